Source: an optimization exercise on an open RTL-to-GDS flow (aim: small area). Production flows keep margins and buffers that such runs may drop. At most, simulation tests tie the RTL to the original design; equivalence was not proved. Order is by start time. A run may have started before the one above it ended, and the first run may already hold edits. Some runs may be left out. An edit can pass the tests and still lose a function that they never use. The RTL of runs 2 and 8 was laid out without a check of its function.

<file path="flow/run.sh">
#!/bin/bash
# synth_recipe.tcl (not shown) runs the flow's synth.tcl, then flattens the netlist and writes it again
# the make line also repeats each setting of config.mk as NAME=value (left out here)
make -C /OpenROAD-flow-scripts/flow DESIGN_CONFIG=/design/flow/config.mk WORK_HOME=/design/flow/orfs CLKGATE_MAP_FILE= SYNTH_SCRIPT=/design/flow/synth_recipe.tcl finish
</file>
<file path="flow/config.mk">
export PLATFORM = sky130hd
export DESIGN_NAME = fme_satd_8x8
export DESIGN_NICKNAME = fme_satd_8x8
export VERILOG_FILES = /design/flow/design.v
export SDC_FILE = /design/flow/constraint.sdc
export NUM_CORES = 4
export LEC_CHECK = 0
export CAP_MARGIN = 20
export CORE_MARGIN = 2
export CORE_UTILIZATION = 40
export SLEW_MARGIN = 20
</file>
<file path="flow/design.v">
`timescale 1ns/100ps
module fme_abs (
    a_i,
    b_o
);
parameter INPUT_BITS = 8;
input     [INPUT_BITS-1 : 0] a_i;
output    [INPUT_BITS-2 : 0] b_o;
wire      [INPUT_BITS-1 : 0] b_o_w ; 
assign b_o_w = ({(INPUT_BITS-1){a_i[INPUT_BITS-1]}} ^ {a_i[INPUT_BITS-2:0]}) + {{(INPUT_BITS-1){1'b0}},a_i[INPUT_BITS-1]};
assign b_o   = b_o_w[INPUT_BITS-2:0];
endmodule
module hadamard_trans_1d (
    idata_0, 
    idata_1, 
    idata_2, 
    idata_3, 
    idata_4, 
    idata_5, 
    idata_6, 
    idata_7,
    odata_0,
    odata_1,
    odata_2,
    odata_3,
    odata_4,
    odata_5,
    odata_6,
    odata_7
);
parameter DATA_WIDTH = 8 + 1;
input  signed  [DATA_WIDTH-1         :0] idata_0;
input  signed  [DATA_WIDTH-1         :0] idata_1;
input  signed  [DATA_WIDTH-1         :0] idata_2;
input  signed  [DATA_WIDTH-1         :0] idata_3;
input  signed  [DATA_WIDTH-1         :0] idata_4;
input  signed  [DATA_WIDTH-1         :0] idata_5;
input  signed  [DATA_WIDTH-1         :0] idata_6;
input  signed  [DATA_WIDTH-1         :0] idata_7;
output signed  [DATA_WIDTH+2         :0] odata_0;
output signed  [DATA_WIDTH+2         :0] odata_1;
output signed  [DATA_WIDTH+2         :0] odata_2;
output signed  [DATA_WIDTH+2         :0] odata_3;
output signed  [DATA_WIDTH+2         :0] odata_4;
output signed  [DATA_WIDTH+2         :0] odata_5;
output signed  [DATA_WIDTH+2         :0] odata_6;
output signed  [DATA_WIDTH+2         :0] odata_7;
wire   signed  [DATA_WIDTH           :0] m1_0;
wire   signed  [DATA_WIDTH           :0] m1_1;
wire   signed  [DATA_WIDTH           :0] m1_2;
wire   signed  [DATA_WIDTH           :0] m1_3;
wire   signed  [DATA_WIDTH           :0] m1_4;
wire   signed  [DATA_WIDTH           :0] m1_5;
wire   signed  [DATA_WIDTH           :0] m1_6;
wire   signed  [DATA_WIDTH           :0] m1_7;
wire   signed  [DATA_WIDTH+1         :0] m2_0;
wire   signed  [DATA_WIDTH+1         :0] m2_1;
wire   signed  [DATA_WIDTH+1         :0] m2_2;
wire   signed  [DATA_WIDTH+1         :0] m2_3;
wire   signed  [DATA_WIDTH+1         :0] m2_4;
wire   signed  [DATA_WIDTH+1         :0] m2_5;
wire   signed  [DATA_WIDTH+1         :0] m2_6;
wire   signed  [DATA_WIDTH+1         :0] m2_7;
assign m1_0    = {idata_0[DATA_WIDTH-1],idata_0} + {idata_4[DATA_WIDTH-1],idata_4};
assign m1_1    = {idata_1[DATA_WIDTH-1],idata_1} + {idata_5[DATA_WIDTH-1],idata_5};
assign m1_2    = {idata_2[DATA_WIDTH-1],idata_2} + {idata_6[DATA_WIDTH-1],idata_6};
assign m1_3    = {idata_3[DATA_WIDTH-1],idata_3} + {idata_7[DATA_WIDTH-1],idata_7};
assign m1_4    = {idata_0[DATA_WIDTH-1],idata_0} - {idata_4[DATA_WIDTH-1],idata_4};
assign m1_5    = {idata_1[DATA_WIDTH-1],idata_1} - {idata_5[DATA_WIDTH-1],idata_5};
assign m1_6    = {idata_2[DATA_WIDTH-1],idata_2} - {idata_6[DATA_WIDTH-1],idata_6};
assign m1_7    = {idata_3[DATA_WIDTH-1],idata_3} - {idata_7[DATA_WIDTH-1],idata_7};
assign m2_0    = {m1_0[DATA_WIDTH],m1_0}         + {m1_2[DATA_WIDTH],m1_2};
assign m2_1    = {m1_1[DATA_WIDTH],m1_1}         + {m1_3[DATA_WIDTH],m1_3};
assign m2_2    = {m1_0[DATA_WIDTH],m1_0}         - {m1_2[DATA_WIDTH],m1_2};
assign m2_3    = {m1_1[DATA_WIDTH],m1_1}         - {m1_3[DATA_WIDTH],m1_3};
assign m2_4    = {m1_4[DATA_WIDTH],m1_4}         + {m1_6[DATA_WIDTH],m1_6};
assign m2_5    = {m1_5[DATA_WIDTH],m1_5}         + {m1_7[DATA_WIDTH],m1_7};
assign m2_6    = {m1_4[DATA_WIDTH],m1_4}         - {m1_6[DATA_WIDTH],m1_6};
assign m2_7    = {m1_5[DATA_WIDTH],m1_5}         - {m1_7[DATA_WIDTH],m1_7};
assign odata_0 = {m2_0[DATA_WIDTH+1],m2_0}       + {m2_1[DATA_WIDTH+1],m2_1};
assign odata_1 = {m2_0[DATA_WIDTH+1],m2_0}       - {m2_1[DATA_WIDTH+1],m2_1};
assign odata_2 = {m2_2[DATA_WIDTH+1],m2_2}       + {m2_3[DATA_WIDTH+1],m2_3};
assign odata_3 = {m2_2[DATA_WIDTH+1],m2_2}       - {m2_3[DATA_WIDTH+1],m2_3};
assign odata_4 = {m2_4[DATA_WIDTH+1],m2_4}       + {m2_5[DATA_WIDTH+1],m2_5};
assign odata_5 = {m2_4[DATA_WIDTH+1],m2_4}       - {m2_5[DATA_WIDTH+1],m2_5};
assign odata_6 = {m2_6[DATA_WIDTH+1],m2_6}       + {m2_7[DATA_WIDTH+1],m2_7};
assign odata_7 = {m2_6[DATA_WIDTH+1],m2_6}       - {m2_7[DATA_WIDTH+1],m2_7};
endmodule
module hadamard_trans_2d (
    clk,
    rstn,
    valid_i,
    diff0_i, diff1_i, diff2_i, diff3_i,
    diff4_i, diff5_i, diff6_i, diff7_i,
    htvalid_o,
    ht0_o,   ht1_o,   ht2_o,   ht3_o,
    ht4_o,   ht5_o,   ht6_o,   ht7_o
);
parameter DATAIN_WIDTH      = 8 + 1;
localparam HAD_1D_IN_WIDTH  = DATAIN_WIDTH;
localparam HAD_1D_OUT_WIDTH = DATAIN_WIDTH + 3;
localparam HAD_2D_IN_WIDTH  = DATAIN_WIDTH + 3;
localparam HAD_2D_OUT_WIDTH = DATAIN_WIDTH + 6;
localparam DATAOUT_WIDTH    = DATAIN_WIDTH + 6;
input                               clk; 
input				    rstn;
input                               valid_i;
input  signed [DATAIN_WIDTH-1  : 0] diff0_i, diff1_i, diff2_i, diff3_i;
input  signed [DATAIN_WIDTH-1  : 0] diff4_i, diff5_i, diff6_i, diff7_i;
output                              htvalid_o;
output signed [DATAOUT_WIDTH-1 : 0] ht0_o,   ht1_o,   ht2_o,   ht3_o;
output signed [DATAOUT_WIDTH-1 : 0] ht4_o,   ht5_o,   ht6_o,   ht7_o;
wire   signed [DATAIN_WIDTH+2  : 0] ht_0, ht_1, ht_2, ht_3, ht_4, ht_5, ht_6, ht_7; 
reg           [2               : 0] write_cnt, read_cnt;
reg                                 flag               ;  
reg                                 read_available     ;  
wire   signed [DATAIN_WIDTH+2  : 0] ht_2d_0, ht_2d_1, ht_2d_2, ht_2d_3, ht_2d_4, ht_2d_5, ht_2d_6, ht_2d_7; 
always @ (posedge clk or negedge rstn) begin
    if (~rstn) begin
	read_available <= 1'b0;
    end
    else if (write_cnt == 3'd7 && valid_i) begin 
	read_available <= 1'b1;
    end
    else if (read_cnt == 3'd7) begin
	read_available <= 1'b0;
    end
end
always @ (posedge clk or negedge rstn) begin
    if (~rstn) begin
	write_cnt <= 'd0;
    end
    else if(valid_i) begin
	write_cnt <= write_cnt + 'd1;
    end
end
always @ (posedge clk or negedge rstn) begin
    if (~rstn) begin
	read_cnt <= 'd0;
    end
    else if(read_available) begin
	read_cnt <= read_cnt + 'd1;
    end
end
always @ (posedge clk or negedge rstn) begin
    if (~rstn) begin
	flag <= 1'b0;
    end
    else if (write_cnt == 3'd7 && valid_i) begin
	flag <= ~flag;
    end
end
reg	      [DATAIN_WIDTH+2  : 0] tb00,tb01,tb02,tb03,tb04,tb05,tb06,tb07; 
reg	      [DATAIN_WIDTH+2  : 0] tb10,tb11,tb12,tb13,tb14,tb15,tb16,tb17; 
reg	      [DATAIN_WIDTH+2  : 0] tb20,tb21,tb22,tb23,tb24,tb25,tb26,tb27; 
reg	      [DATAIN_WIDTH+2  : 0] tb30,tb31,tb32,tb33,tb34,tb35,tb36,tb37; 
reg	      [DATAIN_WIDTH+2  : 0] tb40,tb41,tb42,tb43,tb44,tb45,tb46,tb47; 
reg	      [DATAIN_WIDTH+2  : 0] tb50,tb51,tb52,tb53,tb54,tb55,tb56,tb57; 
reg	      [DATAIN_WIDTH+2  : 0] tb60,tb61,tb62,tb63,tb64,tb65,tb66,tb67; 
reg	      [DATAIN_WIDTH+2  : 0] tb70,tb71,tb72,tb73,tb74,tb75,tb76,tb77; 
always @ (posedge clk or negedge rstn) begin
    if(~rstn) begin
	tb00 <= 'd0; tb01 <= 'd0; tb02 <= 'd0; tb03 <= 'd0; tb04 <= 'd0; tb05 <= 'd0; tb06 <= 'd0; tb07 <= 'd0;
	tb10 <= 'd0; tb11 <= 'd0; tb12 <= 'd0; tb13 <= 'd0; tb14 <= 'd0; tb15 <= 'd0; tb16 <= 'd0; tb17 <= 'd0;
	tb20 <= 'd0; tb21 <= 'd0; tb22 <= 'd0; tb23 <= 'd0; tb24 <= 'd0; tb25 <= 'd0; tb26 <= 'd0; tb27 <= 'd0;
	tb30 <= 'd0; tb31 <= 'd0; tb32 <= 'd0; tb33 <= 'd0; tb34 <= 'd0; tb35 <= 'd0; tb36 <= 'd0; tb37 <= 'd0;
	tb40 <= 'd0; tb41 <= 'd0; tb42 <= 'd0; tb43 <= 'd0; tb44 <= 'd0; tb45 <= 'd0; tb46 <= 'd0; tb47 <= 'd0;
	tb50 <= 'd0; tb51 <= 'd0; tb52 <= 'd0; tb53 <= 'd0; tb54 <= 'd0; tb55 <= 'd0; tb56 <= 'd0; tb57 <= 'd0;
	tb60 <= 'd0; tb61 <= 'd0; tb62 <= 'd0; tb63 <= 'd0; tb64 <= 'd0; tb65 <= 'd0; tb66 <= 'd0; tb67 <= 'd0;
	tb70 <= 'd0; tb71 <= 'd0; tb72 <= 'd0; tb73 <= 'd0; tb74 <= 'd0; tb75 <= 'd0; tb76 <= 'd0; tb77 <= 'd0;
    end
    else if (flag & (valid_i | read_available)) begin
	tb00 <= ht_0; tb01 <= ht_1; tb02 <= ht_2; tb03 <= ht_3; tb04 <= ht_4; tb05 <= ht_5; tb06 <= ht_6; tb07 <= ht_7; 
	tb10 <= tb00; tb11 <= tb01; tb12 <= tb02; tb13 <= tb03; tb14 <= tb04; tb15 <= tb05; tb16 <= tb06; tb17 <= tb07; 
	tb20 <= tb10; tb21 <= tb11; tb22 <= tb12; tb23 <= tb13; tb24 <= tb14; tb25 <= tb15; tb26 <= tb16; tb27 <= tb17; 
	tb30 <= tb20; tb31 <= tb21; tb32 <= tb22; tb33 <= tb23; tb34 <= tb24; tb35 <= tb25; tb36 <= tb26; tb37 <= tb27; 
	tb40 <= tb30; tb41 <= tb31; tb42 <= tb32; tb43 <= tb33; tb44 <= tb34; tb45 <= tb35; tb46 <= tb36; tb47 <= tb37; 
	tb50 <= tb40; tb51 <= tb41; tb52 <= tb42; tb53 <= tb43; tb54 <= tb44; tb55 <= tb45; tb56 <= tb46; tb57 <= tb47; 
	tb60 <= tb50; tb61 <= tb51; tb62 <= tb52; tb63 <= tb53; tb64 <= tb54; tb65 <= tb55; tb66 <= tb56; tb67 <= tb57; 
	tb70 <= tb60; tb71 <= tb61; tb72 <= tb62; tb73 <= tb63; tb74 <= tb64; tb75 <= tb65; tb76 <= tb66; tb77 <= tb67; 
    end
    else if (~flag & (valid_i | read_available)) begin
	tb00 <= ht_0; tb10 <= ht_1; tb20 <= ht_2; tb30 <= ht_3; tb40 <= ht_4; tb50 <= ht_5; tb60 <= ht_6; tb70 <= ht_7;
	tb01 <= tb00; tb11 <= tb10; tb21 <= tb20; tb31 <= tb30; tb41 <= tb40; tb51 <= tb50; tb61 <= tb60; tb71 <= tb70;
	tb02 <= tb01; tb12 <= tb11; tb22 <= tb21; tb32 <= tb31; tb42 <= tb41; tb52 <= tb51; tb62 <= tb61; tb72 <= tb71;
	tb03 <= tb02; tb13 <= tb12; tb23 <= tb22; tb33 <= tb32; tb43 <= tb42; tb53 <= tb52; tb63 <= tb62; tb73 <= tb72;
	tb04 <= tb03; tb14 <= tb13; tb24 <= tb23; tb34 <= tb33; tb44 <= tb43; tb54 <= tb53; tb64 <= tb63; tb74 <= tb73;
	tb05 <= tb04; tb15 <= tb14; tb25 <= tb24; tb35 <= tb34; tb45 <= tb44; tb55 <= tb54; tb65 <= tb64; tb75 <= tb74;
	tb06 <= tb05; tb16 <= tb15; tb26 <= tb25; tb36 <= tb35; tb46 <= tb45; tb56 <= tb55; tb66 <= tb65; tb76 <= tb75;
	tb07 <= tb06; tb17 <= tb16; tb27 <= tb26; tb37 <= tb36; tb47 <= tb46; tb57 <= tb56; tb67 <= tb66; tb77 <= tb76;
    end
end
hadamard_trans_1d #( .DATA_WIDTH(HAD_1D_IN_WIDTH)
) ht_1d(
    .idata_0(diff0_i), 
    .idata_1(diff1_i), 
    .idata_2(diff2_i), 
    .idata_3(diff3_i), 
    .idata_4(diff4_i), 
    .idata_5(diff5_i), 
    .idata_6(diff6_i), 
    .idata_7(diff7_i),
    .odata_0(ht_0),
    .odata_1(ht_1),
    .odata_2(ht_2),
    .odata_3(ht_3),
    .odata_4(ht_4),
    .odata_5(ht_5),
    .odata_6(ht_6),
    .odata_7(ht_7)
);
assign ht_2d_0 = (flag) ?  tb70 : tb07 ;
assign ht_2d_1 = (flag) ?  tb71 : tb17 ;
assign ht_2d_2 = (flag) ?  tb72 : tb27 ;
assign ht_2d_3 = (flag) ?  tb73 : tb37 ;
assign ht_2d_4 = (flag) ?  tb74 : tb47 ;
assign ht_2d_5 = (flag) ?  tb75 : tb57 ;
assign ht_2d_6 = (flag) ?  tb76 : tb67 ;
assign ht_2d_7 = (flag) ?  tb77 : tb77 ;
hadamard_trans_1d #( .DATA_WIDTH(HAD_2D_IN_WIDTH) 
) ht_2d(
    .idata_0(ht_2d_0), 
    .idata_1(ht_2d_1), 
    .idata_2(ht_2d_2), 
    .idata_3(ht_2d_3), 
    .idata_4(ht_2d_4), 
    .idata_5(ht_2d_5), 
    .idata_6(ht_2d_6), 
    .idata_7(ht_2d_7),
    .odata_0(ht0_o),
    .odata_1(ht1_o),
    .odata_2(ht2_o),
    .odata_3(ht3_o),
    .odata_4(ht4_o),
    .odata_5(ht5_o),
    .odata_6(ht6_o),
    .odata_7(ht7_o)
);
assign htvalid_o = read_available;
endmodule
module fme_satd_8x8 (
    clk,
    rstn,
    cur_p0_i, cur_p1_i, cur_p2_i, cur_p3_i,
    cur_p4_i, cur_p5_i, cur_p6_i, cur_p7_i,
    sp0_i,    sp1_i,    sp2_i,    sp3_i,
    sp4_i,    sp5_i,    sp6_i,    sp7_i,
    sp_valid_i,
    satd_8x8_o,
    satd_8x8_valid_o
);
parameter       DIFF_WIDTH          = 8 + 1               ;  
parameter       HAD_1D_WIDTH        = 8 + 1 + 3           ;  
parameter       HAD_2D_WIDTH        = 8 + 1 + 3 + 3       ;  
parameter       ABS_WIDTH           = 8 + 1 + 3 + 3 -1    ;  
parameter       SATD_SUM_WIDTH      = 8 + 1 + 3 + 3 -1 + 6;  
parameter       SATD_WIDTH          = 8 + 1 + 3 + 3 -1 + 6 - 2;  
input                                 clk;
input                                 rstn;
input		[8-1  : 0] cur_p0_i, cur_p1_i, cur_p2_i, cur_p3_i;
input		[8-1  : 0] cur_p4_i, cur_p5_i, cur_p6_i, cur_p7_i;
input           [8-1  : 0] sp0_i,    sp1_i,    sp2_i,    sp3_i;
input           [8-1  : 0] sp4_i,    sp5_i,    sp6_i,    sp7_i;
input                                 sp_valid_i;
output          [SATD_WIDTH-1    : 0] satd_8x8_o;
output                                satd_8x8_valid_o;
wire            [DIFF_WIDTH-1    : 0] diff0,diff1,diff2,diff3,diff4,diff5,diff6,diff7;
wire            [HAD_2D_WIDTH-1  : 0] ht0,ht1,ht2,ht3,ht4,ht5,ht6,ht7;
wire            [ABS_WIDTH-1     : 0] abs_ht0,abs_ht1,abs_ht2,abs_ht3,abs_ht4,abs_ht5,abs_ht6,abs_ht7;
wire                                  htvalid;
reg             [HAD_2D_WIDTH-1  : 0] ht0_r,ht1_r,ht2_r,ht3_r,ht4_r,ht5_r,ht6_r,ht7_r;
reg				      sum_satd_valid;
wire            [ABS_WIDTH       : 0] sum_satd00, sum_satd01, sum_satd02, sum_satd03;
wire            [ABS_WIDTH+1     : 0] sum_satd10, sum_satd11;
wire            [ABS_WIDTH+2     : 0] sum_satd_row;
reg             [SATD_SUM_WIDTH-1: 0] satd_8x8;
wire            [SATD_SUM_WIDTH-1: 0] satd_8x8_tmp;
reg		[2               : 0] cnt;
reg                                   satd_8x8_valid_o;
assign          diff0 = {1'b0,cur_p0_i} - {1'b0,sp0_i};
assign          diff1 = {1'b0,cur_p1_i} - {1'b0,sp1_i};
assign          diff2 = {1'b0,cur_p2_i} - {1'b0,sp2_i};
assign          diff3 = {1'b0,cur_p3_i} - {1'b0,sp3_i};
assign          diff4 = {1'b0,cur_p4_i} - {1'b0,sp4_i};
assign          diff5 = {1'b0,cur_p5_i} - {1'b0,sp5_i};
assign          diff6 = {1'b0,cur_p6_i} - {1'b0,sp6_i};
assign          diff7 = {1'b0,cur_p7_i} - {1'b0,sp7_i};
assign          sum_satd00 = abs_ht0 + abs_ht1;
assign          sum_satd01 = abs_ht2 + abs_ht3;
assign          sum_satd02 = abs_ht4 + abs_ht5;
assign          sum_satd03 = abs_ht6 + abs_ht7;
assign          sum_satd10 = sum_satd00 + sum_satd01;
assign          sum_satd11 = sum_satd02 + sum_satd03;
assign          sum_satd_row = sum_satd10 + sum_satd11;  
assign          satd_8x8_tmp = satd_8x8 + 2;
assign          satd_8x8_o   = satd_8x8_tmp[SATD_SUM_WIDTH-1:2];
always @ (posedge clk or negedge rstn) begin
    if (~rstn) begin
        ht0_r <= 'd0;
	ht1_r <= 'd0;
	ht2_r <= 'd0;
	ht3_r <= 'd0;
	ht4_r <= 'd0;
	ht5_r <= 'd0;
	ht6_r <= 'd0;
	ht7_r <= 'd0;
	sum_satd_valid <= 1'b0;
    end
    else begin
	ht0_r <= ht0;
	ht1_r <= ht1;
	ht2_r <= ht2;
	ht3_r <= ht3;
	ht4_r <= ht4;
	ht5_r <= ht5;
	ht6_r <= ht6;
	ht7_r <= ht7;
	sum_satd_valid <= htvalid;
    end
end
always @ (posedge clk or negedge rstn) begin
    if (~rstn) begin
	cnt <= 'd0;
    end
    else if (sum_satd_valid) begin
	cnt <= cnt + 'd1;
    end
end
always @ (posedge clk or negedge rstn) begin
    if (~rstn) begin
	satd_8x8 <= 'd0;
	satd_8x8_valid_o <= 1'b0;
    end
    else if (sum_satd_valid) begin
	satd_8x8 <= ((cnt == 'd0) ? ({SATD_SUM_WIDTH{1'b0}}) : (satd_8x8)) + {3'b0,sum_satd_row};
	satd_8x8_valid_o <= (cnt == 'd7);
    end
    else begin
	satd_8x8 <= satd_8x8;
	satd_8x8_valid_o <= 1'b0;
    end
end
hadamard_trans_2d #(
    .DATAIN_WIDTH(DIFF_WIDTH)
) hadamard (
    .clk      (clk ),
    .rstn     (rstn),
    .valid_i  (sp_valid_i),
    .diff0_i  (diff0  ),   .diff1_i(diff1),  .diff2_i(diff2),   .diff3_i(diff3),
    .diff4_i  (diff4  ),   .diff5_i(diff5),  .diff6_i(diff6),   .diff7_i(diff7),
    .htvalid_o(htvalid),
    .ht0_o    (ht0    ),   .ht1_o  (ht1  ),  .ht2_o  (ht2  ),   .ht3_o  (ht3  ),
    .ht4_o    (ht4    ),   .ht5_o  (ht5  ),  .ht6_o  (ht6  ),   .ht7_o  (ht7  )
);
fme_abs #(.INPUT_BITS(HAD_2D_WIDTH)) ht_abs0 (.a_i(ht0_r), .b_o(abs_ht0));
fme_abs #(.INPUT_BITS(HAD_2D_WIDTH)) ht_abs1 (.a_i(ht1_r), .b_o(abs_ht1));
fme_abs #(.INPUT_BITS(HAD_2D_WIDTH)) ht_abs2 (.a_i(ht2_r), .b_o(abs_ht2));
fme_abs #(.INPUT_BITS(HAD_2D_WIDTH)) ht_abs3 (.a_i(ht3_r), .b_o(abs_ht3));
fme_abs #(.INPUT_BITS(HAD_2D_WIDTH)) ht_abs4 (.a_i(ht4_r), .b_o(abs_ht4));
fme_abs #(.INPUT_BITS(HAD_2D_WIDTH)) ht_abs5 (.a_i(ht5_r), .b_o(abs_ht5));
fme_abs #(.INPUT_BITS(HAD_2D_WIDTH)) ht_abs6 (.a_i(ht6_r), .b_o(abs_ht6));
fme_abs #(.INPUT_BITS(HAD_2D_WIDTH)) ht_abs7 (.a_i(ht7_r), .b_o(abs_ht7));
endmodule
</file>
<file path="flow/constraint.sdc">
create_clock -name core_clock -period 7.0 [get_ports {clk}]
set_input_delay 1.4000 -clock core_clock [delete_from_list [all_inputs] [get_ports {clk}]]
set_output_delay 1.4000 -clock core_clock [all_outputs]
set_load 0.01 [all_outputs]
</file>
==> qor.csv, run 1 <==
stage;metric;value;unit
critical_path;crit_arrival;7.29;ns
critical_path;timing.rr.end;ht7_r[13];
placed_design;port_buffers;149;
sta;relSlewSlack;0.257;
cts;clk_path_buf_depth;3;
yosys;synth_edf_count;0;
global_routing;grt_pass1_vias;55600;
cts;root_buffer;clkbuf_16;
global_routing;grt_max_degree;307;
yosys;yosysSeqAreaShare;0.310;
yosys;synth.distinct_cells;94;
final_layout;n_fill_cell;17900;
yosys;ys_top_cells_by_count;dfrtp_1 (917), o21ai_0 (907), nand2_1 (870);
yosys;syn-cell-area;0.0740;sq mm
placed_design;dpl.hpwl;152000;um
yosys;synth.top_cells.by_area;dfrtp_1 (31%), ha_1 (11%), mux2i_1 (9.6%), o21ai_0 (6.1%), xnor2_1 (5.1%);
cts;cts-htree-levels;3;
yosys;ys.warnings.count;2;
sta;grt_setup_unrepaired;false;
yosys;synth_cells;8374;
hold_path;hold_end;hadamard.write_cnt[0];
route;drtIter0Drc;3681;
cts;post-cts-setup-buffers;0;
final_layout;syn2layout_area_growth;11.6;%
yosys;synth_top_area_share;0.310;
critical_path;critPathCaptureType;flop;
placed_design;place_area;0.0793;sq mm
critical_path;crit_buf_inv;6;
die;start_util;0.403;
critical_path;cp_cell_sequence;buf_12 > buf_12 > buf_12 > buf_12 > mux2_2 > ha_1 > inv_1 > o41ai_1 > nor2_1 > xnor2_1 > ha_1 > nor2_1 > a21oi_1 > nand3_1 > xnor2_1 > ha_1 > inv_1 > a21oi_1 > o21bai_1 > nor3_1 > a221oi_1 > xnor2_1;
critical_path;r2r-start;hadamard.flag;
critical_path;critical_path.max_stage_delay;0.66;ns
sta;tns;0;ns
final_layout;design_area;0.0826;sq mm
critical_path;crit_family;compound AO/OA/AOI/OAI gates;
cts;cts_buffers;100;
route;first_pass_iters;5;
placed_design;globalplace.congestion;0.914;
critical_path;critPathRequiredTime;7.65;ns
final_layout;nNetsFinal;9422;
yosys;synth_flop_cell;dfrtp_1;
critical_path;regToRegSetupSlack;0.36;ns
placed_design;pre_cts_ws;-0.278;ns
hold_path;whs_path_depth;1;
yosys;synth_top_area_cell;dfrtp_1;
sta;tightest_slew;1.12;ns
critical_path;path_max_fanout;32;
global_routing;grt_remaining_overflow;0;
die;core;0.183;sq mm
route;avgViaCountPerCell;5.21;
critical_path;critPathKind;reg2reg;
cts;cts.sinks;917;
hold_path;worstHoldStart;hadamard.write_cnt[0];
die;io_pins;150;
sta;setup_viol;0;
sta;finalCritPeriodShare;0.948;
final_layout;drive_above_1_share;0.0728;
critical_path;critPathLaunchType;flop;
die;fp.dieW;434;um
global_routing;antenna_found_initial;2;
route;vias;57400;
yosys;ys_async_sr_fraction;1.00;
cts;cts_resized;0;
global_routing;grt_pass1_wl;307000;um
cts;cts_tree;built;
sta;timing.hold.ws;0.474;ns
yosys;avgSynthCellArea;8.84;sq um
run_status;status;timing/DRC/antenna clean;
critical_path;crit_top_cell;buf_12;
sta;fmax;151;MHz
route;post-route-drc-count;0;
cts;ctsHoldBuffers;0;
yosys;ys_ff_latch;917;
sta;setup_ws;0.361;ns
route;routed_wl;193000;um
route;wire_per_inst;17.5;um
critical_path;reg2reg_depth;22;
global_routing;grt_usage;0.202;
die;num_rows;157;
cts;clk_latency;0.75;ns
sta;period_minus_slack;6.64;ns
hold_path;hp-class;reg2reg;
yosys;synth_most_common_cell;dfrtp_1;
cts;clk_pin_slew;0.06;ns
die;die-area;0.189;sq mm
sta;finalHoldViolations;0;
critical_path;slowest_stage;dfrtp_4;
sta;fin_skew;0.0599;ns
sta;drv_slew;0;
run;maxCapViolCount;0;
route;ant_nets;0;
die;dieHeight;434;um
==> cells in the final DEF (no fill, tap or decap), drive strengths merged, types with 59 or more instances in the layout <==
master,n
nor2b,73
fa,153
nand2b,105
ha,663
xor2,227
buf,298
o21ai,911
inv,654
mux2i,709
a21o,87
clkbuf,149
o21bai,59
and3,59
mux2,76
xnor2,435
a21oi,437
nand2,870
nor2,458
nand3,73
clkdlybuf4s50,148
o21a,62
nor3,169
dfrtp,917
==> logic make-up after synthesis <==
group           Yosys count  share of synthesized area
simple gates           2069                      0.129
compound gates         2030                      0.165
buf+inv                1095                     0.0569
flops                   917                      0.310
fa+ha+maj               816                      0.153
mux                     785                      0.107
xor+xnor                662                     0.0783
==> per-stage QoR <==
step,util,instances
floorplan,-,8374
global placement,0.432,10800
detailed placement,0.432,10800
CTS,0.450,11000
global route,0.450,11000
finish,0.450,11000
==> how the worst max path moves through the flow <==
stage / depth (start not counted) / slack (ns) / from / endpoint
after floorplan: 23 / 0.57 / cur_p2_i[0] / hadamard.tb20[9]
after global placement: 23 / -0.22 / cur_p2_i[0] / hadamard.tb20[9]
after detailed placement: 22 / -0.28 / sp2_i[0] / hadamard.tb20[9]
after CTS: 24 / 0.31 / hadamard.flag / ht2_r[12]
after global routing: 23 / 0.003 / hadamard.flag / ht7_r[13]
final: 22 / 0.36 / hadamard.flag / ht7_r[13]
==> registers in the layout, summed over array words and instances (netlist names), 14 cells and up <==
name and flops:
ht5_r 15, ht4_r 14, ht3_r 15, ht6_r 15, ht7_r 14, ht1_r 15
satd_8x8 20, ht2_r 14, ht0_r 14
==> layer usage <==
metal / GRT usage / up-vias / wire, um
met5: 0 / - / 13
met4: 0.0612 / 2 / 5660
met3: 0.0197 / 240 / 5680
met2: 0.347 / 886 / 93700
met1: 0.268 / 27300 / 87800
li1: - / 29000 / -
==> area by class of cell <==
| cell class | instances | area, sq um | share of cell area |
|---|---|---|---|
| inverter | 648 | 2430 | 0.0295 |
| antenna | 1 | 2.50 | 0.0000303 |
| sequential | 917 | 23000 | 0.278 |
| clock buffer | 149 | 2910 | 0.0352 |
| timing repair buffer | 446 | 3950 | 0.0478 |
| tap | 2464 | 3080 | 0.0373 |
| multi-input combinational | 6362 | 46900 | 0.567 |
| clock inverter | 31 | 410 | 0.00497 |
Power of run 1 is left out: the tool's default activity adds up to more than one toggle a clock period on the data nets, which glitch-free logic cannot reach.
==> run 2, diff against run 1 <==
==> flow/design.v (replaced) <==
`timescale 1ns/100ps
module satd_rca #(parameter W = 8) (
    input  [W-1:0] a,
    input  [W-1:0] b,
    input          ci,
    output [W-1:0] s
);
wire [W:0] c;
assign c[0] = ci;
genvar i;
generate
for (i = 0; i < W; i = i + 1) begin : bit_
    assign s[i]   = a[i] ^ b[i] ^ c[i];
    assign c[i+1] = (a[i] & b[i]) | (c[i] & (a[i] ^ b[i]));
end
endgenerate
endmodule
module fme_satd_8x8 (
    clk,
    rstn,
    cur_p0_i, cur_p1_i, cur_p2_i, cur_p3_i,
    cur_p4_i, cur_p5_i, cur_p6_i, cur_p7_i,
    sp0_i,    sp1_i,    sp2_i,    sp3_i,
    sp4_i,    sp5_i,    sp6_i,    sp7_i,
    sp_valid_i,
    satd_8x8_o,
    satd_8x8_valid_o
);
input                                 clk;
input                                 rstn;
input		[8-1  : 0] cur_p0_i, cur_p1_i, cur_p2_i, cur_p3_i;
input		[8-1  : 0] cur_p4_i, cur_p5_i, cur_p6_i, cur_p7_i;
input           [8-1  : 0] sp0_i,    sp1_i,    sp2_i,    sp3_i;
input           [8-1  : 0] sp4_i,    sp5_i,    sp6_i,    sp7_i;
input                                 sp_valid_i;
output          [17              : 0] satd_8x8_o;
output                                satd_8x8_valid_o;
reg  [2:0] cnt;           
reg        win;           
wire       adv = sp_valid_i | win;
always @(posedge clk or negedge rstn) begin
    if (~rstn) begin
        cnt <= 3'd0;
        win <= 1'b0;
    end else if (adv) begin
        cnt <= cnt + 3'd1;
        if (cnt == 3'd7) win <= sp_valid_i;
    end
end
reg        adv1;
reg  [1:0] cnt1;
reg  [3:0] load_d;        
reg  [4:0] done_d;        
always @(posedge clk) begin
    adv1   <= adv;
    cnt1   <= cnt[1:0];
    load_d <= {load_d[2:0], adv & (cnt == 3'd7)};
end
always @(posedge clk or negedge rstn) begin
    if (~rstn) done_d <= 5'd0;
    else       done_d <= {done_d[3:0], win & (cnt == 3'd6)};
end
assign satd_8x8_valid_o = done_d[4];
wire [8-1:0] cur [0:7];
wire [8-1:0] sp  [0:7];
assign cur[0] = cur_p0_i; assign cur[1] = cur_p1_i; assign cur[2] = cur_p2_i; assign cur[3] = cur_p3_i;
assign cur[4] = cur_p4_i; assign cur[5] = cur_p5_i; assign cur[6] = cur_p6_i; assign cur[7] = cur_p7_i;
assign sp[0]  = sp0_i;    assign sp[1]  = sp1_i;    assign sp[2]  = sp2_i;    assign sp[3]  = sp3_i;
assign sp[4]  = sp4_i;    assign sp[5]  = sp5_i;    assign sp[6]  = sp6_i;    assign sp[7]  = sp7_i;
reg  [9:0]  f1 [0:3][0:7];
reg  [10:0] f2 [0:1][0:7];
reg  [11:0] f3 [0:7];
reg  [9:0]  r1 [0:7];       
reg  [11:0] r2 [0:7];       
wire h1 = cnt[2];
wire h2 = cnt1[1];
wire h3 = cnt1[0];
genvar g;
generate
for (g = 0; g < 8; g = g + 1) begin : lane
    wire [8:0] x1;
    satd_rca #(9) u_d (.a({1'b0, cur[g]}), .b({1'b1, ~sp[g]}), .ci(1'b1), .s(x1));
    wire [9:0] x1e = {x1[8], x1};
    wire [9:0] o1, i1;
    satd_rca #(10) u_o1 (.a(f1[3][g]), .b(x1e & {10{h1}}),    .ci(1'b0), .s(o1));
    satd_rca #(10) u_i1 (.a(x1e),      .b(~(f1[3][g] & {10{h1}})), .ci(1'b1), .s(i1));
    always @(posedge clk) begin
        if (adv) begin
            f1[0][g] <= i1;
            f1[1][g] <= f1[0][g];
            f1[2][g] <= f1[1][g];
            f1[3][g] <= f1[2][g];
        end
        r1[g] <= o1;
    end
    wire [10:0] x2e = {r1[g][9], r1[g]};
    wire [10:0] o2, i2;
    satd_rca #(11) u_o2 (.a(f2[1][g]), .b(x2e & {11{h2}}),    .ci(1'b0), .s(o2));
    satd_rca #(11) u_i2 (.a(x2e),      .b(~(f2[1][g] & {11{h2}})), .ci(1'b1), .s(i2));
    always @(posedge clk) if (adv1) begin
        f2[0][g] <= i2;
        f2[1][g] <= f2[0][g];
    end
    wire [11:0] x3e = {o2[10], o2};
    wire [11:0] o3, i3;
    satd_rca #(12) u_o3 (.a(f3[g]), .b(x3e & {12{h3}}),    .ci(1'b0), .s(o3));
    satd_rca #(12) u_i3 (.a(x3e),   .b(~(f3[g] & {12{h3}})), .ci(1'b1), .s(i3));
    always @(posedge clk) begin
        if (adv1) f3[g] <= i3;
        r2[g] <= o3;
    end
end
endgenerate
wire [12:0] a [0:7];
wire [13:0] b [0:7];
reg  [13:0] r3 [0:7];
generate
for (g = 0; g < 4; g = g + 1) begin : rs1
    satd_rca #(13) u_s (.a({r2[g][11], r2[g]}), .b({r2[g+4][11], r2[g+4]}),  .ci(1'b0), .s(a[g]));
    satd_rca #(13) u_d (.a({r2[g][11], r2[g]}), .b(~{r2[g+4][11], r2[g+4]}), .ci(1'b1), .s(a[g+4]));
end
for (g = 0; g < 4; g = g + 1) begin : rs2
    localparam integer I = (g < 2) ? g : g + 2;    
    wire [13:0] ae  = {a[I][12],   a[I]};
    wire [13:0] ae2 = {a[I+2][12], a[I+2]};
    satd_rca #(14) u_s (.a(ae), .b(ae2),  .ci(1'b0), .s(b[I]));
    satd_rca #(14) u_d (.a(ae), .b(~ae2), .ci(1'b1), .s(b[I+2]));
end
for (g = 0; g < 8; g = g + 1) begin : rr3
    always @(posedge clk) r3[g] <= b[g];
end
endgenerate
reg  [12:0] r4 [0:3];      
reg  [3:0]  r4s;           
generate
for (g = 0; g < 4; g = g + 1) begin : mx
    wire signed [14:0] p = {r3[2*g][13],   r3[2*g]};
    wire signed [14:0] q = {r3[2*g+1][13], r3[2*g+1]};
    wire [14:0] sum = p + q;
    wire [14:0] dif = p - q;
    wire        selp = ~(sum[14] ^ dif[14]);
    wire [13:0] v = selp ? r3[2*g] : r3[2*g+1];
    always @(posedge clk) begin
        r4[g]  <= v[12:0] ^ {13{v[13]}};
        r4s[g] <= v[13];
    end
end
endgenerate
reg  [15:0] acc;
wire [15:0] acc_n = (load_d[3] ? 16'd1 : acc) + r4[0] + r4[1] + r4[2] + r4[3]
                    + r4s[0] + r4s[1] + r4s[2] + r4s[3];
always @(posedge clk) acc <= acc_n;
assign satd_8x8_o = {3'b000, acc[15:1]};
endmodule
==> run 2 against run 1 <==
Synthesized area decreased by 30%. Core utilization increased by 0.69 points. Synthesized cell count decreased by 55%. Global-route usage decreased by 5.7 points. Critical path type unchanged. Largest cell class is now sequential cells.
==> qor.csv, run 2 <==
stage;metric;value;unit;change
run_status;status;timing/DRC/antenna clean;;
yosys;yosysSeqAreaShare;0.487;;+0.177
route;vias;25200;;-56%
cts;ctsHoldBuffers;0;;unchanged
global_routing;grt_usage;0.145;;-0.0569
cts;cts-htree-levels;3;;unchanged
sta;tns;0;ns;unchanged
placed_design;dpl.hpwl;70200;um;-54%
critical_path;worstSetupStartpoint;r2[4][0];;
critical_path;critPathKind;reg2reg;;
critical_path;reg2reg_depth;16;;-27%
critical_path;crit_arrival;7.30;ns;about the same
yosys;ys.warnings.count;15;;+13
yosys;ys_top_cells_by_count;inv_1 (851), fa_1 (713), edfxtp_1 (592);;
run;maxCapViolCount;0;;unchanged
cts;root_buffer;clkbuf_16;;
sta;tightest_slew;1.06;ns;-0.0545 ns
sta;grt_setup_unrepaired;false;;
final_layout;syn2layout_area_growth;13.9;%;
sta;finalHoldViolations;0;;unchanged
die;fp.dieW;364;um;-16%
final_layout;drive_above_1_share;0.0574;;-0.0154
route;ant_nets;0;;unchanged
yosys;synth_cells;3797;;-55%
global_routing;grt_pass1_wl;149000;um;-51%
yosys;synth_edf_count;592;;+592
die;io_pins;150;;unchanged
final_layout;reg_top3;f1: 320 flops, f2: 176 flops, r3: 106 flops;;
die;core;0.129;sq mm;-30%
sta;finalCritPeriodShare;0.959;;+0.0107
die;num_rows;132;;-16%
cts;cts_tree;built;;
route;routed_wl;90700;um;-53%
final_layout;nNetsFinal;5035;;-47%
final_layout;final_common_cell;inv_1;;
yosys;synth_most_common_cell;inv_1;;
yosys;syn-cell-area;0.0519;sq mm;-30%
route;drtIter0Drc;1405;;-62%
sta;fmax;149;MHz;-1.1%
sta;setup_viol;0;;unchanged
sta;timing.hold.ws;0.326;ns;-0.148 ns
die;dieHeight;364;um;-16%
final_layout;n_fill_cell;11700;;-35%
sta;relSlewSlack;0.292;;+0.0354
placed_design;port_buffers;146;;-2.0%
global_routing;grt_max_degree;164;;-47%
critical_path;critPathCaptureType;flop;;
critical_path;timing.rr.end;r3[0][12];;
yosys;ys_ff_latch;962;;+4.9%
sta;drv_slew;0;;unchanged
route;avgViaCountPerCell;4.32;;-17%
global_routing;grt_pass1_vias;27700;;-50%
final_layout;largest_register_ffs;320;;+1500%
sta;period_minus_slack;6.71;ns;+0.0749 ns
cts;clk_pin_slew;0.06;ns;about the same
final_layout;multi_input_area;0.0230;sq mm;-51%
yosys;synth_top_area_share;0.343;;+0.0328
yosys;synth.top_cells.by_area;edfxtp_1 (34%), fa_1 (28%), dfxtp_1 (14%), inv_1 (6.2%), ha_1 (4.6%);;
cts;clk_path_buf_depth;3;;unchanged
critical_path;regToRegSetupSlack;0.29;ns;-0.07 ns
critical_path;critPathRequiredTime;7.59;ns;-0.06 ns
critical_path;critical_path.endpoint;r3[0][12];;
route;first_pass_iters;5;;unchanged
sta;fin_skew;0.0490;ns;-0.0109 ns
critical_path;r2r-start;r2[4][0];;
die;start_util;0.401;;-0.00195
yosys;synth_flop_cell;edfxtp_1;;
global_routing;antenna_found_initial;2;;unchanged
critical_path;critPathLaunchType;flop;;
final_layout;register_area;0.0252;sq mm;+10%
yosys;avgSynthCellArea;13.7;sq um;+54%
final_layout;layout.cells.most_common_list;inv_1 (850), fa_1 (712), edfxtp_1 (592), dfxtp_1 (358), nand2_1 (267);;
yosys;synth.distinct_cells;46;;-51%
cts;clk_latency;0.72;ns;-0.03 ns
route;wire_per_inst;15.5;um;-11%
critical_path;path_max_fanout;2;;-94%
cts;cts_buffers;107;;+7.0%
final_layout;regMostFlops;f1;;
cts;cts.sinks;962;;+4.9%
yosys;ys_async_sr_fraction;0.00936;;-0.991
hold_path;hp-class;reg2reg;;
global_routing;grt_remaining_overflow;0;;unchanged
placed_design;globalplace.congestion;0.870;;-4.9%
die;die-area;0.133;sq mm;-30%
yosys;synth_top_area_cell;edfxtp_1;;
route;post-route-drc-count;0;;unchanged
## run 2: cell types whose count changed in the layout (fill, tap and decap cells not counted), sizes merged, moves of 471 or more
cell | before | now
dfrtp | 917 | 9
edfxtp | 0 | 592
fa | 153 | 713
ha | 663 | 192
mux2i | 709 | 52
nand2 | 870 | 267
o21ai | 911 | 19
## run 2: layout make-up
cell class	instances	area share
clock inverter	59	0.0105
antenna	1	0.0000424
sequential	962	0.428
multi-input combinational	1890	0.389
clock buffer	143	0.0508
timing repair buffer	187	0.0307
inverter	851	0.0542
tap	1742	0.0369
## run 2: metal layers
layer,up-vias,GRT usage,share of wire
met2,381,0.222,0.45
met1,12700,0.214,0.49
met4,0,0.0430,0.023
li1,12000,-,-
met5,-,0,0
met3,126,0.0225,0.038
## run 2: repair_timing
| item | in CTS | in global routing |
|---|---|---|
| setup endpoints to repair | 0 | 4 |
| gates resized for setup | 0 | 1 |
| buffers inserted | 0 | 1 |
## run 2: cells by family (layout without fill, tap and decap cells)
family / count (synthesis) / in the layout / synth area share
buffers and inverters: 947 / 1240 / 0.0707
adders and majority gates: 905 / 905 / 0.322
xor gates and xnor gates: 219 / 219 / 0.0371
other: 1 / 4 / 0.0000723
DFF: 962 / 962 / 0.487
muxes: 58 / 58 / 0.0113
and+or+nand+nor: 586 / 586 / 0.0568
AOI/OAI and AO/OA: 119 / 119 / 0.0159
## run 2: critical path, cell delays in order, from the launching register on
cell	delay, ns
dfxtp_1	0.35
ha_1	0.15
inv_1	0.05
fa_1	0.46
fa_1	0.46
fa_1	0.47
fa_1	0.48
fa_2	0.41
fa_1	0.45
fa_1	0.47
fa_1	0.46
fa_1	0.45
fa_1	0.57
inv_1	0.08
fa_1	0.43
fa_1	0.40
fa_1	0.44
## run 2: worst min-delay path by stage
stage	from	endpoint	slack [ns]	cells after the start
after floorplan	load_d[0]	load_d[1]	0.31	0
after global placement	load_d[1]	load_d[2]	0.32	0
after global routing	load_d[2]	load_d[3]	0.35	0
after detailed placement	load_d[2]	load_d[3]	0.31	0
final	load_d[2]	load_d[3]	0.33	0
after CTS	load_d[2]	load_d[3]	0.33	0
## run 2: through the flow
step / setup WS [ns] / cells / cell area [sq um] / util
floorplan: 0.0427 / 3799 / 51900 / -
global placement: 0.226 / 5631 / 55400 / 0.429
detailed placement: 0.181 / 5631 / 55400 / 0.429
CTS: 0.159 / 5833 / 59000 / 0.457
global route: 0.0195 / 5834 / 59000 / 0.457
finish: 0.286 / 5835 / 59000 / 0.457
Power of run 2 is left out for the same reason.
==> run 3, diff against run 2 <==
--- a/flow/design.v
+++ b/flow/design.v
@@ -49,18 +49,18 @@
 end
 reg        adv1;
 reg  [1:0] cnt1;
-reg  [3:0] load_d;        
-reg  [4:0] done_d;        
+reg  [2:0] load_d;        
+reg  [3:0] done_d;        
 always @(posedge clk) begin
     adv1   <= adv;
     cnt1   <= cnt[1:0];
-    load_d <= {load_d[2:0], adv & (cnt == 3'd7)};
+    load_d <= {load_d[1:0], adv & (cnt == 3'd7)};
 end
 always @(posedge clk or negedge rstn) begin
-    if (~rstn) done_d <= 5'd0;
-    else       done_d <= {done_d[3:0], win & (cnt == 3'd6)};
+    if (~rstn) done_d <= 4'd0;
+    else       done_d <= {done_d[2:0], win & (cnt == 3'd6)};
 end
-assign satd_8x8_valid_o = done_d[4];
+assign satd_8x8_valid_o = done_d[3];
 wire [8-1:0] cur [0:7];
 wire [8-1:0] sp  [0:7];
 assign cur[0] = cur_p0_i; assign cur[1] = cur_p1_i; assign cur[2] = cur_p2_i; assign cur[3] = cur_p3_i;
@@ -130,8 +130,8 @@
     always @(posedge clk) r3[g] <= b[g];
 end
 endgenerate
-reg  [12:0] r4 [0:3];      
-reg  [3:0]  r4s;           
+wire [12:0] mv [0:3];      
+wire [3:0]  ms;            
 generate
 for (g = 0; g < 4; g = g + 1) begin : mx
     wire signed [14:0] p = {r3[2*g][13],   r3[2*g]};
@@ -140,15 +140,13 @@
     wire [14:0] dif = p - q;
     wire        selp = ~(sum[14] ^ dif[14]);
     wire [13:0] v = selp ? r3[2*g] : r3[2*g+1];
-    always @(posedge clk) begin
-        r4[g]  <= v[12:0] ^ {13{v[13]}};
-        r4s[g] <= v[13];
-    end
+    assign mv[g] = v[12:0] ^ {13{v[13]}};
+    assign ms[g] = v[13];
 end
 endgenerate
 reg  [15:0] acc;
-wire [15:0] acc_n = (load_d[3] ? 16'd1 : acc) + r4[0] + r4[1] + r4[2] + r4[3]
-                    + r4s[0] + r4s[1] + r4s[2] + r4s[3];
+wire [15:0] acc_n = (load_d[2] ? 16'd1 : acc) + mv[0] + mv[1] + mv[2] + mv[3]
+                    + ms[0] + ms[1] + ms[2] + ms[3];
 always @(posedge clk) acc <= acc_n;
 assign satd_8x8_o = {3'b000, acc[15:1]};
 endmodule
==> run 3 against run 2 <==
Count of clock-buffer cells in the layout is 8 lower. First-iteration DRC count is 2.0% lower. Maximum frequency is 1.3% higher. Core utilization is 0.13 points lower. Synthesized area is 1.5% lower. Sequential share of layout area is 1.1 points lower. Synthesized cell count is 0.50% higher. Clock skew is 0.027 ns lower. Via count hardly changed. Final cell count is 1.3% lower. Critical path depth is 2 higher. Wire length is 2.1% higher. Critical path type unchanged. Largest cell class unchanged.
==> qor.csv, run 3 <==
stage;metric;value;unit;change
run_status;status;timing/DRC/antenna clean;;
critical_path;critPathCaptureType;flop;;
route;routed_wl;92600;um;+2.1%
global_routing;antenna_found_initial;0;;-2
yosys;synth_most_common_cell;inv_1;;
sta;finalCritPeriodShare;0.947;;-0.0123
route;route.met2.wl;40400;um;-0.51%
cts;cts-htree-levels;3;;unchanged
yosys;synth_edf_count;592;;unchanged
critical_path;crit_family;adder cells;;
sta;relSlewSlack;0.342;;+0.0499
placed_design;place_area;0.0545;sq mm;-1.5%
critical_path;critPathKind;reg2reg;;
final_layout;nNetsFinal;5049;;+0.28%
final_layout;drive_above_1_share;0.0523;;-0.00517
yosys;ys_async_sr_fraction;0.00883;;-0.000525
route;wl_met3;4280;um;+25%
global_routing;grt_remaining_overflow;0;;unchanged
final_layout;regMostFlops;f1;;
yosys;ys.warnings.count;13;;-2
hold_path;hp-class;reg2reg;;
yosys;synth.top_cells.by_area;edfxtp_1 (35%), fa_1 (28%), dfxtp_1 (12%), inv_1 (6.4%), ha_1 (4.8%);;
route;avgViaCountPerCell;4.38;;+1.3%
route;wire_per_inst;16.1;um;+3.5%
yosys;synth_cells;3816;;+0.50%
critical_path;critPathLaunchType;flop;;
cts;clk_path_buf_depth;3;;unchanged
cts;cts_buffers;98;;-8.4%
placed_design;dpl.hpwl;72600;um;+3.5%
critical_path;cp_cell_sequence;buf_12 > and2_1 > ha_1 > inv_1 > fa_1 > inv_1 > fa_1 > fa_1 > fa_1 > fa_1 > fa_1 > fa_1 > fa_1 > fa_1 > fa_1 > fa_1 > xnor2_1 > xnor2_1;;
sta;tns;0;ns;unchanged
cts;clk_pin_slew;0.06;ns;about the same
yosys;avgSynthCellArea;13.4;sq um;-2.0%
sta;grt_setup_unrepaired;false;;
sta;fmax;151;MHz;+1.3%
yosys;yosysSeqAreaShare;0.472;;-0.0144
route;drtIter0Drc;1377;;-2.0%
sta;fin_skew;0.0220;ns;-0.0270 ns
die;num_rows;131;;-0.76%
critical_path;crit_arrival;7.06;ns;-0.24 ns
route;post-route-drc-count;0;;unchanged
yosys;synth.distinct_cells;67;;+46%
placed_design;place_inst;5571;;-1.1%
yosys;synth_top_area_cell;edfxtp_1;;
placed_design;port_buffers;146;;unchanged
route;ant_nets;0;;unchanged
die;die-area;0.131;sq mm;-1.5%
critical_path;slowest_stage;fa_1;;
die;core;0.127;sq mm;-1.6%
sta;timing.hold.ws;0.324;ns;-0.00152 ns
yosys;ys_top_cells_by_count;inv_1 (870), fa_1 (712), edfxtp_1 (592);;
cts;clk_latency;0.70;ns;-0.02 ns
final_layout;syn2layout_area_growth;13.4;%;
sta;tightest_slew;0.987;ns;-0.0734 ns
cts;ctsHoldBuffers;0;;unchanged
die;start_util;0.402;;+0.000415
final_layout;n_fill_cell;11400;;-2.9%
sta;period_minus_slack;6.63;ns;-0.0864 ns
yosys;ys_ff_latch;906;;-5.8%
final_layout;reg_top3;f1: 320 flops, f2: 176 flops, r3: 108 flops;;
route;wl_met1;44900;um;+0.45%
final_layout;layout.cells.most_common_list;inv_1 (869), fa_1 (712), edfxtp_1 (592), dfxtp_1 (303), nand2_1 (273);;
cts;root_buffer;clkbuf_16;;
die;dieHeight;361;um;-0.77%
global_routing;grt_pass1_wl;152000;um;+1.8%
final_layout;design_area;0.0579;sq mm;-1.9%
sta;drv_slew;0;;unchanged
critical_path;path_max_fanout;19;;+17
global_routing;grt_pass1_vias;27500;;-0.57%
route;top_layer;met4;;
critical_path;critical_path.max_stage_delay;0.50;ns;-0.07 ns
cts;cts.sinks;906;;-5.8%
critical_path;critPathRequiredTime;7.43;ns;-0.16 ns
sta;setup_viol;0;;unchanged
yosys;syn-cell-area;0.0511;sq mm;-1.5%
sta;finalHoldViolations;0;;unchanged
die;io_pins;150;;unchanged
placed_design;globalplace.congestion;0.875;;+0.56%
yosys;synth_top_area_share;0.348;;+0.00538
final_layout;largest_register_ffs;320;;unchanged
final_layout;layout.cells.non_filler;5758;;-1.3%
route;vias;25200;;-0.059%
run;maxCapViolCount;0;;unchanged
final_layout;final_common_cell;inv_1;;
die;fp.dieW;361;um;-0.77%
route;first_pass_iters;5;;unchanged
global_routing;grt_max_degree;172;;+4.9%
cts;cts_tree;built;;
yosys;synth_flop_cell;edfxtp_1;;
global_routing;grt_usage;0.149;;+0.00453
critical_path;crit_buf_inv;3;;+1
critical_path;crit_top_cell;fa_1;;
## run 3: changes by cell type in the layout (fill, tap and decap cells not counted), sizes merged, moves of 9 or more
cell    change
xor2       +41
inv        +15
nand2b     +20
a21oi      -10
o21ai      +10
xnor2      -43
dfxtp      -55
mux2i       -9
## run 3: area by class of cell
| cell class | instances | area [sq um] | area share |
|---|---|---|---|
| Clock inverter | 51 | 622 | 0.0107 |
| Tap cell | 1662 | 2080 | 0.0359 |
| Sequential cell | 906 | 24100 | 0.417 |
| Antenna cell | 1 | 2.50 | 0.0000432 |
| Clock buffer | 135 | 2720 | 0.0470 |
| Timing Repair Buffer | 186 | 1820 | 0.0315 |
| Inverter | 870 | 3270 | 0.0565 |
| Multi-Input combinational cell | 1947 | 23300 | 0.402 |
## run 3: through the flow
| stage | setup slack (ns) | util |
|---|---|---|
| global route | 0.00365 | 0.456 |
| global placement | 0.401 | 0.429 |
| floorplan | 0.0434 | - |
| detailed placement | 0.308 | 0.429 |
| CTS | 0.309 | 0.456 |
| finish | 0.372 | 0.456 |
## run 3: final timing paths
check,slack (ns),to,depth (start not counted),startpoint
max in group asynchronous,5.69,cnt[2],1,rstn
min in group asynchronous,1.00,cnt[2],1,rstn
hold reg to reg,0.32,load_d[1],0,load_d[0]
setup / recovery,0.37,f3[4][11],18,cnt1[1]
setup reg to reg,0.37,f3[4][11],18,cnt1[1]
hold / removal,0.32,load_d[1],0,load_d[0]
## run 3: per-layer routing
metal,GRT usage,vias to the layer above
met5,0,-
li1,-,12000
met4,0.0583,0
met2,0.224,441
met3,0.0249,138
met1,0.217,12600
## run 3: kinds of logic (layout without fill, tap and decap cells)
family	Yosys count	count (layout)	share of synthesized area
buf+inv	965	1242	0.0725
fa+ha+maj	909	909	0.327
flops	906	906	0.472
simple gates	639	639	0.0635
xor+xnor	217	217	0.0374
compound gates	131	131	0.0173
mux	48	48	0.00961
other cells	1	4	0.0000735
## run 3: what timing repair did
| item | 4_1_cts | 5_1_grt |
|---|---|---|
| gates resized for setup | 0 | 2 |
| setup buffers | 0 | 0 |
| setup endpoints to repair | 0 | 3 |
## run 3: worst register-to-register path, delay by kind of cell, from the launching register on
kind	cells	cell delay, ns
and+or+nand+nor	1	0.14
buffers and inverters	3	0.28
xor gates and xnor gates	2	0.28
DFF	1	0.42
adders and majority gates	12	5.24
Power of run 3 is left out for the same reason.
==> run 4, diff against run 3 <==
--- a/flow/config.mk
+++ b/flow/config.mk
@@ -7,5 +7,8 @@
 export LEC_CHECK = 0
 export CAP_MARGIN = 20
 export CORE_MARGIN = 2
-export CORE_UTILIZATION = 40
+export CORE_UTILIZATION = 60
+export CTS_BUF_LIST = sky130_fd_sc_hd__clkbuf_4 sky130_fd_sc_hd__clkbuf_8
+export CTS_CLUSTER_DIAMETER = 60
+export CTS_CLUSTER_SIZE = 20
 export SLEW_MARGIN = 20
==> run 4 against run 3 <==
Cell area decreased by 3.8%. Wire length grew 2.4%. Clock skew increased by 0.049 ns. Flip-flop and latch count is the same. Setup slack got worse by 0.035 ns. Maximum frequency decreased by 0.53%. Final cell count down 9.8%. Critical endpoint unchanged.
==> qor.csv, run 4 <==
stage;metric;value;unit;change
die;num_rows;106;;-19%
final_layout;syn2layout_area_growth;9.06;%;
final_layout;reg_top3;f1: 320 flops, f2: 176 flops, r3: 108 flops;;
yosys;synth.distinct_cells;67;;unchanged
critical_path;path_max_fanout;18;;-1
sta;fin_skew;0.0709;ns;+0.0489 ns
sta;drv_slew;0;;unchanged
sta;period_minus_slack;6.66;ns;+0.0353 ns
final_layout;multi_input_area;0.0233;sq mm;unchanged
placed_design;dpl.hpwl;75300;um;+3.7%
placed_design;place_area;0.0539;sq mm;-1.3%
route;post-route-drc-count;0;;unchanged
die;fp.dieW;296;um;-18%
yosys;synth_compound_area_frac;0.0173;;unchanged
final_layout;design_area;0.0557;sq mm;-3.8%
route;routed_wl;94800;um;+2.4%
final_layout;register_area;0.0241;sq mm;unchanged
yosys;synth_mux_area_frac;0.00961;;unchanged
yosys;synth_top_area_cell;edfxtp_1;;
run_status;status;timing/DRC/antenna clean;;
critical_path;critPathCaptureType;flop;;
cts;clk_pin_slew;0.12;ns;+0.06 ns
sta;tns;0;ns;unchanged
yosys;synth_fa_ha_area_frac;0.327;;unchanged
route;avgViaCountPerCell;4.95;;+13%
die;dieHeight;296;um;-18%
placed_design;globalplace.congestion;0.896;;+2.5%
global_routing;grt_usage;0.234;;+0.0844
die;core;0.0840;sq mm;-34%
yosys;synth_cells;3816;;unchanged
route;vias;25700;;+1.9%
route;wire_per_inst;18.3;um;+14%
yosys;synth_top_area_share;0.348;;unchanged
cts;cts_tree;built;;
critical_path;critPathRequiredTime;7.47;ns;+0.04 ns
sta;tightest_slew;1.02;ns;+0.0327 ns
global_routing;gr-max-usage-layer;met2;;
global_routing;grt_use_met2;0.374;;+0.150
yosys;avgSynthCellArea;13.4;sq um;unchanged
global_routing;grt_remaining_overflow;0;;unchanged
global_routing;grtUsageMet1;0.346;;+0.128
yosys;ys_ff_latch;906;;unchanged
sta;setup_viol;0;;unchanged
final_layout;final_common_cell;inv_1;;
yosys;synthSimpleGateAreaFrac;0.0635;;unchanged
yosys;synth_most_common_cell;inv_1;;
global_routing;grt_pass1_wl;156000;um;+3.0%
cts;cts.sinks;906;;unchanged
placed_design;port_buffers;146;;unchanged
final_layout;layout.cells.most_common_list;inv_1 (869), fa_1 (712), edfxtp_1 (592), dfxtp_1 (303), nand2_1 (273);;
yosys;synth_edf_count;592;;unchanged
route;ant_nets;0;;unchanged
placed_design;place_inst;5045;;-9.4%
final_layout;n_fill_cell;6201;;-45%
final_layout;largest_register_ffs;320;;unchanged
hold_path;hp-class;reg2reg;;
cts;ctsHoldBuffers;0;;unchanged
die;start_util;0.608;;+0.206
critical_path;crit_arrival;7.13;ns;+0.07 ns
die;die-area;0.0874;sq mm;-33%
yosys;synthXorXnorAreaFrac;0.0374;;unchanged
sta;relSlewSlack;0.320;;-0.0218
yosys;synth_top_family_by_area;adder cells;;
route;first_pass_iters;5;;unchanged
yosys;yosysSeqAreaShare;0.472;;unchanged
cts;root_buffer;clkbuf_8;;
yosys;ys_top_cells_by_count;inv_1 (870), fa_1 (712), edfxtp_1 (592);;
final_layout;regMostFlops;f1;;
route;drtIter0Drc;1509;;+9.6%
global_routing;antenna_found_initial;1;;+1
cts;cts_buffers;77;;-21%
sta;finalHoldViolations;0;;unchanged
sta;timing.hold.ws;0.351;ns;+0.0265 ns
run;maxCapViolCount;0;;unchanged
yosys;ys_async_sr_fraction;0.00883;;unchanged
yosys;synth.top_cells.by_area;edfxtp_1 (35%), fa_1 (28%), dfxtp_1 (12%), inv_1 (6.4%), ha_1 (4.8%);;
critical_path;critPathKind;reg2reg;;
critical_path;critPathLaunchType;flop;;
cts;clk_path_buf_depth;3;;unchanged
yosys;ys.warnings.count;13;;unchanged
final_layout;layout.cells.non_filler;5192;;-9.8%
global_routing;grt_max_degree;178;;+3.5%
global_routing;grt_pass1_vias;28600;;+3.8%
cts;clk_latency;0.73;ns;+0.03 ns
sta;finalCritPeriodShare;0.952;;+0.00505
yosys;syn-cell-area;0.0511;sq mm;unchanged
final_layout;drive_above_1_share;0.0508;;-0.00147
cts;cts-htree-levels;3;;unchanged
final_layout;nNetsFinal;5032;;-0.34%
yosys;synth_flop_cell;edfxtp_1;;
sta;fmax;150;MHz;-0.53%
global_routing;grtUsageMet3;0.0239;;-0.00104
die;io_pins;150;;unchanged
run 4: through the flow:
stage          utilization  setup WS (ns)
5_1_grt              0.663        -0.0196
4_1_cts              0.662          0.176
6_report             0.663          0.337
3_3_place_gp         0.642          0.276
3_5_place_dp         0.642          0.205
2_1_floorplan            -         0.0434
run 4: worst max-delay path, stage by stage (launching register included):
cell and delay [ns]:
dfxtp_4 0.56, and2_1 0.23, ha_1 0.15, inv_1 0.05
fa_1 0.42, fa_1 0.54, inv_1 0.05, fa_1 0.39
fa_1 0.48, fa_1 0.46, fa_1 0.46, fa_1 0.48
fa_1 0.46, fa_1 0.47, fa_1 0.46, fa_1 0.45
xnor2_1 0.21, xnor2_1 0.09
run 4: final timing paths:
kind	start	endpoint	depth (start not counted)	slack, ns
worst max-delay path	cnt1[1]	f3[4][11]	17	0.34
worst min-delay path	done_d[0]	done_d[1]	0	0.35
worst max register to register	cnt1[1]	f3[4][11]	17	0.34
worst min register to register	done_d[0]	done_d[1]	0	0.35
max in group asynchronous	rstn	cnt[2]	1	5.78
min in group asynchronous	rstn	cnt[2]	1	0.94
run 4: cell families (layout without fill, tap and decap cells):
| group | count (synthesis) | after routing |
|---|---|---|
| DFF | 906 | 906 |
| other | 1 | 5 |
| and+or+nand+nor | 639 | 639 |
| buffers and inverters | 965 | 1203 |
| adders and majority gates | 909 | 909 |
| muxes | 48 | 48 |
| xor gates and xnor gates | 217 | 217 |
| AOI/OAI and AO/OA | 131 | 131 |
run 4: repair_timing:
| item | in CTS | in global routing |
|---|---|---|
| setup buffers | 0 | 1 |
| endpoints found under the setup margin | 0 | 8 |
| gates resized for setup | 0 | 1 |
run 4: metal layers:
metal	vias up	wire, um
met5	-	0
met4	0	2710
met3	130	3110
met2	430	44700
met1	13200	44300
li1	12000	-
run 4: cell type report:
cell class	count	share of cell area
inverters	870	0.0587
well taps	1134	0.0255
multi-input cells	1947	0.418
clock inverters	46	0.00921
repair buffers	190	0.0331
diodes	2	0.0000899
flip-flops and latches	906	0.433
clock buffers	97	0.0223
Power of run 4 is left out for the same reason.
==> run 5, diff against run 4 <==
--- a/flow/config.mk
+++ b/flow/config.mk
@@ -7,7 +7,7 @@
 export LEC_CHECK = 0
 export CAP_MARGIN = 20
 export CORE_MARGIN = 2
-export CORE_UTILIZATION = 60
+export CORE_UTILIZATION = 40
 export CTS_BUF_LIST = sky130_fd_sc_hd__clkbuf_4 sky130_fd_sc_hd__clkbuf_8
 export CTS_CLUSTER_DIAMETER = 60
 export CTS_CLUSTER_SIZE = 20
==> run 5 against run 4 <==
Still clean on timing, DRC and antenna. Wire length fell by 3.3%. Register-to-register slack improved by 0.02 ns. Non-clock buffer count fell by 4. Cell area rose by 1.5%. Critical path type unchanged. Critical endpoint is now f3[0][11].
==> qor.csv, run 5 <==
stage;metric;value;unit;change
critical_path;crit_top_cell;fa_1;;
critical_path;critical_path.max_stage_delay;0.49;ns;-0.07 ns
die;start_util;0.402;;-0.206
global_routing;grt_usage;0.147;;-0.0865
placed_design;globalplace.congestion;0.875;;-2.4%
route;post-route-drc-count;0;;unchanged
final_layout;largest_register_ffs;320;;unchanged
route;vias;25100;;-2.3%
die;num_rows;131;;+24%
critical_path;critPathLaunchType;flop;;
sta;fmax;150;MHz;+0.24%
route;avgViaCountPerCell;4.38;;-11%
global_routing;grt_pass1_vias;27300;;-4.6%
cts;post-cts-setup-buffers;0;;unchanged
yosys;avgSynthCellArea;13.4;sq um;unchanged
route;drtIter0Drc;1420;;-5.9%
critical_path;path_max_fanout;19;;+1
cts;clk_path_buf_depth;3;;unchanged
die;core;0.127;sq mm;+51%
yosys;syn-cell-area;0.0511;sq mm;unchanged
cts;root_buffer;clkbuf_8;;
cts;clk_pin_slew;0.10;ns;-0.02 ns
sta;setup_viol;0;;unchanged
critical_path;critPathRequiredTime;7.46;ns;about the same
critical_path;crit_arrival;7.11;ns;-0.02 ns
critical_path;worstSetupStartpoint;cnt1[1];;
final_layout;layout.cells.most_common_list;inv_1 (869), fa_1 (712), edfxtp_1 (592), dfxtp_1 (303), nand2_1 (273);;
sta;finalCritPeriodShare;0.950;;-0.00230
sta;relSlewSlack;0.342;;+0.0217
cts;clk_latency;0.77;ns;+0.04 ns
critical_path;critPathCaptureType;flop;;
run;maxCapViolCount;0;;unchanged
critical_path;slowest_stage;fa_1;;
critical_path;r2r-start;cnt1[1];;
cts;cts_tree;built;;
final_layout;drive_above_1_share;0.0526;;+0.00186
final_layout;reg_top3;f1: 320 flops, f2: 176 flops, r3: 108 flops;;
final_layout;final_common_cell;inv_1;;
hold_path;worstHoldStart;load_d[0];;
global_routing;grt_max_degree;172;;-3.4%
yosys;synth.distinct_cells;67;;unchanged
yosys;synth.top_cells.by_area;edfxtp_1 (35%), fa_1 (28%), dfxtp_1 (12%), inv_1 (6.4%), ha_1 (4.8%);;
yosys;synth_top_area_cell;edfxtp_1;;
global_routing;antenna_found_initial;2;;+1
sta;period_minus_slack;6.65;ns;-0.0161 ns
sta;finalHoldViolations;0;;unchanged
yosys;ys_top_cells_by_count;inv_1 (870), fa_1 (712), edfxtp_1 (592);;
yosys;yosysSeqAreaShare;0.472;;unchanged
cts;ctsHoldBuffers;0;;unchanged
die;io_pins;150;;unchanged
route;routed_wl;91700;um;-3.3%
yosys;ys.warnings.count;13;;unchanged
route;ant_nets;0;;unchanged
yosys;synth_edf_count;592;;unchanged
die;dieHeight;361;um;+22%
yosys;synth_most_common_cell;inv_1;;
final_layout;nNetsFinal;5034;;+0.040%
global_routing;grt_remaining_overflow;0;;unchanged
yosys;synth_flop_cell;edfxtp_1;;
placed_design;port_buffers;146;;unchanged
route;first_pass_iters;5;;unchanged
route;wire_per_inst;16.0;um;-12%
cts;cts_buffers;83;;+7.8%
cts;cts-htree-levels;3;;unchanged
yosys;ys_async_sr_fraction;0.00883;;unchanged
sta;grt_setup_unrepaired;false;;
sta;fin_skew;0.0535;ns;-0.0174 ns
sta;tightest_slew;0.987;ns;-0.0325 ns
run_status;status;timing/DRC/antenna clean;;
final_layout;design_area;0.0565;sq mm;+1.5%
yosys;synth_cells;3816;;unchanged
yosys;ys_ff_latch;906;;unchanged
hold_path;hp-class;reg2reg;;
global_routing;grt_pass1_wl;150000;um;-3.7%
yosys;synth_top_area_share;0.348;;unchanged
critical_path;cp_cell_sequence;buf_12 > and2_1 > ha_1 > inv_1 > fa_1 > inv_1 > fa_1 > fa_1 > fa_1 > fa_1 > fa_1 > fa_1 > fa_1 > fa_1 > fa_1 > fa_1 > xnor2_1 > xnor2_1;;
placed_design;place_area;0.0545;sq mm;+1.3%
placed_design;dpl.hpwl;72600;um;-3.5%
die;die-area;0.131;sq mm;+49%
sta;drv_slew;0;;unchanged
final_layout;syn2layout_area_growth;10.7;%;
cts;cts.sinks;906;;unchanged
critical_path;critPathKind;reg2reg;;
sta;tns;0;ns;unchanged
final_layout;regMostFlops;f1;;
die;fp.dieW;361;um;+22%
-- run 5: cell counts after synthesis --
No cell type changed its count.
-- run 5: layer usage --
metal | vias up | track usage | share of wire
met5 | - | 0 | 0
met4 | 0 | 0.0447 | 0.025
met3 | 121 | 0.0202 | 0.038
met2 | 410 | 0.226 | 0.44
met1 | 12600 | 0.218 | 0.49
li1 | 12000 | - | -
-- run 5: cell type report --
| type | instances | area, sq um |
|---|---|---|
| diodes | 1 | 2.50 |
| repair buffers | 186 | 1820 |
| clock inverters | 68 | 769 |
| well taps | 1662 | 2080 |
| clock buffers | 88 | 1200 |
| inverters | 870 | 3270 |
| multi-input cells | 1947 | 23300 |
| flip-flops and latches | 906 | 24100 |
| fillers | 11500 | 70500 |
-- run 5: logic make-up (layout without fill, tap and decap cells) --
| kind of cell | after synthesis | after routing | share of synthesized area |
|---|---|---|---|
| xor gates and xnor gates | 217 | 217 | 0.0374 |
| AOI/OAI and AO/OA | 131 | 131 | 0.0173 |
| other | 1 | 4 | 0.0000735 |
| DFF | 906 | 906 | 0.472 |
| and+or+nand+nor | 639 | 639 | 0.0635 |
| buffers and inverters | 965 | 1212 | 0.0725 |
| muxes | 48 | 48 | 0.00961 |
| adders and majority gates | 909 | 909 | 0.327 |
-- run 5: path summary, 6_finish.rpt --
check                                  to  slack (ns)  depth (start not counted)
worst max-delay path            f3[0][11]        0.35                         18
worst min-delay path            load_d[1]        0.33                          0
worst max register to register  f3[0][11]        0.35                         18
worst min register to register  load_d[1]        0.33                          0
max in group asynchronous          cnt[2]        5.77                          1
min in group asynchronous       done_d[2]        0.92                          1
-- run 5: repair_timing --
item | 4_1_cts | 5_1_grt
hold endpoints to repair | 0 | 0
setup endpoints to repair | 0 | 3
gates resized for setup | 0 | 2
-- run 5: critical path: cells and delay by family (launching register included) --
family	cells	cell delay, ns
xor+xnor	2	0.30
buf+inv	3	0.27
flops	1	0.44
fa+ha+maj	12	5.19
simple gates	1	0.13
-- run 5: metrics by stage --
stage           util  hold slack [ns]  std cells  worst slack (ns)
2_1_floorplan      -            0.310       3818            0.0434
3_3_place_gp   0.429            0.318       5571             0.401
3_5_place_dp   0.429            0.312       5571             0.308
4_1_cts        0.445            0.332       5727             0.268
5_1_grt        0.445            0.345       5728            0.0154
6_report       0.445            0.331       5728             0.353
Power of run 5 is left out for the same reason.
==> run 6, diff against run 5 <==
--- a/flow/config.mk
+++ b/flow/config.mk
@@ -7,8 +7,8 @@
 export LEC_CHECK = 0
 export CAP_MARGIN = 20
 export CORE_MARGIN = 2
-export CORE_UTILIZATION = 40
+export CORE_UTILIZATION = 60
 export CTS_BUF_LIST = sky130_fd_sc_hd__clkbuf_4 sky130_fd_sc_hd__clkbuf_8
-export CTS_CLUSTER_DIAMETER = 60
-export CTS_CLUSTER_SIZE = 20
+export CTS_CLUSTER_DIAMETER = 40
+export CTS_CLUSTER_SIZE = 12
 export SLEW_MARGIN = 20
==> run 6 against run 5 <==
Maximum frequency decreased by 0.23%. Synthesized area unchanged. Cell area increased by 1.3%.
==> qor.csv, run 6 <==
stage;metric;value;unit;change
run_status;status;timing/DRC/antenna clean;;
sta;tns;0;ns;unchanged
route;vias;26100;;+4.0%
yosys;synth_top_family_by_area;adder cells;;
placed_design;pre_cts_ws;0.205;ns;-0.103 ns
route;routed_wl;96200;um;+4.9%
sta;fin_skew;0.0430;ns;-0.0105 ns
yosys;synth_mux_area_frac;0.00961;;unchanged
yosys;avgSynthCellArea;13.4;sq um;unchanged
die;dieHeight;296;um;-18%
yosys;synth_cells;3816;;unchanged
yosys;synth_top_area_share;0.348;;unchanged
critical_path;timing.rr.end;f3[4][11];;
final_layout;reg_top3;f1: 320 flops, f2: 176 flops, r3: 108 flops;;
yosys;synth_top_area_cell;edfxtp_1;;
global_routing;grt_pass1_vias;29400;;+8.0%
sta;fmax;150;MHz;-0.23%
global_routing;grt_usage;0.239;;+0.0920
critical_path;path_max_fanout;18;;-1
sta;tightest_slew;1.26;ns;+0.275 ns
cts;clk_latency;0.80;ns;+0.03 ns
run;maxCapViolCount;0;;unchanged
yosys;syn-cell-area;0.0511;sq mm;unchanged
global_routing;grt_remaining_overflow;0;;unchanged
global_routing;grtUsageMet3;0.0369;;+0.0167
yosys;yosysSeqAreaShare;0.472;;unchanged
die;fp.dieW;296;um;-18%
die;core;0.0840;sq mm;-34%
final_layout;layout.cells.most_common_list;inv_1 (869), fa_1 (712), edfxtp_1 (592), dfxtp_1 (303), nand2_1 (273);;
yosys;synth.top_cells.by_area;edfxtp_1 (35%), fa_1 (28%), dfxtp_1 (12%), inv_1 (6.4%), ha_1 (4.8%);;
global_routing;gr-max-usage-layer;met2;;
sta;finalHoldViolations;0;;unchanged
global_routing;grtUsageMet1;0.347;;+0.128
critical_path;critPathRequiredTime;7.54;ns;+0.08 ns
global_routing;antenna_found_initial;1;;-1
yosys;synth_edf_count;592;;unchanged
route;avgViaCountPerCell;4.92;;+12%
cts;root_buffer;clkbuf_8;;
final_layout;nNetsFinal;5098;;+1.3%
yosys;ys_async_sr_fraction;0.00883;;unchanged
route;drtIter0Drc;1513;;+6.5%
hold_path;hp-class;reg2reg;;
cts;clk_path_buf_depth;3;;unchanged
critical_path;reg2reg_depth;17;;-1
critical_path;critPathKind;reg2reg;;
critical_path;critPathCaptureType;flop;;
critical_path;crit_arrival;7.20;ns;+0.09 ns
die;num_rows;106;;-19%
hold_path;whs_path_depth;0;;unchanged
die;start_util;0.608;;+0.206
cts;cts_tree;built;;
cts;clk_pin_slew;0.08;ns;-0.02 ns
global_routing;grt_max_degree;178;;+3.5%
sta;grt_setup_unrepaired;false;;
final_layout;drive_above_1_share;0.0769;;+0.0242
placed_design;port_buffers;146;;unchanged
yosys;ys_ff_latch;906;;unchanged
critical_path;r2r-start;cnt1[1];;
cts;cts_buffers;144;;+73%
yosys;synth.distinct_cells;67;;unchanged
route;first_pass_iters;5;;unchanged
sta;drv_slew;0;;unchanged
route;wire_per_inst;18.1;um;+13%
global_routing;grt_pass1_wl;159000;um;+5.8%
final_layout;final_common_cell;inv_1;;
die;io_pins;150;;unchanged
sta;finalCritPeriodShare;0.952;;+0.00216
final_layout;largest_register_ffs;320;;unchanged
yosys;synth_most_common_cell;inv_1;;
cts;cts-htree-levels;4;;+1
cts;cts.sinks;906;;unchanged
die;die-area;0.0874;sq mm;-33%
global_routing;grt_use_met2;0.371;;+0.145
yosys;ys_top_cells_by_count;inv_1 (870), fa_1 (712), edfxtp_1 (592);;
sta;period_minus_slack;6.66;ns;+0.0151 ns
yosys;synthXorXnorAreaFrac;0.0374;;unchanged
hold_path;worstHoldStart;load_d[0];;
yosys;synthSimpleGateAreaFrac;0.0635;;unchanged
sta;setup_viol;0;;unchanged
hold_path;hold_end;load_d[1];;
placed_design;dpl.hpwl;75300;um;+3.7%
final_layout;syn2layout_area_growth;12.2;%;
cts;ctsHoldBuffers;0;;unchanged
critical_path;critPathLaunchType;flop;;
final_layout;regMostFlops;f1;;
yosys;synth_fa_ha_area_frac;0.327;;unchanged
route;post-route-drc-count;0;;unchanged
critical_path;regToRegSetupSlack;0.34;ns;-0.02 ns
yosys;synth_compound_area_frac;0.0173;;unchanged
sta;relSlewSlack;0.159;;-0.183
yosys;synth_flop_cell;edfxtp_1;;
placed_design;globalplace.congestion;0.896;;+2.5%
route;ant_nets;0;;unchanged
sta;setup_ws;0.338;ns;-0.0151 ns
yosys;ys.warnings.count;13;;unchanged
[run 6: cell counts after synthesis]
No cell type changed its count.
[run 6: critical path, stage by stage (launching register included)]
cell	delay (ns)
dfxtp_4	0.55
and2_1	0.22
ha_1	0.15
inv_1	0.05
fa_1	0.43
fa_1	0.54
inv_1	0.05
fa_1	0.39
fa_1	0.48
fa_1	0.46
fa_1	0.45
fa_1	0.48
fa_1	0.46
fa_1	0.47
fa_1	0.46
fa_1	0.45
xnor2_1	0.21
xnor2_1	0.09
[run 6: layout make-up]
| class | instances | area, sq um |
|---|---|---|
| clock inverter | 98 | 1200 |
| inverter | 870 | 3270 |
| fill | 6044 | 26700 |
| antenna | 3 | 7.51 |
| clock buffer | 165 | 2180 |
| timing repair buffer | 189 | 1820 |
| tap | 1134 | 1420 |
| sequential | 906 | 24100 |
| multi-input combinational | 1947 | 23300 |
[run 6: cell families (layout without fill, tap and decap cells)]
logic type / Yosys count / after routing
compound gates: 131 / 131
xor+xnor: 217 / 217
fa+ha+maj: 909 / 909
buf+inv: 965 / 1322
flops: 906 / 906
mux: 48 / 48
other cells: 1 / 6
simple gates: 639 / 639
[run 6: worst max-delay path by stage]
| stage | from | endpoint | slack [ns] | cells after the start |
|---|---|---|---|---|
| after global placement | cnt1[1] | f3[7][11] | 0.28 | 18 |
| after CTS | cnt1[1] | f3[7][11] | 0.18 | 18 |
| after detailed placement | cnt1[1] | f3[7][11] | 0.20 | 18 |
| after global routing | r3[3][7] | acc[15] | 0.01 | 24 |
| after floorplan | cnt1[1] | f3[6][11] | 0.04 | 20 |
| final | cnt1[1] | f3[4][11] | 0.34 | 17 |
[run 6: what timing repair did]
action	in CTS	in global routing
setup buffers	0	1
endpoints found under the setup margin	0	6
gates resized for setup	0	2
hold endpoints to repair	0	0
[run 6: per-stage QoR]
step	instance area, sq um	hold WS, ns	utilization	instances
CTS	57200	0.348	0.682	5308
global route	57300	0.354	0.682	5311
finish	57300	0.347	0.682	5312
detailed placement	53900	0.331	0.642	5045
global placement	53900	0.312	0.642	5045
floorplan	51100	0.310	-	3818
[run 6: metal layers]
metal  vias up  routed length (um)
li1      12200                   -
met3       169                3830
met5         -                   0
met4         0                3290
met1     13300               44100
met2       473               44900
Power of run 6 is left out for the same reason.
==> run 7, diff against run 6 <==
--- a/flow/config.mk
+++ b/flow/config.mk
@@ -8,7 +8,7 @@
 export CAP_MARGIN = 20
 export CORE_MARGIN = 2
 export CORE_UTILIZATION = 60
-export CTS_BUF_LIST = sky130_fd_sc_hd__clkbuf_4 sky130_fd_sc_hd__clkbuf_8
-export CTS_CLUSTER_DIAMETER = 40
-export CTS_CLUSTER_SIZE = 12
+export CTS_BUF_LIST = sky130_fd_sc_hd__clkbuf_8
+export CTS_CLUSTER_DIAMETER = 50
+export CTS_CLUSTER_SIZE = 16
 export SLEW_MARGIN = 20
==> run 7 against run 6 <==
Register-to-register slack about the same. Cell area down 1.7%. Wire length down 1.3%. Final cell count down 1.3%.
==> qor.csv, run 7 <==
stage;metric;value;unit;change
critical_path;crit_buf_inv;2;;unchanged
hold_path;worstHoldStart;load_d[0];;
die;fp.dieW;296;um;unchanged
critical_path;reg2reg_depth;17;;unchanged
placed_design;pre_cts_ws;0.205;ns;unchanged
sta;period_minus_slack;6.67;ns;+0.00705 ns
cts;ctsHoldBuffers;0;;unchanged
sta;setup_viol;0;;unchanged
placed_design;port_buffers;146;;unchanged
sta;drv_slew;0;;unchanged
route;routed_wl;95000;um;-1.3%
critical_path;timing.rr.end;f3[4][11];;
critical_path;critPathCaptureType;flop;;
cts;root_buffer;clkbuf_8;;
route;wire_per_inst;18.1;um;about the same
sta;timing.hold.ws;0.342;ns;-0.00494 ns
critical_path;r2r-start;cnt1[1];;
route;avgViaCountPerCell;4.93;;+0.26%
critical_path;critPathKind;reg2reg;;
die;dieHeight;296;um;unchanged
yosys;synth_cells;3816;;unchanged
critical_path;crit_arrival;7.17;ns;-0.03 ns
yosys;ys.warnings.count;13;;unchanged
die;io_pins;150;;unchanged
sta;finalCritPeriodShare;0.953;;+0.00101
global_routing;grt_pass1_wl;157000;um;-1.4%
run_status;status;timing/DRC/antenna clean;;
final_layout;n_fill_cell;6173;;+2.1%
yosys;synth_flop_cell;edfxtp_1;;
placed_design;globalplace.congestion;0.896;;unchanged
final_layout;drive_above_1_share;0.0594;;-0.0175
global_routing;grt_pass1_vias;28900;;-1.8%
final_layout;reg_top3;f1: 320 flops, f2: 176 flops, r3: 108 flops;;
cts;clk_latency;0.76;ns;-0.04 ns
sta;fmax;150;MHz;-0.11%
yosys;yosysSeqAreaShare;0.472;;unchanged
critical_path;regToRegSetupSlack;0.33;ns;about the same
critical_path;slowest_stage;dfxtp_4;;
yosys;ys_top_cells_by_count;inv_1 (870), fa_1 (712), edfxtp_1 (592);;
yosys;synth_edf_count;592;;unchanged
critical_path;path_max_fanout;18;;unchanged
yosys;synth_most_common_cell;inv_1;;
cts;cts-htree-levels;3;;-1
final_layout;layout.cells.most_common_list;inv_1 (882), fa_1 (712), edfxtp_1 (592), dfxtp_1 (303), nand2_1 (273);;
route;first_pass_iters;5;;unchanged
route;vias;25900;;-1.0%
critical_path;cp_cell_sequence;and2_1 > ha_1 > inv_1 > fa_1 > fa_1 > inv_1 > fa_1 > fa_1 > fa_1 > fa_1 > fa_1 > fa_1 > fa_1 > fa_1 > fa_1 > xnor2_1 > xnor2_1;;
yosys;avgSynthCellArea;13.4;sq um;unchanged
hold_path;whs_path_depth;0;;unchanged
final_layout;syn2layout_area_growth;10.2;%;
cts;cts.sinks;906;;unchanged
route;ant_nets;0;;unchanged
final_layout;register_area;0.0241;sq mm;unchanged
die;start_util;0.608;;unchanged
sta;setup_ws;0.331;ns;-0.00705 ns
placed_design;dpl.hpwl;75300;um;unchanged
final_layout;nNetsFinal;5057;;-0.80%
route;post-route-drc-count;0;;unchanged
cts;clk_path_buf_depth;3;;unchanged
hold_path;hold_end;load_d[1];;
global_routing;grt_max_degree;178;;unchanged
yosys;synth_top_area_share;0.348;;unchanged
die;num_rows;106;;unchanged
yosys;ys_async_sr_fraction;0.00883;;unchanged
yosys;synth_top_area_cell;edfxtp_1;;
final_layout;multi_input_area;0.0233;sq mm;about the same
critical_path;crit_top_cell;fa_1;;
yosys;synth.top_cells.by_area;edfxtp_1 (35%), fa_1 (28%), dfxtp_1 (12%), inv_1 (6.4%), ha_1 (4.8%);;
sta;fin_skew;0.0366;ns;-0.00642 ns
global_routing;grt_usage;0.235;;-0.00458
critical_path;crit_family;adder cells;;
final_layout;largest_register_ffs;320;;unchanged
sta;finalHoldViolations;0;;unchanged
cts;clk_pin_slew;0.09;ns;about the same
critical_path;critical_path.max_stage_delay;0.55;ns;about the same
final_layout;final_common_cell;inv_1;;
final_layout;regMostFlops;f1;;
yosys;syn-cell-area;0.0511;sq mm;unchanged
cts;cts_tree;built;;
route;drtIter0Drc;1577;;+4.2%
global_routing;antenna_found_initial;2;;+1
die;die-area;0.0874;sq mm;unchanged
global_routing;grt_remaining_overflow;0;;unchanged
yosys;ys_ff_latch;906;;unchanged
run;maxCapViolCount;0;;unchanged
critical_path;critPathLaunchType;flop;;
yosys;synth.distinct_cells;67;;unchanged
hold_path;hp-class;reg2reg;;
sta;relSlewSlack;0.325;;+0.166
die;core;0.0840;sq mm;unchanged
sta;tightest_slew;1.00;ns;-0.260 ns
critical_path;critPathRequiredTime;7.50;ns;-0.04 ns
cts;cts_buffers;102;;-29%
[run 7: cell type report]
class	instances	area share
antenna	4	0.000178
tap	1134	0.0252
clock buffer	106	0.0259
clock inverter	88	0.0159
multi-input combinational	1947	0.413
sequential	906	0.429
inverter	870	0.0581
timing repair buffer	190	0.0328
[run 7: per-layer routing]
metal	track usage	vias up	share of wire
met3	0.0304	146	0.040
met5	0	-	0
met1	0.346	13200	0.46
met4	0.0734	0	0.032
met2	0.370	479	0.47
li1	-	12100	-
[run 7: what timing repair did]
action,4_1_cts,5_1_grt
gates resized for setup,0,1
setup buffers,0,1
endpoints found under the setup margin,0,8
[run 7: metrics by stage]
| step | util | cell area, sq um | instances | setup TNS (ns) |
|---|---|---|---|---|
| final | 0.670 | 56300 | 5245 | 0 |
| after global routing | 0.670 | 56300 | 5245 | -0.00887 |
| after CTS | 0.670 | 56200 | 5239 | 0 |
| after detailed placement | 0.642 | 53900 | 5045 | 0 |
| after global placement | 0.642 | 53900 | 5045 | 0 |
| after floorplan | - | 51100 | 3818 | 0 |
[run 7: logic make-up after synthesis]
logic type | Yosys count | synth area share
xor gates and xnor gates | 217 | 0.0374
other | 1 | 0.0000735
buffers and inverters | 965 | 0.0725
muxes | 48 | 0.00961
adders and majority gates | 909 | 0.327
and+or+nand+nor | 639 | 0.0635
DFF | 906 | 0.472
AOI/OAI and AO/OA | 131 | 0.0173
[run 7: worst max path at each step]
stage,start,end,slack [ns],depth (start not counted)
6_report,cnt1[1],f3[4][11],0.33,17
4_1_cts,cnt1[1],f3[7][11],0.18,18
3_5_place_dp,cnt1[1],f3[7][11],0.20,18
2_1_floorplan,cnt1[1],f3[6][11],0.04,20
5_1_grt,r3[3][7],acc[14],-0.009,26
3_3_place_gp,cnt1[1],f3[7][11],0.28,18
Power of run 7 is left out for the same reason.
==> run 8, diff against run 7 <==
--- a/flow/design.v
+++ b/flow/design.v
@@ -14,6 +14,16 @@
     assign c[i+1] = (a[i] & b[i]) | (c[i] & (a[i] ^ b[i]));
 end
 endgenerate
+endmodule
+module satd_csa #(parameter W = 8) (
+    input  [W-1:0] a,
+    input  [W-1:0] b,
+    input  [W-1:0] c,
+    output [W-1:0] s,
+    output [W-1:0] co
+);
+assign s  = a ^ b ^ c;
+assign co = (a & b) | (c & (a ^ b));
 endmodule
 module fme_satd_8x8 (
     clk,
@@ -49,18 +59,18 @@
 end
 reg        adv1;
 reg  [1:0] cnt1;
-reg  [2:0] load_d;        
-reg  [3:0] done_d;        
+reg  [3:0] load_d;        
+reg  [4:0] done_d;        
 always @(posedge clk) begin
     adv1   <= adv;
     cnt1   <= cnt[1:0];
-    load_d <= {load_d[1:0], adv & (cnt == 3'd7)};
+    load_d <= {load_d[2:0], adv & (cnt == 3'd7)};
 end
 always @(posedge clk or negedge rstn) begin
-    if (~rstn) done_d <= 4'd0;
-    else       done_d <= {done_d[2:0], win & (cnt == 3'd6)};
+    if (~rstn) done_d <= 5'd0;
+    else       done_d <= {done_d[3:0], win & (cnt == 3'd6)};
 end
-assign satd_8x8_valid_o = done_d[3];
+assign satd_8x8_valid_o = done_d[4];
 wire [8-1:0] cur [0:7];
 wire [8-1:0] sp  [0:7];
 assign cur[0] = cur_p0_i; assign cur[1] = cur_p1_i; assign cur[2] = cur_p2_i; assign cur[3] = cur_p3_i;
@@ -83,7 +93,7 @@
     wire [9:0] x1e = {x1[8], x1};
     wire [9:0] o1, i1;
     satd_rca #(10) u_o1 (.a(f1[3][g]), .b(x1e & {10{h1}}),    .ci(1'b0), .s(o1));
-    satd_rca #(10) u_i1 (.a(x1e),      .b(~(f1[3][g] & {10{h1}})), .ci(1'b1), .s(i1));
+    satd_rca #(10) u_i1 (.a(x1e),      .b(~f1[3][g] & {10{h1}}), .ci(h1), .s(i1));
     always @(posedge clk) begin
         if (adv) begin
             f1[0][g] <= i1;
@@ -96,7 +106,7 @@
     wire [10:0] x2e = {r1[g][9], r1[g]};
     wire [10:0] o2, i2;
     satd_rca #(11) u_o2 (.a(f2[1][g]), .b(x2e & {11{h2}}),    .ci(1'b0), .s(o2));
-    satd_rca #(11) u_i2 (.a(x2e),      .b(~(f2[1][g] & {11{h2}})), .ci(1'b1), .s(i2));
+    satd_rca #(11) u_i2 (.a(x2e),      .b(~f2[1][g] & {11{h2}}), .ci(h2), .s(i2));
     always @(posedge clk) if (adv1) begin
         f2[0][g] <= i2;
         f2[1][g] <= f2[0][g];
@@ -104,7 +114,7 @@
     wire [11:0] x3e = {o2[10], o2};
     wire [11:0] o3, i3;
     satd_rca #(12) u_o3 (.a(f3[g]), .b(x3e & {12{h3}}),    .ci(1'b0), .s(o3));
-    satd_rca #(12) u_i3 (.a(x3e),   .b(~(f3[g] & {12{h3}})), .ci(1'b1), .s(i3));
+    satd_rca #(12) u_i3 (.a(x3e),   .b(~f3[g] & {12{h3}}), .ci(h3), .s(i3));
     always @(posedge clk) begin
         if (adv1) f3[g] <= i3;
         r2[g] <= o3;
@@ -130,23 +140,46 @@
     always @(posedge clk) r3[g] <= b[g];
 end
 endgenerate
-wire [12:0] mv [0:3];      
-wire [3:0]  ms;            
+reg  [12:0] r4 [0:3];      
+reg  [3:0]  r4s;           
 generate
 for (g = 0; g < 4; g = g + 1) begin : mx
-    wire signed [14:0] p = {r3[2*g][13],   r3[2*g]};
-    wire signed [14:0] q = {r3[2*g+1][13], r3[2*g+1]};
-    wire [14:0] sum = p + q;
-    wire [14:0] dif = p - q;
-    wire        selp = ~(sum[14] ^ dif[14]);
-    wire [13:0] v = selp ? r3[2*g] : r3[2*g+1];
-    assign mv[g] = v[12:0] ^ {13{v[13]}};
-    assign ms[g] = v[13];
+    wire [13:0] p = r3[2*g];
+    wire [13:0] q = r3[2*g+1];
+    wire [14:0] cs, cd;
+    assign cs[0] = 1'b0;
+    assign cd[0] = 1'b1;
+    genvar k;
+    for (k = 0; k < 14; k = k + 1) begin : ch
+        assign cs[k+1] = (p[k] & q[k])  | (p[k] & cs[k]) | (q[k] & cs[k]);
+        assign cd[k+1] = (p[k] & ~q[k]) | (p[k] & cd[k]) | (~q[k] & cd[k]);
+    end
+    wire        selp = cs[14] ^ cd[14];
+    wire [13:0] v = selp ? p : q;
+    always @(posedge clk) begin
+        r4[g]  <= v[12:0] ^ {13{v[13]}};
+        r4s[g] <= v[13];
+    end
 end
 endgenerate
+wire        load = load_d[3];
 reg  [15:0] acc;
-wire [15:0] acc_n = (load_d[2] ? 16'd1 : acc) + mv[0] + mv[1] + mv[2] + mv[3]
-                    + ms[0] + ms[1] + ms[2] + ms[3];
-always @(posedge clk) acc <= acc_n;
-assign satd_8x8_o = {3'b000, acc[15:1]};
+reg         c8;
+wire [15:0] accg = {acc[15:1] & {15{~load}}, acc[0] | load};
+wire [12:0] s1, k1;
+satd_csa #(13) u_l1 (.a(r4[0]), .b(r4[1]), .c(r4[2]), .s(s1), .co(k1));
+wire [13:0] s2, k2;
+satd_csa #(14) u_l2 (.a({1'b0, s1}), .b({k1, r4s[0]}), .c({1'b0, r4[3]}), .s(s2), .co(k2));
+wire [15:0] s3, k3;
+satd_csa #(16) u_l3 (.a({2'b00, s2}), .b({1'b0, k2, r4s[1]}), .c(accg), .s(s3), .co(k3));
+wire [8:0]  lo;
+satd_rca #(9) u_lo (.a({1'b0, s3[7:0]}), .b({1'b0, k3[6:0], r4s[2]}), .ci(r4s[3]), .s(lo));
+wire [7:0]  hi;
+satd_rca #(8) u_hi (.a(s3[15:8]), .b(k3[14:7]), .ci(c8 & ~load), .s(hi));
+always @(posedge clk) begin
+    acc <= {hi, lo[7:0]};
+    c8  <= lo[8];
+end
+wire [7:0] acc_hi = acc[15:8] + {7'd0, c8};
+assign satd_8x8_o = {3'b000, acc_hi, acc[7:1]};
 endmodule
==> flow/flow/run.sh (new file) <==
#!/bin/bash
set -euo pipefail
W="$(cd "$(dirname "${BASH_SOURCE[0]}")/.." && pwd)"
cd "$W"
F="$W/flow"
PLAT="${FLOW_PLATFORM:-sky130hd}"
R="$W/orfs/results/$PLAT/fme_satd_8x8/base"
LIB="$FLOW_HOME/platforms/$PLAT/lib/sky130_fd_sc_hd__tt_025C_1v80.lib"
PORTBUF="BUFFER_PORTS_ARGS=-buffer_cell sky130_fd_sc_hd__buf_1"

# 1. the standard synthesis
bash standard.sh "$PORTBUF" "$R/1_2_yosys.v" > "$W/log_1_synth.log" 2>&1
cp "$R/1_2_yosys.v" "$W/standard_1_2_yosys.v"

# 2. map the combinational logic again
P="$W/post"
mkdir -p "$P"
python3 "$F/gen_models.py" "$LIB" "$P/models.v" \
    sky130_fd_sc_hd__fa_1,sky130_fd_sc_hd__fa_2,sky130_fd_sc_hd__fa_4,sky130_fd_sc_hd__ha_1,sky130_fd_sc_hd__ha_2,sky130_fd_sc_hd__ha_4 \
    > "$W/log_2_models.log" 2>&1
POST_LIB="$LIB" POST_MODELS="$P/models.v" POST_NET="$W/standard_1_2_yosys.v" \
POST_TOP="${FLOW_TOP:-fme_satd_8x8}" POST_DIR="$P" POST_PY="$F/polarity.py" \
POST_ABC="$F/abc_area.script" POST_OUT="$P/1_2_yosys.v" \
    yosys -c "$F/post.tcl" > "$W/log_2_post.log" 2>&1
cp "$P/1_2_yosys.v" "$R/1_2_yosys.v"

# 3. the rest of the standard layout
bash standard.sh "$PORTBUF" finish > "$W/log_3_layout.log" 2>&1
==> flow/flow/abc_area.script (new file) <==
strash
dch
amap
topo
==> flow/flow/gen_models.py (new file) <==
#!/usr/bin/env python3
"""Write Verilog models of the library's single-output combinational cells (from their
liberty functions), and list the cells left as black boxes."""
import re, sys
lib, out = sys.argv[1], sys.argv[2]
keep_bb = set(sys.argv[3].split(',')) if len(sys.argv) > 3 else set()
t = open(lib).read()
# split into cell groups
starts = [m for m in re.finditer(r'\n\s*cell\s*\(\s*"?([\w]+)"?\s*\)\s*\{', t)]
mods = []
for i, m in enumerate(starts):
    name = m.group(1)
    body = t[m.end(): starts[i + 1].start() if i + 1 < len(starts) else len(t)]
    if name in keep_bb:
        continue
    if re.search(r'\b(ff|latch|statetable|ff_bank|latch_bank)\s*\(', body):
        continue
    pins = re.findall(r'\n\s*pin\s*\(\s*"?(\w+)"?\s*\)\s*\{(.*?)\n\s{8}\}', body, re.S)
    ins, outs = [], []
    for pn, pb in pins:
        d = re.search(r'direction\s*:\s*"?(\w+)"?', pb)
        if not d:
            continue
        f = re.search(r'function\s*:\s*"([^"]*)"', pb)
        if d.group(1) == 'input':
            ins.append(pn)
        elif d.group(1) == 'output':
            outs.append((pn, f.group(1) if f else None))
    if len(outs) != 1 or outs[0][1] is None or not ins:
        continue
    pn, fn = outs[0]
    if 'VPWR' in fn or 'VGND' in fn:
        continue
    expr = fn.replace('!', '~').replace('+', '|')
    mods.append(f"module {name} ({', '.join(ins + [pn])});\n" +
                ''.join(f"  input {x};\n" for x in ins) +
                f"  output {pn};\n  assign {pn} = {expr};\nendmodule\n")
open(out, 'w').write('\n'.join(mods))
print(len(mods), 'models')
==> flow/flow/polarity.py (new file) <==
#!/usr/bin/env python3
"""Choose, for each full-adder cell, whether to build it from inverted inputs (a full adder is
self-dual: FA(~a,~b,~c) = (~sum, ~cout)), so that fewer inverters sit between adder, flip-flop
and port pins. Works on a Yosys JSON netlist of generic gates plus library black boxes; a flipped
adder gets $_NOT_ cells on its inputs and outputs, which ABC then merges or cancels."""
import json, sys, collections, random
src, dst, top = sys.argv[1], sys.argv[2], sys.argv[3]
FA = {'sky130_fd_sc_hd__fa_1', 'sky130_fd_sc_hd__fa_2', 'sky130_fd_sc_hd__fa_4'}
d = json.load(open(src))
m = d['modules'][top]
cells = m['cells']
OUTP = {'SUM', 'COUT'}
# net -> driver (cell, pin) ; net -> loads
drv = {}
loads = collections.defaultdict(list)
for cn, c in cells.items():
    pd = c.get('port_directions', {})
    for p, bits in c['connections'].items():
        dirn = pd.get(p, 'input')
        for i, b in enumerate(bits):
            if isinstance(b, str):
                continue
            if dirn == 'output':
                drv[b] = (cn, p)
            else:
                loads[b].append((cn, p))
for pn, p in m['ports'].items():
    for b in p['bits']:
        if isinstance(b, str):
            continue
        if p['direction'] == 'input':
            drv[b] = ('$port', pn)
        else:
            loads[b].append(('$port', pn))

def kind(cn):
    if cn == '$port':
        return 'hard'
    t = cells[cn]['type']
    if t == '$_NOT_':
        return 'not'
    if t.startswith('$'):
        return 'soft'
    return 'hard'

fas = [cn for cn, c in cells.items() if c['type'] in FA]
# edges: trace each hard input pin back through NOT chains to its source net
# edge: (src_net, src_node or None, sink_node or None, parity)
edges = []
for cn, c in cells.items():
    if kind(cn) != 'hard':
        continue
    pd = c.get('port_directions', {})
    for p, bits in c['connections'].items():
        if pd.get(p, 'input') == 'output':
            continue
        for b in bits:
            if isinstance(b, str):
                continue
            par = 0
            n = b
            while n in drv and drv[n][0] != '$port' and kind(drv[n][0]) == 'not':
                n = cells[drv[n][0]]['connections']['A'][0]
                par ^= 1
                if isinstance(n, str):
                    break
            if isinstance(n, str) or n not in drv:
                continue
            sc, sp = drv[n]
            if sc != '$port' and kind(sc) != 'hard':
                continue
            edges.append((n, sc, cn, par))
# output ports
for pn, p in m['ports'].items():
    if p['direction'] != 'output':
        continue
    for b in p['bits']:
        if isinstance(b, str):
            continue
        par = 0
        n = b
        while n in drv and drv[n][0] != '$port' and kind(drv[n][0]) == 'not':
            n = cells[drv[n][0]]['connections']['A'][0]
            par ^= 1
            if isinstance(n, str):
                break
        if isinstance(n, str) or n not in drv:
            continue
        sc, sp = drv[n]
        if sc != '$port' and kind(sc) != 'hard':
            continue
        edges.append((n, sc, '$port', par))
faset = set(fas)
flip = {cn: 0 for cn in fas}
by_src = collections.defaultdict(list)
for e in edges:
    by_src[e[0]].append(e)
node_srcs = collections.defaultdict(set)
for e in edges:
    n, sc, sk, par = e
    if sc in faset:
        node_srcs[sc].add(n)
    if sk in faset:
        node_srcs[sk].add(n)

def fl(x):
    return flip.get(x, 0)

def src_cost(n):
    need = set()
    for (_, sc, sk, par) in by_src[n]:
        need.add(par ^ fl(sc) ^ fl(sk))
    return 1 if 1 in need else 0

def total():
    return sum(src_cost(n) for n in by_src)

before = total()
random.seed(1)
improved = True
it = 0
while improved and it < 50:
    improved = False
    it += 1
    order = fas[:]
    random.shuffle(order)
    for x in order:
        srcs = node_srcs[x]
        old = sum(src_cost(n) for n in srcs)
        flip[x] ^= 1
        new = sum(src_cost(n) for n in srcs)
        if new < old:
            improved = True
        else:
            flip[x] ^= 1
# try flipping connected groups (carry chains) together
def chains():
    adj = collections.defaultdict(set)
    for (n, sc, sk, par) in edges:
        if sc in faset and sk in faset and cells[sc]['connections'].get('COUT', [None])[0] == n:
            adj[sc].add(sk); adj[sk].add(sc)
    seen = set(); out = []
    for x in fas:
        if x in seen:
            continue
        st = [x]; grp = []
        seen.add(x)
        while st:
            y = st.pop(); grp.append(y)
            for z in adj[y]:
                if z not in seen:
                    seen.add(z); st.append(z)
        out.append(grp)
    return out
for rnd in range(20):
    changed = False
    for grp in chains():
        srcs = set().union(*(node_srcs[x] for x in grp))
        old = sum(src_cost(n) for n in srcs)
        for x in grp: flip[x] ^= 1
        new = sum(src_cost(n) for n in srcs)
        if new < old:
            changed = True
        else:
            for x in grp: flip[x] ^= 1
    for x in fas:
        srcs = node_srcs[x]
        old = sum(src_cost(n) for n in srcs)
        flip[x] ^= 1
        new = sum(src_cost(n) for n in srcs)
        if new < old:
            changed = True
        else:
            flip[x] ^= 1
    if not changed:
        break
after = total()
# rewrite flipped adders
nxt = [max([b for nn in m['netnames'].values() for b in nn['bits'] if not isinstance(b, str)] + [0]) + 1]
def newnet():
    nxt[0] += 1
    return nxt[0]
k = 0
def add_not(a, y):
    global k
    k += 1
    cells[f'$pol$not${k}'] = {'hide_name': 1, 'type': '$_NOT_', 'parameters': {}, 'attributes': {},
                              'port_directions': {'A': 'input', 'Y': 'output'},
                              'connections': {'A': [a], 'Y': [y]}}
nflip = 0
for x in fas:
    if not flip[x]:
        continue
    nflip += 1
    c = cells[x]
    for p in ('A', 'B', 'CIN'):
        a = c['connections'][p][0]
        y = newnet()
        if isinstance(a, str):
            y = '1' if a == '0' else '0' if a == '1' else a
        else:
            add_not(a, y)
        c['connections'][p] = [y]
    for p in ('SUM', 'COUT'):
        yo = c['connections'][p][0]
        if isinstance(yo, str):
            continue
        a = newnet()
        c['connections'][p] = [a]
        add_not(a, yo)
# collapse NOT(NOT(x)) -> x for loads that are cell pins
drv2 = {}
for cn, c in cells.items():
    pd = c.get('port_directions', {})
    for p, bits in c['connections'].items():
        if pd.get(p, 'input') == 'output':
            for b in bits:
                if not isinstance(b, str):
                    drv2[b] = cn
outbits = set(b for p in m['ports'].values() if p['direction'] == 'output' for b in p['bits'])
nfold = 0
for cn, c in list(cells.items()):
    if c['type'] != '$_NOT_':
        continue
    a = c['connections']['A'][0]
    n1 = drv2.get(a)
    if n1 is None or cells[n1]['type'] != '$_NOT_':
        continue
    s0 = cells[n1]['connections']['A'][0]
    y = c['connections']['Y'][0]
    if y in outbits:
        continue
    for cn2, c2 in cells.items():
        pd = c2.get('port_directions', {})
        for p, bits in c2['connections'].items():
            if pd.get(p, 'input') != 'output' and y in bits:
                c2['connections'][p] = [s0 if b == y else b for b in bits]
    nfold += 1
print('folded', nfold, 'double inverters')
json.dump({'creator': d.get('creator',''), 'modules': {top: m}}, open(dst, 'w'))
print(f'polarity: {len(fas)} adders, {len(edges)} edges, inverter estimate {before} -> {after}, flipped {nflip}')
==> flow/flow/post.tcl (new file) <==
# Re-map the combinational logic of the standard synthesis netlist. Flip-flops, full and half
# adders and tie cells stay exactly as synthesized (same instances, names and cell types); every
# other cell is turned back into gates (models.v, from the library's functions), polarity.py
# chooses each full adder's polarity to save inverters, and ABC maps the gates again with an
# area-oriented script.
set lib $::env(POST_LIB)
yosys read_liberty -lib $lib
yosys read_verilog -overwrite $::env(POST_MODELS)
yosys read_verilog $::env(POST_NET)
yosys hierarchy -top $::env(POST_TOP)
yosys flatten
yosys proc
yosys opt_clean
yosys techmap
yosys opt -fast
yosys opt_clean -purge
yosys write_json $::env(POST_DIR)/pre.json
exec python3 $::env(POST_PY) $::env(POST_DIR)/pre.json $::env(POST_DIR)/post.json $::env(POST_TOP) >@ stdout
yosys delete $::env(POST_TOP)
yosys read_json $::env(POST_DIR)/post.json
yosys hierarchy -top $::env(POST_TOP)
yosys opt_clean
yosys abc -script $::env(POST_ABC) -liberty $lib -dont_use sky130_fd_sc_hd__probe_p_8 -dont_use sky130_fd_sc_hd__probec_p_8 -dont_use sky130_fd_sc_hd__lpflow_*
yosys opt_clean -purge
yosys hilomap -singleton -hicell sky130_fd_sc_hd__conb_1 HI -locell sky130_fd_sc_hd__conb_1 LO
yosys splitnets
yosys opt_clean -purge
yosys tee -o $::env(POST_DIR)/post_stat.txt stat -liberty $lib
yosys write_verilog -noattr -nohex -nodec $::env(POST_OUT)
==> flow/standard.sh (new file) <==
#!/bin/bash
# synth_recipe.tcl (not shown) runs the flow's synth.tcl, then flattens the netlist and writes it again
# the make line also repeats each setting of config.mk as NAME=value (left out here)
make -C /OpenROAD-flow-scripts/flow DESIGN_CONFIG=/design/flow/config.mk WORK_HOME=/design/flow/orfs CLKGATE_MAP_FILE= SYNTH_SCRIPT=/design/flow/synth_recipe.tcl "${@:-finish}"
removed: flow/run.sh
==> run 8 against run 7 <==
Highest routed layer is now met5. Final cell count down 6.9%. Die area down 4.6%. Hold slack worse by 0.0079 ns. Setup slack better by 0.011 ns. Via count down 1.3%. Still clean on timing, DRC and antenna. Clock skew up 0.0028 ns. Register-to-register slack about the same. Cell area down 4.9%. Maximum frequency up 0.17%. Synthesized area down 4.7%. Critical path depth unchanged. Global-route usage down 0.11 points.
==> qor.csv, run 8 <==
stage;metric;value;unit;change
route;vias;25500;;-1.3%
cts;clk_path_buf_depth;3;;unchanged
yosys;synth_cells;3430;;-10%
critical_path;path_max_fanout;48;;+30
die;start_util;0.605;;-0.00295
final_layout;layout.cells.most_common_list;fa_1 (751), edfxtp_1 (592), clkinv_1 (523), nor2_1 (461), dfxtp_1 (362);;
cts;cts_tree;built;;
die;core;0.0804;sq mm;-4.2%
hold_path;hp-class;reg2reg;;
route;first_pass_iters;6;;+1
route;ant_nets;0;;unchanged
yosys;avgSynthCellArea;14.2;sq um;+6.1%
die;fp.dieW;289;um;-2.3%
sta;finalHoldViolations;0;;unchanged
global_routing;grt_remaining_overflow;0;;unchanged
critical_path;critPathLaunchType;flop;;
critical_path;critPathKind;reg2reg;;
cts;post-cts-setup-buffers;0;;unchanged
sta;tns;0;ns;unchanged
final_layout;largest_register_ffs;320;;unchanged
sta;grt_setup_unrepaired;false;;
die;num_rows;104;;-1.9%
final_layout;final_common_cell;fa_1;;
cts;clk_latency;0.75;ns;about the same
die;die-area;0.0834;sq mm;-4.6%
yosys;ys.warnings.count;15;;+2
cts;clk_pin_slew;0.10;ns;about the same
final_layout;nNetsFinal;4656;;-7.9%
global_routing;grt_usage;0.234;;-0.00107
cts;cts-htree-levels;3;;unchanged
cts;cts_resized;0;;unchanged
placed_design;globalplace.congestion;0.932;;+4.0%
global_routing;grt_max_degree;169;;-5.1%
route;post-route-drc-count;0;;unchanged
route;wire_per_inst;18.6;um;+2.8%
final_layout;drive_above_1_share;0.0628;;+0.00340
global_routing;grt_pass1_vias;28200;;-2.4%
global_routing;grt_pass1_wl;150000;um;-4.6%
critical_path;critPathCaptureType;flop;;
route;routed_wl;91000;um;-4.2%
sta;period_minus_slack;6.66;ns;-0.0112 ns
final_layout;regMostFlops;f1;;
cts;root_buffer;clkbuf_8;;
sta;fmax;150;MHz;+0.17%
cts;cts.sinks;965;;+6.5%
sta;relSlewSlack;0.310;;-0.0151
final_layout;reg_top3;f1: 320 flops, f2: 176 flops, r3: 108 flops;;
global_routing;antenna_found_initial;2;;unchanged
critical_path;critPathRequiredTime;7.48;ns;-0.02 ns
die;dieHeight;289;um;-2.3%
route;drtIter0Drc;1775;;+13%
sta;tightest_slew;1.03;ns;+0.0264 ns
placed_design;port_buffers;146;;unchanged
route;top_layer;met5;;
critical_path;crit_arrival;7.14;ns;-0.03 ns
sta;setup_viol;0;;unchanged
run;maxCapViolCount;0;;unchanged
route;wl_met1;41100;um;-5.8%
sta;drv_slew;0;;unchanged
route;route.met2.wl;42900;um;-3.4%
final_layout;syn2layout_area_growth;9.98;%;
cts;ctsHoldBuffers;0;;unchanged
die;io_pins;150;;unchanged
sta;finalCritPeriodShare;0.951;;-0.00160
sta;fin_skew;0.0394;ns;+0.00280 ns
route;wl_met3;4070;um;+6.9%
route;avgViaCountPerCell;5.23;;+6.0%
yosys;syn-cell-area;0.0487;sq mm;-4.7%
cts;cts_buffers;112;;+9.8%
run_status;status;timing/DRC/antenna clean;;
placed_design;dpl.hpwl;68900;um;-8.5%
-- run 8: layer usage --
layer	track usage	vias up
met1	0.347	13000
met2	0.366	620
li1	-	11800
met3	0.0311	160
met4	0.0741	2
met5	0	-
-- run 8: critical path, cell delays in order (launching register included) --
cell,delay [ns]
dfxtp_4,0.41
clkinv_8,0.21
buf_4,0.28
nor2b_1,0.17
fa_1,0.20
clkinv_1,0.08
fa_1,0.50
fa_1,0.42
fa_1,0.47
fa_1,0.46
fa_1,0.46
fa_1,0.46
fa_1,0.46
fa_1,0.46
fa_1,0.47
fa_1,0.46
o31ai_1,0.31
a21oi_1,0.11
-- run 8: worst paths after layout --
| path | from | slack (ns) | endpoint | cells past startpoint |
|---|---|---|---|---|
| max in group asynchronous | rstn | 6.06 | done_d[0] | 1 |
| min in group asynchronous | rstn | 0.59 | done_d[4] | 1 |
| worst max-delay path | cnt1[1] | 0.34 | f3[3][11] | 17 |
| worst max register to register | cnt1[1] | 0.34 | f3[3][11] | 17 |
| worst min-delay path | load_d[0] | 0.33 | load_d[1] | 0 |
| worst min register to register | load_d[0] | 0.33 | load_d[1] | 0 |
-- run 8: final cells by class --
cell class                      count  area, sq um
Tap cell                         1060         1330
Fill cell                        5921        26900
Multi-Input combinational cell   1939        21400
Clock inverter                     96         1030
Clock buffer                      118         1620
Timing Repair Buffer              177          818
Inverter                          526         2010
Antenna cell                        4         10.0
Sequential cell                   965        25300
-- run 8: stage by stage --
step	cell area (sq um)	util	setup WS, ns	hold slack (ns)	instances
finish	53500	0.666	0.342	0.334	4885
global route	53500	0.666	0.00147	0.342	4885
CTS	53500	0.665	0.286	0.337	4881
detailed placement	50800	0.632	0.256	0.315	4667
global placement	50800	0.632	0.391	0.322	4667
floorplan	48700	-	0.0439	0.310	3432
Power of run 8 is left out for the same reason.
==> run 9, diff against run 8 <==
--- a/flow/design.v
+++ b/flow/design.v
@@ -14,16 +14,6 @@
     assign c[i+1] = (a[i] & b[i]) | (c[i] & (a[i] ^ b[i]));
 end
 endgenerate
-endmodule
-module satd_csa #(parameter W = 8) (
-    input  [W-1:0] a,
-    input  [W-1:0] b,
-    input  [W-1:0] c,
-    output [W-1:0] s,
-    output [W-1:0] co
-);
-assign s  = a ^ b ^ c;
-assign co = (a & b) | (c & (a ^ b));
 endmodule
 module fme_satd_8x8 (
     clk,
@@ -59,18 +49,18 @@
 end
 reg        adv1;
 reg  [1:0] cnt1;
-reg  [3:0] load_d;        
-reg  [4:0] done_d;        
+reg  [2:0] load_d;        
+reg  [3:0] done_d;        
 always @(posedge clk) begin
     adv1   <= adv;
     cnt1   <= cnt[1:0];
-    load_d <= {load_d[2:0], adv & (cnt == 3'd7)};
+    load_d <= {load_d[1:0], adv & (cnt == 3'd7)};
 end
 always @(posedge clk or negedge rstn) begin
-    if (~rstn) done_d <= 5'd0;
-    else       done_d <= {done_d[3:0], win & (cnt == 3'd6)};
+    if (~rstn) done_d <= 4'd0;
+    else       done_d <= {done_d[2:0], win & (cnt == 3'd6)};
 end
-assign satd_8x8_valid_o = done_d[4];
+assign satd_8x8_valid_o = done_d[3];
 wire [8-1:0] cur [0:7];
 wire [8-1:0] sp  [0:7];
 assign cur[0] = cur_p0_i; assign cur[1] = cur_p1_i; assign cur[2] = cur_p2_i; assign cur[3] = cur_p3_i;
@@ -140,46 +130,23 @@
     always @(posedge clk) r3[g] <= b[g];
 end
 endgenerate
-reg  [12:0] r4 [0:3];      
-reg  [3:0]  r4s;           
+wire [12:0] mv [0:3];      
+wire [3:0]  ms;            
 generate
 for (g = 0; g < 4; g = g + 1) begin : mx
     wire [13:0] p = r3[2*g];
     wire [13:0] q = r3[2*g+1];
-    wire [14:0] cs, cd;
-    assign cs[0] = 1'b0;
-    assign cd[0] = 1'b1;
-    genvar k;
-    for (k = 0; k < 14; k = k + 1) begin : ch
-        assign cs[k+1] = (p[k] & q[k])  | (p[k] & cs[k]) | (q[k] & cs[k]);
-        assign cd[k+1] = (p[k] & ~q[k]) | (p[k] & cd[k]) | (~q[k] & cd[k]);
-    end
-    wire        selp = cs[14] ^ cd[14];
+    wire        same = ~(p[13] ^ q[13]);
+    wire [14:0] r = {p[13], p} + {q[13] ^ same, q ^ {14{same}}} + {14'd0, same};
+    wire        selp = ~(r[14] ^ p[13]);
     wire [13:0] v = selp ? p : q;
-    always @(posedge clk) begin
-        r4[g]  <= v[12:0] ^ {13{v[13]}};
-        r4s[g] <= v[13];
-    end
+    assign mv[g] = v[12:0] ^ {13{v[13]}};
+    assign ms[g] = v[13];
 end
 endgenerate
-wire        load = load_d[3];
 reg  [15:0] acc;
-reg         c8;
-wire [15:0] accg = {acc[15:1] & {15{~load}}, acc[0] | load};
-wire [12:0] s1, k1;
-satd_csa #(13) u_l1 (.a(r4[0]), .b(r4[1]), .c(r4[2]), .s(s1), .co(k1));
-wire [13:0] s2, k2;
-satd_csa #(14) u_l2 (.a({1'b0, s1}), .b({k1, r4s[0]}), .c({1'b0, r4[3]}), .s(s2), .co(k2));
-wire [15:0] s3, k3;
-satd_csa #(16) u_l3 (.a({2'b00, s2}), .b({1'b0, k2, r4s[1]}), .c(accg), .s(s3), .co(k3));
-wire [8:0]  lo;
-satd_rca #(9) u_lo (.a({1'b0, s3[7:0]}), .b({1'b0, k3[6:0], r4s[2]}), .ci(r4s[3]), .s(lo));
-wire [7:0]  hi;
-satd_rca #(8) u_hi (.a(s3[15:8]), .b(k3[14:7]), .ci(c8 & ~load), .s(hi));
-always @(posedge clk) begin
-    acc <= {hi, lo[7:0]};
-    c8  <= lo[8];
-end
-wire [7:0] acc_hi = acc[15:8] + {7'd0, c8};
-assign satd_8x8_o = {3'b000, acc_hi, acc[7:1]};
+wire [15:0] acc_n = (load_d[2] ? 16'd1 : acc) + mv[0] + mv[1] + mv[2] + mv[3]
+                    + ms[0] + ms[1] + ms[2] + ms[3];
+always @(posedge clk) acc <= acc_n;
+assign satd_8x8_o = {3'b000, acc[15:1]};
 endmodule
==> run 9 against run 8 <==
Still clean on timing, DRC and antenna. Sequential share of layout area is 2.1 points lower. Critical path depth is 3 lower. First-iteration DRC count is 9.9% lower. Wire length is 4.6% higher. Count of clock-buffer cells in the layout is 15 lower. Die area is 1.3% lower. Hold slack better by 0.0030 ns. Synthesized cell count is 0.87% lower. Critical path type unchanged. Largest cell class unchanged. Highest routed layer is now met4.
==> qor.csv, run 9 <==
stage;metric;value;unit;change
run_status;status;timing/DRC/antenna clean;;
yosys;synth_cells;3400;;-0.87%
global_routing;antenna_found_initial;1;;-1
die;dieHeight;287;um;-0.66%
sta;fmax;148;MHz;-1.5%
sta;tightest_slew;1.03;ns;-0.000116 ns
die;fp.dieW;287;um;-0.66%
route;post-route-drc-count;0;;unchanged
cts;cts_tree;built;;
critical_path;critPathKind;reg2reg;;
die;core;0.0791;sq mm;-1.6%
final_layout;largest_register_ffs;320;;unchanged
final_layout;regMostFlops;f1;;
cts;cts_buffers;99;;-12%
final_layout;layout.cells.most_common_list;fa_1 (739), edfxtp_1 (592), clkinv_1 (520), nor2_1 (371), dfxtp_1 (300);;
critical_path;critPathRequiredTime;7.60;ns;+0.12 ns
route;drtIter0Drc;1600;;-9.9%
placed_design;place_inst;4701;;+0.73%
global_routing;grt_max_degree;176;;+4.1%
final_layout;final_common_cell;fa_1;;
sta;setup_viol;0;;unchanged
route;avgViaCountPerCell;5.23;;+0.11%
final_layout;syn2layout_area_growth;11.3;%;
run;maxCapViolCount;0;;unchanged
global_routing;grt_pass1_wl;156000;um;+4.1%
final_layout;n_fill_cell;5660;;-4.4%
critical_path;path_max_fanout;2;;-96%
placed_design;dpl.hpwl;73900;um;+7.3%
cts;root_buffer;clkbuf_8;;
final_layout;drive_above_1_share;0.0905;;+0.0277
final_layout;reg_top3;f1: 320 flops, f2: 176 flops, r3: 108 flops;;
cts;clk_path_buf_depth;3;;unchanged
critical_path;crit_top_cell;fa_1;;
sta;finalHoldViolations;0;;unchanged
route;ant_nets;0;;unchanged
route;wire_per_inst;19.4;um;+4.4%
die;die-area;0.0823;sq mm;-1.3%
yosys;ys.warnings.count;13;;-2
final_layout;postLayoutCoreUtil;0.675;;+0.00962
route;routed_wl;95200;um;+4.6%
die;start_util;0.607;;+0.00165
route;first_pass_iters;6;;unchanged
critical_path;critPathLaunchType;flop;;
global_routing;grt_usage;0.248;;+0.0142
sta;drv_slew;0;;unchanged
route;vias;25600;;+0.36%
hold_path;hp-class;reg2reg;;
critical_path;cp_cell_sequence;ha_1 > fa_1 > fa_1 > fa_1 > fa_1 > fa_1 > fa_1 > fa_1 > fa_1 > fa_1 > fa_1 > fa_1 > fa_1 > fa_1;;
die;io_pins;150;;unchanged
cts;cts-htree-levels;3;;unchanged
sta;relSlewSlack;0.314;;+0.00468
sta;fin_skew;0.0561;ns;+0.0168 ns
sta;grt_setup_unrepaired;true;;
critical_path;crit_buf_inv;0;;-3
critical_path;critPathCaptureType;flop;;
cts;clk_pin_slew;0.10;ns;about the same
critical_path;slowest_stage;fa_1;;
sta;period_minus_slack;6.76;ns;+0.104 ns
yosys;syn-cell-area;0.0480;sq mm;-1.3%
die;num_rows;103;;-0.96%
yosys;avgSynthCellArea;14.1;sq um;-0.46%
placed_design;globalplace.congestion;0.950;;+2.0%
cts;cts.sinks;906;;-6.1%
critical_path;critical_path.max_stage_delay;0.56;ns;+0.06 ns
cts;ctsHoldBuffers;0;;unchanged
global_routing;grt_pass1_vias;28300;;+0.33%
critical_path;crit_arrival;7.36;ns;+0.22 ns
critical_path;crit_family;adder cells;;
cts;clk_latency;0.76;ns;about the same
final_layout;layout.cells.non_filler;4897;;+0.25%
final_layout;nNetsFinal;4753;;+2.1%
global_routing;grt_remaining_overflow;0;;unchanged
placed_design;port_buffers;146;;unchanged
sta;finalCritPeriodShare;0.966;;+0.0149
==> run 9: final cells by class <==
class,instances,area [sq um],share of cell area
repair buffers,263,1500,0.0280
multi-input cells,1956,22100,0.414
flip-flops and latches,906,24100,0.451
well taps,1050,1310,0.0246
clock inverters,85,926,0.0173
diodes,3,7.51,0.000141
inverters,531,2050,0.0384
clock buffers,103,1420,0.0265
==> run 9: worst register-to-register path, cell delays in order (launching register included) <==
cell and delay (ns):
dfxtp_1 0.35, ha_1 0.23, fa_1 0.45, fa_1 0.46
fa_1 0.47, fa_1 0.46, fa_1 0.47, fa_1 0.46
fa_1 0.46, fa_1 0.41, fa_1 0.42, fa_1 0.41
fa_1 0.56, fa_1 0.49, fa_1 0.50
==> run 9: worst paths after layout <==
kind / cells after the start / slack [ns] / from / to
max: 14 / 0.24 / r2[3][0] / r3[1][12]
min in group asynchronous: 1 / 0.59 / rstn / done_d[2]
min: 0 / 0.34 / load_d[1] / load_d[2]
max in group asynchronous: 1 / 6.10 / rstn / done_d[0]
max reg2reg: 14 / 0.24 / r2[3][0] / r3[1][12]
min reg2reg: 0 / 0.34 / load_d[1] / load_d[2]
==> run 9: repair_timing <==
action	CTS	global route
buffers inserted	0	5
endpoints found under the setup margin	0	15
gates resized for setup	0	59
==> run 9: metrics by stage <==
step                      hold WS, ns  TNS (ns)  setup WS, ns  area [sq um]
after detailed placement        0.317         0       0.00659         50800
final                           0.337         0         0.238         53400
after CTS                       0.340         0        0.0195         53200
after floorplan                 0.310         0       0.00318         48100
after global placement          0.318         0         0.205         50800
after global routing            0.348    -0.685        -0.185         53400
==> run 9: routing by layer <==
layer  vias to the layer above  part of all wire  GRT usage
met4                         0             0.025     0.0639
li1                      11900                 -          -
met2                       504              0.48      0.396
met1                     13100              0.45      0.363
met3                       120             0.043     0.0388
met5                         -                 0          0
Power of run 9 is left out for the same reason.
==> run 10, diff against run 9 <==
--- a/flow/design.v
+++ b/flow/design.v
@@ -137,8 +137,14 @@
     wire [13:0] p = r3[2*g];
     wire [13:0] q = r3[2*g+1];
     wire        same = ~(p[13] ^ q[13]);
-    wire [14:0] r = {p[13], p} + {q[13] ^ same, q ^ {14{same}}} + {14'd0, same};
-    wire        selp = ~(r[14] ^ p[13]);
+    wire [13:0] qq = q ^ {14{same}};
+    wire [14:0] c;                       
+    assign c[0] = same;
+    genvar k;
+    for (k = 0; k < 14; k = k + 1) begin : ch
+        assign c[k+1] = (p[k] & qq[k]) | (c[k] & (p[k] | qq[k]));
+    end
+    wire        selp = c[14] ^ p[13];
     wire [13:0] v = selp ? p : q;
     assign mv[g] = v[12:0] ^ {13{v[13]}};
     assign ms[g] = v[13];
--- a/flow/flow/polarity.py
+++ b/flow/flow/polarity.py
@@ -116,62 +116,81 @@
     return sum(src_cost(n) for n in by_src)
 
 before = total()
-random.seed(1)
-improved = True
-it = 0
-while improved and it < 50:
-    improved = False
-    it += 1
-    order = fas[:]
-    random.shuffle(order)
-    for x in order:
-        srcs = node_srcs[x]
-        old = sum(src_cost(n) for n in srcs)
-        flip[x] ^= 1
-        new = sum(src_cost(n) for n in srcs)
-        if new < old:
-            improved = True
-        else:
+# carry chains: adders joined COUT -> CIN flip together
+adj = collections.defaultdict(set)
+for (n, sc, sk, par) in edges:
+    if sc in faset and sk in faset and cells[sc]['connections'].get('COUT', [None])[0] == n \
+            and (par ^ fl(sc) ^ fl(sk)) == 0:
+        adj[sc].add(sk); adj[sk].add(sc)
+group = {}
+groups = []
+for x in fas:
+    if x in group:
+        continue
+    st = [x]; grp = []
+    group[x] = len(groups)
+    while st:
+        y = st.pop(); grp.append(y)
+        for z in adj[y]:
+            if z not in group:
+                group[z] = len(groups); st.append(z)
+    groups.append(grp)
+gsrcs = [set().union(*(node_srcs[x] for x in g)) for g in groups]
+# neighbouring groups: share a source net
+src_groups = collections.defaultdict(set)
+for gi, ss in enumerate(gsrcs):
+    for n in ss:
+        src_groups[n].add(gi)
+gnb = [set() for _ in groups]
+for n, gs in src_groups.items():
+    for gi in gs:
+        gnb[gi] |= gs
+for gi in range(len(groups)):
+    gnb[gi].discard(gi)
+
+def flip_groups(gl):
+    for gi in gl:
+        for x in groups[gi]:
             flip[x] ^= 1
-# try flipping connected groups (carry chains) together
-def chains():
-    adj = collections.defaultdict(set)
-    for (n, sc, sk, par) in edges:
-        if sc in faset and sk in faset and cells[sc]['connections'].get('COUT', [None])[0] == n:
-            adj[sc].add(sk); adj[sk].add(sc)
-    seen = set(); out = []
-    for x in fas:
-        if x in seen:
-            continue
-        st = [x]; grp = []
-        seen.add(x)
-        while st:
-            y = st.pop(); grp.append(y)
-            for z in adj[y]:
-                if z not in seen:
-                    seen.add(z); st.append(z)
-        out.append(grp)
-    return out
-for rnd in range(20):
-    changed = False
-    for grp in chains():
-        srcs = set().union(*(node_srcs[x] for x in grp))
-        old = sum(src_cost(n) for n in srcs)
-        for x in grp: flip[x] ^= 1
-        new = sum(src_cost(n) for n in srcs)
-        if new < old:
-            changed = True
-        else:
-            for x in grp: flip[x] ^= 1
+
+def try_move(gl):
+    srcs = set().union(*(gsrcs[gi] for gi in gl))
+    old = sum(src_cost(n) for n in srcs)
+    flip_groups(gl)
+    new = sum(src_cost(n) for n in srcs)
+    if new < old:
+        return True
+    flip_groups(gl)
+    return False
+
+def single_moves():
+    ch = False
     for x in fas:
         srcs = node_srcs[x]
         old = sum(src_cost(n) for n in srcs)
         flip[x] ^= 1
         new = sum(src_cost(n) for n in srcs)
         if new < old:
-            changed = True
+            ch = True
         else:
             flip[x] ^= 1
+    return ch
+
+for rnd in range(30):
+    changed = single_moves()
+    for gi in range(len(groups)):
+        if try_move([gi]):
+            changed = True
+    for gi in range(len(groups)):
+        for gj in gnb[gi]:
+            if gj > gi and try_move([gi, gj]):
+                changed = True
+    for gi in range(len(groups)):
+        nb = sorted(gnb[gi])
+        for a_ in range(len(nb)):
+            for b_ in range(a_ + 1, len(nb)):
+                if try_move([gi, nb[a_], nb[b_]]):
+                    changed = True
     if not changed:
         break
 after = total()
==> run 10 against run 9 <==
Now fails the layout checks on negative setup slack. First-iteration DRC count increased by 17%. Global-route usage fell by 0.46 points. Die area down 2.2%. Critical path depth is 22 higher. Setup slack worse by 0.60 ns. Largest cell class unchanged.
==> qor.csv, run 10 <==
stage;metric;value;unit;change
route;wire_per_inst;19.5;um;+0.59%
placed_design;globalplace.congestion;0.913;;-3.9%
final_layout;syn2layout_area_growth;12.9;%;
cts;clk_path_buf_depth;3;;unchanged
critical_path;critPathRequiredTime;7.64;ns;+0.04 ns
run_status;check.faults;negative setup slack;;
critical_path;critical_path.max_stage_delay;0.60;ns;+0.04 ns
route;avgViaCountPerCell;5.31;;+1.5%
critical_path;crit_arrival;8.00;ns;+0.64 ns
cts;cts_buffers;100;;+1.0%
die;start_util;0.606;;-0.000730
die;num_rows;102;;-0.97%
sta;setup_viol;5;;+5
global_routing;grt_usage;0.243;;-0.00458
sta;fin_skew;0.0475;ns;-0.00865 ns
run;maxCapViolCount;0;;unchanged
placed_design;pre_cts_ws;-0.710;ns;-0.716 ns
final_layout;regMostFlops;f1;;
yosys;ys.warnings.count;13;;unchanged
sta;finalHoldViolations;0;;unchanged
critical_path;critPathKind;reg2reg;;
global_routing;grt_max_degree;156;;-11%
sta;fmax;136;MHz;-8.2%
final_layout;reg_top3;f1: 320 flops, f2: 176 flops, r3: 108 flops;;
final_layout;register_area;0.0241;sq mm;about the same
cts;cts_tree;built;;
global_routing;antenna_found_initial;2;;+1
sta;period_minus_slack;7.36;ns;+0.600 ns
final_layout;layout.cells.most_common_list;fa_1 (733), edfxtp_1 (592), nor2_1 (442), clkinv_1 (347), dfxtp_1 (300);;
critical_path;critPathLaunchType;flop;;
final_layout;n_fill_cell;5415;;-4.3%
route;post-route-drc-count;0;;unchanged
final_layout;postLayoutCoreUtil;0.684;;+0.00896
hold_path;hp-class;reg2reg;;
final_layout;nNetsFinal;4559;;-4.1%
critical_path;critPathCaptureType;flop;;
route;ant_nets;0;;unchanged
sta;tns;-1.26;ns;-1.26 ns
route;first_pass_iters;7;;+1
cts;clk_latency;0.75;ns;about the same
cts;clk_pin_slew;0.10;ns;about the same
die;die-area;0.0805;sq mm;-2.2%
route;drtIter0Drc;1866;;+17%
run_status;status;failed layout checks;;
global_routing;grt_pass1_vias;27800;;-1.8%
critical_path;path_max_fanout;4;;+2
placed_design;port_buffers;146;;unchanged
critical_path;crit_top_cell;nor2_1;;
yosys;syn-cell-area;0.0470;sq mm;-2.2%
final_layout;multi_input_area;0.0218;sq mm;-1.2%
cts;cts.sinks;906;;unchanged
cts;ctsHoldBuffers;0;;unchanged
sta;drv_slew;0;;unchanged
final_layout;final_common_cell;fa_1;;
yosys;avgSynthCellArea;14.7;sq um;+4.2%
final_layout;drive_above_1_share;0.114;;+0.0235
sta;timing.hold.ws;0.337;ns;-0.000687 ns
die;core;0.0775;sq mm;-2.1%
critical_path;slowest_stage;a222oi_1;;
yosys;synth_cells;3190;;-6.2%
route;vias;25300;;-1.4%
die;io_pins;150;;unchanged
cts;cts-htree-levels;3;;unchanged
sta;tightest_slew;1.05;ns;+0.0254 ns
die;fp.dieW;284;um;-1.1%
cts;root_buffer;clkbuf_8;;
sta;setup_ws;-0.363;ns;-0.600 ns
route;routed_wl;93000;um;-2.3%
global_routing;grt_pass1_wl;151000;um;-3.1%
final_layout;largest_register_ffs;320;;unchanged
sta;relSlewSlack;0.297;;-0.0169
global_routing;grt_remaining_overflow;0;;unchanged
sta;finalCritPeriodShare;1.05;;+0.0858
sta;grt_setup_unrepaired;true;;
placed_design;dpl.hpwl;69700;um;-5.7%
die;dieHeight;284;um;-1.1%
-- run 10: layout make-up --
| type | count | share of cell area |
|---|---|---|
| Timing Repair Buffer | 329 | 0.0378 |
| Timing Repair inverter | 2 | 0.000331 |
| Sequential cell | 906 | 0.455 |
| Clock inverter | 80 | 0.0150 |
| Multi-Input combinational cell | 1925 | 0.412 |
| Tap cell | 1040 | 0.0246 |
| Clock buffer | 110 | 0.0286 |
| Antenna cell | 4 | 0.000189 |
| Inverter | 359 | 0.0266 |
-- run 10: stage by stage --
stage | area [sq um] | cells
2_1_floorplan | 47200 | 3192
3_3_place_gp | 50300 | 4536
3_5_place_dp | 50300 | 4536
4_1_cts | 52800 | 4741
5_1_grt | 53000 | 4755
6_report | 53000 | 4755
-- run 10: path summary, 6_finish.rpt --
path / startpoint / slack, ns / to / cells after the start
setup / recovery: r3[3][13] / -0.36 / acc[12] / 36
hold / removal: load_d[0] / 0.34 / load_d[1] / 0
setup reg to reg: r3[3][13] / -0.36 / acc[12] / 36
hold reg to reg: load_d[0] / 0.34 / load_d[1] / 0
max in group asynchronous: rstn / 6.09 / done_d[1] / 1
min in group asynchronous: rstn / 0.57 / cnt[1] / 1
-- run 10: critical path, delay by kind of cell (launching register included) --
family | cells | cell delay (ns)
simple gates | 8 | 0.83
buf+inv | 7 | 1.04
compound gates | 17 | 3.40
flops | 1 | 0.39
fa+ha+maj | 4 | 1.61
-- run 10: what timing repair did --
| item | CTS | global route |
|---|---|---|
| setup endpoints to repair | 5 | 16 |
| pin swaps | 14 | 29 |
| resized for setup | 20 | 31 |
| cloned | 0 | 2 |
| setup buffers | 15 | 14 |
-- run 10: routing by layer --
layer / track usage / part of all wire
met1: 0.374 / 0.46
met2: 0.377 / 0.47
met3: 0.0285 / 0.040
met4: 0.0643 / 0.024
met5: 0 / 0
Power of run 10 is left out for the same reason.
==> run 11, diff against run 10 <==
--- a/flow/design.v
+++ b/flow/design.v
@@ -137,14 +137,8 @@
     wire [13:0] p = r3[2*g];
     wire [13:0] q = r3[2*g+1];
     wire        same = ~(p[13] ^ q[13]);
-    wire [13:0] qq = q ^ {14{same}};
-    wire [14:0] c;                       
-    assign c[0] = same;
-    genvar k;
-    for (k = 0; k < 14; k = k + 1) begin : ch
-        assign c[k+1] = (p[k] & qq[k]) | (c[k] & (p[k] | qq[k]));
-    end
-    wire        selp = c[14] ^ p[13];
+    wire [14:0] r = {p[13], p} + {q[13] ^ same, q ^ {14{same}}} + {14'd0, same};
+    wire        selp = ~(r[14] ^ p[13]);
     wire [13:0] v = selp ? p : q;
     assign mv[g] = v[12:0] ^ {13{v[13]}};
     assign ms[g] = v[13];
==> run 11 against run 10 <==
Now clean on timing, DRC and antenna. Maximum frequency grew 7.8%. Sequential share of layout area is essentially flat. Die area grew 1.1%. Count of clock-buffer cells in the layout grew 1. Via count grew 0.25%. Wire length grew 4.4%. Core utilization shrank 0.96 points. Global-route usage grew 0.99 points. Critical path depth grew 3. Hold slack gained 0.00080 ns. Highest routed layer unchanged.
==> qor.csv, run 11 <==
stage;metric;value;unit;change
run_status;status;timing/DRC/antenna clean;;
die;die-area;0.0814;sq mm;+1.1%
placed_design;dpl.hpwl;74400;um;+6.8%
cts;clk_latency;0.75;ns;about the same
cts;ctsHoldBuffers;0;;unchanged
global_routing;grt_pass1_wl;157000;um;+3.8%
critical_path;crit_family;adder cells;;
die;core;0.0786;sq mm;+1.5%
cts;cts-htree-levels;3;;unchanged
sta;finalHoldViolations;0;;unchanged
final_layout;reg_top3;f1: 320 flops, f2: 176 flops, r3: 108 flops;;
critical_path;path_max_fanout;5;;+1
route;avgViaCountPerCell;5.34;;+0.61%
route;vias;25300;;+0.25%
critical_path;slowest_stage;fa_1;;
critical_path;critPathRequiredTime;7.66;ns;+0.02 ns
yosys;syn-cell-area;0.0475;sq mm;+1.1%
yosys;ys.warnings.count;13;;unchanged
critical_path;critPathCaptureType;flop;;
sta;setup_viol;0;;-5
critical_path;crit_buf_inv;6;;-1
sta;grt_setup_unrepaired;true;;
final_layout;register_area;0.0241;sq mm;about the same
sta;tightest_slew;1.06;ns;+0.00365 ns
sta;fin_skew;0.0386;ns;-0.00893 ns
sta;drv_slew;0;;unchanged
critical_path;critPathLaunchType;flop;;
final_layout;largest_register_ffs;320;;unchanged
cts;cts_tree;built;;
hold_path;hp-class;reg2reg;;
cts;root_buffer;clkbuf_8;;
yosys;avgSynthCellArea;14.7;sq um;+0.11%
global_routing;grt_usage;0.253;;+0.00986
die;num_rows;103;;+0.98%
route;wire_per_inst;20.5;um;+4.8%
die;fp.dieW;285;um;+0.53%
die;start_util;0.604;;-0.00239
route;post-route-drc-count;0;;unchanged
final_layout;layout.cells.most_common_list;fa_1 (734), edfxtp_1 (592), nor2_1 (423), clkinv_1 (328), dfxtp_1 (299);;
final_layout;drive_above_1_share;0.102;;-0.0117
route;drtIter0Drc;1804;;-3.3%
placed_design;port_buffers;146;;unchanged
route;routed_wl;97100;um;+4.4%
die;io_pins;150;;unchanged
global_routing;grt_pass1_vias;28200;;+1.4%
final_layout;multi_input_area;0.0223;sq mm;+2.2%
route;first_pass_iters;5;;-2
cts;cts_buffers;104;;+4.0%
final_layout;final_common_cell;fa_1;;
cts;clk_path_buf_depth;3;;unchanged
final_layout;nNetsFinal;4589;;+0.66%
sta;finalCritPeriodShare;0.976;;-0.0762
cts;clk_pin_slew;0.09;ns;about the same
global_routing;grt_max_degree;165;;+5.8%
critical_path;critPathKind;reg2reg;;
final_layout;layout.cells.non_filler;4738;;-0.36%
global_routing;antenna_found_initial;3;;+1
critical_path;crit_top_cell;nor2_1;;
sta;fmax;146;MHz;+7.8%
die;dieHeight;285;um;+0.53%
final_layout;syn2layout_area_growth;11.7;%;
global_routing;grt_remaining_overflow;0;;unchanged
sta;period_minus_slack;6.83;ns;-0.534 ns
final_layout;regMostFlops;f1;;
critical_path;crit_arrival;7.49;ns;-0.51 ns
final_layout;n_fill_cell;5541;;+2.3%
yosys;synth_cells;3221;;+0.97%
critical_path;critical_path.max_stage_delay;0.51;ns;-0.09 ns
placed_design;place_inst;4526;;-0.22%
placed_design;globalplace.congestion;0.945;;+3.4%
run;maxCapViolCount;0;;unchanged
cts;cts.sinks;906;;unchanged
route;ant_nets;0;;unchanged
sta;relSlewSlack;0.295;;-0.00243
run 11: cell types whose count changed in the layout (fill, tap and decap cells not counted), sizes merged, moves of 5 or more:
| cell | change |
|---|---|
| buf | -61 |
| nor2 | -23 |
| nand2 | +10 |
| o22a | -5 |
| nand3 | +6 |
| a211oi | +7 |
| fa | +8 |
| ha | +52 |
| o21ai | +29 |
| a222oi | -35 |
| clkinv | -12 |
| a221oi | +16 |
run 11: timing repair:
item / in CTS / in global routing
pin swaps: 4 / 15
endpoints found under the setup margin: 6 / 16
setup buffers: 0 / 9
gates cloned: 0 / 2
resized for setup: 12 / 49
run 11: through the flow:
step	hold slack, ns	TNS [ns]	util	setup slack [ns]	cell area, sq um
finish	0.338	0	0.674	0.171	53000
global route	0.344	-0.816	0.674	-0.407	53000
CTS	0.337	0	0.671	0.00449	52800
detailed placement	0.326	-1.16	0.640	-0.306	50300
global placement	0.315	-0.163	0.640	-0.0844	50300
floorplan	0.310	0	-	0.0102	47600
run 11: layout make-up:
class	count	area share
clock buffer	111	0.0288
clock inverter	86	0.0168
timing repair inverter	2	0.000330
tap	1050	0.0248
timing repair buffer	268	0.0283
antenna	4	0.000189
inverter	344	0.0254
multi-input combinational	1967	0.420
sequential	906	0.455
run 11: worst paths after layout:
path	start	end	slack, ns	depth (start not counted)
worst max-delay path	r3[2][13]	acc[12]	0.17	39
worst min-delay path	load_d[0]	load_d[1]	0.34	0
worst max register to register	r3[2][13]	acc[12]	0.17	39
worst min register to register	load_d[0]	load_d[1]	0.34	0
max in group asynchronous	rstn	done_d[0]	6.10	1
min in group asynchronous	rstn	done_d[2]	0.58	1
run 11: per-layer routing:
| layer | up-vias | wire length [um] | global-route usage |
|---|---|---|---|
| met5 | - | 0 | 0 |
| met4 | 0 | 2570 | 0.0750 |
| met3 | 155 | 4510 | 0.0302 |
| met2 | 602 | 46300 | 0.402 |
| met1 | 13000 | 43600 | 0.377 |
| li1 | 11500 | - | - |
Power of run 11 is left out for the same reason.
==> run 12, diff against run 11 <==
--- a/flow/flow/run.sh
+++ b/flow/flow/run.sh
@@ -1,4 +1,10 @@
 #!/bin/bash
+# Own layout flow: the standard layout (standard.sh) with three changes.
+#  1. After the standard synthesis (unchanged), the combinational logic is mapped again
+#     (post.tcl): registers, full/half adders and tie cells are kept as synthesized.
+#  2. Port buffers use the smallest buffer cell (buffer_ports -buffer_cell).
+#  3. Clock tree synthesis without dummy loads, with config.mk's clustering settings.
+# Each tool's output goes to its own log file in the work folder.
 set -euo pipefail
 W="$(cd "$(dirname "${BASH_SOURCE[0]}")/.." && pwd)"
 cd "$W"
@@ -7,6 +13,8 @@
 R="$W/orfs/results/$PLAT/fme_satd_8x8/base"
 LIB="$FLOW_HOME/platforms/$PLAT/lib/sky130_fd_sc_hd__tt_025C_1v80.lib"
 PORTBUF="BUFFER_PORTS_ARGS=-buffer_cell sky130_fd_sc_hd__buf_1"
+# CTS as the standard flow runs it with config.mk's settings, without dummy loads
+CTS="CTS_ARGS=-sink_clustering_enable -repair_clock_nets -sink_clustering_size 16 -sink_clustering_max_diameter 50 -buf_list sky130_fd_sc_hd__clkbuf_8 -dont_use_dummy_load"
 
 # 1. the standard synthesis
 bash standard.sh "$PORTBUF" "$R/1_2_yosys.v" > "$W/log_1_synth.log" 2>&1
@@ -25,4 +33,4 @@
 cp "$P/1_2_yosys.v" "$R/1_2_yosys.v"
 
 # 3. the rest of the standard layout
-bash standard.sh "$PORTBUF" finish > "$W/log_3_layout.log" 2>&1
+bash standard.sh "$PORTBUF" "$CTS" finish > "$W/log_3_layout.log" 2>&1
--- a/flow/config.mk
+++ b/flow/config.mk
@@ -11,4 +11,5 @@
 export CTS_BUF_LIST = sky130_fd_sc_hd__clkbuf_8
 export CTS_CLUSTER_DIAMETER = 50
 export CTS_CLUSTER_SIZE = 16
+export SETUP_SLACK_MARGIN = 0.1
 export SLEW_MARGIN = 20
==> run 12 against run 11 <==
Die area stayed put. Synthesized area stayed put. First-iteration DRC count is 5.1% higher. Critical endpoint unchanged. Flip-flop and latch count stayed put. Clock skew is 0.047 ns higher. Cell area is 1.3% lower. Highest routed layer unchanged. Critical path type unchanged. Hold slack hardly changed. Count of clock-buffer cells in the layout is 7 lower. Final cell count is 1.6% lower. Non-clock buffer count is 21 higher. Core utilization is 0.88 points lower. Global-route usage is 0.31 points lower. Now fails the layout checks on negative setup slack.
==> qor.csv, run 12 <==
stage;metric;value;unit;change
run_status;status;failed layout checks;;
run_status;check.faults;negative setup slack;;
route;first_pass_iters;5;;unchanged
sta;tns;-0.488;ns;-0.488 ns
route;drtIter0Drc;1896;;+5.1%
die;die-area;0.0814;sq mm;unchanged
critical_path;critPathKind;reg2reg;;
final_layout;drive_above_1_share;0.0953;;-0.00707
placed_design;dpl.hpwl;74200;um;-0.32%
critical_path;crit_arrival;7.83;ns;+0.34 ns
global_routing;antenna_found_initial;2;;-1
yosys;ys.warnings.count;13;;unchanged
sta;finalHoldViolations;0;;unchanged
final_layout;largest_register_ffs;320;;unchanged
cts;clk_path_buf_depth;3;;unchanged
placed_design;port_buffers;146;;unchanged
global_routing;grt_pass1_wl;155000;um;-0.94%
cts;cts-htree-levels;3;;unchanged
die;fp.dieW;285;um;unchanged
final_layout;syn2layout_area_growth;10.3;%;
cts;cts.sinks;906;;unchanged
placed_design;globalplace.congestion;0.919;;-2.7%
sta;tightest_slew;1.11;ns;+0.0529 ns
die;start_util;0.604;;unchanged
global_routing;grt_remaining_overflow;0;;unchanged
cts;clk_latency;0.74;ns;about the same
final_layout;register_area;0.0241;sq mm;about the same
run;maxCapViolCount;0;;unchanged
hold_path;hp-class;reg2reg;;
die;core;0.0786;sq mm;unchanged
final_layout;layout.cells.most_common_list;fa_1 (720), edfxtp_1 (592), nor2_1 (415), clkinv_1 (325), dfxtp_1 (299);;
sta;drv_slew;0;;unchanged
cts;cts_tree;built;;
global_routing;grt_usage;0.250;;-0.00312
die;io_pins;150;;unchanged
sta;setup_ws;-0.223;ns;-0.394 ns
critical_path;slowest_stage;fa_1;;
route;wire_per_inst;20.5;um;+0.18%
die;num_rows;103;;unchanged
route;ant_nets;0;;unchanged
route;routed_wl;95700;um;-1.4%
cts;clk_pin_slew;0.09;ns;about the same
yosys;synth_cells;3221;;unchanged
route;vias;25100;;-1.0%
sta;fmax;138;MHz;-5.4%
critical_path;critPathCaptureType;flop;;
route;post-route-drc-count;0;;unchanged
sta;relSlewSlack;0.260;;-0.0353
final_layout;reg_top3;f1: 320 flops, f2: 176 flops, r3: 108 flops;;
critical_path;critical_path.max_stage_delay;0.55;ns;+0.04 ns
die;dieHeight;285;um;unchanged
sta;fin_skew;0.0855;ns;+0.0470 ns
route;avgViaCountPerCell;5.38;;+0.56%
global_routing;grt_pass1_vias;28000;;-0.71%
final_layout;n_fill_cell;5650;;+2.0%
final_layout;final_common_cell;fa_1;;
cts;cts_buffers;104;;unchanged
sta;grt_setup_unrepaired;true;;
final_layout;nNetsFinal;4609;;+0.44%
critical_path;crit_top_cell;nor2_2;;
yosys;syn-cell-area;0.0475;sq mm;unchanged
sta;finalCritPeriodShare;1.03;;+0.0562
sta;setup_viol;4;;+4
final_layout;regMostFlops;f1;;
yosys;avgSynthCellArea;14.7;sq um;unchanged
critical_path;critPathRequiredTime;7.61;ns;-0.05 ns
cts;ctsHoldBuffers;0;;unchanged
cts;root_buffer;clkbuf_8;;
sta;period_minus_slack;7.22;ns;+0.394 ns
critical_path;critPathLaunchType;flop;;
global_routing;grt_max_degree;175;;+6.1%
critical_path;path_max_fanout;6;;+1
final_layout;multi_input_area;0.0224;sq mm;+0.46%
-- run 12: metal layers --
| layer | wire length, um | track usage |
|---|---|---|
| met2 | 45700 | 0.396 |
| met3 | 3770 | 0.0315 |
| met1 | 43600 | 0.376 |
| met5 | 0 | 0 |
| met4 | 2610 | 0.0648 |
-- run 12: layout make-up --
cell class | instances | share of cell area
Sequential cell | 906 | 0.461
Timing Repair inverter | 1 | 0.000215
Timing Repair Buffer | 289 | 0.0319
Clock buffer | 104 | 0.0274
Antenna cell | 3 | 0.000143
Multi-Input combinational cell | 1967 | 0.428
Tap cell | 1050 | 0.0251
Inverter | 344 | 0.0263
-- run 12: worst max-delay path, delay by kind of cell (launching register included) --
family	cells	cell delay, ns
adders and majority gates	5	2.10
AOI/OAI and AO/OA	9	1.87
DFF	1	0.39
buffers and inverters	7	0.78
and+or+nand+nor	17	2.00
-- run 12: metrics by stage --
stage / cells / hold WS (ns) / setup WS (ns) / util / cell area, sq um
global route: 4664 / 0.353 / -0.562 / 0.666 / 52300
detailed placement: 4528 / 0.320 / -0.316 / 0.641 / 50400
finish: 4664 / 0.338 / -0.223 / 0.666 / 52300
CTS: 4652 / 0.341 / -0.0592 / 0.662 / 52100
floorplan: 3223 / 0.310 / 0.0985 / - / 47600
global placement: 4528 / 0.316 / -0.217 / 0.641 / 50400
-- run 12: final timing paths --
| kind | start | endpoint | slack (ns) | cells past startpoint |
|---|---|---|---|---|
| setup / recovery | r3[5][13] | acc[12] | -0.22 | 38 |
| hold / removal | load_d[0] | load_d[1] | 0.34 | 0 |
| setup reg to reg | r3[5][13] | acc[12] | -0.22 | 38 |
| hold reg to reg | load_d[0] | load_d[1] | 0.34 | 0 |
| max in group asynchronous | rstn | cnt[1] | 6.16 | 1 |
| min in group asynchronous | rstn | done_d[2] | 0.54 | 1 |
-- run 12: timing repair --
action / in CTS / in global routing
setup buffers: 20 / 8
gates resized for setup: 37 / 56
endpoints found under the setup margin: 9 / 20
pin swaps: 21 / 33
gates cloned: 0 / 1
Power of run 12 is left out for the same reason.
==> run 13, diff against run 12 <==
--- a/flow/design.v
+++ b/flow/design.v
@@ -14,6 +14,16 @@
     assign c[i+1] = (a[i] & b[i]) | (c[i] & (a[i] ^ b[i]));
 end
 endgenerate
+endmodule
+module satd_csa #(parameter W = 8) (
+    input  [W-1:0] a,
+    input  [W-1:0] b,
+    input  [W-1:0] c,
+    output [W-1:0] s,
+    output [W-1:0] co
+);
+assign s  = a ^ b ^ c;
+assign co = (a & b) | (c & (a ^ b));
 endmodule
 module fme_satd_8x8 (
     clk,
@@ -137,16 +147,35 @@
     wire [13:0] p = r3[2*g];
     wire [13:0] q = r3[2*g+1];
     wire        same = ~(p[13] ^ q[13]);
-    wire [14:0] r = {p[13], p} + {q[13] ^ same, q ^ {14{same}}} + {14'd0, same};
-    wire        selp = ~(r[14] ^ p[13]);
+    wire [13:0] qq = q ^ {14{same}};
+    wire [14:0] c;                       
+    assign c[0] = same;
+    genvar k;
+    for (k = 0; k < 14; k = k + 1) begin : ch
+        assign c[k+1] = (p[k] & qq[k]) | (c[k] & (p[k] | qq[k]));
+    end
+    wire        selp = c[14] ^ p[13];
     wire [13:0] v = selp ? p : q;
     assign mv[g] = v[12:0] ^ {13{v[13]}};
     assign ms[g] = v[13];
 end
 endgenerate
-reg  [15:0] acc;
-wire [15:0] acc_n = (load_d[2] ? 16'd1 : acc) + mv[0] + mv[1] + mv[2] + mv[3]
-                    + ms[0] + ms[1] + ms[2] + ms[3];
-always @(posedge clk) acc <= acc_n;
+wire        load = load_d[2];
+reg  [15:0] accs, accc;
+wire [15:0] sg = {accs[15:1] & {15{~load}}, accs[0] | load};
+wire [15:0] cg = accc & {16{~load}};
+wire [12:0] s1, k1;
+satd_csa #(13) u_l1a (.a(mv[0]), .b(mv[1]), .c(mv[2]), .s(s1), .co(k1));
+wire [15:0] s2, k2;
+satd_csa #(16) u_l1b (.a({3'b000, mv[3]}), .b(sg), .c(cg), .s(s2), .co(k2));
+wire [15:0] s3, k3;
+satd_csa #(16) u_l2 (.a({3'b000, s1}), .b({2'b00, k1, ms[0]}), .c(s2), .s(s3), .co(k3));
+wire [15:0] s4, k4;
+satd_csa #(16) u_l3 (.a(s3), .b({k3[14:0], ms[1]}), .c({k2[14:0], ms[2]}), .s(s4), .co(k4));
+always @(posedge clk) begin
+    accs <= s4;
+    accc <= {k4[14:0], ms[3]};
+end
+wire [15:0] acc = accs + accc;
 assign satd_8x8_o = {3'b000, acc[15:1]};
 endmodule
--- a/flow/config.mk
+++ b/flow/config.mk
@@ -11,5 +11,4 @@
 export CTS_BUF_LIST = sky130_fd_sc_hd__clkbuf_8
 export CTS_CLUSTER_DIAMETER = 50
 export CTS_CLUSTER_SIZE = 16
-export SETUP_SLACK_MARGIN = 0.1
 export SLEW_MARGIN = 20
==> run 13 against run 12 <==
The run now finishes clean. Synthesized area up 0.21%. Hold slack worse by 0.0062 ns. Synthesized cell count rose by 0.40%. Count of clock-buffer cells in the layout shrank 2. Sequential share of layout area grew 1.5 points. Final cell count is 1.5% lower. Register-to-register slack gained 0.59 ns. Clock skew is 0.0082 ns higher. Maximum frequency rose by 8.8%.
==> qor.csv, run 13 <==
stage;metric;value;unit;change
cts;ctsHoldBuffers;0;;unchanged
global_routing;grtUsageMet1;0.356;;-0.0196
global_routing;gr-max-usage-layer;met1;;
final_layout;design_area;0.0513;sq mm;-1.9%
cts;post-cts-setup-buffers;0;;-100%
critical_path;critPathLaunchType;flop;;
critical_path;critPathRequiredTime;7.45;ns;-0.16 ns
cts;cts_tree;built;;
yosys;synth_cells;3234;;+0.40%
cts;root_buffer;clkbuf_8;;
final_layout;layout.cells.most_common_list;fa_1 (751), edfxtp_1 (592), nor2_1 (471), clkinv_1 (347), dfxtp_1 (320);;
yosys;ys.warnings.count;13;;unchanged
hold_path;hp-class;reg2reg;;
final_layout;final_common_cell;fa_1;;
die;io_pins;150;;unchanged
sta;grt_setup_unrepaired;false;;
cts;clk_path_buf_depth;3;;unchanged
global_routing;grt_remaining_overflow;0;;unchanged
route;drtIter0Drc;1907;;+0.58%
route;post-route-drc-count;0;;unchanged
global_routing;grtUsageMet3;0.0420;;+0.0105
global_routing;grt_usage;0.234;;-0.0166
global_routing;grt_max_degree;137;;-22%
run_status;status;timing/DRC/antenna clean;;
global_routing;grt_pass1_vias;27300;;-2.3%
route;first_pass_iters;9;;+4
route;vias;24900;;-0.80%
cts;cts_buffers;102;;-1.9%
final_layout;nNetsFinal;4492;;-2.5%
sta;timing.hold.ws;0.332;ns;-0.00623 ns
placed_design;globalplace.congestion;0.878;;-4.4%
yosys;avgSynthCellArea;14.7;sq um;-0.20%
global_routing;grt_use_met2;0.354;;-0.0413
final_layout;reg_top3;f1: 320 flops, f2: 176 flops, r3: 108 flops;;
critical_path;critPathCaptureType;flop;;
sta;setup_viol;0;;-4
final_layout;postLayoutCoreUtil;0.652;;-0.0136
die;core;0.0787;sq mm;+0.16%
sta;drv_slew;0;;unchanged
sta;finalCritPeriodShare;0.948;;-0.0838
die;fp.dieW;286;um;+0.10%
critical_path;path_max_fanout;23;;+17
sta;period_minus_slack;6.64;ns;-0.587 ns
final_layout;largest_register_ffs;320;;unchanged
cts;cts_resized;0;;-100%
placed_design;place_area;0.0499;sq mm;-0.86%
sta;tns;0;ns;+0.488 ns
cts;clk_pin_slew;0.09;ns;about the same
sta;fmax;151;MHz;+8.8%
route;avgViaCountPerCell;5.42;;+0.75%
sta;relSlewSlack;0.304;;+0.0440
final_layout;drive_above_1_share;0.0477;;-0.0475
die;dieHeight;286;um;+0.10%
die;start_util;0.604;;about the same
placed_design;port_buffers;146;;unchanged
final_layout;syn2layout_area_growth;7.96;%;
sta;fin_skew;0.0937;ns;+0.00817 ns
die;die-area;0.0815;sq mm;+0.20%
die;num_rows;103;;unchanged
cts;cts-htree-levels;3;;unchanged
cts;clk_latency;0.73;ns;about the same
run;maxCapViolCount;0;;unchanged
route;wire_per_inst;19.3;um;-5.9%
sta;tightest_slew;1.04;ns;-0.0674 ns
route;routed_wl;88700;um;-7.3%
sta;finalHoldViolations;0;;unchanged
critical_path;crit_arrival;7.08;ns;-0.75 ns
global_routing;antenna_found_initial;4;;+2
yosys;syn-cell-area;0.0476;sq mm;+0.21%
global_routing;grt_pass1_wl;147000;um;-5.6%
final_layout;regMostFlops;f1;;
route;ant_nets;0;;unchanged
critical_path;critPathKind;reg2reg;;
cts;cts.sinks;922;;+1.8%
placed_design;dpl.hpwl;68300;um;-7.9%
-- run 13: worst max-delay path, cell delays in order, from the launching register on --
cell,delay (ns)
dfxtp_2,0.40
clkinv_8,0.17
nor2b_1,0.16
ha_1,0.26
fa_1,0.42
fa_1,0.46
fa_1,0.46
fa_1,0.46
fa_1,0.46
fa_1,0.47
fa_1,0.47
fa_1,0.47
fa_1,0.46
fa_1,0.46
fa_1,0.44
nor2_1,0.11
a21oi_1,0.06
nor2_1,0.10
a21oi_1,0.04
-- run 13: path summary, 6_finish.rpt --
check / start / endpoint / slack [ns] / cells after the start
min in group asynchronous: rstn / cnt[2] / 0.58 / 1
setup reg to reg: cnt1[1] / f3[2][11] / 0.36 / 18
setup / recovery: cnt1[1] / f3[2][11] / 0.36 / 18
hold reg to reg: load_d[0] / load_d[1] / 0.33 / 0
hold / removal: load_d[0] / load_d[1] / 0.33 / 0
max in group asynchronous: rstn / done_d[0] / 6.11 / 1
-- run 13: final cells by class --
cell class	count	area, sq um
clock buffer	102	1400
antenna	2	5.00
fill	5740	27400
multi-input combinational	1960	21800
inverter	351	1350
sequential	922	24400
tap	1050	1310
timing repair buffer	205	1020
-- run 13: per-stage QoR --
step	cells	setup slack (ns)
6_report	4592	0.364
5_1_grt	4592	0.0205
4_1_cts	4590	0.286
3_5_place_dp	4488	0.316
3_3_place_gp	4488	0.371
2_1_floorplan	3236	0.0217
-- run 13: metal layers --
| metal | part of all wire | vias to the layer above | wire length (um) |
|---|---|---|---|
| met1 | 0.46 | 12800 | 40600 |
| met3 | 0.056 | 124 | 5010 |
| li1 | - | 11400 | - |
| met5 | 0 | - | 0 |
| met4 | 0.023 | 0 | 2070 |
| met2 | 0.46 | 571 | 41000 |
Power of run 13 is left out for the same reason.
==> run 14, diff against run 13 <==
--- a/flow/flow/run.sh
+++ b/flow/flow/run.sh
@@ -14,7 +14,7 @@
 LIB="$FLOW_HOME/platforms/$PLAT/lib/sky130_fd_sc_hd__tt_025C_1v80.lib"
 PORTBUF="BUFFER_PORTS_ARGS=-buffer_cell sky130_fd_sc_hd__buf_1"
 # CTS as the standard flow runs it with config.mk's settings, without dummy loads
-CTS="CTS_ARGS=-sink_clustering_enable -repair_clock_nets -sink_clustering_size 16 -sink_clustering_max_diameter 50 -buf_list sky130_fd_sc_hd__clkbuf_8 -dont_use_dummy_load"
+CTS="CTS_ARGS=-sink_clustering_enable -repair_clock_nets -sink_clustering_size 16 -sink_clustering_max_diameter 75 -buf_list sky130_fd_sc_hd__clkbuf_8 -dont_use_dummy_load"
 
 # 1. the standard synthesis
 bash standard.sh "$PORTBUF" "$R/1_2_yosys.v" > "$W/log_1_synth.log" 2>&1
==> run 14 against run 13 <==
Still clean. Flip-flop and latch count unchanged. Hold slack improved by 0.016 ns. Synthesized cell count is the same. Cell area down 0.88%. Count of clock-buffer cells in the layout fell by 33. Core utilization decreased by 0.57 points. Sequential share of layout area up 0.42 points. Clock skew decreased by 0.019 ns. Critical path type unchanged. Critical endpoint is now f3[6][11].
==> qor.csv, run 14 <==
stage;metric;value;unit;change
run_status;status;timing/DRC/antenna clean;;
die;num_rows;103;;unchanged
critical_path;cp_cell_sequence;clkinv_8 > nor2b_1 > ha_1 > fa_1 > fa_1 > fa_1 > fa_1 > fa_1 > fa_1 > fa_1 > fa_1 > fa_1 > fa_1 > fa_1 > nor2_1 > a21oi_1 > nor2_1 > a21oi_1;;
final_layout;layout.cells.most_common_list;fa_1 (751), edfxtp_1 (592), nor2_1 (471), clkinv_1 (347), dfxtp_1 (320);;
die;die-area;0.0815;sq mm;unchanged
final_layout;n_fill_cell;5787;;+0.82%
critical_path;crit_family;adder cells;;
sta;fin_skew;0.0749;ns;-0.0188 ns
placed_design;globalplace.congestion;0.878;;unchanged
global_routing;grt_pass1_wl;146000;um;-0.48%
route;avgViaCountPerCell;5.39;;-0.43%
critical_path;critPathLaunchType;flop;;
die;io_pins;150;;unchanged
global_routing;grt_pass1_vias;27100;;-0.86%
route;post-route-drc-count;0;;unchanged
cts;cts-htree-levels;3;;unchanged
cts;ctsHoldBuffers;0;;unchanged
cts;cts.sinks;922;;unchanged
cts;root_buffer;clkbuf_8;;
die;dieHeight;286;um;unchanged
sta;tightest_slew;1.05;ns;+0.00204 ns
cts;post-cts-setup-buffers;0;;unchanged
placed_design;port_buffers;146;;unchanged
sta;finalCritPeriodShare;0.946;;-0.00167
sta;tns;0;ns;unchanged
global_routing;antenna_found_initial;3;;-1
global_routing;grt_remaining_overflow;0;;unchanged
cts;cts_resized;0;;unchanged
route;vias;24600;;-1.1%
final_layout;final_common_cell;fa_1;;
sta;finalHoldViolations;0;;unchanged
placed_design;dpl.hpwl;68300;um;unchanged
yosys;syn-cell-area;0.0476;sq mm;unchanged
final_layout;postLayoutCoreUtil;0.646;;-0.00574
sta;drv_slew;0;;unchanged
route;routed_wl;88300;um;-0.45%
cts;cts_buffers;69;;-32%
sta;period_minus_slack;6.62;ns;-0.0117 ns
route;wire_per_inst;19.4;um;+0.25%
critical_path;critPathRequiredTime;7.40;ns;-0.05 ns
yosys;avgSynthCellArea;14.7;sq um;unchanged
final_layout;reg_top3;f1: 320 flops, f2: 176 flops, r3: 108 flops;;
critical_path;crit_arrival;7.02;ns;-0.06 ns
cts;clk_latency;0.69;ns;-0.04 ns
route;first_pass_iters;9;;unchanged
sta;fmax;151;MHz;+0.18%
critical_path;crit_top_cell;fa_1;;
cts;clk_path_buf_depth;3;;unchanged
route;ant_nets;0;;unchanged
final_layout;nNetsFinal;4459;;-0.73%
critical_path;critPathKind;reg2reg;;
critical_path;path_max_fanout;23;;unchanged
final_layout;regMostFlops;f1;;
yosys;ys.warnings.count;13;;unchanged
critical_path;crit_buf_inv;1;;unchanged
final_layout;multi_input_area;0.0218;sq mm;unchanged
die;fp.dieW;286;um;unchanged
sta;grt_setup_unrepaired;false;;
cts;cts_tree;built;;
sta;relSlewSlack;0.302;;-0.00136
sta;setup_viol;0;;unchanged
critical_path;slowest_stage;fa_1;;
critical_path;critical_path.max_stage_delay;0.48;ns;about the same
cts;clk_pin_slew;0.11;ns;+0.02 ns
global_routing;grt_usage;0.233;;-0.00102
final_layout;syn2layout_area_growth;7.01;%;
critical_path;critPathCaptureType;flop;;
route;drtIter0Drc;1901;;-0.31%
final_layout;drive_above_1_share;0.0388;;-0.00896
final_layout;largest_register_ffs;320;;unchanged
final_layout;register_area;0.0244;sq mm;unchanged
run;maxCapViolCount;0;;unchanged
die;core;0.0787;sq mm;unchanged
yosys;synth_cells;3234;;unchanged
global_routing;grt_max_degree;137;;unchanged
die;start_util;0.604;;unchanged
hold_path;hp-class;reg2reg;;
-- run 14: path summary, 6_finish.rpt --
kind	depth (start not counted)	to	slack (ns)	startpoint
worst min register to register	0	load_d[1]	0.35	load_d[0]
worst max-delay path	18	f3[6][11]	0.38	cnt1[1]
max in group asynchronous	1	done_d[3]	6.02	rstn
worst max register to register	18	f3[6][11]	0.38	cnt1[1]
min in group asynchronous	1	done_d[1]	0.66	rstn
worst min-delay path	0	load_d[1]	0.35	load_d[0]
-- run 14: stage by stage --
step	instances	hold WS (ns)	worst slack [ns]	area, sq um
after floorplan	3236	0.310	0.0217	47600
after global placement	4488	0.332	0.371	49900
after detailed placement	4488	0.330	0.316	49900
after CTS	4557	0.361	0.315	50900
after global routing	4560	0.360	0.0580	50900
final	4560	0.347	0.376	50900
-- run 14: area by class of cell --
type | instances | area share
timing repair buffer | 205 | 0.0200
sequential | 922 | 0.480
inverter | 351 | 0.0265
antenna | 3 | 0.000148
clock buffer | 69 | 0.0187
tap | 1050 | 0.0258
multi-input combinational | 1960 | 0.429
-- run 14: metal layers --
layer	up-vias	routed length, um	track usage
met4	0	2250	0.0615
met2	533	40900	0.356
met1	12600	40900	0.358
met5	-	0	0
li1	11300	-	-
met3	113	4210	0.0333
-- run 14: worst reg2reg max path: cells and delay by family (launching register included) --
kind	cells	cell delay (ns)
adders and majority gates	12	5.31
DFF	1	0.40
and+or+nand+nor	3	0.40
buffers and inverters	1	0.16
AOI/OAI and AO/OA	2	0.10
Power of run 14 is left out for the same reason.
==> run 15, diff against run 14 <==
==> flow/config.mk (replaced) <==
export PLATFORM = sky130hd
export DESIGN_NAME = fme_satd_8x8
export DESIGN_NICKNAME = fme_satd_8x8
export VERILOG_FILES = /design/flow/design.v
export SDC_FILE = /design/flow/constraint.sdc
export NUM_CORES = 4
export LEC_CHECK = 0
export CAP_MARGIN = 10
export CORE_MARGIN = 2
export CORE_UTILIZATION = 60
export SLEW_MARGIN = 10
==> run 15 against run 14 <==
Flip-flop and latch count unchanged. Synthesized cell count unchanged. Die area unchanged. Count of clock-buffer cells in the layout unchanged. Still clean. Sequential share of layout area about the same. Setup slack worse by 0.00094 ns. Core utilization about the same. Global-route usage unchanged. Critical path type unchanged.
==> qor.csv, run 15 <==
stage;metric;value;unit;change
critical_path;critPathLaunchType;flop;;
critical_path;crit_top_cell;fa_1;;
die;core;0.0787;sq mm;unchanged
critical_path;critPathKind;reg2reg;;
global_routing;grt_pass1_vias;27100;;unchanged
global_routing;grt_remaining_overflow;0;;unchanged
placed_design;port_buffers;146;;unchanged
sta;fin_skew;0.0749;ns;+0.00000860 ns
route;drtIter0Drc;1922;;+1.1%
die;dieHeight;286;um;unchanged
critical_path;slowest_stage;fa_1;;
cts;cts-htree-levels;3;;unchanged
final_layout;design_area;0.0509;sq mm;about the same
die;io_pins;150;;unchanged
critical_path;crit_arrival;7.02;ns;about the same
die;num_rows;103;;unchanged
route;avgViaCountPerCell;5.40;;about the same
global_routing;grt_pass1_wl;146000;um;unchanged
critical_path;critPathCaptureType;flop;;
placed_design;dpl.hpwl;68300;um;unchanged
die;die-area;0.0815;sq mm;unchanged
sta;timing.hold.ws;0.347;ns;unchanged
hold_path;worstHoldStart;load_d[0];;
route;post-route-drc-count;0;;unchanged
sta;relSlewSlack;0.266;;-0.0366
final_layout;layout.cells.most_common_list;fa_1 (751), edfxtp_1 (592), nor2_1 (471), clkinv_1 (347), dfxtp_1 (320);;
sta;grt_setup_unrepaired;false;;
sta;tns;0;ns;unchanged
critical_path;reg2reg_depth;18;;unchanged
cts;post-cts-setup-buffers;0;;unchanged
yosys;syn-cell-area;0.0476;sq mm;unchanged
die;fp.dieW;286;um;unchanged
cts;cts_tree;built;;
final_layout;final_common_cell;fa_1;;
critical_path;cp_cell_sequence;clkinv_8 > nor2b_1 > ha_1 > fa_1 > fa_1 > fa_1 > fa_1 > fa_1 > fa_1 > fa_1 > fa_1 > fa_1 > fa_1 > fa_1 > nor2_1 > a21oi_1 > nor2_1 > a21oi_1;;
global_routing;antenna_found_initial;3;;unchanged
final_layout;regMostFlops;f1;;
sta;fmax;151;MHz;about the same
route;ant_nets;0;;unchanged
route;vias;24600;;+0.061%
sta;tightest_slew;1.10;ns;+0.0513 ns
run_status;status;timing/DRC/antenna clean;;
final_layout;drive_above_1_share;0.0385;;-0.000285
final_layout;largest_register_ffs;320;;unchanged
yosys;avgSynthCellArea;14.7;sq um;unchanged
cts;clk_latency;0.69;ns;about the same
critical_path;critPathRequiredTime;7.40;ns;about the same
critical_path;path_max_fanout;23;;unchanged
critical_path;regToRegSetupSlack;0.37;ns;about the same
hold_path;whs_path_depth;0;;unchanged
final_layout;reg_top3;f1: 320 flops, f2: 176 flops, r3: 108 flops;;
hold_path;hold_end;load_d[1];;
cts;clk_pin_slew;0.11;ns;about the same
sta;finalHoldViolations;0;;unchanged
critical_path;worstSetupStartpoint;cnt1[1];;
global_routing;grt_max_degree;137;;unchanged
final_layout;syn2layout_area_growth;7.00;%;about the same
sta;setup_viol;0;;unchanged
run;maxCapViolCount;0;;unchanged
yosys;synth_cells;3234;;unchanged
cts;ctsHoldBuffers;0;;unchanged
critical_path;crit_buf_inv;1;;unchanged
cts;root_buffer;clkbuf_8;;
critical_path;r2r-start;cnt1[1];;
critical_path;crit_family;adder cells;;
placed_design;place_area;0.0499;sq mm;unchanged
route;routed_wl;88300;um;about the same
final_layout;nNetsFinal;4459;;unchanged
placed_design;globalplace.congestion;0.878;;unchanged
yosys;ys.warnings.count;13;;unchanged
route;wire_per_inst;19.4;um;about the same
cts;cts_buffers;69;;unchanged
critical_path;critical_path.max_stage_delay;0.48;ns;about the same
final_layout;postLayoutCoreUtil;0.646;;about the same
sta;period_minus_slack;6.63;ns;+0.000937 ns
hold_path;hp-class;reg2reg;;
cts;cts.sinks;922;;unchanged
cts;clk_path_buf_depth;3;;unchanged
critical_path;timing.rr.end;f3[6][11];;
global_routing;grt_usage;0.233;;unchanged
sta;drv_slew;0;;unchanged
sta;finalCritPeriodShare;0.946;;about the same
cts;cts_resized;0;;unchanged
die;start_util;0.604;;unchanged
route;first_pass_iters;8;;-1
## run 15: per-stage QoR
| step | setup slack, ns | cells |
|---|---|---|
| final | 0.375 | 4560 |
| after CTS | 0.315 | 4557 |
| after floorplan | 0.0217 | 3236 |
| after detailed placement | 0.316 | 4488 |
| after global routing | 0.0580 | 4560 |
| after global placement | 0.371 | 4488 |
## run 15: worst max-delay path by stage
| stage | slack, ns | cells after the start | to |
|---|---|---|---|
| 2_1_floorplan | 0.02 | 15 | f1[1][9] |
| 5_1_grt | 0.06 | 18 | f3[1][11] |
| 6_report | 0.37 | 18 | f3[6][11] |
| 3_5_place_dp | 0.32 | 15 | f1[5][9] |
| 4_1_cts | 0.32 | 18 | f3[1][11] |
| 3_3_place_gp | 0.37 | 17 | f1[1][9] |
## run 15: layout make-up
type	instances	area [sq um]
repair buffers	205	1020
well taps	1050	1310
fillers	5788	27900
flip-flops and latches	922	24400
inverters	351	1350
diodes	3	7.51
clock buffers	69	950
multi-input cells	1960	21800
## run 15: metal layers
metal / up-vias / routed length (um) / global-route usage
met3: 113 / 4210 / 0.0333
met1: 12600 / 40900 / 0.358
li1: 11300 / - / -
met2: 534 / 40900 / 0.356
met4: 0 / 2250 / 0.0615
met5: - / 0 / 0
## run 15: worst register-to-register path: stages (launching register included)
cell and delay (ns):
dfxtp_2 0.40, clkinv_8 0.16, nor2b_1 0.20, ha_1 0.26, fa_1 0.40, fa_1 0.46, fa_1 0.48, fa_1 0.47
fa_1 0.46, fa_1 0.47, fa_1 0.48, fa_1 0.46, fa_1 0.46, fa_1 0.46, fa_1 0.45, nor2_1 0.11
a21oi_1 0.06, nor2_1 0.09, a21oi_1 0.04
Power of run 15 is left out for the same reason.
==> run 16, diff against run 15 <==
==> flow/config.mk (replaced) <==
export PLATFORM = sky130hd
export DESIGN_NAME = fme_satd_8x8
export DESIGN_NICKNAME = fme_satd_8x8
export VERILOG_FILES = /design/flow/design.v
export SDC_FILE = /design/flow/constraint.sdc
export NUM_CORES = 4
export LEC_CHECK = 0
export CAP_MARGIN = 20
export CORE_MARGIN = 2
export CORE_UTILIZATION = 70
export SLEW_MARGIN = 20
==> run 16 against run 15 <==
Maximum frequency is essentially flat. Final cell count is 4.2% lower. Critical path depth unchanged. Non-clock buffer count decreased by 13. Critical endpoint unchanged. Die area decreased by 14%. Still clean on timing, DRC and antenna. Global-route usage is 3.3 points higher. Flip-flop and latch count stayed put. Setup slack improved by 0.0033 ns. Hold slack better by 0.012 ns. Sequential share of layout area up 0.30 points.
==> qor.csv, run 16 <==
stage;metric;value;unit;change
run_status;status;timing/DRC/antenna clean;;
die;start_util;0.708;;+0.104
yosys;avgSynthCellArea;14.7;sq um;unchanged
global_routing;grt_remaining_overflow;0;;unchanged
cts;cts.sinks;922;;unchanged
die;die-area;0.0700;sq mm;-14%
final_layout;layout.cells.most_common_list;fa_1 (751), edfxtp_1 (592), nor2_1 (471), clkinv_1 (347), dfxtp_1 (320);;
sta;relSlewSlack;0.195;;-0.0703
sta;fmax;151;MHz;about the same
cts;root_buffer;clkbuf_8;;
critical_path;r2r-start;cnt1[1];;
cts;cts-htree-levels;3;;unchanged
global_routing;antenna_found_initial;2;;-1
final_layout;reg_top3;f1: 320 flops, f2: 176 flops, r3: 108 flops;;
global_routing;grt_max_degree;180;;+31%
sta;tns;0;ns;unchanged
critical_path;critPathRequiredTime;7.41;ns;about the same
route;first_pass_iters;6;;-2
critical_path;crit_arrival;7.03;ns;about the same
yosys;ys.warnings.count;13;;unchanged
critical_path;reg2reg_depth;18;;unchanged
route;routed_wl;86000;um;-2.5%
hold_path;hold_end;done_d[3];;
sta;period_minus_slack;6.62;ns;-0.00333 ns
critical_path;timing.rr.end;f3[6][11];;
cts;clk_pin_slew;0.10;ns;about the same
final_layout;regMostFlops;f1;;
route;post-route-drc-count;0;;unchanged
final_layout;final_common_cell;fa_1;;
route;wire_per_inst;19.7;um;+1.7%
critical_path;critPathKind;reg2reg;;
placed_design;dpl.hpwl;65800;um;-3.8%
die;num_rows;95;;-7.8%
placed_design;globalplace.congestion;0.911;;+3.7%
cts;clk_latency;0.69;ns;about the same
hold_path;worstHoldStart;done_d[2];;
cts;cts_tree;built;;
global_routing;grt_pass1_wl;143000;um;-1.9%
final_layout;nNetsFinal;4446;;-0.29%
route;avgViaCountPerCell;5.68;;+5.3%
die;io_pins;150;;unchanged
sta;finalCritPeriodShare;0.946;;about the same
critical_path;regToRegSetupSlack;0.38;ns;about the same
final_layout;layout.cells.non_filler;4369;;-4.2%
critical_path;critPathCaptureType;flop;;
cts;ctsHoldBuffers;0;;unchanged
yosys;synth_cells;3234;;unchanged
run;maxCapViolCount;0;;unchanged
cts;cts_buffers;67;;-2.9%
yosys;syn-cell-area;0.0476;sq mm;unchanged
hold_path;hp-class;reg2reg;;
sta;tightest_slew;1.21;ns;+0.111 ns
route;ant_nets;0;;unchanged
sta;drv_slew;0;;unchanged
sta;grt_setup_unrepaired;false;;
global_routing;grt_usage;0.266;;+0.0331
hold_path;whs_path_depth;0;;unchanged
sta;fin_skew;0.0356;ns;-0.0394 ns
placed_design;place_inst;4297;;-4.3%
placed_design;port_buffers;146;;unchanged
final_layout;drive_above_1_share;0.0352;;-0.00329
die;fp.dieW;265;um;-7.3%
die;core;0.0672;sq mm;-15%
die;dieHeight;265;um;-7.3%
sta;finalHoldViolations;0;;unchanged
final_layout;largest_register_ffs;320;;unchanged
global_routing;grt_pass1_vias;27300;;+0.64%
sta;setup_viol;0;;unchanged
final_layout;syn2layout_area_growth;6.34;%;
route;drtIter0Drc;2260;;+18%
critical_path;critPathLaunchType;flop;;
critical_path;path_max_fanout;12;;-48%
cts;clk_path_buf_depth;3;;unchanged
route;vias;24800;;+0.86%
-- run 16: repair_timing --
action	in CTS	in global routing
endpoints found under the hold margin	0	0
setup endpoints to repair	0	5
resized for setup	0	2
setup buffers	0	1
-- run 16: area by class of cell --
| cell class | count | area [sq um] |
|---|---|---|
| diodes | 2 | 5.00 |
| repair buffers | 192 | 935 |
| clock buffers | 67 | 922 |
| fillers | 4160 | 16600 |
| inverters | 351 | 1350 |
| flip-flops and latches | 922 | 24400 |
| repair inverters | 2 | 17.5 |
| multi-input cells | 1960 | 21800 |
| well taps | 873 | 1090 |
-- run 16: routing by layer --
metal / global-route usage / part of all wire / up-vias
met4: 0.0610 / 0.024 / 0
met3: 0.0405 / 0.051 / 137
met1: 0.409 / 0.45 / 12800
met2: 0.413 / 0.48 / 603
met5: 0 / 0 / -
li1: - / - / 11300
-- run 16: worst max-delay path by stage --
stage / startpoint / endpoint / slack [ns]
2_1_floorplan: cnt[2] / f1[1][9] / 0.02
5_1_grt: cnt1[1] / f3[5][11] / 0.09
6_report: cnt1[1] / f3[6][11] / 0.38
3_5_place_dp: cnt1[1] / f3[6][11] / 0.23
4_1_cts: cnt1[1] / f3[6][11] / 0.21
3_3_place_gp: cnt1[1] / f3[0][11] / 0.38
-- run 16: critical path, cell delays in order (launching register included) --
cell and delay [ns]:
dfxtp_4 0.40, clkinv_8 0.15, nor2b_1 0.15, ha_1 0.26, fa_1 0.40, fa_1 0.46
fa_1 0.46, fa_1 0.46, fa_1 0.46, fa_1 0.46, fa_1 0.47, fa_1 0.47
fa_1 0.48, fa_1 0.48, fa_1 0.45, nor2_1 0.12, a21oi_1 0.06, nor2_1 0.10
a21oi_1 0.05
-- run 16: metrics by stage --
step,hold WS [ns],area [sq um],utilization,worst slack [ns]
finish,0.359,50600,0.753,0.378
global route,0.362,50600,0.753,0.0888
CTS,0.359,50500,0.752,0.210
detailed placement,0.337,49600,0.739,0.230
global placement,0.332,49600,0.739,0.383
floorplan,0.310,47600,-,0.0217
Power of run 16 is left out for the same reason.
==> run 17, diff against run 16 <==
--- a/flow/config.mk
+++ b/flow/config.mk
@@ -7,5 +7,6 @@
 export LEC_CHECK = 0
 export CAP_MARGIN = 20
 export CORE_MARGIN = 2
-export CORE_UTILIZATION = 70
+export CORE_UTILIZATION = 88
+export PLACE_DENSITY = 0.92
 export SLEW_MARGIN = 20
==> run 17 against run 16 <==
Synthesized area stayed put. Synthesized cell count stayed put. The flow now stops in global routing (5_1_grt).
==> qor.csv, run 17 <==
stage;metric;value;unit;change
run_status;status;stopped before the end;;
run_status;stop_stage;global routing (5_1_grt);;
cts;root_buffer;clkbuf_8;;
cts;cts_buffers;67;;unchanged
yosys;syn-cell-area;0.0476;sq mm;unchanged
global_routing;grt_remaining_overflow;124;;
sta;worstEndpointType;register input;;
placed_design;dpl.hpwl;87000;um;+32%
placed_design;pre_cts_ws;-0.0278;ns;-0.258 ns
global_routing;grt_usage;0.715;;
yosys;avgSynthCellArea;14.7;sq um;unchanged
placed_design;globalplace.congestion;0.986;;+8.3%
die;num_rows;85;;-11%
cts;cts-htree-levels;3;;unchanged
yosys;synth_cells;3234;;unchanged
placed_design;port_buffers;146;;unchanged
global_routing;grt_max_degree;143;;
run_status;error_line;[ERROR GRT-0232] Routing congestion too high. Check the congestion heatmap in the GUI.;;
yosys;ys.warnings.count;13;;unchanged
die;dieHeight;236;um;-11%
die;fp.dieW;236;um;-11%
die;start_util;0.887;;+0.179
cts;clk_path_buf_depth;3;;unchanged
sta;crit_endpoint;r2[3][11]$_DFF_P_/D;;
die;io_pins;150;;unchanged
run 17: timing repair:
item | CTS
setup endpoints to repair | 9
gates resized for setup | 10
gates cloned | 1
setup buffers | 4
hold buffers | 0
pin swaps | 0
run 17: through the flow:
stage	cells	cell area, sq um	hold WS (ns)	util
detailed placement	4116	49400	0.323	0.921
floorplan	3236	47600	0.310	-
CTS	4188	50400	0.345	0.939
global placement	4116	49400	0.317	0.921
run 17: how the worst max path moves through the flow:
stage / startpoint / end / slack (ns) / depth (start not counted)
3_3_place_gp: cur_p1_i[0] / f1[1][9] / 0.44 / 17
4_1_cts: cnt1[1] / f3[4][11] / 0.0006 / 18
2_1_floorplan: cnt[2] / f1[1][9] / 0.02 / 15
3_5_place_dp: cnt1[1] / f3[0][11] / -0.03 / 18
run 17: metal layers:
layer | track usage | overflow
met5 | 0.181 | 0
met4 | 0.712 | 62
met3 | 0.500 | 1
met2 | 0.916 | 60
met1 | 0.737 | 1
==> run 18, diff against run 17 <==
--- a/flow/flow/run.sh
+++ b/flow/flow/run.sh
@@ -14,7 +14,7 @@
 LIB="$FLOW_HOME/platforms/$PLAT/lib/sky130_fd_sc_hd__tt_025C_1v80.lib"
 PORTBUF="BUFFER_PORTS_ARGS=-buffer_cell sky130_fd_sc_hd__buf_1"
 # CTS as the standard flow runs it with config.mk's settings, without dummy loads
-CTS="CTS_ARGS=-sink_clustering_enable -repair_clock_nets -sink_clustering_size 16 -sink_clustering_max_diameter 75 -buf_list sky130_fd_sc_hd__clkbuf_8 -dont_use_dummy_load"
+CTS="CTS_ARGS=-sink_clustering_enable -repair_clock_nets -sink_clustering_size 19 -sink_clustering_max_diameter 75 -buf_list sky130_fd_sc_hd__clkbuf_8 -dont_use_dummy_load"
 
 # 1. the standard synthesis
 bash standard.sh "$PORTBUF" "$R/1_2_yosys.v" > "$W/log_1_synth.log" 2>&1
--- a/flow/config.mk
+++ b/flow/config.mk
@@ -7,6 +7,5 @@
 export LEC_CHECK = 0
 export CAP_MARGIN = 20
 export CORE_MARGIN = 2
-export CORE_UTILIZATION = 88
-export PLACE_DENSITY = 0.92
+export CORE_UTILIZATION = 70
 export SLEW_MARGIN = 20
==> run 18 against run 17 <==
The run now finishes clean. Synthesized area is the same. Synthesized cell count is the same.
==> qor.csv, run 18 <==
stage;metric;value;unit;change
critical_path;r2r-start;cnt1[1];;
final_layout;multi_input_area;0.0218;sq mm;
yosys;avgSynthCellArea;14.7;sq um;unchanged
global_routing;antenna_found_initial;3;;
placed_design;dpl.hpwl;65800;um;-24%
run_status;status;timing/DRC/antenna clean;;
global_routing;grt_pass1_vias;27200;;
cts;clk_latency;0.73;ns;
hold_path;worstHoldStart;done_d[1];;
route;avgViaCountPerCell;5.67;;
final_layout;final_common_cell;fa_1;;
sta;tns;0;ns;
critical_path;critPathLaunchType;flop;;
hold_path;hp-class;reg2reg;;
route;drtIter0Drc;2156;;
sta;tightest_slew;1.13;ns;
final_layout;largest_register_ffs;320;;
cts;clk_path_buf_depth;3;;unchanged
final_layout;regMostFlops;f1;;
global_routing;grt_usage;0.264;;
critical_path;critPathRequiredTime;7.42;ns;
sta;relSlewSlack;0.244;;
final_layout;layout.cells.most_common_list;fa_1 (751), edfxtp_1 (592), nor2_1 (471), clkinv_1 (347), dfxtp_1 (320);;
route;post-route-drc-count;0;;
final_layout;register_area;0.0244;sq mm;
placed_design;globalplace.congestion;0.911;;-7.6%
sta;fin_skew;0.0843;ns;
critical_path;crit_arrival;7.07;ns;
sta;finalHoldViolations;0;;
global_routing;grt_max_degree;180;;
yosys;syn-cell-area;0.0476;sq mm;unchanged
global_routing;grt_pass1_wl;143000;um;
critical_path;reg2reg_depth;18;;
die;core;0.0672;sq mm;
run;maxCapViolCount;0;;
die;dieHeight;265;um;+12%
global_routing;grt_remaining_overflow;0;;
critical_path;critPathKind;reg2reg;;
critical_path;worstSetupStartpoint;cnt1[1];;
final_layout;n_fill_cell;4175;;
route;wire_per_inst;19.7;um;
sta;setup_viol;0;;
cts;cts_buffers;56;;-16%
die;io_pins;150;;unchanged
die;fp.dieW;265;um;+12%
cts;cts.sinks;922;;
cts;clk_pin_slew;0.12;ns;
cts;cts-htree-levels;2;;-1
die;start_util;0.708;;-0.179
final_layout;reg_top3;f1: 320 flops, f2: 176 flops, r3: 108 flops;;
cts;cts_tree;built;;
yosys;ys.warnings.count;13;;unchanged
die;num_rows;95;;+12%
route;routed_wl;85800;um;
route;first_pass_iters;9;;
final_layout;drive_above_1_share;0.0322;;
cts;root_buffer;clkbuf_8;;
final_layout;syn2layout_area_growth;6.02;%;
die;die-area;0.0700;sq mm;
sta;drv_slew;0;;
sta;fmax;150;MHz;
route;ant_nets;0;;
yosys;synth_cells;3234;;unchanged
final_layout;nNetsFinal;4435;;
sta;period_minus_slack;6.65;ns;
critical_path;path_max_fanout;12;;
sta;grt_setup_unrepaired;false;;
hold_path;whs_path_depth;0;;
critical_path;critPathCaptureType;flop;;
placed_design;port_buffers;146;;unchanged
route;vias;24700;;
sta;finalCritPeriodShare;0.950;;
run 18: final timing paths:
path / to / slack, ns
min: done_d[2] / 0.36
min reg2reg: done_d[2] / 0.36
min in group asynchronous: done_d[2] / 0.59
max reg2reg: f3[6][11] / 0.35
max: f3[6][11] / 0.35
max in group asynchronous: cnt[0] / 6.10
run 18: per-layer routing:
metal,global-route usage,part of all wire,vias to the layer above
li1,-,-,11200
met1,0.408,0.45,12800
met2,0.414,0.48,548
met3,0.0372,0.050,112
met4,0.0534,0.019,4
met5,0,0.00027,-
run 18: critical path, cell delays in order, from the launching register on:
cell	delay [ns]
dfxtp_4	0.41
clkinv_8	0.14
nor2b_1	0.15
ha_1	0.26
fa_1	0.40
fa_1	0.46
fa_1	0.46
fa_1	0.46
fa_1	0.46
fa_1	0.46
fa_1	0.47
fa_1	0.47
fa_1	0.48
fa_1	0.47
fa_1	0.46
nor2_1	0.12
a21oi_1	0.06
nor2_1	0.10
a21oi_1	0.05
run 18: through the flow:
| stage | utilization | setup WS (ns) | area [sq um] | hold slack (ns) | std cells |
|---|---|---|---|---|---|
| final | 0.751 | 0.348 | 50400 | 0.356 | 4357 |
| after global routing | 0.751 | 0.0914 | 50400 | 0.366 | 4357 |
| after CTS | 0.750 | 0.162 | 50400 | 0.363 | 4353 |
| after detailed placement | 0.739 | 0.230 | 49600 | 0.337 | 4297 |
| after global placement | 0.739 | 0.383 | 49600 | 0.332 | 4297 |
| after floorplan | - | 0.0217 | 47600 | 0.310 | 3236 |
run 18: cell type report:
cell class	count	area share
multi-input combinational	1960	0.433
timing repair buffer	192	0.0185
timing repair inverter	2	0.000347
inverter	351	0.0268
clock buffer	56	0.0153
antenna	1	0.0000496
sequential	922	0.485
tap	873	0.0217
run 18: what timing repair did:
item	in CTS	in global routing
endpoints found under the setup margin	0	6
gates resized for setup	0	2
hold buffers	0	0
buffers inserted	0	1
Power of run 18 is left out for the same reason.
==> run 19, diff against run 18 <==
--- a/flow/flow/run.sh
+++ b/flow/flow/run.sh
@@ -3,7 +3,8 @@
 #  1. After the standard synthesis (unchanged), the combinational logic is mapped again
 #     (post.tcl): registers, full/half adders and tie cells are kept as synthesized.
 #  2. Port buffers use the smallest buffer cell (buffer_ports -buffer_cell).
-#  3. Clock tree synthesis without dummy loads, with config.mk's clustering settings.
+#  3. Clock tree synthesis with clkbuf_8 buffers, sinks clustered by 16 within 75 um, and
+#     no dummy loads.
 # Each tool's output goes to its own log file in the work folder.
 set -euo pipefail
 W="$(cd "$(dirname "${BASH_SOURCE[0]}")/.." && pwd)"
@@ -13,8 +14,8 @@
 R="$W/orfs/results/$PLAT/fme_satd_8x8/base"
 LIB="$FLOW_HOME/platforms/$PLAT/lib/sky130_fd_sc_hd__tt_025C_1v80.lib"
 PORTBUF="BUFFER_PORTS_ARGS=-buffer_cell sky130_fd_sc_hd__buf_1"
-# CTS as the standard flow runs it with config.mk's settings, without dummy loads
-CTS="CTS_ARGS=-sink_clustering_enable -repair_clock_nets -sink_clustering_size 19 -sink_clustering_max_diameter 75 -buf_list sky130_fd_sc_hd__clkbuf_8 -dont_use_dummy_load"
+# CTS as the standard flow runs it, with these settings and without dummy loads
+CTS="CTS_ARGS=-sink_clustering_enable -repair_clock_nets -sink_clustering_size 16 -sink_clustering_max_diameter 75 -buf_list sky130_fd_sc_hd__clkbuf_8 -dont_use_dummy_load"
 
 # 1. the standard synthesis
 bash standard.sh "$PORTBUF" "$R/1_2_yosys.v" > "$W/log_1_synth.log" 2>&1
==> run 19 against run 18 <==
Still clean on timing, DRC and antenna. Maximum frequency is 0.46% higher. Flip-flop and latch count did not move. Sequential share of layout area fell by 0.15 points. Critical path depth unchanged. Via count is 0.52% higher. Cell area increased by 0.31%. Global-route usage increased by 0.17 points.
==> qor.csv, run 19 <==
stage;metric;value;unit;change
critical_path;critPathRequiredTime;7.41;ns;about the same
yosys;synth_cells;3234;;unchanged
global_routing;grt_pass1_wl;143000;um;+0.29%
cts;cts-htree-levels;3;;+1
placed_design;dpl.hpwl;65800;um;unchanged
sta;relSlewSlack;0.195;;-0.0484
die;start_util;0.708;;unchanged
sta;setup_viol;0;;unchanged
final_layout;regMostFlops;f1;;
sta;tns;0;ns;unchanged
sta;drv_slew;0;;unchanged
global_routing;grt_remaining_overflow;0;;unchanged
global_routing;grt_pass1_vias;27300;;+0.39%
yosys;syn-cell-area;0.0476;sq mm;unchanged
die;io_pins;150;;unchanged
cts;clk_latency;0.69;ns;-0.04 ns
sta;period_minus_slack;6.62;ns;-0.0303 ns
sta;timing.hold.ws;0.359;ns;+0.00281 ns
placed_design;port_buffers;146;;unchanged
critical_path;crit_arrival;7.03;ns;-0.04 ns
final_layout;final_common_cell;fa_1;;
sta;finalCritPeriodShare;0.946;;-0.00432
global_routing;grt_max_degree;180;;unchanged
cts;ctsHoldBuffers;0;;unchanged
route;routed_wl;86000;um;+0.30%
die;core;0.0672;sq mm;unchanged
final_layout;largest_register_ffs;320;;unchanged
die;num_rows;95;;unchanged
cts;clk_pin_slew;0.10;ns;-0.02 ns
critical_path;critPathKind;reg2reg;;
final_layout;nNetsFinal;4446;;+0.25%
cts;cts_buffers;67;;+20%
final_layout;layout.cells.most_common_list;fa_1 (751), edfxtp_1 (592), nor2_1 (471), clkinv_1 (347), dfxtp_1 (320);;
cts;clk_path_buf_depth;3;;unchanged
cts;cts_tree;built;;
route;wire_per_inst;19.7;um;about the same
critical_path;critPathCaptureType;flop;;
sta;fin_skew;0.0356;ns;-0.0488 ns
die;dieHeight;265;um;unchanged
sta;finalHoldViolations;0;;unchanged
placed_design;pre_cts_ws;0.230;ns;unchanged
cts;cts.sinks;922;;unchanged
sta;tightest_slew;1.21;ns;+0.0726 ns
route;post-route-drc-count;0;;unchanged
placed_design;globalplace.congestion;0.911;;unchanged
final_layout;n_fill_cell;4160;;-0.36%
sta;setup_ws;0.378;ns;+0.0303 ns
cts;root_buffer;clkbuf_8;;
route;drtIter0Drc;2260;;+4.8%
sta;fmax;151;MHz;+0.46%
critical_path;path_max_fanout;12;;unchanged
yosys;ys.warnings.count;13;;unchanged
hold_path;hp-class;reg2reg;;
route;vias;24800;;+0.52%
global_routing;antenna_found_initial;2;;-1
sta;grt_setup_unrepaired;false;;
run_status;status;timing/DRC/antenna clean;;
final_layout;drive_above_1_share;0.0352;;+0.00305
yosys;avgSynthCellArea;14.7;sq um;unchanged
final_layout;reg_top3;f1: 320 flops, f2: 176 flops, r3: 108 flops;;
route;first_pass_iters;6;;-3
run;maxCapViolCount;0;;unchanged
route;ant_nets;0;;unchanged
die;die-area;0.0700;sq mm;unchanged
critical_path;critPathLaunchType;flop;;
die;fp.dieW;265;um;unchanged
final_layout;postLayoutCoreUtil;0.753;;+0.00229
global_routing;grt_usage;0.266;;+0.00172
route;avgViaCountPerCell;5.68;;+0.25%
final_layout;syn2layout_area_growth;6.34;%;
-- run 19: cell count changes in the layout (fill, tap and decap cells not counted), sizes merged --
cell,before,now
clkbuf,56,67
diode,1,2
-- run 19: timing repair --
item,in CTS,in global routing
setup endpoints to repair,0,5
gates resized for setup,0,2
buffers inserted,0,1
-- run 19: path summary, 6_finish.rpt --
check                      slack, ns  startpoint         to  cells after the start
setup / recovery                0.38     cnt1[1]  f3[6][11]                     18
hold / removal                  0.36   done_d[2]  done_d[3]                      0
setup reg to reg                0.38     cnt1[1]  f3[6][11]                     18
max in group asynchronous       6.07        rstn  done_d[3]                      1
min in group asynchronous       0.63        rstn     cnt[2]                      1
hold reg to reg                 0.36   done_d[2]  done_d[3]                      0
-- run 19: metrics by stage --
step	cell area [sq um]	cells
2_1_floorplan	47600	3236
3_3_place_gp	49600	4297
3_5_place_dp	49600	4297
4_1_cts	50500	4364
5_1_grt	50600	4369
6_report	50600	4369
-- run 19: worst max-delay path, stage by stage, from the launching register on --
cell	delay (ns)
dfxtp_4	0.40
clkinv_8	0.15
nor2b_1	0.15
ha_1	0.26
fa_1	0.40
fa_1	0.46
fa_1	0.46
fa_1	0.46
fa_1	0.46
fa_1	0.46
fa_1	0.47
fa_1	0.47
fa_1	0.48
fa_1	0.48
fa_1	0.45
nor2_1	0.12
a21oi_1	0.06
nor2_1	0.10
a21oi_1	0.05
-- run 19: layer usage --
metal / GRT usage / vias up / share of wire
met5: 0 / - / 0
met2: 0.413 / 603 / 0.48
met4: 0.0610 / 0 / 0.024
met3: 0.0405 / 137 / 0.051
met1: 0.409 / 12800 / 0.45
li1: - / 11300 / -
-- run 19: cell type report --
cell class	instances	area, sq um	share of cell area
clock buffer	67	922	0.0182
timing repair inverter	2	17.5	0.000346
timing repair buffer	192	935	0.0185
tap	873	1090	0.0216
inverter	351	1350	0.0267
sequential	922	24400	0.483
antenna	2	5.00	0.0000990
multi-input combinational	1960	21800	0.431
Power of run 19 is left out for the same reason.
==> run 20, diff against run 19 <==
==> flow/flow/abc_area.script (replaced) <==
strash
dc2
dch
amap
topo
==> run 20 against run 19 <==
Still clean on timing, DRC and antenna. Hold slack got worse by 0.026 ns. Count of clock-buffer cells in the layout up 2. Global-route usage grew 0.052 points. Sequential share of layout area fell by 0.069 points. Via count shrank 0.26%. First-iteration DRC count decreased by 19%. Non-clock buffer count grew 4.
==> qor.csv, run 20 <==
stage;metric;value;unit;change
sta;tns;0;ns;unchanged
cts;cts_tree;built;;
yosys;syn-cell-area;0.0476;sq mm;about the same
critical_path;crit_arrival;7.09;ns;+0.06 ns
critical_path;critPathCaptureType;flop;;
sta;relSlewSlack;0.257;;+0.0619
final_layout;syn2layout_area_growth;6.40;%;about the same
final_layout;reg_top3;f1: 320 flops, f2: 176 flops, r3: 108 flops;;
final_layout;nNetsFinal;4464;;+0.40%
yosys;ys.warnings.count;13;;unchanged
final_layout;largest_register_ffs;320;;unchanged
critical_path;critPathLaunchType;flop;;
final_layout;final_common_cell;fa_1;;
critical_path;reg2reg_depth;18;;unchanged
route;first_pass_iters;7;;+1
final_layout;postLayoutCoreUtil;0.753;;about the same
die;start_util;0.708;;about the same
cts;clk_path_buf_depth;3;;unchanged
final_layout;design_area;0.0506;sq mm;+0.15%
sta;fin_skew;0.0589;ns;+0.0234 ns
sta;drv_slew;0;;unchanged
yosys;synth_cells;3247;;+0.40%
sta;finalHoldViolations;0;;unchanged
run_status;status;timing/DRC/antenna clean;;
placed_design;globalplace.congestion;0.901;;-1.1%
sta;finalCritPeriodShare;0.954;;+0.00776
cts;clk_pin_slew;0.09;ns;about the same
die;core;0.0673;sq mm;+0.18%
cts;cts.sinks;922;;unchanged
critical_path;critical_path.max_stage_delay;0.49;ns;about the same
final_layout;drive_above_1_share;0.0364;;+0.00124
final_layout;regMostFlops;f1;;
yosys;avgSynthCellArea;14.7;sq um;-0.30%
critical_path;crit_top_cell;fa_1;;
critical_path;cp_cell_sequence;clkinv_8 > nor2b_1 > ha_1 > fa_1 > fa_1 > fa_1 > fa_1 > fa_1 > fa_1 > fa_1 > fa_1 > fa_1 > fa_1 > fa_1 > nor2_1 > a21oi_1 > nand2_1 > o21ai_0;;
route;wire_per_inst;19.9;um;+1.0%
global_routing;grt_pass1_vias;27200;;-0.31%
cts;root_buffer;clkbuf_8;;
die;fp.dieW;265;um;about the same
critical_path;path_max_fanout;19;;+7
cts;cts-htree-levels;3;;unchanged
route;post-route-drc-count;0;;unchanged
run;maxCapViolCount;0;;unchanged
global_routing;grt_pass1_wl;142000;um;-0.55%
sta;period_minus_slack;6.68;ns;+0.0543 ns
sta;setup_viol;0;;unchanged
critical_path;slowest_stage;fa_1;;
route;vias;24700;;-0.26%
sta;grt_setup_unrepaired;false;;
final_layout;n_fill_cell;4182;;+0.53%
global_routing;antenna_found_initial;2;;unchanged
placed_design;place_area;0.0497;sq mm;+0.13%
die;io_pins;150;;unchanged
critical_path;critPathKind;reg2reg;;
cts;ctsHoldBuffers;0;;unchanged
die;dieHeight;265;um;about the same
cts;cts_buffers;69;;+3.0%
sta;fmax;150;MHz;-0.81%
route;ant_nets;0;;unchanged
cts;clk_latency;0.70;ns;about the same
route;avgViaCountPerCell;5.64;;-0.65%
route;drtIter0Drc;1831;;-19%
critical_path;critPathRequiredTime;7.41;ns;about the same
hold_path;whs_path_depth;0;;unchanged
global_routing;grt_remaining_overflow;0;;unchanged
placed_design;port_buffers;146;;unchanged
global_routing;grt_max_degree;172;;-4.4%
hold_path;hp-class;reg2reg;;
global_routing;grt_usage;0.266;;+0.000521
die;num_rows;95;;unchanged
placed_design;dpl.hpwl;66300;um;+0.79%
die;die-area;0.0701;sq mm;about the same
sta;tightest_slew;1.11;ns;-0.0929 ns
route;routed_wl;87300;um;+1.4%
final_layout;layout.cells.most_common_list;fa_1 (751), edfxtp_1 (592), nor2_1 (505), clkinv_1 (333), dfxtp_1 (319);;
[run 20: repair_timing]
| item | CTS | global route |
|---|---|---|
| gates resized for setup | 0 | 2 |
| buffers inserted | 0 | 1 |
| endpoints found under the setup margin | 0 | 11 |
| hold endpoints to repair | 0 | 0 |
[run 20: routing by layer]
metal / wire (um) / global-route usage / vias to the layer above / share of wire
met5: 8 / 0 / - / 0.000092
met3: 5180 / 0.0436 / 159 / 0.059
met1: 37000 / 0.389 / 12700 / 0.42
li1: - / - / 11300 / -
met4: 3560 / 0.0997 / 2 / 0.041
met2: 41500 / 0.415 / 608 / 0.48
[run 20: area by class of cell]
| cell class | count | area (sq um) | share of cell area |
|---|---|---|---|
| Clock buffer | 69 | 950 | 0.0188 |
| Timing Repair inverter | 1 | 8.76 | 0.000173 |
| Timing Repair Buffer | 196 | 948 | 0.0187 |
| Multi-Input combinational cell | 1987 | 21900 | 0.433 |
| Tap cell | 873 | 1090 | 0.0216 |
| Sequential cell | 922 | 24400 | 0.482 |
| Inverter | 337 | 1300 | 0.0256 |
| Antenna cell | 1 | 2.50 | 0.0000494 |
[run 20: metrics by stage]
| stage | hold WS (ns) | cells | setup slack (ns) |
|---|---|---|---|
| floorplan | 0.310 | 3249 | 0.0198 |
| global placement | 0.317 | 4314 | 0.423 |
| detailed placement | 0.315 | 4314 | 0.212 |
| CTS | 0.336 | 4383 | 0.204 |
| global route | 0.345 | 4386 | 0.0150 |
| finish | 0.334 | 4386 | 0.324 |
[run 20: critical path: cells and delay by family, from the launching register on]
kind / cells / cell delay, ns
adder cells (fa/ha/maj): 12 / 5.39
AO/OA/AOI/OAI: 2 / 0.12
AND/OR/NAND/NOR: 3 / 0.35
buffers and inverters: 1 / 0.16
flip-flops: 1 / 0.40
[run 20: worst paths after layout]
check | start | end | slack, ns
worst max-delay path | cnt1[1] | f3[5][11] | 0.32
worst min-delay path | load_d[1] | load_d[2] | 0.33
worst max register to register | cnt1[1] | f3[5][11] | 0.32
worst min register to register | load_d[1] | load_d[2] | 0.33
max in group asynchronous | rstn | cnt[0] | 6.06
min in group asynchronous | rstn | done_d[3] | 0.63
Power of run 20 is left out for the same reason.
==> run 21, diff against run 20 <==
--- a/flow/flow/run.sh
+++ b/flow/flow/run.sh
@@ -15,7 +15,7 @@
 LIB="$FLOW_HOME/platforms/$PLAT/lib/sky130_fd_sc_hd__tt_025C_1v80.lib"
 PORTBUF="BUFFER_PORTS_ARGS=-buffer_cell sky130_fd_sc_hd__buf_1"
 # CTS as the standard flow runs it, with these settings and without dummy loads
-CTS="CTS_ARGS=-sink_clustering_enable -repair_clock_nets -sink_clustering_size 16 -sink_clustering_max_diameter 75 -buf_list sky130_fd_sc_hd__clkbuf_8 -dont_use_dummy_load"
+CTS="CTS_ARGS=-sink_clustering_enable -repair_clock_nets -sink_clustering_size 18 -sink_clustering_max_diameter 75 -buf_list sky130_fd_sc_hd__clkbuf_8 -dont_use_dummy_load"
 
 # 1. the standard synthesis
 bash standard.sh "$PORTBUF" "$R/1_2_yosys.v" > "$W/log_1_synth.log" 2>&1
==> run 21 against run 20 <==
Largest cell class unchanged. First-iteration DRC count grew 9.2%. Setup slack better by 0.034 ns. Still clean. Wire length down 0.21%. Critical path type unchanged. Flip-flop and latch count unchanged.
==> qor.csv, run 21 <==
stage;metric;value;unit;change
yosys;avgSynthCellArea;14.7;sq um;unchanged
run;maxCapViolCount;0;;unchanged
cts;cts_tree;built;;
sta;finalHoldViolations;0;;unchanged
sta;period_minus_slack;6.64;ns;-0.0336 ns
global_routing;grt_pass1_wl;142000;um;-0.36%
final_layout;nNetsFinal;4453;;-0.25%
global_routing;grt_usage;0.264;;-0.00197
final_layout;n_fill_cell;4205;;+0.55%
route;drtIter0Drc;2000;;+9.2%
placed_design;dpl.hpwl;66300;um;unchanged
cts;cts.sinks;922;;unchanged
critical_path;critPathKind;reg2reg;;
global_routing;grt_pass1_vias;27000;;-0.53%
placed_design;globalplace.congestion;0.901;;unchanged
die;io_pins;150;;unchanged
global_routing;grt_remaining_overflow;0;;unchanged
sta;setup_viol;0;;unchanged
run_status;status;timing/DRC/antenna clean;;
die;die-area;0.0701;sq mm;unchanged
global_routing;antenna_found_initial;3;;+1
final_layout;drive_above_1_share;0.0334;;-0.00303
final_layout;largest_register_ffs;320;;unchanged
yosys;syn-cell-area;0.0476;sq mm;unchanged
final_layout;regMostFlops;f1;;
cts;root_buffer;clkbuf_8;;
sta;relSlewSlack;0.250;;-0.00695
route;routed_wl;87100;um;-0.21%
sta;tightest_slew;1.12;ns;+0.0104 ns
final_layout;reg_top3;f1: 320 flops, f2: 176 flops, r3: 108 flops;;
die;core;0.0673;sq mm;unchanged
sta;fin_skew;0.0438;ns;-0.0151 ns
route;wire_per_inst;19.9;um;about the same
sta;finalCritPeriodShare;0.949;;-0.00480
critical_path;critPathLaunchType;flop;;
final_layout;syn2layout_area_growth;6.08;%;
sta;tns;0;ns;unchanged
placed_design;port_buffers;146;;unchanged
yosys;synth_cells;3247;;unchanged
yosys;ys.warnings.count;13;;unchanged
cts;clk_path_buf_depth;3;;unchanged
critical_path;path_max_fanout;19;;unchanged
critical_path;crit_arrival;7.10;ns;about the same
cts;cts-htree-levels;2;;-1
route;ant_nets;0;;unchanged
route;avgViaCountPerCell;5.65;;about the same
route;first_pass_iters;6;;-1
sta;fmax;151;MHz;+0.51%
final_layout;final_common_cell;fa_1;;
route;post-route-drc-count;0;;unchanged
sta;drv_slew;0;;unchanged
critical_path;critPathCaptureType;flop;;
critical_path;critPathRequiredTime;7.46;ns;+0.05 ns
route;vias;24700;;-0.18%
die;fp.dieW;265;um;unchanged
die;start_util;0.708;;unchanged
global_routing;grt_max_degree;172;;unchanged
final_layout;layout.cells.most_common_list;fa_1 (751), edfxtp_1 (592), nor2_1 (505), clkinv_1 (333), dfxtp_1 (319);;
hold_path;hp-class;reg2reg;;
cts;clk_pin_slew;0.11;ns;+0.02 ns
sta;grt_setup_unrepaired;false;;
cts;cts_buffers;58;;-16%
die;dieHeight;265;um;unchanged
cts;clk_latency;0.72;ns;+0.02 ns
die;num_rows;95;;unchanged
[run 21: cell types whose count changed in the layout (fill, tap and decap cells not counted), sizes merged]
cell / previous run / this run
clkbuf: 69 / 58
[run 21: layout make-up]
type | instances | area (sq um) | area share
Sequential cell | 922 | 24400 | 0.484
Multi-Input combinational cell | 1987 | 21900 | 0.434
Inverter | 337 | 1300 | 0.0257
Tap cell | 873 | 1090 | 0.0216
Timing Repair Buffer | 196 | 948 | 0.0188
Clock buffer | 58 | 798 | 0.0158
Timing Repair inverter | 1 | 8.76 | 0.000173
Antenna cell | 1 | 2.50 | 0.0000496
[run 21: path summary, 6_finish.rpt]
kind,slack (ns),start,depth (start not counted),endpoint
worst max-delay path,0.36,cnt1[1],18,f3[6][11]
worst min-delay path,0.33,load_d[1],0,load_d[2]
worst max register to register,0.36,cnt1[1],18,f3[6][11]
worst min register to register,0.33,load_d[1],0,load_d[2]
max in group asynchronous,6.11,rstn,1,cnt[2]
min in group asynchronous,0.60,rstn,1,done_d[3]
[run 21: repair_timing]
action / CTS / global route
endpoints found under the setup margin: 0 / 16
setup buffers: 0 / 1
hold buffers: 0 / 0
resized for setup: 0 / 3
[run 21: worst max-delay path: stages (launching register included)]
cell and delay, ns:
dfxtp_4 0.40, clkinv_8 0.16, nor2b_1 0.18, ha_1 0.27, fa_1 0.40, fa_1 0.48, fa_1 0.47, fa_1 0.46
fa_1 0.47, fa_1 0.48, fa_1 0.46, fa_1 0.46, fa_1 0.46, fa_1 0.46, fa_1 0.45, nor2_1 0.11
a21oi_1 0.06, nand2_1 0.07, o21ai_0 0.08
[run 21: metrics by stage]
step,cells,hold WS [ns],util,worst slack (ns),area [sq um]
3_5_place_dp,4314,0.315,0.738,0.212,49700
5_1_grt,4375,0.343,0.751,0.0181,50500
3_3_place_gp,4314,0.317,0.738,0.423,49700
2_1_floorplan,3249,0.310,-,0.0198,47600
6_report,4375,0.333,0.751,0.357,50500
4_1_cts,4372,0.335,0.750,0.236,50500
[run 21: metal layers]
metal,share of wire,GRT usage,up-vias
met2,0.48,0.417,561
met1,0.43,0.389,12700
met3,0.058,0.0452,137
li1,-,-,11300
met5,0.00031,0,-
met4,0.034,0.0796,4
Power of run 21 is left out for the same reason.

## port drivers added, routing unchanged
The results above use ideal ports. As a check the final layouts listed here were re-extracted and re-timed, cells and wires unchanged. Step 1: set_driving_cell puts a clkbuf_16 on clk and a buf_2 on each other input, an assumption about the parent block. Step 2, shift: input delay + t, output delay - t, t = (earliest + latest rising clock arrival at the registers) / 2. This alone moves slack from input paths to output paths. Slacks: no drivers / after step 1 / after step 2; pairs: no drivers / after step 1.
| run | shift t [ns] | slack for setup (ns) | hold WS [ns] | latest minus earliest clock arrival (ns) | slew at the worst register clock pin (ns) |
|---|---|---|---|---|---|
| run 1 | 0.803 | 0.361 / 0.361 / -0.321 | 0.474 / 0.474 / 0.474 | 0.068 / 0.068 | 0.07 / 0.07 |
| run 2 | 0.764 | 0.286 / 0.286 / 0.286 | 0.326 / 0.326 / 0.326 | 0.053 / 0.053 | 0.06 / 0.06 |
| run 3 | 0.755 | 0.372 / 0.372 / 0.372 | 0.324 / 0.324 / 0.324 | 0.027 / 0.026 | 0.07 / 0.07 |
| run 4 | 0.764 | 0.337 / 0.337 / 0.337 | 0.351 / 0.351 / 0.351 | 0.071 / 0.071 | 0.12 / 0.12 |
| run 5 | 0.805 | 0.353 / 0.353 / 0.353 | 0.331 / 0.331 / 0.331 | 0.059 / 0.059 | 0.12 / 0.12 |
| run 6 | 0.851 | 0.338 / 0.338 / 0.338 | 0.347 / 0.347 / 0.347 | 0.048 / 0.049 | 0.08 / 0.08 |
| run 7 | 0.812 | 0.331 / 0.331 / 0.331 | 0.342 / 0.342 / 0.342 | 0.040 / 0.040 | 0.10 / 0.10 |
| run 8 | 0.793 | 0.342 / 0.342 / 0.342 | 0.334 / 0.334 / 0.334 | 0.043 / 0.043 | 0.10 / 0.10 |
| run 9 | 0.797 | 0.238 / 0.238 / 0.238 | 0.337 / 0.337 / 0.337 | 0.061 / 0.062 | 0.10 / 0.10 |
| run 10 | 0.787 | -0.363 / -0.363 / -0.363 | 0.337 / 0.337 / 0.337 | 0.052 / 0.051 | 0.10 / 0.10 |
| run 11 | 0.791 | 0.171 / 0.171 / 0.171 | 0.338 / 0.338 / 0.338 | 0.039 / 0.040 | 0.10 / 0.10 |
| run 12 | 0.764 | -0.223 / -0.223 / -0.223 | 0.338 / 0.338 / 0.338 | 0.103 / 0.104 | 0.10 / 0.10 |
| run 13 | 0.754 | 0.364 / 0.364 / 0.320 | 0.332 / 0.332 / 0.332 | 0.100 / 0.100 | 0.10 / 0.10 |
| run 14 | 0.722 | 0.376 / 0.376 / 0.344 | 0.347 / 0.347 / 0.347 | 0.085 / 0.085 | 0.11 / 0.11 |
| run 15 | 0.722 | 0.375 / 0.375 / 0.344 | 0.347 / 0.347 / 0.347 | 0.085 / 0.085 | 0.11 / 0.11 |
| run 16 | 0.738 | 0.378 / 0.378 / 0.355 | 0.359 / 0.359 / 0.359 | 0.039 / 0.039 | 0.11 / 0.11 |
| run 18 | 0.749 | 0.348 / 0.348 / 0.348 | 0.356 / 0.356 / 0.356 | 0.085 / 0.084 | 0.12 / 0.12 |
| run 19 | 0.738 | 0.378 / 0.378 / 0.355 | 0.359 / 0.359 / 0.359 | 0.039 / 0.039 | 0.11 / 0.11 |
| run 20 | 0.730 | 0.324 / 0.324 / 0.283 | 0.334 / 0.334 / 0.334 | 0.075 / 0.075 | 0.11 / 0.11 |
| run 21 | 0.760 | 0.357 / 0.357 / 0.202 | 0.333 / 0.333 / 0.333 | 0.057 / 0.057 | 0.12 / 0.12 |
With both steps, setup timing fails in run 1, where it was met with ideal ports. For run 1, which loses most, drivers alone change the setup slack by 0.000 ns; drivers and shift together by -0.682 ns.
